Context: an optimization exercise on an open-source flow, tuned for small area. The choices shown serve that exercise and are no tape-out recipe. Where RTL was checked, it was by simulation tests only, not by an equivalence proof against the original. Runs are listed by start time; runs that overlapped did not see each other's results, and the first one shown may already differ from the original design. Not every run is shown, and edits may drop behaviour that the tests do not exercise. Only the layout flow was run in runs 11, 16, 17 and 21; the RTL was not checked for function there. Power is estimated from default activity; no workload was simulated.

==> flow/config.mk <==
export PLATFORM = sky130hd
export DESIGN_NAME = RandomNumberGenerator
export DESIGN_NICKNAME = RandomNumberGenerator
export VERILOG_FILES = /design/flow/design.v
export SDC_FILE = /design/flow/constraint.sdc
export NUM_CORES = 4
export LEC_CHECK = 0
export CAP_MARGIN = 20
export CORE_MARGIN = 2
export CORE_UTILIZATION = 40
export SLEW_MARGIN = 20
==> flow/constraint.sdc <==
create_clock -name core_clock -period 10.0 [get_ports {clk}]
set_input_delay 2.0000 -clock core_clock [delete_from_list [all_inputs] [get_ports {clk}]]
set_output_delay 2.0000 -clock core_clock [all_outputs]
set_load 0.01 [all_outputs]
==> flow/design.v <==
module RandomNumberGenerator(clk, rst, load, key_x, seed_r, seed_g, seed_b, Rout, Gout, Bout, Key_ready);
    input wire clk;
    input wire rst;
    input wire load;                  
    input wire [15:0] key_x;          
    input wire [15:0] seed_r;         
    input wire [15:0] seed_g;
    input wire [15:0] seed_b;
    output reg [7:0] Rout;
    output reg [7:0] Gout;
    output reg [7:0] Bout;
    output reg Key_ready;
    wire Rout_bit;
    wire Gout_bit;
    wire Bout_bit;
    reg[15:0] Rlfsr;
    reg[15:0] Glfsr;
    reg[15:0] Blfsr;
    reg [2:0] bit_count;
    wire Rfeedback_lfsr;
    wire Gfeedback_lfsr;
    wire Bfeedback_lfsr;
    wire Rout_lfsr;
    wire Gout_lfsr;
    wire Bout_lfsr;
    reg signed [15:0] x; 
    reg signed [31:0] x_square; 
    reg signed [31:0] x_mult;  
    reg signed [15:0] x_next;
    wire out_chaotic;
    assign Rfeedback_lfsr = Rlfsr[15] ^ Rlfsr[13] ^ Rlfsr[12] ^ Rlfsr[10]; 
    assign Gfeedback_lfsr = Glfsr[15] ^ Glfsr[13] ^ Glfsr[12] ^ Glfsr[10]; 
    assign Bfeedback_lfsr = Blfsr[15] ^ Blfsr[13] ^ Blfsr[12] ^ Blfsr[10]; 
    assign Rout_lfsr = Rlfsr[15];
    assign Gout_lfsr = Glfsr[15];
    assign Bout_lfsr = Blfsr[15];
    assign out_chaotic = x_next[15];
    assign Rout_bit = Rout_lfsr ^ out_chaotic;
    assign Gout_bit = Gout_lfsr ^ out_chaotic;
    assign Bout_bit = Bout_lfsr ^ out_chaotic;
    always @(posedge clk or posedge rst) begin
        if (rst) begin
            Rlfsr <= 16'b0000000000000001;
            Glfsr <= 16'b0000000000000010;
            Blfsr <= 16'b0000000000000011;
            x <= 16'sh7EF0;                          
            Rout <= 8'b0;
            Gout <= 8'b0;
            Bout <= 8'b0;
            Key_ready <= 0;
            bit_count <=0;
            x_square <= 0;
            x_next <= 0;
            x_mult <= 0;
        end
        else if (load) begin
            Rlfsr <= seed_r;
            Glfsr <= seed_g;
            Blfsr <= seed_b;
            x <= key_x;
            Rout <= 8'b0;
            Gout <= 8'b0;
            Bout <= 8'b0;
            Key_ready <= 0;
            bit_count <=0;
            x_square <= 0;
            x_next <= 0;
            x_mult <= 0;
        end
        else begin
            Rlfsr <= {Rlfsr[14:0], Rfeedback_lfsr};
            Glfsr <= {Glfsr[14:0], Gfeedback_lfsr};
            Blfsr <= {Blfsr[14:0], Bfeedback_lfsr};
            Rout <= {Rout[6:0], Rout_bit};
            Gout <= {Gout[6:0], Gout_bit};
            Bout <= {Bout[6:0], Bout_bit};
            if (bit_count == 3'd7) begin
                Key_ready <= 1;   
                bit_count <= 0;
            end 
            else begin
                Key_ready <= 0;
                bit_count <= bit_count + 1;
            end
            x_square <= x * x;                        
            x_mult <= x_square <<< 1;                 
            x_next <= 16'sh7FFF - x_mult[30:15];      
            x <= x_next;
        end
    end
endmodule
==> flow/run.sh <==
#!/bin/bash
# synth_recipe.tcl (not shown) runs the flow's synth.tcl, then flattens the netlist and writes it again
# the make line also repeats each setting of config.mk as NAME=value (left out here)
make -C /OpenROAD-flow-scripts/flow DESIGN_CONFIG=/design/flow/config.mk WORK_HOME=/design/flow/orfs CLKGATE_MAP_FILE= SYNTH_SCRIPT=/design/flow/synth_recipe.tcl finish
==> results.txt, run 1 <==
The run finished with no timing, DRC or antenna violations. The net count of the finished layout is 1,667. Global routing used 17.38% of the available tracks.

The via count of the first global-routing pass was 8,893. The count of cells in the finished layout, fillers not included, comes to 1,748. For the DRC violation total after the first TritonRoute iteration, the log shows 480. The tools report the number of search-and-repair iterations in the first detailed-routing pass as 4. The number of sinks handled by clock tree synthesis was 140. The congestion estimate from routability-driven global placement came to 0.8349. Once the clock tree was built, the resizer swapped 0 gates to a different size. Initial antenna violation count: 1. The leading register cell type out of synthesis was sky130_fd_sc_hd__dfrtp_1. 92 I/O pins were placed. The synthesis-to-layout area growth was 14.72%; the average cell area after synthesis was 10.74 µm². The post-route netlist has 9.272% of its cells at a drive strength greater than 1.

The library cell used as clock root buffer was sky130_fd_sc_hd__clkbuf_16. Setup repair after global routing left no endpoint under its margin. The total via count in the routed design was 7,940. Count of mapped cells out of synthesis: 1,217. The run gives 0 as the number of max-slew violations in the final report.

By area the synthesized netlist is led by sky130_fd_sc_hd__fa_1, sky130_fd_sc_hd__dfrtp_1, sky130_fd_sc_hd__inv_1. In this run the number of H-tree levels came out at 4. The tools report the global-route congestion overflow total as 0. For the post-route setup TNS, the log shows 0 ns.

The multi-input combinational cells in the finished layout cover a total of 8237 µm². The relative slew slack came out at 37.25%. After clock tree synthesis, the setup repair step added 0 buffers.

The total CTS buffers is 17. The cell taking the most area after synthesis was sky130_fd_sc_hd__fa_1. Wire length of the first global-routing pass: 45,770 µm.

The horizontal die dimension is 184.8 µm, and the maximum fanout count along the critical path is 16. Number of placed instances, taps included: 1,715. In this run the remaining antenna-violating nets after routing total 0.

STA classifies the critical path startpoint as a register. Path type of the worst min-delay path: register to register. Dividing the detail-routed via count by the number of cells gives 4.542. The portion of synthesized cell area occupied by the leading cell type was 34.14%. The run gives 3521 µm² as the sequential cell area. Of the available clock period, the critical path in the final layout requires 68.08%.

Counting along the longest clock path gives a buffer depth of 2. Entering global routing, the biggest net connects 79 pins. In this run the vertical extent of the chip is 184.8 µm. In this run the cell area of the synthesized design comes to 13,080 µm².

The tools report the area of the die as 34,150 µm². TritonCTS built the clock tree. Endpoint arrival time on the critical path: 7.10 ns. The number of buffers inserted by port buffering was 91; the average wire length per cell after detail routing was 15.36 µm. For this design, the CTS-stage hold fixing added 0 buffers.

The smallest clock period supported by the final layout is computed as 6.808 ns. Clock insertion delay at the later pin of the skew report: 0.42 ns. The count of standard-cell rows came out at 66. Clock-pin slew was measured on the worst setup and hold paths at 0.07 ns. The post-route DRC violation count was 0; the achievable frequency was 146.9 MHz.

The filler cell count in the final layout is 3,057, and the worst-margin pin slew is 0.9413 ns. The synthesized design contains 140 register bits. Counting every net in the synthesized netlist gives 1,592. The number of synthesized flops with an enable pin was 0; the distinct cell type count of the synthesized netlist was 43. The minimum setup slack among reg-to-reg paths came out at 3.19 ns. The final number of hold-violating endpoints came out at 0. The critical path is of the register to register type.

The worst setup path is captured at a register. Summed over all layers, the routed wires come to 26,860 µm. For this configuration, the core starts out at a cell density of 40.39%. The core region is 32,370 µm². The count of maximum capacitance violations is 0. Largest clock skew in the final design: 0.01161 ns.

The total number of yosys warnings came out at 1. Proportion of synthesized chip area in sequential cells: 26.93%. The placed wire-length estimate came out at 21,700 µm. The fraction of synthesis flops using an asynchronous set or reset pin came out at 100.0%. At the worst endpoint, the required time is 10.29 ns.

Setup violations remaining at the end of the flow were counted as 0.
==> metal layers <==
metal / wire, µm / GRT usage, % / up-vias
li1: - / - / 3731
met1: 11870 / 23.35 / 3995
met2: 12930 / 28.19 / 171
met3: 1446 / 3.952 / 43
met4: 613 / 5.238 / 0
met5: 0 / 0 / -
==> flip-flops by register name, indices dropped and copies added (netlist names) <==
signal and count:
x_mult 16, x_next 16, Key_ready 1, Bout 8
bit_count 3, Rout 8, x_square 16, Gout 8
Glfsr 16, x 16, Blfsr 16, Rlfsr 16
==> cell families after synthesis <==
logic type / synth area share [%]
buffers and inverters: 10.08
adder cells (fa/ha/maj): 42.28
AND/OR/NAND/NOR: 9.608
flip-flops: 26.93
multiplexers: 5.598
AO/OA/AOI/OAI: 2.833
XOR/XNOR: 2.679
==> through the flow <==
step	worst slack [ns]	instance area [µm²]	hold WS (ns)	util [%]
floorplan	3.917	13080	0.3730	-
global placement	3.338	14420	0.3736	44.54
detailed placement	3.202	14420	0.3765	44.54
CTS	3.135	15000	0.3844	46.33
global route	2.842	15000	0.3880	46.33
finish	3.192	15000	0.3861	46.34
==> synth_stat cells (14+ instances only) <==
cell	instances
sky130_fd_sc_hd__inv_1	313
sky130_fd_sc_hd__nor2_1	66
sky130_fd_sc_hd__dfstp_2	14
sky130_fd_sc_hd__nand2_1	79
sky130_fd_sc_hd__xnor2_1	34
sky130_fd_sc_hd__and2_1	36
sky130_fd_sc_hd__fa_1	223
sky130_fd_sc_hd__nor2b_1	45
sky130_fd_sc_hd__clkbuf_1	30
sky130_fd_sc_hd__dfrtp_1	126
sky130_fd_sc_hd__a21oi_1	14
sky130_fd_sc_hd__mux2_2	64
sky130_fd_sc_hd__ha_1	85
==> final cells by class <==
| class | instances | share of cell area (%) |
|---|---|---|
| clock buffer | 19 | 2.953 |
| multi-input combinational | 726 | 54.91 |
| sequential | 140 | 23.47 |
| tap | 442 | 3.687 |
| timing repair buffer | 93 | 6.156 |
| clock inverter | 13 | 0.9092 |
| inverter | 314 | 7.891 |
| antenna | 1 | 0.01668 |
==> cells in the final DEF (no fill, tap or decap), drive strengths merged, types with 2 or more instances in the layout <==
cell           count
inv              317
fa               223
dfrtp            126
clkdlybuf4s50     90
ha                85
nand2             79
nor2              66
mux2              65
nor2b             45
and2              36
xnor2             34
clkbuf            19
a21oi             16
dfstp             14
o21ai             12
nor3              12
a21o               7
clkinv             7
nand2b             6
xor2               6
nand4              4
o21a               3
nand3              3
o21bai             3
buf                3
a31o               2
and3               2
o211ai             2
a211o              2
clkinvlp           2
==> worst max-delay path: stages (launching register included) <==
cell	delay, ns
sky130_fd_sc_hd__dfrtp_1	0.57
sky130_fd_sc_hd__inv_1	0.46
sky130_fd_sc_hd__nor2_1	0.12
sky130_fd_sc_hd__fa_1	0.70
sky130_fd_sc_hd__inv_1	0.15
sky130_fd_sc_hd__fa_1	0.76
sky130_fd_sc_hd__inv_1	0.19
sky130_fd_sc_hd__fa_1	0.50
sky130_fd_sc_hd__fa_1	0.60
sky130_fd_sc_hd__fa_1	0.44
sky130_fd_sc_hd__fa_1	0.44
sky130_fd_sc_hd__ha_1	0.36
sky130_fd_sc_hd__and3_1	0.21
sky130_fd_sc_hd__a22o_1	0.21
sky130_fd_sc_hd__a21oi_2	0.25
sky130_fd_sc_hd__a211oi_4	0.13
sky130_fd_sc_hd__o41ai_2	0.23
sky130_fd_sc_hd__mux2_1	0.35
==> final timing paths <==
check                                          start                      to  depth (start not counted)
worst max-delay path                 x[15]$_DFF_PP0_  x_square[28]$_DFF_PP0_                         17
worst min-delay path            x_mult[17]$_DFF_PP0_     x_next[2]$_DFF_PP0_                          1
worst max register to register       x[15]$_DFF_PP0_  x_square[28]$_DFF_PP0_                         17
worst min register to register  x_mult[17]$_DFF_PP0_     x_next[2]$_DFF_PP0_                          1
max in group asynchronous                        rst     Rlfsr[14]$_DFF_PP0_                          3
min in group asynchronous                        rst     Glfsr[10]$_DFF_PP0_                          2
Power of run 1 is left out: the tool's default activity adds up to more than one toggle a clock period on the data nets, which glitch-free logic cannot reach.
==> run 2, diff against run 1 <==
==> flow/design.v (replaced) <==
module RandomNumberGenerator(clk, rst, load, key_x, seed_r, seed_g, seed_b, Rout, Gout, Bout, Key_ready);
    input wire clk;
    input wire rst;
    input wire load;                  
    input wire [15:0] key_x;          
    input wire [15:0] seed_r;         
    input wire [15:0] seed_g;
    input wire [15:0] seed_b;
    output reg [7:0] Rout;
    output reg [7:0] Gout;
    output reg [7:0] Bout;
    output reg Key_ready;
    reg [15:0] Rlfsr;
    reg [15:0] Glfsr;
    reg [15:0] Blfsr;
    reg [2:0] bit_count;
    reg [15:0] x;         
    reg [6:0] zc;         
    wire t0 = x[1] & (x[0] & x[1]);
    wire t1 = (x[0] & x[2]) & t0;
    wire t2 = (x[2] & (x[0] & x[3])) | (x[2] & (x[1] & x[2])) | ((x[0] & x[3]) & (x[1] & x[2]));
    wire t3 = x[2] ^ (x[0] & x[3]) ^ (x[1] & x[2]);
    wire t4 = t1 & t3;
    wire t5 = ((x[0] & x[4]) & (x[1] & x[3])) | ((x[0] & x[4]) & t2) | ((x[1] & x[3]) & t2);
    wire t6 = (x[0] & x[4]) ^ (x[1] & x[3]) ^ t2;
    wire t7 = t4 & t6;
    wire t8 = (x[3] & (x[0] & x[5])) | (x[3] & (x[1] & x[4])) | ((x[0] & x[5]) & (x[1] & x[4]));
    wire t9 = x[3] ^ (x[0] & x[5]) ^ (x[1] & x[4]);
    wire t10 = ((x[2] & x[3]) & t9) | ((x[2] & x[3]) & t5) | (t9 & t5);
    wire t11 = (x[2] & x[3]) ^ t9 ^ t5;
    wire t12 = t7 & t11;
    wire t13 = ((x[0] & x[6]) & (x[1] & x[5])) | ((x[0] & x[6]) & (x[2] & x[4])) | ((x[1] & x[5]) & (x[2] & x[4]));
    wire t14 = (x[0] & x[6]) ^ (x[1] & x[5]) ^ (x[2] & x[4]);
    wire t15 = (t8 & t14) | (t8 & t10) | (t14 & t10);
    wire t16 = t8 ^ t14 ^ t10;
    wire t17 = t12 & t16;
    wire t18 = (x[4] & (x[0] & x[7])) | (x[4] & (x[1] & x[6])) | ((x[0] & x[7]) & (x[1] & x[6]));
    wire t19 = x[4] ^ (x[0] & x[7]) ^ (x[1] & x[6]);
    wire t20 = ((x[2] & x[5]) & (x[3] & x[4])) | ((x[2] & x[5]) & t13) | ((x[3] & x[4]) & t13);
    wire t21 = (x[2] & x[5]) ^ (x[3] & x[4]) ^ t13;
    wire t22 = (t19 & t21) | (t19 & t15) | (t21 & t15);
    wire t23 = t19 ^ t21 ^ t15;
    wire t24 = t17 & t23;
    wire t25 = ((x[0] & x[8]) & (x[1] & x[7])) | ((x[0] & x[8]) & (x[2] & x[6])) | ((x[1] & x[7]) & (x[2] & x[6]));
    wire t26 = (x[0] & x[8]) ^ (x[1] & x[7]) ^ (x[2] & x[6]);
    wire t27 = ((x[3] & x[5]) & t18) | ((x[3] & x[5]) & t26) | (t18 & t26);
    wire t28 = (x[3] & x[5]) ^ t18 ^ t26;
    wire t29 = (t20 & t28) | (t20 & t22) | (t28 & t22);
    wire t30 = t20 ^ t28 ^ t22;
    wire t31 = t24 & t30;
    wire t32 = (x[5] & (x[0] & x[9])) | (x[5] & (x[1] & x[8])) | ((x[0] & x[9]) & (x[1] & x[8]));
    wire t33 = x[5] ^ (x[0] & x[9]) ^ (x[1] & x[8]);
    wire t34 = ((x[2] & x[7]) & (x[3] & x[6])) | ((x[2] & x[7]) & (x[4] & x[5])) | ((x[3] & x[6]) & (x[4] & x[5]));
    wire t35 = (x[2] & x[7]) ^ (x[3] & x[6]) ^ (x[4] & x[5]);
    wire t36 = (t25 & t33) | (t25 & t35) | (t33 & t35);
    wire t37 = t25 ^ t33 ^ t35;
    wire t38 = (t27 & t37) | (t27 & t29) | (t37 & t29);
    wire t39 = t27 ^ t37 ^ t29;
    wire t40 = t31 & t39;
    wire t41 = ((x[0] & x[10]) & (x[1] & x[9])) | ((x[0] & x[10]) & (x[2] & x[8])) | ((x[1] & x[9]) & (x[2] & x[8]));
    wire t42 = (x[0] & x[10]) ^ (x[1] & x[9]) ^ (x[2] & x[8]);
    wire t43 = ((x[3] & x[7]) & (x[4] & x[6])) | ((x[3] & x[7]) & t32) | ((x[4] & x[6]) & t32);
    wire t44 = (x[3] & x[7]) ^ (x[4] & x[6]) ^ t32;
    wire t45 = (t34 & t42) | (t34 & t36) | (t42 & t36);
    wire t46 = t34 ^ t42 ^ t36;
    wire t47 = (t44 & t46) | (t44 & t38) | (t46 & t38);
    wire t48 = t44 ^ t46 ^ t38;
    wire t49 = t40 & t48;
    wire t50 = (x[6] & (x[0] & x[11])) | (x[6] & (x[1] & x[10])) | ((x[0] & x[11]) & (x[1] & x[10]));
    wire t51 = x[6] ^ (x[0] & x[11]) ^ (x[1] & x[10]);
    wire t52 = ((x[2] & x[9]) & (x[3] & x[8])) | ((x[2] & x[9]) & (x[4] & x[7])) | ((x[3] & x[8]) & (x[4] & x[7]));
    wire t53 = (x[2] & x[9]) ^ (x[3] & x[8]) ^ (x[4] & x[7]);
    wire t54 = ((x[5] & x[6]) & t41) | ((x[5] & x[6]) & t51) | (t41 & t51);
    wire t55 = (x[5] & x[6]) ^ t41 ^ t51;
    wire t56 = (t53 & t43) | (t53 & t55) | (t43 & t55);
    wire t57 = t53 ^ t43 ^ t55;
    wire t58 = (t45 & t57) | (t45 & t47) | (t57 & t47);
    wire t59 = t45 ^ t57 ^ t47;
    wire t60 = t49 & t59;
    wire t61 = ((x[0] & x[12]) & (x[1] & x[11])) | ((x[0] & x[12]) & (x[2] & x[10])) | ((x[1] & x[11]) & (x[2] & x[10]));
    wire t62 = (x[0] & x[12]) ^ (x[1] & x[11]) ^ (x[2] & x[10]);
    wire t63 = ((x[3] & x[9]) & (x[4] & x[8])) | ((x[3] & x[9]) & (x[5] & x[7])) | ((x[4] & x[8]) & (x[5] & x[7]));
    wire t64 = (x[3] & x[9]) ^ (x[4] & x[8]) ^ (x[5] & x[7]);
    wire t65 = (t50 & t52) | (t50 & t62) | (t52 & t62);
    wire t66 = t50 ^ t52 ^ t62;
    wire t67 = (t64 & t54) | (t64 & t66) | (t54 & t66);
    wire t68 = t64 ^ t54 ^ t66;
    wire t69 = (t56 & t68) | (t56 & t58) | (t68 & t58);
    wire t70 = t56 ^ t68 ^ t58;
    wire t71 = t60 & t70;
    wire t72 = (x[7] & (x[0] & x[13])) | (x[7] & (x[1] & x[12])) | ((x[0] & x[13]) & (x[1] & x[12]));
    wire t73 = x[7] ^ (x[0] & x[13]) ^ (x[1] & x[12]);
    wire t74 = ((x[2] & x[11]) & (x[3] & x[10])) | ((x[2] & x[11]) & (x[4] & x[9])) | ((x[3] & x[10]) & (x[4] & x[9]));
    wire t75 = (x[2] & x[11]) ^ (x[3] & x[10]) ^ (x[4] & x[9]);
    wire t76 = ((x[5] & x[8]) & (x[6] & x[7])) | ((x[5] & x[8]) & t61) | ((x[6] & x[7]) & t61);
    wire t77 = (x[5] & x[8]) ^ (x[6] & x[7]) ^ t61;
    wire t78 = (t63 & t73) | (t63 & t75) | (t73 & t75);
    wire t79 = t63 ^ t73 ^ t75;
    wire t80 = (t65 & t77) | (t65 & t79) | (t77 & t79);
    wire t81 = t65 ^ t77 ^ t79;
    wire t82 = (t67 & t81) | (t67 & t69) | (t81 & t69);
    wire t83 = t67 ^ t81 ^ t69;
    wire t84 = t71 & t83;
    wire t85 = t71 ^ t83;
    wire t86 = ((x[0] & x[14]) & (x[1] & x[13])) | ((x[0] & x[14]) & (x[2] & x[12])) | ((x[1] & x[13]) & (x[2] & x[12]));
    wire t87 = (x[0] & x[14]) ^ (x[1] & x[13]) ^ (x[2] & x[12]);
    wire t88 = ((x[3] & x[11]) & (x[4] & x[10])) | ((x[3] & x[11]) & (x[5] & x[9])) | ((x[4] & x[10]) & (x[5] & x[9]));
    wire t89 = (x[3] & x[11]) ^ (x[4] & x[10]) ^ (x[5] & x[9]);
    wire t90 = ((x[6] & x[8]) & t72) | ((x[6] & x[8]) & t74) | (t72 & t74);
    wire t91 = (x[6] & x[8]) ^ t72 ^ t74;
    wire t92 = (t87 & t89) | (t87 & t76) | (t89 & t76);
    wire t93 = t87 ^ t89 ^ t76;
    wire t94 = (t78 & t91) | (t78 & t93) | (t91 & t93);
    wire t95 = t78 ^ t91 ^ t93;
    wire t96 = (t80 & t95) | (t80 & t82) | (t95 & t82);
    wire t97 = t80 ^ t95 ^ t82;
    wire t98 = t84 & t97;
    wire t99 = t84 ^ t97;
    wire t100 = (x[8] & (x[1] & x[14])) | (x[8] & (x[2] & x[13])) | ((x[1] & x[14]) & (x[2] & x[13]));
    wire t101 = x[8] ^ (x[1] & x[14]) ^ (x[2] & x[13]);
    wire t102 = ((x[3] & x[12]) & (x[4] & x[11])) | ((x[3] & x[12]) & (x[5] & x[10])) | ((x[4] & x[11]) & (x[5] & x[10]));
    wire t103 = (x[3] & x[12]) ^ (x[4] & x[11]) ^ (x[5] & x[10]);
    wire t104 = ((x[6] & x[9]) & (x[7] & x[8])) | ((x[6] & x[9]) & (x[15] & x[0])) | ((x[7] & x[8]) & (x[15] & x[0]));
    wire t105 = (x[6] & x[9]) ^ (x[7] & x[8]) ^ (x[15] & x[0]);
    wire t106 = (t86 & t88) | (t86 & t101) | (t88 & t101);
    wire t107 = t86 ^ t88 ^ t101;
    wire t108 = (t103 & t105) | (t103 & t90) | (t105 & t90);
    wire t109 = t103 ^ t105 ^ t90;
    wire t110 = (t107 & t92) | (t107 & t109) | (t92 & t109);
    wire t111 = t107 ^ t92 ^ t109;
    wire t112 = (t94 & t111) | (t94 & t96) | (t111 & t96);
    wire t113 = t94 ^ t111 ^ t96;
    wire t114 = t98 & t113;
    wire t115 = t98 ^ t113;
    wire t116 = ((x[2] & x[14]) & (x[3] & x[13])) | ((x[2] & x[14]) & (x[4] & x[12])) | ((x[3] & x[13]) & (x[4] & x[12]));
    wire t117 = (x[2] & x[14]) ^ (x[3] & x[13]) ^ (x[4] & x[12]);
    wire t118 = ((x[5] & x[11]) & (x[6] & x[10])) | ((x[5] & x[11]) & (x[7] & x[9])) | ((x[6] & x[10]) & (x[7] & x[9]));
    wire t119 = (x[5] & x[11]) ^ (x[6] & x[10]) ^ (x[7] & x[9]);
    wire t120 = (~(x[15] & x[0]) & ~(x[15] & x[1])) | (~(x[15] & x[0]) & t100) | (~(x[15] & x[1]) & t100);
    wire t121 = ~(x[15] & x[0]) ^ ~(x[15] & x[1]) ^ t100;
    wire t122 = (t102 & t104) | (t102 & t117) | (t104 & t117);
    wire t123 = t102 ^ t104 ^ t117;
    wire t124 = (t119 & t106) | (t119 & t121) | (t106 & t121);
    wire t125 = t119 ^ t106 ^ t121;
    wire t126 = (t123 & t108) | (t123 & t125) | (t108 & t125);
    wire t127 = t123 ^ t108 ^ t125;
    wire t128 = (t110 & t127) | (t110 & t112) | (t127 & t112);
    wire t129 = t110 ^ t127 ^ t112;
    wire t130 = t114 & t129;
    wire t131 = t114 ^ t129;
    wire t132 = (x[9] & (x[3] & x[14])) | (x[9] & (x[4] & x[13])) | ((x[3] & x[14]) & (x[4] & x[13]));
    wire t133 = x[9] ^ (x[3] & x[14]) ^ (x[4] & x[13]);
    wire t134 = ((x[5] & x[12]) & (x[6] & x[11])) | ((x[5] & x[12]) & (x[7] & x[10])) | ((x[6] & x[11]) & (x[7] & x[10]));
    wire t135 = (x[5] & x[12]) ^ (x[6] & x[11]) ^ (x[7] & x[10]);
    wire t136 = ((x[8] & x[9]) & ~(x[15] & x[2])) | ((x[8] & x[9]) & t116) | (~(x[15] & x[2]) & t116);
    wire t137 = (x[8] & x[9]) ^ ~(x[15] & x[2]) ^ t116;
    wire t138 = (t118 & t133) | (t118 & t135) | (t133 & t135);
    wire t139 = t118 ^ t133 ^ t135;
    wire t140 = (t120 & t122) | (t120 & t137) | (t122 & t137);
    wire t141 = t120 ^ t122 ^ t137;
    wire t142 = (t139 & t124) | (t139 & t141) | (t124 & t141);
    wire t143 = t139 ^ t124 ^ t141;
    wire t144 = (t126 & t143) | (t126 & t128) | (t143 & t128);
    wire t145 = t126 ^ t143 ^ t128;
    wire t146 = t130 & t145;
    wire t147 = t130 ^ t145;
    wire t148 = ((x[4] & x[14]) & (x[5] & x[13])) | ((x[4] & x[14]) & (x[6] & x[12])) | ((x[5] & x[13]) & (x[6] & x[12]));
    wire t149 = (x[4] & x[14]) ^ (x[5] & x[13]) ^ (x[6] & x[12]);
    wire t150 = ((x[7] & x[11]) & (x[8] & x[10])) | ((x[7] & x[11]) & ~(x[15] & x[3])) | ((x[8] & x[10]) & ~(x[15] & x[3]));
    wire t151 = (x[7] & x[11]) ^ (x[8] & x[10]) ^ ~(x[15] & x[3]);
    wire t152 = (t132 & t134) | (t132 & t149) | (t134 & t149);
    wire t153 = t132 ^ t134 ^ t149;
    wire t154 = (t151 & t136) | (t151 & t138) | (t136 & t138);
    wire t155 = t151 ^ t136 ^ t138;
    wire t156 = (t153 & t140) | (t153 & t155) | (t140 & t155);
    wire t157 = t153 ^ t140 ^ t155;
    wire t158 = (t142 & t157) | (t142 & t144) | (t157 & t144);
    wire t159 = t142 ^ t157 ^ t144;
    wire t160 = t146 & t159;
    wire t161 = t146 ^ t159;
    wire t162 = (x[10] & (x[5] & x[14])) | (x[10] & (x[6] & x[13])) | ((x[5] & x[14]) & (x[6] & x[13]));
    wire t163 = x[10] ^ (x[5] & x[14]) ^ (x[6] & x[13]);
    wire t164 = ((x[7] & x[12]) & (x[8] & x[11])) | ((x[7] & x[12]) & (x[9] & x[10])) | ((x[8] & x[11]) & (x[9] & x[10]));
    wire t165 = (x[7] & x[12]) ^ (x[8] & x[11]) ^ (x[9] & x[10]);
    wire t166 = (~(x[15] & x[4]) & t148) | (~(x[15] & x[4]) & t150) | (t148 & t150);
    wire t167 = ~(x[15] & x[4]) ^ t148 ^ t150;
    wire t168 = (t163 & t165) | (t163 & t152) | (t165 & t152);
    wire t169 = t163 ^ t165 ^ t152;
    wire t170 = (t167 & t154) | (t167 & t169) | (t154 & t169);
    wire t171 = t167 ^ t154 ^ t169;
    wire t172 = (t156 & t171) | (t156 & t158) | (t171 & t158);
    wire t173 = t156 ^ t171 ^ t158;
    wire t174 = t160 & t173;
    wire t175 = t160 ^ t173;
    wire t176 = ((x[6] & x[14]) & (x[7] & x[13])) | ((x[6] & x[14]) & (x[8] & x[12])) | ((x[7] & x[13]) & (x[8] & x[12]));
    wire t177 = (x[6] & x[14]) ^ (x[7] & x[13]) ^ (x[8] & x[12]);
    wire t178 = ((x[9] & x[11]) & ~(x[15] & x[5])) | ((x[9] & x[11]) & t162) | (~(x[15] & x[5]) & t162);
    wire t179 = (x[9] & x[11]) ^ ~(x[15] & x[5]) ^ t162;
    wire t180 = (t164 & t177) | (t164 & t166) | (t177 & t166);
    wire t181 = t164 ^ t177 ^ t166;
    wire t182 = (t179 & t168) | (t179 & t181) | (t168 & t181);
    wire t183 = t179 ^ t168 ^ t181;
    wire t184 = (t183 & t170) | (t183 & t172) | (t170 & t172);
    wire t185 = t183 ^ t170 ^ t172;
    wire t186 = t174 & t185;
    wire t187 = t174 ^ t185;
    wire t188 = (x[11] & (x[7] & x[14])) | (x[11] & (x[8] & x[13])) | ((x[7] & x[14]) & (x[8] & x[13]));
    wire t189 = x[11] ^ (x[7] & x[14]) ^ (x[8] & x[13]);
    wire t190 = ((x[9] & x[12]) & (x[10] & x[11])) | ((x[9] & x[12]) & ~(x[15] & x[6])) | ((x[10] & x[11]) & ~(x[15] & x[6]));
    wire t191 = (x[9] & x[12]) ^ (x[10] & x[11]) ^ ~(x[15] & x[6]);
    wire t192 = (t176 & t189) | (t176 & t191) | (t189 & t191);
    wire t193 = t176 ^ t189 ^ t191;
    wire t194 = (t178 & t193) | (t178 & t180) | (t193 & t180);
    wire t195 = t178 ^ t193 ^ t180;
    wire t196 = (t182 & t195) | (t182 & t184) | (t195 & t184);
    wire t197 = t182 ^ t195 ^ t184;
    wire t198 = t186 & t197;
    wire t199 = t186 ^ t197;
    wire t200 = ((x[8] & x[14]) & (x[9] & x[13])) | ((x[8] & x[14]) & (x[10] & x[12])) | ((x[9] & x[13]) & (x[10] & x[12]));
    wire t201 = (x[8] & x[14]) ^ (x[9] & x[13]) ^ (x[10] & x[12]);
    wire t202 = (~(x[15] & x[7]) & t188) | (~(x[15] & x[7]) & t190) | (t188 & t190);
    wire t203 = ~(x[15] & x[7]) ^ t188 ^ t190;
    wire t204 = (t201 & t192) | (t201 & t203) | (t192 & t203);
    wire t205 = t201 ^ t192 ^ t203;
    wire t206 = (t205 & t194) | (t205 & t196) | (t194 & t196);
    wire t207 = t205 ^ t194 ^ t196;
    wire t208 = t198 & t207;
    wire t209 = t198 ^ t207;
    wire t210 = (x[12] & (x[9] & x[14])) | (x[12] & (x[10] & x[13])) | ((x[9] & x[14]) & (x[10] & x[13]));
    wire t211 = x[12] ^ (x[9] & x[14]) ^ (x[10] & x[13]);
    wire t212 = ((x[11] & x[12]) & ~(x[15] & x[8])) | ((x[11] & x[12]) & t200) | (~(x[15] & x[8]) & t200);
    wire t213 = (x[11] & x[12]) ^ ~(x[15] & x[8]) ^ t200;
    wire t214 = (t211 & t202) | (t211 & t213) | (t202 & t213);
    wire t215 = t211 ^ t202 ^ t213;
    wire t216 = (t204 & t215) | (t204 & t206) | (t215 & t206);
    wire t217 = t204 ^ t215 ^ t206;
    wire t218 = t208 & t217;
    wire t219 = t208 ^ t217;
    wire t220 = ((x[10] & x[14]) & (x[11] & x[13])) | ((x[10] & x[14]) & ~(x[15] & x[9])) | ((x[11] & x[13]) & ~(x[15] & x[9]));
    wire t221 = (x[10] & x[14]) ^ (x[11] & x[13]) ^ ~(x[15] & x[9]);
    wire t222 = (t210 & t221) | (t210 & t212) | (t221 & t212);
    wire t223 = t210 ^ t221 ^ t212;
    wire t224 = (t214 & t223) | (t214 & t216) | (t223 & t216);
    wire t225 = t214 ^ t223 ^ t216;
    wire t226 = t218 & t225;
    wire t227 = t218 ^ t225;
    wire t228 = (x[13] & (x[11] & x[14])) | (x[13] & (x[12] & x[13])) | ((x[11] & x[14]) & (x[12] & x[13]));
    wire t229 = x[13] ^ (x[11] & x[14]) ^ (x[12] & x[13]);
    wire t230 = (~(x[15] & x[10]) & t220) | (~(x[15] & x[10]) & t229) | (t220 & t229);
    wire t231 = ~(x[15] & x[10]) ^ t220 ^ t229;
    wire t232 = (t231 & t222) | (t231 & t224) | (t222 & t224);
    wire t233 = t231 ^ t222 ^ t224;
    wire t234 = t226 & t233;
    wire t235 = t226 ^ t233;
    wire t236 = ((x[12] & x[14]) & ~(x[15] & x[11])) | ((x[12] & x[14]) & t228) | (~(x[15] & x[11]) & t228);
    wire t237 = (x[12] & x[14]) ^ ~(x[15] & x[11]) ^ t228;
    wire t238 = (t230 & t237) | (t230 & t232) | (t237 & t232);
    wire t239 = t230 ^ t237 ^ t232;
    wire t240 = t234 & t239;
    wire t241 = t234 ^ t239;
    wire t242 = (x[14] & (x[13] & x[14])) | (x[14] & ~(x[15] & x[12])) | ((x[13] & x[14]) & ~(x[15] & x[12]));
    wire t243 = x[14] ^ (x[13] & x[14]) ^ ~(x[15] & x[12]);
    wire t244 = (t243 & t236) | (t243 & t238) | (t236 & t238);
    wire t245 = t243 ^ t236 ^ t238;
    wire t246 = t240 & t245;
    wire t247 = t240 ^ t245;
    wire t248 = ~(x[15] & x[13]) ^ t242 ^ t244;
    wire t249 = t246 ^ t248;
    wire [29:14] sq;
    assign sq[14] = t85;
    assign sq[15] = t99;
    assign sq[16] = t115;
    assign sq[17] = t131;
    assign sq[18] = t147;
    assign sq[19] = t161;
    assign sq[20] = t175;
    assign sq[21] = t187;
    assign sq[22] = t199;
    assign sq[23] = t209;
    assign sq[24] = t219;
    assign sq[25] = t227;
    assign sq[26] = t235;
    assign sq[27] = t241;
    assign sq[28] = t247;
    assign sq[29] = t249;
    reg zbit;
    always @(*) begin
        case (zc)
            7'd50: zbit = 1'b1;
            7'd51: zbit = 1'b1;
            7'd52: zbit = 1'b1;
            7'd53: zbit = 1'b1;
            7'd54: zbit = 1'b1;
            7'd55: zbit = 1'b1;
            7'd56: zbit = 1'b1;
            7'd59: zbit = 1'b1;
            7'd60: zbit = 1'b1;
            7'd61: zbit = 1'b1;
            7'd66: zbit = 1'b1;
            7'd68: zbit = 1'b1;
            7'd69: zbit = 1'b1;
            7'd71: zbit = 1'b1;
            7'd72: zbit = 1'b1;
            7'd74: zbit = 1'b1;
            7'd79: zbit = 1'b1;
            7'd80: zbit = 1'b1;
            7'd82: zbit = 1'b1;
            7'd87: zbit = 1'b1;
            7'd92: zbit = 1'b1;
            7'd93: zbit = 1'b1;
            7'd94: zbit = 1'b1;
            7'd98: zbit = 1'b1;
            7'd100: zbit = 1'b1;
            7'd102: zbit = 1'b1;
            7'd105: zbit = 1'b1;
            7'd106: zbit = 1'b1;
            7'd107: zbit = 1'b1;
            7'd109: zbit = 1'b1;
            7'd110: zbit = 1'b1;
            7'd111: zbit = 1'b1;
            7'd112: zbit = 1'b1;
            7'd113: zbit = 1'b1;
            7'd115: zbit = 1'b1;
            7'd119: zbit = 1'b1;
            7'd126: zbit = 1'b1;
            7'd127: zbit = 1'b1;
            default: zbit = 1'b0;
        endcase
    end
    wire [15:0] x_new = {sq[29], ~sq[28:14]};
    wire phase3 = (bit_count[1:0] == 2'd3);
    wire c = phase3 ? sq[29] : zbit;
    wire Rfb = Rlfsr[15] ^ Rlfsr[13] ^ Rlfsr[12] ^ Rlfsr[10];
    wire Gfb = Glfsr[15] ^ Glfsr[13] ^ Glfsr[12] ^ Glfsr[10];
    wire Bfb = Blfsr[15] ^ Blfsr[13] ^ Blfsr[12] ^ Blfsr[10];
    always @(posedge clk or posedge rst) begin
        if (rst) begin
            Rlfsr <= 16'h0001;
            Glfsr <= 16'h0002;
            Blfsr <= 16'h0003;
            x <= 16'h7EF0;
            zc <= 7'd48;
            Rout <= 8'b0;
            Gout <= 8'b0;
            Bout <= 8'b0;
            Key_ready <= 1'b0;
            bit_count <= 3'd0;
        end else if (load) begin
            Rlfsr <= seed_r;
            Glfsr <= seed_g;
            Blfsr <= seed_b;
            x <= key_x;
            zc <= 7'd48;
            Rout <= 8'b0;
            Gout <= 8'b0;
            Bout <= 8'b0;
            Key_ready <= 1'b0;
            bit_count <= 3'd0;
        end else begin
            Rlfsr <= {Rlfsr[14:0], Rfb};
            Glfsr <= {Glfsr[14:0], Gfb};
            Blfsr <= {Blfsr[14:0], Bfb};
            Rout <= {Rout[6:0], Rlfsr[15] ^ c};
            Gout <= {Gout[6:0], Glfsr[15] ^ c};
            Bout <= {Bout[6:0], Blfsr[15] ^ c};
            Key_ready <= (bit_count == 3'd7);
            bit_count <= bit_count + 3'd1;
            if (bit_count[1:0] == 2'd0)
                zc <= (zc == 7'd127) ? 7'd49 : zc + 7'd1;
            if (phase3)
                x <= x_new;
        end
    end
endmodule
==> run 2 against run 1 <==
Now fails the layout checks on negative setup slack. Cell count fell by 37%. Cell area fell by 37%. Critical path type unchanged. Worst hold slack improved by 0.084 ns. Critical path depth rose by 19.
==> results.txt, run 2 <==
The critical path is of the register to register type. For this run, the detailed router's first-pass iteration total came to 4. The placed instances occupy a cell area of 9029 µm². The count of maximum capacitance violations is 0, and the end-of-flow core utilization is 50.04%.

The horizontal die dimension was 142.9 µm; the number of buffers inserted by port buffering was 91. Terminus of the critical flop-to-flop path: Bout[0]$_DFF_PP0_. For this run, the top clock speed supported by timing is 95.18 MHz.

The worst setup path is launched from a register. After routing the design area is 9423 µm². The count of inserted antenna diode cells is 0, and the maximum clock path buffer count is 2.

The tools report the number of max-slew violations in the final report as 0. Hold repair after CTS inserted 0 buffers. The minimum setup slack among reg-to-reg paths was -0.51 ns; the via count of the first global-routing pass was 5,830. The total number of yosys warnings was 1; the endpoint arrival time on the critical path was 10.72 ns. Source of the worst register-to-register timing path: x[0]$_DFFE_PP0P_.

The portion of synthesized cell area occupied by the leading cell type was 26.90%; the proportion of synthesized chip area in sequential cells was 32.35%. The post-route netlist has 17.94% of its cells at a drive strength greater than 1. Net count of the finished layout: 1,023. After clock tree synthesis, the clock-pin slew on the worst setup and hold paths is 0.07 ns. The clock period minus final worst setup slack is 10.51 ns. The commonest cells after synthesis are sky130_fd_sc_hd__inv_1, sky130_fd_sc_hd__fa_1, sky130_fd_sc_hd__nand2_1. Summing internal, switching and leakage power gives 2.343 mW. In this run the worst setup path terminates at Bout[0]$_DFF_PP0_. Routability-driven placement finished with a final weighted congestion of 0.8086.

Global routing consumed, over all layers together, 17.17% of the routing resources. The maximum fanout count along the critical path is 4. The largest total area in the synthesized netlist belongs to sky130_fd_sc_hd__dfrtp_1. The cell area that synthesis handed to floorplanning was 7720 µm². The tightest hold path in the finished design has a slack of 0.4703 ns.

The run gives 0 as the final number of hold-violating endpoints. The setup slack of the critical path after layout came out at -0.5062 ns. The maximum number of pins on one net before global-route repair was 79; the filler cell count in the final layout was 1,717. The path type of the worst min-delay path was register to register. The run gives 0 as the initial antenna violation count.

The synthesized netlist net count is 933. The run finished, with violations left. The largest clock skew in the final design was 0.007427 ns. The synthesized netlist contains 42 unique library cells. The die covers 20,430 µm². Dividing the detail-routed via count by the number of cells gives 4.777.

The wire length reported by the detailed router is 16,100 µm, and the wire length of the first global-routing pass is 27,910 µm. Timing analysis after detailed placement gives a worst setup slack of -0.5100 ns. For the met3 routed wirelength, the log shows 712 µm.

For this configuration, the core starts out at a cell density of 41.00%. Among the stages of the critical path, the cell type that occurs most often is sky130_fd_sc_hd__fa_2. The remaining antenna violation count after routing was 0. Power spread over the standard cell area amounts to 248.6 nW/µm². The number of standard cells in the layout, taps in and fillers out was 1,096.

In this run, CTS created clock tree buffers numbering 9. The leading register cell type out of synthesis was sky130_fd_sc_hd__dfrtp_1. The floorplan step set the die height to 142.9 µm. The most frequent cell after synthesis is sky130_fd_sc_hd__inv_1. The most frequent standard cell in the layout excluding fill and tap cells is sky130_fd_sc_hd__inv_1. The worst path uses 105.1% of the clock period. Headroom to the max-slew limit came out at 43.41%. The slowest stage of the critical path is the sky130_fd_sc_hd__fa_1 cell. After detailed routing, no signal wire sits above met4. The standby leakage power is 4.201 nW, and the count of endpoints failing setup in the final report is 4. Leaving out fill and tap cells, the most frequent cells in the layout are sky130_fd_sc_hd__inv_1, sky130_fd_sc_hd__clkdlybuf4s50_1, sky130_fd_sc_hd__nand2_1, sky130_fd_sc_hd__dfrtp_1, sky130_fd_sc_hd__fa_1.

In the detailed route, the total length drawn on met2 is 8165 µm. Kind of end point of the critical path: a register. Worst path required time: 10.21 ns. Library cell used as clock root buffer: sky130_fd_sc_hd__clkbuf_16. Detailed placement ended at an HPWL of 11,880 µm. For this run, asynchronously set or reset flops after synthesis account for 100.0%.

The highest ir drop seen on vdd was 0.1364 mV; the number of top-level design ports was 92. The number of synthesized flops with an enable pin is 0. The clock drives 99 sinks.

In this run the standard cell core region covers 18,830 µm². The total via count in the routed design is 5,236. The synthesis-to-layout area growth is 22.06%. In the post-synthesis netlist, the biggest area contributors are sky130_fd_sc_hd__dfrtp_1, sky130_fd_sc_hd__fa_1, sky130_fd_sc_hd__mux2_2. TritonCTS built the clock tree. At the later pin of the worst-skew pair, clock insertion delay measures 0.34 ns. After detailed routing, the number of remaining DRC violations is 0. Counting cells, the worst reg-to-reg path comes to 36.

After the first detailed-routing iteration, the DRC count stood at 205. Tracing the worst setup path back leads to its startpoint at x[0]$_DFFE_PP0P_. Summed over all failing endpoints, the final setup total negative slack is -1.811 ns. The count of standard-cell rows was 50; the number of H-tree branching levels was 3. The synthesized design contains 99 register bits.

The run gives 1,076 as the number of placed instances, taps included. The total overflow left after global routing is 0. In the synthesized netlist, the number of instances is 741. The average wire length per cell after detail routing is 14.69 µm, and the detailed-routing wirelength on met1 is 7097 µm. The peak per-stage delay on the critical path is 0.50 ns. The checks that failed: negative setup slack. The average cell area after synthesis was 10.42 µm². The worst-margin pin slew works out to 0.8488 ns. Setup repair after global routing could not meet its margin everywhere.
## run 2: layout make-up
| class | instances | area [µm²] | area share, % |
|---|---|---|---|
| multi-input cells | 480 | 4696 | 49.83 |
| flip-flops and latches | 99 | 2497 | 26.50 |
| repair buffers | 122 | 1145 | 12.15 |
| inverters | 119 | 449.2 | 4.767 |
| well taps | 260 | 325.3 | 3.452 |
| clock buffers | 11 | 242.7 | 2.576 |
| clock inverters | 5 | 67.56 | 0.7170 |
## run 2: worst min-delay path by stage
stage          cells after the start                endpoint              startpoint
3_5_place_dp                       1  bit_count[0]$_DFF_PP0_  bit_count[0]$_DFF_PP0_
4_1_cts                            1  bit_count[0]$_DFF_PP0_  bit_count[0]$_DFF_PP0_
6_report                           1  bit_count[0]$_DFF_PP0_  bit_count[0]$_DFF_PP0_
3_3_place_gp                       1  bit_count[0]$_DFF_PP0_  bit_count[0]$_DFF_PP0_
5_1_grt                            1      Rlfsr[7]$_DFF_PP0_      Rlfsr[6]$_DFF_PP0_
2_1_floorplan                      1  bit_count[0]$_DFF_PP0_  bit_count[0]$_DFF_PP0_
## run 2: layer usage
metal,track usage [%],vias up
li1,-,2437
met2,29.89,87
met3,3.991,14
met5,0,-
met4,3.127,0
met1,22.12,2698
## run 2: what timing repair did
action | in CTS | in global routing
pin swaps | 3 | 4
setup endpoints to repair | 4 | 5
hold endpoints to repair | 0 | 0
buffers inserted | 2 | 2
gates resized for setup | 6 | 10
## run 2: cell families after synthesis
group / count (synthesis) / share of synthesized area [%]
xor+xnor: 16 / 1.815
simple gates: 233 / 15.79
compound gates: 56 / 4.571
buf+inv: 162 / 8.250
fa+ha+maj: 125 / 29.98
mux: 50 / 7.245
flops: 99 / 32.35
## run 2: critical path: cells and delay by family (launching register included)
kind            cells  cell delay (ns)
compound gates      4             0.57
xor+xnor            1             0.15
fa+ha+maj          26             8.64
buf+inv             3             0.16
flops               1             0.40
simple gates        2             0.45
## run 2: where the power goes
part	switching (mW)	leakage (nW)	internal [mW]
Clock	0.156	0.153	0.205
Combinational	0.821	2.84	0.678
Sequential	0.0339	1.21	0.449
==> run 3, diff against run 2 <==
==> flow/design.v (replaced) <==
module RandomNumberGenerator(clk, rst, load, key_x, seed_r, seed_g, seed_b, Rout, Gout, Bout, Key_ready);
    input wire clk;
    input wire rst;
    input wire load;                  
    input wire [15:0] key_x;          
    input wire [15:0] seed_r;         
    input wire [15:0] seed_g;
    input wire [15:0] seed_b;
    output reg [7:0] Rout;
    output reg [7:0] Gout;
    output reg [7:0] Bout;
    output reg Key_ready;
    reg [15:0] Rlfsr;
    reg [15:0] Glfsr;
    reg [15:0] Blfsr;
    reg [2:0] bit_count;
    reg [15:0] x;         
    reg [6:0] zc;         
    reg [2:0] csq;        
    wire t0 = ~x[1] | ~(x[0] & x[1]);
    wire t1 = ~(x[0] & x[2]) | t0;
    wire [1:0] t2 = {1'b0, ~x[2]} + {1'b0, ~(x[0] & x[3])} + {1'b0, ~(x[1] & x[2])};
    wire t3 = t1 | t2[0];
    wire [1:0] t4 = {1'b0, ~(x[0] & x[4])} + {1'b0, ~(x[1] & x[3])} + {1'b0, t2[1]};
    wire t5 = t3 | t4[0];
    wire [1:0] t6 = {1'b0, ~x[3]} + {1'b0, ~(x[0] & x[5])} + {1'b0, ~(x[1] & x[4])};
    wire [1:0] t7 = {1'b0, ~(x[2] & x[3])} + {1'b0, t6[0]} + {1'b0, t4[1]};
    wire t8 = t5 | t7[0];
    wire [1:0] t9 = {1'b0, ~(x[0] & x[6])} + {1'b0, ~(x[1] & x[5])} + {1'b0, ~(x[2] & x[4])};
    wire [1:0] t10 = {1'b0, t6[1]} + {1'b0, t9[0]} + {1'b0, t7[1]};
    wire t11 = t8 | t10[0];
    wire [1:0] t12 = {1'b0, ~x[4]} + {1'b0, ~(x[0] & x[7])} + {1'b0, ~(x[1] & x[6])};
    wire [1:0] t13 = {1'b0, ~(x[2] & x[5])} + {1'b0, ~(x[3] & x[4])} + {1'b0, t9[1]};
    wire [1:0] t14 = {1'b0, t12[0]} + {1'b0, t13[0]} + {1'b0, t10[1]};
    wire t15 = t11 | t14[0];
    wire [1:0] t16 = {1'b0, ~(x[0] & x[8])} + {1'b0, ~(x[1] & x[7])} + {1'b0, ~(x[2] & x[6])};
    wire [1:0] t17 = {1'b0, ~(x[3] & x[5])} + {1'b0, t12[1]} + {1'b0, t16[0]};
    wire [1:0] t18 = {1'b0, t13[1]} + {1'b0, t17[0]} + {1'b0, t14[1]};
    wire t19 = t15 | t18[0];
    wire [1:0] t20 = {1'b0, ~x[5]} + {1'b0, ~(x[0] & x[9])} + {1'b0, ~(x[1] & x[8])};
    wire [1:0] t21 = {1'b0, ~(x[2] & x[7])} + {1'b0, ~(x[3] & x[6])} + {1'b0, ~(x[4] & x[5])};
    wire [1:0] t22 = {1'b0, t16[1]} + {1'b0, t20[0]} + {1'b0, t21[0]};
    wire [1:0] t23 = {1'b0, t17[1]} + {1'b0, t22[0]} + {1'b0, t18[1]};
    wire t24 = t19 | t23[0];
    wire [1:0] t25 = {1'b0, ~(x[0] & x[10])} + {1'b0, ~(x[1] & x[9])} + {1'b0, ~(x[2] & x[8])};
    wire [1:0] t26 = {1'b0, ~(x[3] & x[7])} + {1'b0, ~(x[4] & x[6])} + {1'b0, t20[1]};
    wire [1:0] t27 = {1'b0, t21[1]} + {1'b0, t25[0]} + {1'b0, t22[1]};
    wire [1:0] t28 = {1'b0, t26[0]} + {1'b0, t27[0]} + {1'b0, t23[1]};
    wire t29 = t24 | t28[0];
    wire [1:0] t30 = {1'b0, ~x[6]} + {1'b0, ~(x[0] & x[11])} + {1'b0, ~(x[1] & x[10])};
    wire [1:0] t31 = {1'b0, ~(x[2] & x[9])} + {1'b0, ~(x[3] & x[8])} + {1'b0, ~(x[4] & x[7])};
    wire [1:0] t32 = {1'b0, ~(x[5] & x[6])} + {1'b0, t25[1]} + {1'b0, t30[0]};
    wire [1:0] t33 = {1'b0, t31[0]} + {1'b0, t26[1]} + {1'b0, t32[0]};
    wire [1:0] t34 = {1'b0, t27[1]} + {1'b0, t33[0]} + {1'b0, t28[1]};
    wire t35 = t29 | t34[0];
    wire [1:0] t36 = {1'b0, ~(x[0] & x[12])} + {1'b0, ~(x[1] & x[11])} + {1'b0, ~(x[2] & x[10])};
    wire [1:0] t37 = {1'b0, ~(x[3] & x[9])} + {1'b0, ~(x[4] & x[8])} + {1'b0, ~(x[5] & x[7])};
    wire [1:0] t38 = {1'b0, t30[1]} + {1'b0, t31[1]} + {1'b0, t36[0]};
    wire [1:0] t39 = {1'b0, t37[0]} + {1'b0, t32[1]} + {1'b0, t38[0]};
    wire [1:0] t40 = {1'b0, t33[1]} + {1'b0, t39[0]} + {1'b0, t34[1]};
    wire t41 = t35 | t40[0];
    wire [1:0] t42 = {1'b0, t36[1]} + {1'b0, t37[1]} + {1'b0, t38[1]};
    wire [1:0] t43 = {1'b0, t39[1]} + {1'b0, t42[0]} + {1'b0, t40[1]};
    wire t44 = t41 | t43[0];
    wire t45 = ~(t41 ^ t43[0]);
    wire [1:0] t46 = {1'b0, t42[1]} + {1'b0, t43[1]} + {1'b0, t44};
    wire [1:0] t47 = {1'b0, ~x[7]} + {1'b0, csq[0]} + {1'b0, ~(x[0] & x[13])};
    wire [1:0] t48 = {1'b0, ~(x[1] & x[12])} + {1'b0, ~(x[2] & x[11])} + {1'b0, ~(x[3] & x[10])};
    wire [1:0] t49 = {1'b0, ~(x[4] & x[9])} + {1'b0, ~(x[5] & x[8])} + {1'b0, ~(x[6] & x[7])};
    wire [1:0] t50 = {1'b0, t47[0]} + {1'b0, t48[0]} + {1'b0, t49[0]};
    wire [1:0] t51 = {1'b0, csq[1]} + {1'b0, ~(x[0] & x[14])} + {1'b0, ~(x[1] & x[13])};
    wire [1:0] t52 = {1'b0, ~(x[2] & x[12])} + {1'b0, ~(x[3] & x[11])} + {1'b0, ~(x[4] & x[10])};
    wire [1:0] t53 = {1'b0, ~(x[5] & x[9])} + {1'b0, ~(x[6] & x[8])} + {1'b0, t47[1]};
    wire [1:0] t54 = {1'b0, t48[1]} + {1'b0, t49[1]} + {1'b0, t51[0]};
    wire [1:0] t55 = {1'b0, t52[0]} + {1'b0, t50[1]} + {1'b0, t53[0]};
    wire t56 = t54[0] | t55[0];
    wire t57 = ~(t54[0] ^ t55[0]);
    wire [1:0] t58 = {1'b0, ~x[8]} + {1'b0, csq[2]} + {1'b0, ~(x[1] & x[14])};
    wire [1:0] t59 = {1'b0, ~(x[2] & x[13])} + {1'b0, ~(x[3] & x[12])} + {1'b0, ~(x[4] & x[11])};
    wire [1:0] t60 = {1'b0, ~(x[5] & x[10])} + {1'b0, ~(x[6] & x[9])} + {1'b0, ~(x[7] & x[8])};
    wire [1:0] t61 = {1'b0, ~(x[15] & x[0])} + {1'b0, t51[1]} + {1'b0, t52[1]};
    wire [1:0] t62 = {1'b0, t58[0]} + {1'b0, t59[0]} + {1'b0, t60[0]};
    wire [1:0] t63 = {1'b0, t53[1]} + {1'b0, t54[1]} + {1'b0, t61[0]};
    wire [1:0] t64 = {1'b0, t62[0]} + {1'b0, t55[1]} + {1'b0, t63[0]};
    wire t65 = t56 | t64[0];
    wire t66 = ~(t56 ^ t64[0]);
    wire [1:0] t67 = {1'b0, ~(x[2] & x[14])} + {1'b0, ~(x[3] & x[13])} + {1'b0, ~(x[4] & x[12])};
    wire [1:0] t68 = {1'b0, ~(x[5] & x[11])} + {1'b0, ~(x[6] & x[10])} + {1'b0, ~(x[7] & x[9])};
    wire [1:0] t69 = {1'b0, (x[15] & x[0])} + {1'b0, (x[15] & x[1])} + {1'b0, t58[1]};
    wire [1:0] t70 = {1'b0, t59[1]} + {1'b0, t60[1]} + {1'b0, t67[0]};
    wire [1:0] t71 = {1'b0, t68[0]} + {1'b0, t61[1]} + {1'b0, t62[1]};
    wire [1:0] t72 = {1'b0, t69[0]} + {1'b0, t70[0]} + {1'b0, t63[1]};
    wire [1:0] t73 = {1'b0, t71[0]} + {1'b0, t72[0]} + {1'b0, t64[1]};
    wire t74 = t65 | t73[0];
    wire t75 = ~(t65 ^ t73[0]);
    wire [1:0] t76 = {1'b0, ~x[9]} + {1'b0, ~(x[3] & x[14])} + {1'b0, ~(x[4] & x[13])};
    wire [1:0] t77 = {1'b0, ~(x[5] & x[12])} + {1'b0, ~(x[6] & x[11])} + {1'b0, ~(x[7] & x[10])};
    wire [1:0] t78 = {1'b0, ~(x[8] & x[9])} + {1'b0, (x[15] & x[2])} + {1'b0, t67[1]};
    wire [1:0] t79 = {1'b0, t68[1]} + {1'b0, t76[0]} + {1'b0, t77[0]};
    wire [1:0] t80 = {1'b0, t69[1]} + {1'b0, t70[1]} + {1'b0, t78[0]};
    wire [1:0] t81 = {1'b0, t79[0]} + {1'b0, t71[1]} + {1'b0, t80[0]};
    wire [1:0] t82 = {1'b0, t72[1]} + {1'b0, t81[0]} + {1'b0, t73[1]};
    wire t83 = t74 | t82[0];
    wire t84 = ~(t74 ^ t82[0]);
    wire [1:0] t85 = {1'b0, ~(x[4] & x[14])} + {1'b0, ~(x[5] & x[13])} + {1'b0, ~(x[6] & x[12])};
    wire [1:0] t86 = {1'b0, ~(x[7] & x[11])} + {1'b0, ~(x[8] & x[10])} + {1'b0, (x[15] & x[3])};
    wire [1:0] t87 = {1'b0, t76[1]} + {1'b0, t77[1]} + {1'b0, t85[0]};
    wire [1:0] t88 = {1'b0, t86[0]} + {1'b0, t78[1]} + {1'b0, t79[1]};
    wire [1:0] t89 = {1'b0, t87[0]} + {1'b0, t80[1]} + {1'b0, t88[0]};
    wire [1:0] t90 = {1'b0, t81[1]} + {1'b0, t89[0]} + {1'b0, t82[1]};
    wire t91 = t83 | t90[0];
    wire t92 = ~(t83 ^ t90[0]);
    wire [1:0] t93 = {1'b0, ~x[10]} + {1'b0, ~(x[5] & x[14])} + {1'b0, ~(x[6] & x[13])};
    wire [1:0] t94 = {1'b0, ~(x[7] & x[12])} + {1'b0, ~(x[8] & x[11])} + {1'b0, ~(x[9] & x[10])};
    wire [1:0] t95 = {1'b0, (x[15] & x[4])} + {1'b0, t85[1]} + {1'b0, t86[1]};
    wire [1:0] t96 = {1'b0, t93[0]} + {1'b0, t94[0]} + {1'b0, t87[1]};
    wire [1:0] t97 = {1'b0, t95[0]} + {1'b0, t88[1]} + {1'b0, t96[0]};
    wire [1:0] t98 = {1'b0, t89[1]} + {1'b0, t97[0]} + {1'b0, t90[1]};
    wire t99 = t91 | t98[0];
    wire t100 = ~(t91 ^ t98[0]);
    wire [1:0] t101 = {1'b0, ~(x[6] & x[14])} + {1'b0, ~(x[7] & x[13])} + {1'b0, ~(x[8] & x[12])};
    wire [1:0] t102 = {1'b0, ~(x[9] & x[11])} + {1'b0, (x[15] & x[5])} + {1'b0, t93[1]};
    wire [1:0] t103 = {1'b0, t94[1]} + {1'b0, t101[0]} + {1'b0, t95[1]};
    wire [1:0] t104 = {1'b0, t102[0]} + {1'b0, t96[1]} + {1'b0, t103[0]};
    wire [1:0] t105 = {1'b0, t104[0]} + {1'b0, t97[1]} + {1'b0, t98[1]};
    wire t106 = t99 | t105[0];
    wire t107 = ~(t99 ^ t105[0]);
    wire [1:0] t108 = {1'b0, ~x[11]} + {1'b0, ~(x[7] & x[14])} + {1'b0, ~(x[8] & x[13])};
    wire [1:0] t109 = {1'b0, ~(x[9] & x[12])} + {1'b0, ~(x[10] & x[11])} + {1'b0, (x[15] & x[6])};
    wire [1:0] t110 = {1'b0, t101[1]} + {1'b0, t108[0]} + {1'b0, t109[0]};
    wire [1:0] t111 = {1'b0, t102[1]} + {1'b0, t110[0]} + {1'b0, t103[1]};
    wire [1:0] t112 = {1'b0, t104[1]} + {1'b0, t111[0]} + {1'b0, t105[1]};
    wire t113 = t106 | t112[0];
    wire t114 = ~(t106 ^ t112[0]);
    wire [1:0] t115 = {1'b0, ~(x[8] & x[14])} + {1'b0, ~(x[9] & x[13])} + {1'b0, ~(x[10] & x[12])};
    wire [1:0] t116 = {1'b0, (x[15] & x[7])} + {1'b0, t108[1]} + {1'b0, t109[1]};
    wire [1:0] t117 = {1'b0, t115[0]} + {1'b0, t110[1]} + {1'b0, t116[0]};
    wire [1:0] t118 = {1'b0, t117[0]} + {1'b0, t111[1]} + {1'b0, t112[1]};
    wire t119 = t113 | t118[0];
    wire t120 = ~(t113 ^ t118[0]);
    wire [1:0] t121 = {1'b0, ~x[12]} + {1'b0, ~(x[9] & x[14])} + {1'b0, ~(x[10] & x[13])};
    wire [1:0] t122 = {1'b0, ~(x[11] & x[12])} + {1'b0, (x[15] & x[8])} + {1'b0, t115[1]};
    wire [1:0] t123 = {1'b0, t121[0]} + {1'b0, t116[1]} + {1'b0, t122[0]};
    wire [1:0] t124 = {1'b0, t117[1]} + {1'b0, t123[0]} + {1'b0, t118[1]};
    wire t125 = t119 | t124[0];
    wire t126 = ~(t119 ^ t124[0]);
    wire [1:0] t127 = {1'b0, ~(x[10] & x[14])} + {1'b0, ~(x[11] & x[13])} + {1'b0, (x[15] & x[9])};
    wire [1:0] t128 = {1'b0, t121[1]} + {1'b0, t127[0]} + {1'b0, t122[1]};
    wire [1:0] t129 = {1'b0, t123[1]} + {1'b0, t128[0]} + {1'b0, t124[1]};
    wire t130 = t125 | t129[0];
    wire t131 = ~(t125 ^ t129[0]);
    wire [1:0] t132 = {1'b0, ~x[13]} + {1'b0, ~(x[11] & x[14])} + {1'b0, ~(x[12] & x[13])};
    wire [1:0] t133 = {1'b0, (x[15] & x[10])} + {1'b0, t127[1]} + {1'b0, t132[0]};
    wire [1:0] t134 = {1'b0, t133[0]} + {1'b0, t128[1]} + {1'b0, t129[1]};
    wire t135 = t130 | t134[0];
    wire t136 = ~(t130 ^ t134[0]);
    wire [1:0] t137 = {1'b0, ~(x[12] & x[14])} + {1'b0, (x[15] & x[11])} + {1'b0, t132[1]};
    wire [1:0] t138 = {1'b0, t133[1]} + {1'b0, t137[0]} + {1'b0, t134[1]};
    wire t139 = t135 | t138[0];
    wire t140 = ~(t135 ^ t138[0]);
    wire [1:0] t141 = {1'b0, ~x[14]} + {1'b0, ~(x[13] & x[14])} + {1'b0, (x[15] & x[12])};
    wire [1:0] t142 = {1'b0, t141[0]} + {1'b0, t137[1]} + {1'b0, t138[1]};
    wire t143 = t139 | t142[0];
    wire t144 = ~(t139 ^ t142[0]);
    wire t145 = (x[15] & x[13]) ^ t141[1] ^ t142[1];
    wire t146 = ~(t143 ^ t145);
    wire [2:0] csq_new;
    assign csq_new[0] = t45;
    assign csq_new[1] = t46[0];
    assign csq_new[2] = t46[1];
    always @(posedge clk)
        csq <= csq_new;
    wire [29:14] sq;
    assign sq[14] = ~t50[0];
    assign sq[15] = ~t57;
    assign sq[16] = ~t66;
    assign sq[17] = ~t75;
    assign sq[18] = ~t84;
    assign sq[19] = ~t92;
    assign sq[20] = ~t100;
    assign sq[21] = ~t107;
    assign sq[22] = ~t114;
    assign sq[23] = ~t120;
    assign sq[24] = ~t126;
    assign sq[25] = ~t131;
    assign sq[26] = ~t136;
    assign sq[27] = ~t140;
    assign sq[28] = ~t144;
    assign sq[29] = ~t146;
    reg zbit;
    always @(*) begin
        case (zc)
            7'd50: zbit = 1'b1;
            7'd51: zbit = 1'b1;
            7'd52: zbit = 1'b1;
            7'd53: zbit = 1'b1;
            7'd54: zbit = 1'b1;
            7'd55: zbit = 1'b1;
            7'd56: zbit = 1'b1;
            7'd59: zbit = 1'b1;
            7'd60: zbit = 1'b1;
            7'd61: zbit = 1'b1;
            7'd66: zbit = 1'b1;
            7'd68: zbit = 1'b1;
            7'd69: zbit = 1'b1;
            7'd71: zbit = 1'b1;
            7'd72: zbit = 1'b1;
            7'd74: zbit = 1'b1;
            7'd79: zbit = 1'b1;
            7'd80: zbit = 1'b1;
            7'd82: zbit = 1'b1;
            7'd87: zbit = 1'b1;
            7'd92: zbit = 1'b1;
            7'd93: zbit = 1'b1;
            7'd94: zbit = 1'b1;
            7'd98: zbit = 1'b1;
            7'd100: zbit = 1'b1;
            7'd102: zbit = 1'b1;
            7'd105: zbit = 1'b1;
            7'd106: zbit = 1'b1;
            7'd107: zbit = 1'b1;
            7'd109: zbit = 1'b1;
            7'd110: zbit = 1'b1;
            7'd111: zbit = 1'b1;
            7'd112: zbit = 1'b1;
            7'd113: zbit = 1'b1;
            7'd115: zbit = 1'b1;
            7'd119: zbit = 1'b1;
            7'd126: zbit = 1'b1;
            7'd127: zbit = 1'b1;
            default: zbit = 1'b0;
        endcase
    end
    wire [15:0] x_new = {sq[29], ~sq[28:14]};
    wire phase3 = (bit_count[1:0] == 2'd3);
    wire c = phase3 ? sq[29] : zbit;
    wire Rfb = Rlfsr[15] ^ Rlfsr[13] ^ Rlfsr[12] ^ Rlfsr[10];
    wire Gfb = Glfsr[15] ^ Glfsr[13] ^ Glfsr[12] ^ Glfsr[10];
    wire Bfb = Blfsr[15] ^ Blfsr[13] ^ Blfsr[12] ^ Blfsr[10];
    always @(posedge clk or posedge rst) begin
        if (rst) begin
            Rlfsr <= 16'h0001;
            Glfsr <= 16'h0002;
            Blfsr <= 16'h0003;
            x <= 16'h7EF0;
            zc <= 7'd48;
            Rout <= 8'b0;
            Gout <= 8'b0;
            Bout <= 8'b0;
            Key_ready <= 1'b0;
            bit_count <= 3'd0;
        end else if (load) begin
            Rlfsr <= seed_r;
            Glfsr <= seed_g;
            Blfsr <= seed_b;
            x <= key_x;
            zc <= 7'd48;
            Rout <= 8'b0;
            Gout <= 8'b0;
            Bout <= 8'b0;
            Key_ready <= 1'b0;
            bit_count <= 3'd0;
        end else begin
            Rlfsr <= {Rlfsr[14:0], Rfb};
            Glfsr <= {Glfsr[14:0], Gfb};
            Blfsr <= {Blfsr[14:0], Bfb};
            Rout <= {Rout[6:0], Rlfsr[15] ^ c};
            Gout <= {Gout[6:0], Glfsr[15] ^ c};
            Bout <= {Bout[6:0], Blfsr[15] ^ c};
            Key_ready <= (bit_count == 3'd7);
            bit_count <= bit_count + 3'd1;
            if (bit_count[1:0] == 2'd0)
                zc <= (zc == 7'd127) ? 7'd49 : zc + 7'd1;
            if (phase3)
                x <= x_new;
        end
    end
endmodule
==> run 3 against run 2 <==
Now clean on timing, DRC and antenna. Combinational power is 24% lower. Worst hold slack better by 0.0039 ns. Synthesized area down 2.6%. Critical path type unchanged. Synthesized cell count shrank 9.6%. Core utilization fell by 2.1 points. Clock power up 1%.
==> results.txt, run 3 <==
The top cell types in the final layout, fill and taps aside, are sky130_fd_sc_hd__fa_1, sky130_fd_sc_hd__and2_1, sky130_fd_sc_hd__clkdlybuf4s50_1, sky130_fd_sc_hd__dfrtp_1, sky130_fd_sc_hd__nand2_1. The most numerous cell type found on the critical path is sky130_fd_sc_hd__fa_1. The top cell type by area accounts for 27.63% of the synthesized area.

The worst-margin pin slew is 0.7721 ns, and the wire length of the first global-routing pass is 26,900 µm. In this run the most critical hold path is launched from bit_count[0]$_DFF_PP0_. The cell depth of the worst hold path is 1, and the number of resized instances in the post-cts repair step is 0.

Across the VDD grid, the largest voltage drop is 0.1364 mV. The relative slew slack came out at 47.72%. The final number of hold-violating endpoints came out at 0. The synthesized netlist occupies a cell area of 7516 µm². The count of inserted antenna diode cells was 0. The tree is rooted in a sky130_fd_sc_hd__clkbuf_16. Dividing the detail-routed wire length by the instance count gives 16.02 µm. Hold path endpoint: bit_count[0]$_DFF_PP0_.

For the worst path required time, the log shows 10.28 ns. For flop-to-flop paths, the worst setup slack is 0.84 ns. Across the routed clock network, the largest skew measured is 0.007880 ns. The worst path in the final design needs a cycle of 9.161 ns, including I/O delays and setup.

Counting every instance in the synthesized netlist gives 670. Cells with a size suffix above 1 make up 11.42% of the layout. For the number of search-and-repair iterations in the first detailed-routing pass, the log shows 5. In this run the worst path has a maximum fanout of 17. For the final design instance area without fill, the log shows 8910 µm². The run gives 34.03% as the proportion of synthesized chip area in sequential cells.

The logs give 3 for the number of H-tree branching levels and 18,580 µm² for the area inside the core boundary. The largest individual stage delay along the critical path comes from the cell sky130_fd_sc_hd__fa_1. STA classifies the critical path endpoint as a register. The DRC violation total after the first TritonRoute iteration is 236, and the achievable frequency is 109.2 MHz.

The commonest cells after synthesis are sky130_fd_sc_hd__fa_1, sky130_fd_sc_hd__and2_1, sky130_fd_sc_hd__dfrtp_1. Counting every net in the synthesized netlist gives 863. After detailed routing, the number of vias per cell comes to 4.994. On the worst path, the slowest cell contributes a delay of 0.57 ns. Setup violations remaining at the end of the flow were counted as 0. In this design, the largest share of critical-path delay is due to adder cells. The worst setup path category was register to register. For this run the aggregate overflow at the end of global routing stands at 0.

The internal portion of the total power is 1.222 mW. Maximum number of pins on one net before global-route repair: 75. Power spread over the standard cell area amounts to 228.0 nW/µm². By area the synthesized netlist is led by sky130_fd_sc_hd__dfrtp_1, sky130_fd_sc_hd__fa_1, sky130_fd_sc_hd__and2_1.

The most frequent cell after synthesis was sky130_fd_sc_hd__fa_1. Post-detailed-placement cell area: 8606 µm². The number of setup buffers added after CTS is 0. The synthesized design contains 0 enable-type register cells. Most frequent standard cell in the layout excluding fill and tap cells: sky130_fd_sc_hd__fa_1. The biggest area contributor in the post-synthesis netlist is sky130_fd_sc_hd__dfrtp_1. Compared with the post-synthesis result, the final layout area differs by 18.55%. Total power after layout: 2.031 mW. Detailed routing inserted a total of 4,884 vias. In this run the horizontal extent of the chip is 141.1 µm. The maximum clock path buffer count was 2; the clock insertion delay at the later pin of the skew report was 0.35 ns.

Of the total power, the share spent switching nets is 39.83%. The average cell area after synthesis was 11.22 µm². The run finished with no timing, DRC or antenna violations.

Across the whole layout, storage elements account for 2557 µm². The fraction of synthesis flops using an asynchronous set or reset pin was 97.06%. The leading register cell type out of synthesis was sky130_fd_sc_hd__dfrtp_1. The logs give 19,900 µm² for the area of the die and 18.0% for the part of the total power dissipated in the clock network. STA puts the critical path data arrival time at 9.44 ns. The height of the die works out to 141.1 µm.

The count of buffer and inverter cells on the critical path was 2. The share of total power dissipated in combinational logic is 55.9%. For the placed wire-length estimate, the log shows 11,710 µm.

The endpoint identified for the worst register-to-register timing path is Gout[0]$_DFF_PP0_. The cts-stage hold buffer count is 0. The post-route setup TNS was 0 ns. The number of buffers inserted by port buffering was 91.

Global routing consumed, over all layers together, 17.01% of the routing resources. The tightest min-delay check is of the register to register type. For the total number of yosys warnings, the log shows 1. The starting density of the core was 40.45%; the post-route DRC violation count was 0. The initial antenna violation count is 0, and the weighted congestion at the end of routability-driven global placement is 0.8691. The filler cell count in the final layout came out at 1,691. Synthesis instantiated 38 different standard cells from the library. The tools report the count of maximum capacitance violations as 0. The final critical path takes up 91.61% of the cycle. The launching element type of the critical path was a register. The run gives 3.924 nW as the standby leakage power. The tools report the area of the multi-input gates as 4567 µm².

The logs give 0 for the number of max-slew violations in the final report and 15,670 µm for the wire length reported by the detailed router. The cell depth of the worst flop-to-flop path came out at 25. Setup repair after global routing left no endpoint under its margin. The analysis attributes to net switching a power of 809.1 µW. The initialized floorplan defines 50 standard-cell rows.

After the last flow step, the layout net total stands at 933. The synthesis-stage register bit count was 102; the number of sinks handled by clock tree synthesis was 102. Of the total power, registers draw 26.1%. Buffers inserted during clock tree synthesis total 9. After clock tree synthesis, the clock-pin slew on the worst setup and hold paths is 0.07 ns. The tools report the number of top-level design ports as 92. Source of the worst register-to-register timing path: x[2]$_DFFE_PP0P_.

The tools report the via count of the first global-routing pass as 5,496. The count of nets left with antenna violations once routing finished came out at 0. TritonCTS built the clock tree.
run 3: cell count changes in the layout (fill, tap and decap cells not counted), moves of 6 or more:
cell | previous run | this run
sky130_fd_sc_hd__inv_1 | 115 | 59
sky130_fd_sc_hd__fa_1 | 77 | 101
sky130_fd_sc_hd__buf_4 | 31 | 8
sky130_fd_sc_hd__fa_2 | 23 | 0
sky130_fd_sc_hd__nand2_1 | 85 | 63
sky130_fd_sc_hd__and2_1 | 71 | 92
sky130_fd_sc_hd__nand4_1 | 0 | 6
run 3: routing by layer:
metal | routed length, µm | vias up | GRT usage, % | part of all wire, %
met2 | 8036 | 118 | 29.08 | 51
met1 | 6540 | 2502 | 21.80 | 42
met4 | 249 | 0 | 5.105 | 1.6
met3 | 842 | 21 | 3.668 | 5.4
li1 | - | 2243 | - | -
met5 | 0 | - | 0 | 0
run 3: final cells by class:
cell class / instances / area share [%]
Multi-Input combinational cell: 469 / 51.26
Sequential cell: 102 / 28.70
Timing Repair Buffer: 98 / 10.79
Tap cell: 234 / 3.286
Clock buffer: 10 / 2.682
Inverter: 60 / 2.556
Clock inverter: 5 / 0.7302
run 3: how the worst max path moves through the flow:
stage,from,end,cells past startpoint
2_1_floorplan,x[13]$_DFFE_PP1P_,Bout[0]$_DFF_PP0_,28
3_3_place_gp,x[2]$_DFFE_PP0P_,Rout[0]$_DFF_PP0_,25
3_5_place_dp,x[2]$_DFFE_PP0P_,Gout[0]$_DFF_PP0_,25
4_1_cts,x[2]$_DFFE_PP0P_,Gout[0]$_DFF_PP0_,25
5_1_grt,x[2]$_DFFE_PP0P_,Bout[0]$_DFF_PP0_,25
6_report,x[2]$_DFFE_PP0P_,Gout[0]$_DFF_PP0_,25
run 3: logic make-up after synthesis:
family	after synthesis	synth area share, %
adders and majority gates	126	31.06
buffers and inverters	99	5.211
muxes	50	7.408
xor gates and xnor gates	13	1.698
AOI/OAI and AO/OA	50	3.879
and+or+nand+nor	230	16.71
DFF	102	34.03
run 3: power groups by stage:
stage | Combinational [mW] | Sequential, mW | Clock [mW]
2_1_floorplan | 0.869 | 0.499 | 0
3_3_place_gp | 1.13 | 0.535 | 0
3_5_place_dp | 1.16 | 0.537 | 0
4_1_cts | 1.18 | 0.530 | 0.380
5_1_grt | 1.34 | 0.539 | 0.395
6_report | 1.14 | 0.529 | 0.366
run 3: through the flow:
stage | util (%) | std cells | setup slack, ns | hold WS (ns)
6_report | 47.95 | 978 | 0.8389 | 0.4741
5_1_grt | 47.95 | 978 | 0.3843 | 0.4865
4_1_cts | 47.95 | 978 | 0.7590 | 0.4676
3_5_place_dp | 46.32 | 963 | 0.7427 | 0.4567
3_3_place_gp | 46.32 | 963 | 0.9460 | 0.4375
2_1_floorplan | - | 670 | 1.122 | 0.4242
==> run 4, diff against run 3 <==
==> flow/design.v (replaced) <==
module RandomNumberGenerator(clk, rst, load, key_x, seed_r, seed_g, seed_b, Rout, Gout, Bout, Key_ready);
    input wire clk;
    input wire rst;
    input wire load;                  
    input wire [15:0] key_x;          
    input wire [15:0] seed_r;         
    input wire [15:0] seed_g;
    input wire [15:0] seed_b;
    output reg [7:0] Rout;
    output reg [7:0] Gout;
    output reg [7:0] Bout;
    output reg Key_ready;
    reg [15:0] Rlfsr;
    reg [15:0] Glfsr;
    reg [15:0] Blfsr;
    reg [2:0] bit_count;
    reg [15:0] x;         
    reg [6:0] zc;         
    reg [15:0] acc;       
    wire [14:0] w = x[14:0] ^ {15{x[15]}};
    wire [1:0] ph = bit_count[1:0];
    wire [3:0] d = (ph == 2'd0) ? w[3:0] : (ph == 2'd1) ? w[7:4] :
                   (ph == 2'd2) ? w[11:8] : {1'b0, w[14:12]};
    wire [15:0] ain = (ph == 2'd0) ? ({w, 1'b1} & {16{x[15]}}) : acc;
    wire t0 = ~ain[0] | ~(w[0] & d[0]);
    wire [1:0] t1 = {1'b0, ~ain[1]} + {1'b0, ~(w[1] & d[0])} + {1'b0, ~(w[0] & d[1])};
    wire t2 = t0 | t1[0];
    wire [1:0] t3 = {1'b0, ~ain[2]} + {1'b0, ~(w[2] & d[0])} + {1'b0, ~(w[1] & d[1])};
    wire [1:0] t4 = {1'b0, ~(w[0] & d[2])} + {1'b0, t1[1]} + {1'b0, t3[0]};
    wire t5 = t2 | t4[0];
    wire t6 = ~(t2 ^ t4[0]);
    wire [1:0] t7 = {1'b0, ~ain[3]} + {1'b0, ~(w[3] & d[0])} + {1'b0, ~(w[2] & d[1])};
    wire [1:0] t8 = {1'b0, ~(w[1] & d[2])} + {1'b0, ~(w[0] & d[3])} + {1'b0, t3[1]};
    wire [1:0] t9 = {1'b0, t7[0]} + {1'b0, t4[1]} + {1'b0, t8[0]};
    wire t10 = t5 | t9[0];
    wire t11 = ~(t5 ^ t9[0]);
    wire [1:0] t12 = {1'b0, ~ain[4]} + {1'b0, ~(w[4] & d[0])} + {1'b0, ~(w[3] & d[1])};
    wire [1:0] t13 = {1'b0, ~(w[2] & d[2])} + {1'b0, ~(w[1] & d[3])} + {1'b0, t7[1]};
    wire [1:0] t14 = {1'b0, t12[0]} + {1'b0, t8[1]} + {1'b0, t13[0]};
    wire [1:0] t15 = {1'b0, t9[1]} + {1'b0, t14[0]} + {1'b0, t10};
    wire [1:0] t16 = {1'b0, ~ain[5]} + {1'b0, ~(w[5] & d[0])} + {1'b0, ~(w[4] & d[1])};
    wire [1:0] t17 = {1'b0, ~(w[3] & d[2])} + {1'b0, ~(w[2] & d[3])} + {1'b0, t12[1]};
    wire [1:0] t18 = {1'b0, t16[0]} + {1'b0, t13[1]} + {1'b0, t17[0]};
    wire [1:0] t19 = {1'b0, t14[1]} + {1'b0, t18[0]} + {1'b0, t15[1]};
    wire [1:0] t20 = {1'b0, ~ain[6]} + {1'b0, ~(w[6] & d[0])} + {1'b0, ~(w[5] & d[1])};
    wire [1:0] t21 = {1'b0, ~(w[4] & d[2])} + {1'b0, ~(w[3] & d[3])} + {1'b0, t16[1]};
    wire [1:0] t22 = {1'b0, t20[0]} + {1'b0, t17[1]} + {1'b0, t21[0]};
    wire [1:0] t23 = {1'b0, t18[1]} + {1'b0, t22[0]} + {1'b0, t19[1]};
    wire [1:0] t24 = {1'b0, ~ain[7]} + {1'b0, ~(w[7] & d[0])} + {1'b0, ~(w[6] & d[1])};
    wire [1:0] t25 = {1'b0, ~(w[5] & d[2])} + {1'b0, ~(w[4] & d[3])} + {1'b0, t20[1]};
    wire [1:0] t26 = {1'b0, t24[0]} + {1'b0, t21[1]} + {1'b0, t25[0]};
    wire [1:0] t27 = {1'b0, t22[1]} + {1'b0, t26[0]} + {1'b0, t23[1]};
    wire [1:0] t28 = {1'b0, ~ain[8]} + {1'b0, ~(w[8] & d[0])} + {1'b0, ~(w[7] & d[1])};
    wire [1:0] t29 = {1'b0, ~(w[6] & d[2])} + {1'b0, ~(w[5] & d[3])} + {1'b0, t24[1]};
    wire [1:0] t30 = {1'b0, t28[0]} + {1'b0, t25[1]} + {1'b0, t29[0]};
    wire [1:0] t31 = {1'b0, t26[1]} + {1'b0, t30[0]} + {1'b0, t27[1]};
    wire [1:0] t32 = {1'b0, ~ain[9]} + {1'b0, ~(w[9] & d[0])} + {1'b0, ~(w[8] & d[1])};
    wire [1:0] t33 = {1'b0, ~(w[7] & d[2])} + {1'b0, ~(w[6] & d[3])} + {1'b0, t28[1]};
    wire [1:0] t34 = {1'b0, t32[0]} + {1'b0, t29[1]} + {1'b0, t33[0]};
    wire [1:0] t35 = {1'b0, t30[1]} + {1'b0, t34[0]} + {1'b0, t31[1]};
    wire [1:0] t36 = {1'b0, ~ain[10]} + {1'b0, ~(w[10] & d[0])} + {1'b0, ~(w[9] & d[1])};
    wire [1:0] t37 = {1'b0, ~(w[8] & d[2])} + {1'b0, ~(w[7] & d[3])} + {1'b0, t32[1]};
    wire [1:0] t38 = {1'b0, t36[0]} + {1'b0, t33[1]} + {1'b0, t37[0]};
    wire [1:0] t39 = {1'b0, t34[1]} + {1'b0, t38[0]} + {1'b0, t35[1]};
    wire [1:0] t40 = {1'b0, ~ain[11]} + {1'b0, ~(w[11] & d[0])} + {1'b0, ~(w[10] & d[1])};
    wire [1:0] t41 = {1'b0, ~(w[9] & d[2])} + {1'b0, ~(w[8] & d[3])} + {1'b0, t36[1]};
    wire [1:0] t42 = {1'b0, t40[0]} + {1'b0, t37[1]} + {1'b0, t41[0]};
    wire [1:0] t43 = {1'b0, t38[1]} + {1'b0, t42[0]} + {1'b0, t39[1]};
    wire [1:0] t44 = {1'b0, ~ain[12]} + {1'b0, ~(w[12] & d[0])} + {1'b0, ~(w[11] & d[1])};
    wire [1:0] t45 = {1'b0, ~(w[10] & d[2])} + {1'b0, ~(w[9] & d[3])} + {1'b0, t40[1]};
    wire [1:0] t46 = {1'b0, t44[0]} + {1'b0, t41[1]} + {1'b0, t45[0]};
    wire [1:0] t47 = {1'b0, t42[1]} + {1'b0, t46[0]} + {1'b0, t43[1]};
    wire [1:0] t48 = {1'b0, ~ain[13]} + {1'b0, ~(w[13] & d[0])} + {1'b0, ~(w[12] & d[1])};
    wire [1:0] t49 = {1'b0, ~(w[11] & d[2])} + {1'b0, ~(w[10] & d[3])} + {1'b0, t44[1]};
    wire [1:0] t50 = {1'b0, t48[0]} + {1'b0, t45[1]} + {1'b0, t49[0]};
    wire [1:0] t51 = {1'b0, t46[1]} + {1'b0, t50[0]} + {1'b0, t47[1]};
    wire [1:0] t52 = {1'b0, ~ain[14]} + {1'b0, ~(w[14] & d[0])} + {1'b0, ~(w[13] & d[1])};
    wire [1:0] t53 = {1'b0, ~(w[12] & d[2])} + {1'b0, ~(w[11] & d[3])} + {1'b0, t48[1]};
    wire [1:0] t54 = {1'b0, t52[0]} + {1'b0, t49[1]} + {1'b0, t53[0]};
    wire [1:0] t55 = {1'b0, t50[1]} + {1'b0, t54[0]} + {1'b0, t51[1]};
    wire [1:0] t56 = {1'b0, ~ain[15]} + {1'b0, ~(w[14] & d[1])} + {1'b0, ~(w[13] & d[2])};
    wire [1:0] t57 = {1'b0, ~(w[12] & d[3])} + {1'b0, t52[1]} + {1'b0, t56[0]};
    wire [1:0] t58 = {1'b0, t53[1]} + {1'b0, t57[0]} + {1'b0, t54[1]};
    wire t59 = t58[0] | t55[1];
    wire t60 = ~(t58[0] ^ t55[1]);
    wire [1:0] t61 = {1'b0, ~(w[14] & d[2])} + {1'b0, ~(w[13] & d[3])} + {1'b0, t56[1]};
    wire [1:0] t62 = {1'b0, t57[1]} + {1'b0, t61[0]} + {1'b0, t58[1]};
    wire t63 = t62[0] | t59;
    wire t64 = ~(t62[0] ^ t59);
    wire [1:0] t65 = {1'b0, ~(w[14] & d[3])} + {1'b0, t61[1]} + {1'b0, t62[1]};
    wire t66 = t65[0] | t63;
    wire t67 = ~(t65[0] ^ t63);
    wire t68 = t65[1] | t66;
    wire t69 = ~(t65[1] ^ t66);
    wire [19:2] T;
    assign T[2] = ~t6;
    assign T[3] = ~t11;
    assign T[4] = ~t15[0];
    assign T[5] = ~t19[0];
    assign T[6] = ~t23[0];
    assign T[7] = ~t27[0];
    assign T[8] = ~t31[0];
    assign T[9] = ~t35[0];
    assign T[10] = ~t39[0];
    assign T[11] = ~t43[0];
    assign T[12] = ~t47[0];
    assign T[13] = ~t51[0];
    assign T[14] = ~t55[0];
    assign T[15] = ~t60;
    assign T[16] = ~t64;
    assign T[17] = ~t67;
    assign T[18] = ~t69;
    assign T[19] = ~t68;
    reg zbit;
    always @(*) begin
        case (zc)
            7'd50: zbit = 1'b1;
            7'd51: zbit = 1'b1;
            7'd52: zbit = 1'b1;
            7'd53: zbit = 1'b1;
            7'd54: zbit = 1'b1;
            7'd55: zbit = 1'b1;
            7'd56: zbit = 1'b1;
            7'd59: zbit = 1'b1;
            7'd60: zbit = 1'b1;
            7'd61: zbit = 1'b1;
            7'd66: zbit = 1'b1;
            7'd68: zbit = 1'b1;
            7'd69: zbit = 1'b1;
            7'd71: zbit = 1'b1;
            7'd72: zbit = 1'b1;
            7'd74: zbit = 1'b1;
            7'd79: zbit = 1'b1;
            7'd80: zbit = 1'b1;
            7'd82: zbit = 1'b1;
            7'd87: zbit = 1'b1;
            7'd92: zbit = 1'b1;
            7'd93: zbit = 1'b1;
            7'd94: zbit = 1'b1;
            7'd98: zbit = 1'b1;
            7'd100: zbit = 1'b1;
            7'd102: zbit = 1'b1;
            7'd105: zbit = 1'b1;
            7'd106: zbit = 1'b1;
            7'd107: zbit = 1'b1;
            7'd109: zbit = 1'b1;
            7'd110: zbit = 1'b1;
            7'd111: zbit = 1'b1;
            7'd112: zbit = 1'b1;
            7'd113: zbit = 1'b1;
            7'd115: zbit = 1'b1;
            7'd119: zbit = 1'b1;
            7'd126: zbit = 1'b1;
            7'd127: zbit = 1'b1;
            default: zbit = 1'b0;
        endcase
    end
    wire [15:0] x_new = {T[17], ~T[16:2]};
    wire phase3 = (bit_count[1:0] == 2'd3);
    wire c = phase3 ? T[17] : zbit;
    always @(posedge clk)
        acc <= T[19:4];
    wire Rfb = Rlfsr[15] ^ Rlfsr[13] ^ Rlfsr[12] ^ Rlfsr[10];
    wire Gfb = Glfsr[15] ^ Glfsr[13] ^ Glfsr[12] ^ Glfsr[10];
    wire Bfb = Blfsr[15] ^ Blfsr[13] ^ Blfsr[12] ^ Blfsr[10];
    always @(posedge clk or posedge rst) begin
        if (rst) begin
            Rlfsr <= 16'h0001;
            Glfsr <= 16'h0002;
            Blfsr <= 16'h0003;
            x <= 16'h7EF0;
            zc <= 7'd48;
            Rout <= 8'b0;
            Gout <= 8'b0;
            Bout <= 8'b0;
            Key_ready <= 1'b0;
            bit_count <= 3'd0;
        end else if (load) begin
            Rlfsr <= seed_r;
            Glfsr <= seed_g;
            Blfsr <= seed_b;
            x <= key_x;
            zc <= 7'd48;
            Rout <= 8'b0;
            Gout <= 8'b0;
            Bout <= 8'b0;
            Key_ready <= 1'b0;
            bit_count <= 3'd0;
        end else begin
            Rlfsr <= {Rlfsr[14:0], Rfb};
            Glfsr <= {Glfsr[14:0], Gfb};
            Blfsr <= {Blfsr[14:0], Bfb};
            Rout <= {Rout[6:0], Rlfsr[15] ^ c};
            Gout <= {Gout[6:0], Glfsr[15] ^ c};
            Bout <= {Bout[6:0], Blfsr[15] ^ c};
            Key_ready <= (bit_count == 3'd7);
            bit_count <= bit_count + 3'd1;
            if (bit_count[1:0] == 2'd0)
                zc <= (zc == 7'd127) ? 7'd49 : zc + 7'd1;
            if (phase3)
                x <= x_new;
        end
    end
endmodule
==> run 4 against run 3 <==
Still clean on timing, DRC and antenna. Cell area shrank 6.8%. Synthesized area is 13% lower. Fmax fell by 4.0%. Global-route usage decreased by 0.26 points. Core utilization grew 4.1 points. Wire length down 13%.
==> results.txt, run 4 <==
The flow ran to the end and the layout has no timing, DRC or antenna violations. In the post-synthesis netlist, the cell with the most instances is sky130_fd_sc_hd__dfrtp_1. The synthesized design contains 0 enable-type register cells.

The cell taking the most area after synthesis is sky130_fd_sc_hd__dfrtp_1. The tools report the source of the worst register-to-register timing path as x[13]$_DFFE_PP1P_. The total number of yosys warnings is 1. The clock period could shrink to 9.541 ns. The first global-routing pass estimated 22,890 µm of wire. For this run, design rule violations remaining after detail routing come to 0. Of the available clock period, the critical path in the final layout requires 95.41%.

The logs give 4,222 for the total via count in the routed design and 0 for the count of inserted antenna diode cells. The largest clock skew in the final design is 0.008784 ns, and the count of standard-cell rows is 46. Number of search-and-repair iterations in the first detailed-routing pass: 4. Leaving out fill and tap cells, the most frequent cell in the layout is sky130_fd_sc_hd__clkdlybuf4s50_1.

Wires add up to 13,560 µm. Entering global routing, the biggest net connects 69 pins. For the number of max-slew violations in the final report, the log shows 0. The worst register-to-register path ends at Rout[0]$_DFF_PP0_. The horizontal die dimension was 132.0 µm; the clock insertion delay at the later pin of the skew report was 0.42 ns.

The portion of synthesized cell area occupied by the leading cell type was 31.70%. Most frequent cell on the critical path: sky130_fd_sc_hd__fa_1. After synthesis, the cell types taking the most area are sky130_fd_sc_hd__dfrtp_1, sky130_fd_sc_hd__fa_1, sky130_fd_sc_hd__mux2_2. The path class of the tightest hold or removal check is register to register. At the worst endpoint, the required time is 10.26 ns. The logs give 92 for the number of top-level design ports and 41.09% for the starting density of the core.

Dividing the detail-routed via count by the number of cells gives 4.776. The clock edge transition at the registers on the reported setup and hold paths came out at 0.05 ns. The slowest cell on the critical path was sky130_fd_sc_hd__dfstp_2. After synthesis, the mean cell area works out to 11.66 µm².

In this run the clock root is driven by a sky130_fd_sc_hd__clkbuf_16. The net count of the finished layout was 809; the number of sinks handled by clock tree synthesis was 115. The tools report the launch point of the worst hold path as Glfsr[14]$_DFF_PP0_. The logs give 716 for the synthesized netlist net count and 17,420 µm² for the area of the die. In this run the standard cell core region covers 15,940 µm².

At the pin with the least slew margin, the transition time is 0.8840 ns. Routability-driven placement finished with a final weighted congestion of 0.8170. The cell depth of the worst flop-to-flop path works out to 34. The distinct cell type count of the synthesized netlist was 43; the layout cell share with drive strength beyond 1 was 19.16%.

In this design, the stage delay of the slowest critical-path cell is 0.53 ns. Ranked by instance count, the synthesized netlist is headed by sky130_fd_sc_hd__dfrtp_1, sky130_fd_sc_hd__nor2_1, sky130_fd_sc_hd__mux2_2. Across every metal layer, demand over resource in global routing totals 16.75%. Derived from the worst setup path, the maximum achievable clock frequency is 104.8 MHz. The number of buffers inserted by port buffering was 91; the placed wire-length estimate was 9718 µm.

The synthesis-to-layout area growth was 26.74%; the count of maximum capacitance violations was 0. Setup violations remaining at the end of the flow were counted as 0. The fraction of synthesis flops using an asynchronous set or reset pin was 86.09%. The global-route congestion overflow total was 0; the cell depth of the worst hold path was 1. Along the worst path, the maximum fanout reaches 5. Leading register cell type out of synthesis: sky130_fd_sc_hd__dfrtp_1. Synthesis handed over a netlist of 562 instances. Sequential cells were found to cover 43.01% of the synthesized design area. The run gives 4,545 as the via count of the first global-routing pass. TritonCTS built the clock tree. After synthesis the netlist holds a flip-flop and latch count of 115.

The launching element type of the critical path is a register. Leaving out fill and tap cells, the most frequent cells in the layout are sky130_fd_sc_hd__clkdlybuf4s50_1, sky130_fd_sc_hd__dfrtp_1, sky130_fd_sc_hd__nor2_1, sky130_fd_sc_hd__mux2_2, sky130_fd_sc_hd__fa_1. Summing every instance area after synthesis gives 6551 µm².

The total CTS buffers was 17; the height of the die was 132.0 µm. The path with the worst hold slack has its endpoint at Glfsr[15]$_DFF_PP0_. Worst setup path category: register to register. In this run the deepest clock path goes through 2 buffers. STA classifies the critical path endpoint as a register.

After detailed routing, the average wire length per cell comes to 15.34 µm. The endpoint arrival time on the critical path is 9.80 ns, and the initial antenna violation count is 0. The number of H-tree branching levels was 4; the minimum setup slack among reg-to-reg paths was 0.46 ns. The tightest hold path in the finished design has a slack of 0.4708 ns. The remaining antenna violation count after routing came out at 0. Setup repair after global routing left no endpoint under its margin. The run gives 0 as the final number of hold-violating endpoints.

Measured against its own limit, the worst slew margin works out to 41.07%. The post-route setup TNS was 0 ns; the filler cell count in the final layout was 1,403. The detailed router finished its first iteration with 210 violations.
-- run 4: cell count changes after synthesis, sizes merged, moves of 13 or more --
cell / delta
and2: -90
nor2: +59
dfxtp: +13
inv: -26
fa: -45
nand2: -23
mux2: +17
-- run 4: area by class of cell --
type,instances,area (µm²),share of cell area (%)
flip-flops and latches,115,2819,33.95
clock buffers,19,442.9,5.335
inverters,34,130.1,1.567
multi-input cells,385,3497,42.12
well taps,216,270.3,3.255
repair buffers,102,991.0,11.93
clock inverters,13,152.6,1.838
-- run 4: routing by layer --
metal,wire (µm),up-vias,global-route usage (%)
met3,576,17,3.922
met5,0,-,0
met4,198,0,6.582
met1,6271,2083,22.17
met2,6511,80,26.77
li1,-,2042,-
-- run 4: worst max-delay path by stage --
stage,start,endpoint,slack (ns),cells past startpoint
floorplan,x[15]$_DFFE_PP0P_,Bout[0]$_DFF_PP0_,0.45,34
global placement,x[9]$_DFFE_PP1P_,Rout[0]$_DFF_PP0_,0.35,33
detailed placement,x[9]$_DFFE_PP1P_,Gout[0]$_DFF_PP0_,0.18,33
CTS,x[9]$_DFFE_PP1P_,Gout[0]$_DFF_PP0_,0.14,33
global route,x[13]$_DFFE_PP1P_,Rout[0]$_DFF_PP0_,0.01,34
finish,x[13]$_DFFE_PP1P_,Rout[0]$_DFF_PP0_,0.46,34
-- run 4: timing repair --
item,CTS,global route
setup buffers,0,1
endpoints found under the setup margin,0,3
hold buffers,0,0
resized for setup,0,8
-- run 4: critical path, delay by kind of cell (launching register included) --
kind	cells	cell delay [ns]
buffers and inverters	5	0.36
AO/OA/AOI/OAI	4	0.81
AND/OR/NAND/NOR	4	0.49
adder cells (fa/ha/maj)	19	6.73
multiplexers	2	0.45
flip-flops	1	0.53
-- run 4: logic make-up after synthesis --
group                    synth area share (%)
flip-flops                              43.01
buffers and inverters                   4.201
XOR/XNOR                                1.604
multiplexers                            12.34
AO/OA/AOI/OAI                           5.023
adder cells (fa/ha/maj)                 23.03
AND/OR/NAND/NOR                         10.79
-- run 4: per-stage QoR --
| stage | setup slack [ns] | instances | cell area (µm²) | util [%] |
|---|---|---|---|---|
| after CTS | 0.1403 | 883 | 8255 | 51.78 |
| final | 0.4594 | 884 | 8303 | 52.08 |
| after global routing | 0.01432 | 884 | 8303 | 52.08 |
| after floorplan | 0.4539 | 562 | 6551 | - |
| after global placement | 0.3501 | 851 | 7660 | 48.05 |
| after detailed placement | 0.1770 | 851 | 7660 | 48.05 |
Power of run 4 is not shown: the default activity estimate is doubtful for this run.
==> run 5, diff against run 4 <==
==> flow/flow/run.sh (new file) <==
#!/bin/bash
# Standard layout (standard.sh, unchanged synthesis) with two settings changed:
# the port buffers are the smallest buffer, buf_1, instead of
# clkdlybuf4s50_1, and the clock tree uses clkbuf_8 without dummy loads.
set -euo pipefail
export BUFFER_PORTS_ARGS="-buffer_cell sky130_fd_sc_hd__buf_1"
export CTS_ARGS="-sink_clustering_enable -repair_clock_nets -dont_use_dummy_load -buf_list sky130_fd_sc_hd__clkbuf_8 -root_buf sky130_fd_sc_hd__clkbuf_8"
bash standard.sh > standard.log 2>&1
==> flow/standard.sh (new file) <==
#!/bin/bash
# synth_recipe.tcl (not shown) runs the flow's synth.tcl, then flattens the netlist and writes it again
# the make line also repeats each setting of config.mk as NAME=value (left out here)
make -C /OpenROAD-flow-scripts/flow DESIGN_CONFIG=/design/flow/config.mk WORK_HOME=/design/flow/orfs CLKGATE_MAP_FILE= SYNTH_SCRIPT=/design/flow/synth_recipe.tcl "${@:-finish}"
removed: flow/run.sh
==> run 5 against run 4 <==
Via count up 0.17%. Flip-flop and latch count unchanged. Count of clock-buffer cells in the layout decreased by 2. Highest routed layer unchanged. Synthesized cell count did not move. Clock skew increased by 0.0097 ns. Worst hold slack worse by 0.0059 ns. Wire length is 4.6% lower. Sequential share of layout area grew 4.1 points.
==> results.txt, run 5 <==
Number of sinks handled by clock tree synthesis: 115. The count of inserted antenna diode cells is 0. Maximum fanout count along the critical path: 5.

The path type of the worst min-delay path is register to register. Cell taking the most area after synthesis: sky130_fd_sc_hd__dfrtp_1. The library cell used as clock root buffer was sky130_fd_sc_hd__clkbuf_8.

Across the routed clock network, the largest skew measured is 0.01849 ns. The final critical path takes up 94.82% of the cycle. The total number of yosys warnings is 1. The cell depth of the worst hold path was 1.

The critical path contains buffers and inverters numbering 5 combined. For the number of H-tree branching levels, the log shows 4. The tools report the count of standard-cell rows as 46. Global routing finished with a remaining overflow of 0.

The tightest hold path in the finished design has a slack of 0.4649 ns. After synthesis, the most frequently instantiated cells are sky130_fd_sc_hd__dfrtp_1, sky130_fd_sc_hd__nor2_1, sky130_fd_sc_hd__mux2_2. For this design, the slowest cell found on the critical path is sky130_fd_sc_hd__dfstp_2. For the filler cell count in the final layout, the log shows 1,476. After routing, the total negative slack on setup checks comes to 0 ns.

The first TritonRoute pass finished after 4 iterations. In this run, synthesis produced a sequential element count of 115. For this run, the top clock speed supported by timing is 105.5 MHz. For the total CTS buffers, the log shows 17. The congestion estimate from routability-driven global placement came to 0.8541. The post-route netlist has 17.99% of its cells at a drive strength greater than 1. The run gives 16.20% as the global-route usage over all layers. Wires add up to 12,940 µm. Measured against its own limit, the worst slew margin works out to 55.54%. The tool flagged a number of max-cap violations equal to 0. Dividing the detail-routed via count by the number of cells gives 4.850. For the total via count in the routed design, the log shows 4,229.

TritonCTS built the clock tree. Counting I/O delays and the setup requirement, the final critical path takes 9.482 ns. The average wire length per cell after detail routing is 14.84 µm.

Logic depth of the worst path, buffers included: 34. The cell area that synthesis handed to floorplanning was 6551 µm². The clock edge transition at the registers on the reported setup and hold paths works out to 0.07 ns. STA classifies the critical path startpoint as a register.

In this run the mean area of a mapped cell was 11.66 µm². For the number of max-slew violations in the final report, the log shows 0. Of the synthesized area, sequential elements account for 43.01%. Leaving out fill and tap cells, the most frequent cells in the layout are sky130_fd_sc_hd__buf_1, sky130_fd_sc_hd__dfrtp_1, sky130_fd_sc_hd__nor2_1, sky130_fd_sc_hd__mux2_2, sky130_fd_sc_hd__fa_1. The worst setup path is captured at a register. The first global-routing pass estimated 22,400 µm of wire.

In the routed design, unresolved DRC markers number 0. The minimum setup slack among reg-to-reg paths is 0.52 ns. In this run the deepest clock path goes through 2 buffers.

The maximum number of pins on one net before global-route repair came out at 65. Synthesis produced 562 cells. In this run the biggest area consumer among cell types represents 31.70% of the synthesized area.

Synthesis produced a netlist with a net count of 716. The run finished with no timing, DRC or antenna violations. For the pin with the worst max-slew slack, the measured transition is 0.6669 ns. After floorplanning, the core was sized to cover 15,940 µm².

The worst path required time is 10.28 ns. The height of the die is 132.0 µm, and the area of the die is 17,420 µm². The tools report the placed wire-length estimate as 9496 µm.

Buffers inserted to repair hold after CTS numbered 0. The most used flip-flop cell after synthesis is sky130_fd_sc_hd__dfrtp_1. The first routing iteration left 202 violations. Port buffering added 91 buffers. Yosys instantiated no cell more often than sky130_fd_sc_hd__dfrtp_1.

The library cell used most frequently in the layout, excluding fill and tap cells, is sky130_fd_sc_hd__buf_1. The peak per-stage delay on the critical path is 0.53 ns. The tools report the number of top-level design ports as 92.

The tools report the via count of the first global-routing pass as 4,558. Sorting the synthesized cells by area gives the leading types as sky130_fd_sc_hd__dfrtp_1, sky130_fd_sc_hd__fa_1, sky130_fd_sc_hd__mux2_2. Number of synthesized flops with an enable pin: 0. Measured in cells, the most critical reg-to-reg path has a length of 34.

Counting distinct cell types in the post-synthesis netlist gives 43. The tools report the initial antenna violation count as 0. The remaining antenna violation count after routing was 0; the synthesis-to-layout area growth was 13.22%. The tools report the endpoint arrival time on the critical path as 9.76 ns. The horizontal die dimension was 132.0 µm; the count of endpoints failing setup in the final report was 0. The cell family contributing the most delay on the critical path is adder cells.

The critical path in this run is classified as register to register. In this design, the critical path's most frequently occurring cell is sky130_fd_sc_hd__fa_1. After synthesis, the share of flip-flops with an asynchronous set or reset is 86.09%. The final number of hold-violating endpoints was 0; the clock insertion delay at the later pin of the skew report was 0.44 ns. The net count of the finished layout was 812; the starting density of the core was 41.09%.
run 5: cell counts after synthesis:
No cell type changed its count.
run 5: timing repair:
item	in CTS	in global routing
resized for setup	0	10
endpoints found under the setup margin	0	3
endpoints found under the hold margin	0	0
setup buffers	0	4
run 5: routing by layer:
metal	wire length (µm)	track usage (%)	up-vias
li1	-	-	2031
met1	5980	21.21	2108
met2	6235	26.27	76
met3	525	3.883	14
met4	199	5.978	0
met5	0	0	-
run 5: kinds of logic after synthesis:
| logic type | count (synthesis) | synth area share [%] |
|---|---|---|
| fa+ha+maj | 87 | 23.03 |
| simple gates | 158 | 10.79 |
| mux | 73 | 12.34 |
| buf+inv | 62 | 4.201 |
| xor+xnor | 12 | 1.604 |
| compound gates | 55 | 5.023 |
| flops | 115 | 43.01 |
run 5: through the flow:
stage	cell area [µm²]	cells	setup WS [ns]	utilization, %
2_1_floorplan	6551	562	0.4539	-
3_3_place_gp	7097	851	0.3225	44.51
3_5_place_dp	7097	851	0.2032	44.51
4_1_cts	7331	868	0.1783	45.98
5_1_grt	7417	872	-0.01824	46.52
6_report	7417	872	0.5176	46.52
run 5: worst paths after layout:
kind,endpoint,from
worst min-delay path,Blfsr[9]$_DFF_PP0_,Blfsr[8]$_DFF_PP0_
worst max register to register,Gout[0]$_DFF_PP0_,x[9]$_DFFE_PP1P_
worst min register to register,Blfsr[9]$_DFF_PP0_,Blfsr[8]$_DFF_PP0_
min in group asynchronous,Bout[6]$_DFF_PP0_,rst
worst max-delay path,Gout[0]$_DFF_PP0_,x[9]$_DFFE_PP1P_
max in group asynchronous,Glfsr[10]$_DFF_PP0_,rst
run 5: final cells by class:
cell class	count	area, µm²	share of cell area, %
multi-input cells	385	3510	47.32
flip-flops and latches	115	2819	38.01
repair buffers	105	454.2	6.123
well taps	216	270.3	3.644
clock buffers	17	234.0	3.155
inverters	34	130.1	1.754
Power of run 5 is not shown: the default activity estimate is doubtful for this run.
==> run 6, diff against run 5 <==
==> flow/flow/run.sh (replaced) <==
#!/bin/bash
# Standard layout (standard.sh, unchanged synthesis) with two settings changed:
# the port buffers are the smallest buffer, buf_1, instead of
# clkdlybuf4s50_1, and the clock tree uses clkbuf_4 without dummy loads.
set -euo pipefail
export BUFFER_PORTS_ARGS="-buffer_cell sky130_fd_sc_hd__buf_1"
export CTS_ARGS="-sink_clustering_enable -repair_clock_nets -dont_use_dummy_load -buf_list sky130_fd_sc_hd__clkbuf_4 -root_buf sky130_fd_sc_hd__clkbuf_4"
bash standard.sh > standard.log 2>&1
==> run 6 against run 5 <==
Die area unchanged. Fmax up 0.24%. Critical endpoint unchanged. Critical path type unchanged. Largest cell class unchanged. Flip-flop and latch count unchanged. First-iteration DRC count up 5.0%. Highest routed layer unchanged.
==> results.txt, run 6 <==
The flow ran to the end and the layout has no timing, DRC or antenna violations. The first detailed-routing pass took 4 iterations. The die is 132.0 µm tall. Summing the sequential cell areas from Yosys gives 43.01% of the chip area. Max-cap violations in this run came to 0.

For the setup slack of the critical path after layout, the log shows 0.5407 ns. The worst register-to-register path begins at x[15]$_DFFE_PP0P_. The tools report the total via count in the routed design as 4,255.

Of all flip-flops after synthesis, the portion carrying an async set or reset was 86.09%. The path type of the worst min-delay path is register to register. The floorplan step defined a die boundary enclosing 17,420 µm². For hold timing, the worst endpoint is Blfsr[9]$_DFF_PP0_. The global-route usage over all layers was 16.18%; the worst path required time was 10.37 ns.

The relative slew slack was 55.61%; the clock insertion delay at the later pin of the skew report was 0.51 ns. The synthesis-to-layout area growth is 11.42%, and the wire length of the first global-routing pass is 22,380 µm. The mapped netlist covers 6551 µm².

Entering global routing, the biggest net connects 65 pins. In this run the standard cell core region covers 15,940 µm². Yosys mapped a number of flops with a built-in enable equal to 0.

The clock passes through at most 2 buffers. The worst hold-check slack is 0.4598 ns. The most frequent cell on the critical path was sky130_fd_sc_hd__fa_1. The portion of synthesized cell area occupied by the leading cell type is 31.70%, and the average cell area after synthesis is 11.66 µm². Sequential cell area: 2819 µm². The weighted congestion at the end of routability-driven global placement came out at 0.8541. The horizontal die dimension is 132.0 µm, and the cts-stage hold buffer count is 0.

The launching element type of the critical path was a register. Synthesis handed over a netlist of 562 instances. The post-route netlist has 18.02% of its cells at a drive strength greater than 1.

The run gives 12,960 µm as the wire length reported by the detailed router. Counting flops and latches in the post-synthesis netlist gives 115. The commonest cells after synthesis are sky130_fd_sc_hd__dfrtp_1, sky130_fd_sc_hd__nor2_1, sky130_fd_sc_hd__mux2_2. Static timing analysis puts the maximum clock frequency at 105.7 MHz. Summing all multi-input logic gate instances after layout gives 3503 µm². The clock period minus final worst setup slack came out at 9.459 ns. The cell depth of the worst hold path was 1. The share of the clock period used by the worst path after layout was 94.59%. The total number of yosys warnings came out at 1.

The startpoint identified for the worst hold timing path is Blfsr[8]$_DFF_PP0_. During I/O placement, the number of pins put on the boundary was 92. The final number of hold-violating endpoints is 0, and the DRC violation total after the first TritonRoute iteration is 212.

The via count of the first global-routing pass came out at 4,536. After detailed routing, the number of remaining DRC violations is 0. The number of max-slew violations in the final report is 0. When the netlist entered floorplanning its net count stood at 716. STA classifies the critical path endpoint as a register. Worst setup slack before clock tree synthesis: 0.2032 ns. In this run, placement finished with an instance count of 851. For the distinct cell type count of the synthesized netlist, the log shows 43. The tools report the initial antenna violation count as 1.

The slowest stage of the critical path belongs to the cell sky130_fd_sc_hd__fa_1. The peak per-stage delay on the critical path came out at 0.55 ns. Once detailed placement completed, the half-perimeter wirelength came to 9496 µm. Once detail routing completed, the nets flagged for antenna violations numbered 0. Leaving out fill and tap cells, the most frequent cell in the layout is sky130_fd_sc_hd__buf_1. Dividing the detail-routed wire length by the instance count gives 14.87 µm.

After detailed routing, the number of vias per cell comes to 4.880. Leading register cell type out of synthesis: sky130_fd_sc_hd__dfrtp_1. By instance count, the leading cell after synthesis is sky130_fd_sc_hd__dfrtp_1. The H-tree was split into 4 levels. Clock-pin slew was measured on the worst setup and hold paths at 0.11 ns. In the layout the commonest cells are sky130_fd_sc_hd__buf_1, sky130_fd_sc_hd__dfrtp_1, sky130_fd_sc_hd__nor2_1, sky130_fd_sc_hd__mux2_2, sky130_fd_sc_hd__fa_1.

The filler cell count in the final layout is 1,482, and the total CTS buffers is 17. At the end of the flow, the number of nets in the layout was 811. The maximum fanout count along the critical path was 13; the largest clock skew in the final design was 0.02882 ns. In this run the critical register-to-register path is captured at Gout[0]$_DFF_PP0_. After floorplanning, the core was divided into 46 placement rows. In the post-synthesis netlist, the biggest area contributors are sky130_fd_sc_hd__dfrtp_1, sky130_fd_sc_hd__fa_1, sky130_fd_sc_hd__mux2_2. The finished layout holds 872 standard cells, fillers aside. The count of endpoints failing setup in the final report was 0; the number of buffers inserted by port buffering was 91.

TritonCTS built the clock tree. The tools report the global-route congestion overflow total as 0. Cell taking the most area after synthesis: sky130_fd_sc_hd__dfrtp_1. The end-of-flow core utilization was 45.79%. The library cell used as clock root buffer was sky130_fd_sc_hd__clkbuf_4. At the pin with the least slew margin, the transition time is 0.6659 ns.

The starting density of the core was 41.09%; the minimum setup slack among reg-to-reg paths was 0.54 ns. The cell depth of the worst flop-to-flop path is 35. The setup path with the least slack is of type register to register. The tree built by TritonCTS fans out to 115 sinks. STA puts the critical path data arrival time at 9.83 ns.
-- run 6: cell families after synthesis --
kind of cell | Yosys count | synth area share, %
adder cells (fa/ha/maj) | 87 | 23.03
AO/OA/AOI/OAI | 55 | 5.023
multiplexers | 73 | 12.34
buffers and inverters | 62 | 4.201
flip-flops | 115 | 43.01
AND/OR/NAND/NOR | 158 | 10.79
XOR/XNOR | 12 | 1.604
-- run 6: per-stage QoR --
step                cell area, µm²      TNS, ns
floorplan                     6551            0
global placement              7097            0
detailed placement            7097            0
CTS                           7224            0
global route                  7300  -0.00009770
finish                        7300            0
-- run 6: layout make-up --
type	count	area share [%]
diodes	1	0.03428
multi-input cells	385	47.99
inverters	34	1.783
repair buffers	104	6.119
clock buffers	17	1.748
flip-flops and latches	115	38.62
well taps	216	3.702
-- run 6: repair_timing --
| item | CTS | global route |
|---|---|---|
| gates resized for setup | 0 | 11 |
| endpoints found under the setup margin | 0 | 3 |
| buffers inserted | 0 | 3 |
-- run 6: critical path, delay by kind of cell (launching register included) --
kind	cells	cell delay, ns
adder cells (fa/ha/maj)	19	6.93
buffers and inverters	6	0.56
multiplexers	1	0.09
AND/OR/NAND/NOR	4	0.39
AO/OA/AOI/OAI	5	0.88
flip-flops	1	0.45
-- run 6: layer usage --
| metal | global-route usage, % | part of all wire, % | up-vias | wire (µm) |
|---|---|---|---|---|
| met5 | 0 | 0 | - | 0 |
| met1 | 21.33 | 47 | 2122 | 6085 |
| met4 | 5.797 | 1.3 | 0 | 172 |
| li1 | - | - | 2035 | - |
| met3 | 3.883 | 4.1 | 12 | 526 |
| met2 | 26.16 | 48 | 86 | 6179 |
-- run 6: worst max-delay path by stage --
stage / endpoint / depth (start not counted) / startpoint / slack [ns]
6_report: Gout[0]$_DFF_PP0_ / 35 / x[15]$_DFFE_PP0P_ / 0.54
5_1_grt: Rout[0]$_DFF_PP0_ / 34 / x[15]$_DFFE_PP0P_ / -0.0001
4_1_cts: Rout[0]$_DFF_PP0_ / 34 / x[15]$_DFFE_PP0P_ / 0.17
3_5_place_dp: Bout[0]$_DFF_PP0_ / 33 / x[13]$_DFFE_PP1P_ / 0.20
3_3_place_gp: Rout[0]$_DFF_PP0_ / 33 / x[9]$_DFFE_PP1P_ / 0.32
2_1_floorplan: Bout[0]$_DFF_PP0_ / 34 / x[15]$_DFFE_PP0P_ / 0.45
Power of run 6 is not shown: the default activity estimate is doubtful for this run.
==> run 7, diff against run 6 <==
--- a/flow/design.v
+++ b/flow/design.v
@@ -13,15 +13,19 @@
     reg [15:0] Rlfsr;
     reg [15:0] Glfsr;
     reg [15:0] Blfsr;
-    reg [2:0] bit_count;
+    reg [1:0] g;
+    reg h;
     reg [15:0] x;         
     reg [6:0] zc;         
+    wire ph0 = ~g[1] & ~g[0];
+    wire ph1 = ~g[1] &  g[0];
+    wire ph2 =  g[1] &  g[0];
+    wire ph3 =  g[1] & ~g[0];
     reg [15:0] acc;       
     wire [14:0] w = x[14:0] ^ {15{x[15]}};
-    wire [1:0] ph = bit_count[1:0];
-    wire [3:0] d = (ph == 2'd0) ? w[3:0] : (ph == 2'd1) ? w[7:4] :
-                   (ph == 2'd2) ? w[11:8] : {1'b0, w[14:12]};
-    wire [15:0] ain = (ph == 2'd0) ? ({w, 1'b1} & {16{x[15]}}) : acc;
+    wire [3:0] d = ({4{ph0}} & w[3:0]) | ({4{ph1}} & w[7:4]) |
+                   ({4{ph2}} & w[11:8]) | ({4{ph3}} & {1'b0, w[14:12]});
+    wire [15:0] ain = ph0 ? ({w, 1'b1} & {16{x[15]}}) : acc;
     wire t0 = ~ain[0] | ~(w[0] & d[0]);
     wire [1:0] t1 = {1'b0, ~ain[1]} + {1'b0, ~(w[1] & d[0])} + {1'b0, ~(w[0] & d[1])};
     wire t2 = t0 | t1[0];
@@ -156,8 +160,7 @@
         endcase
     end
     wire [15:0] x_new = {T[17], ~T[16:2]};
-    wire phase3 = (bit_count[1:0] == 2'd3);
-    wire c = phase3 ? T[17] : zbit;
+    wire c = ph3 ? T[17] : zbit;
     always @(posedge clk)
         acc <= T[19:4];
     wire Rfb = Rlfsr[15] ^ Rlfsr[13] ^ Rlfsr[12] ^ Rlfsr[10];
@@ -174,7 +177,8 @@
             Gout <= 8'b0;
             Bout <= 8'b0;
             Key_ready <= 1'b0;
-            bit_count <= 3'd0;
+            g <= 2'b00;
+            h <= 1'b0;
         end else if (load) begin
             Rlfsr <= seed_r;
             Glfsr <= seed_g;
@@ -185,7 +189,8 @@
             Gout <= 8'b0;
             Bout <= 8'b0;
             Key_ready <= 1'b0;
-            bit_count <= 3'd0;
+            g <= 2'b00;
+            h <= 1'b0;
         end else begin
             Rlfsr <= {Rlfsr[14:0], Rfb};
             Glfsr <= {Glfsr[14:0], Gfb};
@@ -193,11 +198,13 @@
             Rout <= {Rout[6:0], Rlfsr[15] ^ c};
             Gout <= {Gout[6:0], Glfsr[15] ^ c};
             Bout <= {Bout[6:0], Blfsr[15] ^ c};
-            Key_ready <= (bit_count == 3'd7);
-            bit_count <= bit_count + 3'd1;
-            if (bit_count[1:0] == 2'd0)
+            Key_ready <= h & ph3;
+            g <= {g[0], ~g[1]};
+            if (ph3)
+                h <= ~h;
+            if (ph0)
                 zc <= (zc == 7'd127) ? 7'd49 : zc + 7'd1;
-            if (phase3)
+            if (ph3)
                 x <= x_new;
         end
     end
==> run 7 against run 6 <==
Critical endpoint is now Bout[0]$_DFF_PP0_. Worst hold slack better by 0.0097 ns. First-iteration DRC count up 3.8%. Die area down 0.27%. Global-route usage up 0.61 points. Flip-flop and latch count unchanged. Highest routed layer unchanged. Via count up 3.8%. Sequential share of layout area up 0.39 points. Still clean on timing, DRC and antenna.
==> results.txt, run 7 <==
The run finished with no timing, DRC or antenna violations. The final number of hold-violating endpoints came out at 0. The count of endpoints failing setup in the final report is 0, and the post-route setup TNS is 0 ns. STA puts the critical path data arrival time at 9.85 ns. The tools report the hold path endpoint as Blfsr[4]$_DFF_PP0_. From bottom edge to top edge, the die measures 131.8 µm. Summed over all layers, the routed wires come to 13,360 µm. The number of standard cells in the layout, taps in and fillers out is 900.

Horizontal die dimension: 131.8 µm. The library cell used as clock root buffer was sky130_fd_sc_hd__clkbuf_4. Counting every net in the synthesized netlist gives 744.

92 I/O pins were placed. In the final design database the tool counted 834 nets. The source of the worst register-to-register timing path was x[15]$_DFFE_PP0P_. After detailed routing, the number of remaining DRC violations is 0. The summed instance area of the synthesized netlist was 6533 µm²; the distinct cell type count of the synthesized netlist was 45. The number of search-and-repair iterations in the first detailed-routing pass was 5.

Clock-pin slew was measured on the worst setup and hold paths at 0.12 ns. In this run the remaining antenna-violating nets after routing total 0. At the placement stage, the worst setup path has a slack of 0.4511 ns. Sorting the synthesized cells by area gives the leading types as sky130_fd_sc_hd__dfrtp_1, sky130_fd_sc_hd__fa_1, sky130_fd_sc_hd__mux2_2. Across the routed clock network, the largest skew measured is 0.03415 ns.

The global-route usage over all layers came out at 16.80%. The worst setup path is launched from a register. Data on the critical path is required at its endpoint by 10.38 ns.

At the end of routability-driven placement, the weighted congestion stood at 0.8865. Together, buffers and inverters on the worst path number 6. Average cell area after synthesis: 10.98 µm². Synthesis inferred 115 register bits.

The run gives 0.52 ns as the clock insertion delay at the later pin of the skew report. The H-tree was split into 4 levels. The worst path uses 94.67% of the clock period. The average wire length per cell after detail routing is 14.85 µm. The cts-stage hold buffer count came out at 0.

The worst setup path is captured at a register. The cell depth of the worst flop-to-flop path was 31. The synthesis-to-layout area growth came out at 10.57%. Sequential cells were found to cover 43.13% of the synthesized design area. The maximum clock path buffer count was 2; the clock period minus final worst setup slack was 9.467 ns. Once routing completed, OpenROAD measured the worst setup slack at 0.5330 ns. The maximum number of pins on one net before global-route repair was 73. Of the cells placed in the final design, the portion with a size suffix greater than 1 is 14.49%. The run gives 1 as the initial antenna violation count. In this run the critical register-to-register path is captured at Bout[0]$_DFF_PP0_. In this run, the number of DRC markers left after iteration 0 of detailed routing was 220. The initial utilization of the core area, before any placement, comes to 40.97%. After clock tree synthesis, the repair step resized 0 gates.

The library cells used most frequently in the layout, excluding fill and tap cells, are sky130_fd_sc_hd__buf_1, sky130_fd_sc_hd__nor2_1, sky130_fd_sc_hd__dfrtp_1, sky130_fd_sc_hd__nand2_1, sky130_fd_sc_hd__fa_1. For the pin with the worst max-slew slack, the measured transition is 0.7604 ns. In this run the worst setup path begins at x[15]$_DFFE_PP0P_. The worst hold path begins at Blfsr[3]$_DFF_PP0_. The total via count in the routed design was 4,418. For the number of placed instances, taps included, the log shows 882.

Most frequent standard cell in the layout excluding fill and tap cells: sky130_fd_sc_hd__buf_1. Input and output buffers added on the ports amount to 91. The number of sinks handled by clock tree synthesis is 115, and the number of synthesized flops with an enable pin is 0. The largest single stage delay on the critical path is 0.56 ns. The number of max-slew violations in the final report is 0. The first global-routing pass estimated 23,400 µm of wire.

TritonCTS built the clock tree. The placed wire-length estimate was 9982 µm. After synthesis, the share of flip-flops with an asynchronous set or reset is 86.09%. Leading register cell type out of synthesis: sky130_fd_sc_hd__dfrtp_1.

In this run the post-CTS setup repair buffer count came out at 0. Dominant delay contributor by cell family on the critical path: adder cells. The relative slew slack came out at 49.30%. Path type of the worst min-delay path: register to register. In this design, the critical path's most frequently occurring cell is sky130_fd_sc_hd__fa_1. The count of maximum capacitance violations was 0; the count of mapped cells out of synthesis was 595. For the global-route congestion overflow total, the log shows 0.

The slowest cell on the critical path was sky130_fd_sc_hd__fa_1. By count the netlist is led by sky130_fd_sc_hd__nor2_1, sky130_fd_sc_hd__dfrtp_1, sky130_fd_sc_hd__nand2_1. The synthesized design devotes to its leading area cell type 31.79% of total area. For the area of the die, the log shows 17,370 µm². For the count of standard-cell rows, the log shows 46. The most frequent cell after synthesis is sky130_fd_sc_hd__nor2_1.

In this run the register-to-register setup slack is 0.53 ns. The total area inside the core boundary comes to 15,940 µm². After detailed routing, the number of vias per cell comes to 4.909.

The cell depth of the worst hold path was 1; the total number of yosys warnings was 1. Derived from the worst setup path, the maximum achievable clock frequency is 105.6 MHz. Total CTS buffers: 17. The cell taking the most area after synthesis was sky130_fd_sc_hd__dfrtp_1. The worst setup path category is register to register. The maximum fanout count along the critical path came out at 14. The run gives 4,819 as the via count of the first global-routing pass.

Setup repair after global routing left no endpoint under its margin.
-- run 7: per-layer routing --
layer	up-vias	track usage, %	wire (µm)
li1	2104	-	-
met1	2195	22.00	6062
met2	105	27.81	6605
met3	14	3.652	525
met4	0	5.797	167
met5	-	0	0
-- run 7: per-stage QoR --
stage | utilization [%] | cell area [µm²] | hold slack (ns)
2_1_floorplan | - | 6533 | 0.4556
3_3_place_gp | 44.49 | 7093 | 0.4573
3_5_place_dp | 44.49 | 7093 | 0.4678
4_1_cts | 45.29 | 7221 | 0.4741
5_1_grt | 45.31 | 7223 | 0.4920
6_report | 45.31 | 7223 | 0.4695
-- run 7: cells by family after synthesis --
family                     count (synthesis)  share of synthesized area (%)
buffers and inverters                     64                          4.022
muxes                                     50                          9.117
adders and majority gates                 82                          22.14
and+or+nand+nor                          206                          13.79
AOI/OAI and AO/OA                         67                          6.321
xor gates and xnor gates                  11                          1.475
DFF                                      115                          43.13
-- run 7: worst max-delay path by stage --
stage	end	slack, ns	depth (start not counted)
after floorplan	Rout[0]$_DFF_PP0_	0.82	30
after global placement	Gout[0]$_DFF_PP0_	0.67	31
after detailed placement	Bout[0]$_DFF_PP0_	0.45	31
after CTS	Bout[0]$_DFF_PP0_	0.45	31
after global routing	Gout[0]$_DFF_PP0_	0.03	31
final	Bout[0]$_DFF_PP0_	0.53	31
-- run 7: final cells by class --
type	count	area, µm²
fillers	1513	8720
multi-input cells	416	3455
flip-flops and latches	115	2818
repair buffers	101	420.4
well taps	216	270.3
inverters	34	130.1
clock buffers	17	127.6
diodes	1	2.502
-- run 7: worst register-to-register path: cells and delay by family (launching register included) --
kind / cells / cell delay (ns)
adders and majority gates: 19 / 7.18
AOI/OAI and AO/OA: 3 / 0.65
buffers and inverters: 6 / 0.62
and+or+nand+nor: 2 / 0.26
DFF: 1 / 0.38
muxes: 1 / 0.27
Power of run 7 is not shown: the default activity estimate is doubtful for this run.
==> run 8, diff against run 7 <==
==> flow/flow/run.sh (replaced) <==
#!/bin/bash
set -euo pipefail
here=$(pwd)
rm -rf "$here/scripts_mod"
cp -r "$FLOW_HOME/scripts" "$here/scripts_mod"
printf '%s\n' '&get -n' '&st' '&dch' '&nf -a' '&put' > "$here/scripts_mod/abc_speed.script"
export SCRIPTS_DIR="$here/scripts_mod"
export BUFFER_PORTS_ARGS="-buffer_cell sky130_fd_sc_hd__buf_1"
export CTS_ARGS="-sink_clustering_enable -repair_clock_nets -dont_use_dummy_load -buf_list sky130_fd_sc_hd__clkbuf_4 -root_buf sky130_fd_sc_hd__clkbuf_4"
bash standard.sh > standard.log 2>&1
==> run 8 against run 7 <==
Sequential share of layout area up 1.1 points. Clock skew is 0.0051 ns lower. First-iteration DRC count increased by 15%. Largest cell class unchanged. Cell area decreased by 2.8%. Global-route usage increased by 0.52 points.
==> results.txt, run 8 <==
The flow ran to the end and the layout has no timing, DRC or antenna violations. On the critical path the largest part of the delay comes from adder cells. After the last flow step, the layout net total stands at 793.

Summed over all layers, the routed wires come to 12,990 µm. The H-tree was split into 4 levels. The layout cell share with drive strength beyond 1 was 6.854%.

The peak per-stage delay on the critical path was 0.80 ns. Summing the sequential cell areas from Yosys gives 45.13% of the chip area. The distinct cell type count of the synthesized netlist came out at 30.

STA classifies the critical path startpoint as a register. The run gives 2 as the maximum clock path buffer count. The run gives 0.51 ns as the clock insertion delay at the later pin of the skew report. Worst setup path category: register to register.

The hold path endpoint is Blfsr[4]$_DFF_PP0_. The initial antenna violation count came out at 1. The run gives 254 as the DRC violation total after the first TritonRoute iteration.

The die covers 16,620 µm². When the netlist entered floorplanning its net count stood at 675. Clock-pin slew was measured on the worst setup and hold paths at 0.11 ns. The post-route DRC violation count was 0. The cell depth of the worst flop-to-flop path works out to 30. Averaged over all synthesized cells, the footprint is 11.87 µm². Buffers added to address setup during post-CTS repair amount to 0.

The run gives 17.32% as the global-route usage over all layers. The endpoint arrival time on the critical path is 9.88 ns, and the via count of the first global-routing pass is 4,498. The tools report the total number of yosys warnings as 1. STA classifies the critical path endpoint as a register. The cts-stage hold buffer count was 0.

The relative slew slack was 42.61%. The cell sitting at the root of the clock tree is a sky130_fd_sc_hd__clkbuf_4. The worst register-to-register path has a setup slack of 0.48 ns. The placed wire-length estimate was 9565 µm.

The slowest cell on the critical path was sky130_fd_sc_hd__dfrtp_1. The logs give 6243 µm² for the summed instance area of the synthesized netlist and 0.9011 for the weighted congestion at the end of routability-driven global placement. Sorting the synthesized cells by how often they occur yields sky130_fd_sc_hd__dfrtp_1, sky130_fd_sc_hd__nor2_1, sky130_fd_sc_hd__mux2_1. The path type of the worst min-delay path was register to register. Across the run, the number of max-cap violations was 0. In this run the worst path has a maximum fanout of 17.

The logs give 0 for the final number of hold-violating endpoints and 45 for the count of standard-cell rows. The endpoint identified for the worst register-to-register timing path is Bout[0]$_DFF_PP0_. Synthesis inferred 115 register bits. The number of top-level design ports came out at 92. The height of the die is 128.9 µm.

After clock tree synthesis, the repair step resized 0 gates. The number of buffers inserted by port buffering came out at 91. The most frequent standard cell in the layout excluding fill and tap cells is sky130_fd_sc_hd__buf_1.

Compared with the post-synthesis result, the final layout area differs by 12.42%. The initial utilization of the core area, before any placement, comes to 41.07%. Total CTS buffers: 17. After layout, the worst path uses 95.18% of the clock period.

The cell that appears most often on the critical path is sky130_fd_sc_hd__fa_1. The run gives 0 as the remaining antenna violation count after routing. The via-per-instance ratio came out at 5.008. The worst-margin pin slew was 0.8609 ns. After detailed routing, the average wire length per cell comes to 15.63 µm.

After synthesis, the largest area contributor takes up 33.27% of total cell area. The count of buffer and inverter cells on the critical path is 4. The first global-routing pass estimated 22,160 µm of wire. For this run, asynchronously set or reset flops after synthesis account for 86.09%.

The first detailed-routing pass took 5 iterations. After synthesis, the cell types taking the most area are sky130_fd_sc_hd__dfrtp_1, sky130_fd_sc_hd__fa_1, sky130_fd_sc_hd__mux2_1. The number of synthesized flops with an enable pin works out to 0. Based on the critical path, the design can be clocked at up to 105.1 MHz.

Synthesis produced a netlist whose cell count is 526. Setup repair after global routing left no endpoint under its margin. The cell taking the most area after synthesis is sky130_fd_sc_hd__dfrtp_1. The tools report the post-route setup TNS as 0 ns.

Setup violations remaining at the end of the flow were counted as 0. TritonCTS built the clock tree. The cell depth of the worst hold path was 1. The source of the worst register-to-register timing path was x[15]$_DFFE_PP0P_. The most common cell in the synthesized netlist is sky130_fd_sc_hd__dfrtp_1.

The run gives 10.36 ns as the worst path required time. The global-route congestion overflow total is 0. For this run, the leading register cell type out of synthesis is sky130_fd_sc_hd__dfrtp_1.

For the largest clock skew in the final design, the log shows 0.02907 ns. Detailed routing inserted a total of 4,162 vias. The launch point of the worst hold path is Blfsr[3]$_DFF_PP0_. The top cell types in the final layout, fill and taps aside, are sky130_fd_sc_hd__buf_1, sky130_fd_sc_hd__dfrtp_1, sky130_fd_sc_hd__nor2_1, sky130_fd_sc_hd__mux2_1, sky130_fd_sc_hd__fa_1.

The clock period minus final worst setup slack is 9.518 ns. The horizontal die dimension is 128.9 µm. The number of sinks handled by clock tree synthesis is 115, and the maximum number of pins on one net before global-route repair is 68. The area inside the core boundary is 15,200 µm², and the number of max-slew violations in the final report is 0.
[run 8: changes by cell type after synthesis, moves of 6 or more]
cell,before,now
sky130_fd_sc_hd__a21oi_1,22,7
sky130_fd_sc_hd__buf_2,9,0
sky130_fd_sc_hd__clkbuf_1,16,0
sky130_fd_sc_hd__clkinv_1,0,33
sky130_fd_sc_hd__inv_1,34,0
sky130_fd_sc_hd__mux2_1,1,60
sky130_fd_sc_hd__mux2_2,45,0
sky130_fd_sc_hd__nand2_1,72,43
sky130_fd_sc_hd__nor2_1,86,79
sky130_fd_sc_hd__o21ai_0,10,37
sky130_fd_sc_hd__o21ai_1,14,0
sky130_fd_sc_hd__o22ai_1,0,9
sky130_fd_sc_hd__xor2_1,0,6
[run 8: worst max path at each step]
stage	start	to	depth (start not counted)	slack, ns
after floorplan	g[1]$_DFF_PP0_	Bout[0]$_DFF_PP0_	30	0.44
after global placement	x[15]$_DFFE_PP0P_	Gout[0]$_DFF_PP0_	30	0.59
after detailed placement	x[15]$_DFFE_PP0P_	Gout[0]$_DFF_PP0_	30	0.41
after CTS	x[15]$_DFFE_PP0P_	Bout[0]$_DFF_PP0_	30	0.40
after global routing	x[15]$_DFFE_PP0P_	Bout[0]$_DFF_PP0_	30	0.06
final	x[15]$_DFFE_PP0P_	Bout[0]$_DFF_PP0_	30	0.48
[run 8: metal layers]
layer	GRT usage, %	up-vias	routed length (µm)
met5	0	-	0
met3	3.742	19	500
met4	7.033	0	276
li1	-	1969	-
met2	28.35	100	6310
met1	22.50	2074	5898
[run 8: metrics by stage]
step           cell area (µm²)  setup WS, ns  utilization (%)  hold slack (ns)  instances
2_1_floorplan             6243        0.4379                -           0.4325        526
3_3_place_gp              6887        0.5891            45.30           0.4387        813
3_5_place_dp              6887        0.4129            45.30           0.4418        813
4_1_cts                   7014        0.4002            46.14           0.4558        830
5_1_grt                   7019       0.06250            46.17           0.4781        831
6_report                  7019        0.4822            46.17           0.4509        831
[run 8: cell type report]
type                    count  area, µm²
flip-flops and latches    115       2818
repair buffers             99      405.4
diodes                      1      2.502
multi-input cells         378       3304
inverters                  33      126.4
well taps                 188      235.2
clock buffers              17      127.6
fillers                  1460       8183
[run 8: kinds of logic after synthesis]
family	after synthesis	share of synthesized area, %
xor+xnor	14	1.964
compound gates	62	5.611
fa+ha+maj	82	23.17
simple gates	157	10.84
flops	115	45.13
mux	63	11.30
buf+inv	33	1.984
[run 8: worst reg2reg max path: cells and delay by family, from the launching register on]
family	cells	cell delay, ns
buf+inv	4	0.39
compound gates	2	0.59
xor+xnor	1	0.17
flops	1	0.80
simple gates	4	0.45
fa+ha+maj	19	7.00
Power of run 8 is left out: the tool's default activity adds up to more than one toggle a clock period on the data nets, which glitch-free logic cannot reach.
==> run 9, diff against run 8 <==
==> flow/flow/run.sh (replaced) <==
#!/bin/bash
set -euo pipefail
here=$(pwd)
rm -rf "$here/scripts_mod"
cp -r "$FLOW_HOME/scripts" "$here/scripts_mod"
printf '%s\n' '&get -n' '&st' '&dch' '&nf -a' '&put' > "$here/scripts_mod/abc_speed.script"
export SCRIPTS_DIR="$here/scripts_mod"
export BUFFER_PORTS_ARGS="-buffer_cell sky130_fd_sc_hd__buf_1"
export CTS_ARGS="-sink_clustering_enable -repair_clock_nets -dont_use_dummy_load -sink_clustering_size 40 -sink_clustering_max_diameter 200 -buf_list sky130_fd_sc_hd__clkbuf_8 -root_buf sky130_fd_sc_hd__clkbuf_8"
bash standard.sh > standard.log 2>&1
==> run 9 against run 8 <==
Global-route usage is essentially flat. Cell area is 1.5% higher. Fmax is 0.39% lower. Setup slack got worse by 0.037 ns. Die area did not move. Worst hold slack better by 0.0037 ns. Still clean on timing, DRC and antenna. Synthesized cell count unchanged. Cell count down 0.12%. First-iteration DRC count decreased by 9.4%.
==> results.txt, run 9 <==
The clock net in this run drives a total of 115 sinks. The most used flip-flop cell after synthesis is sky130_fd_sc_hd__dfrtp_1. Worst path required time: 10.28 ns.

The starting density of the core is 41.07%. The fraction of synthesis flops using an asynchronous set or reset pin came out at 86.09%. Setup repair after global routing left no endpoint under its margin.

After detailed routing, the met3 layer carries 518 µm of wire. The slowest cell on the critical path is sky130_fd_sc_hd__dfrtp_1. In this run the cell area of the synthesized design comes to 6243 µm². For this run, design rule violations remaining after detail routing come to 0.

For the maximum clock path buffer count, the log shows 2. The peak per-stage delay on the critical path is 0.82 ns, and the synthesized netlist net count is 675. Minimum setup slack among reg-to-reg paths: 0.45 ns. The clock insertion delay at the later pin of the skew report is 0.42 ns. The capture point of the critical path was Bout[0]$_DFF_PP0_. The tools report the distinct cell type count of the synthesized netlist as 30.

Setup violations remaining at the end of the flow were counted as 0. The remaining antenna violation count after routing came out at 0. Summed over all layers, the global routing overflow is 0. Hold is met by 0.4546 ns. The run gives 4 as the number of search-and-repair iterations in the first detailed-routing pass. By count the netlist is led by sky130_fd_sc_hd__dfrtp_1, sky130_fd_sc_hd__nor2_1, sky130_fd_sc_hd__mux2_1. The most frequent cell on the critical path is sky130_fd_sc_hd__fa_1. The synthesized design contains 115 register bits. At the pin with the least slew margin, the transition time is 0.8589 ns. TritonCTS built the clock tree. Synthesis handed over a netlist of 526 instances. The net count of the finished layout was 793; the cell depth of the worst flop-to-flop path was 30.

Yosys mapped a number of flops with a built-in enable equal to 0. For the post-route setup TNS, the log shows 0 ns. In this run the core area contains 45 standard-cell rows.

The most frequent cell after synthesis was sky130_fd_sc_hd__dfrtp_1. Setup slack closes at 0.4451 ns. Dividing the final minimum period by the clock period gives 95.55%. The first global-routing pass estimated 22,200 µm of wire.

The clock period minus final worst setup slack is 9.555 ns. The clock edge transition at the registers on the reported setup and hold paths is 0.07 ns, and the achievable frequency is 104.7 MHz. The tools report the filler cell count in the final layout as 1,443. Summed over its instances, the top area cell type makes up 33.27% of the synthesized netlist area. For this design the top-level I/O count stands at 92. The worst pin sits at a relative slew slack of 42.74%. The tools report the start point of the critical path as x[15]$_DFFE_PP0P_. Entering global routing, the biggest net connects 68 pins.

In the layout the commonest cells are sky130_fd_sc_hd__buf_1, sky130_fd_sc_hd__dfrtp_1, sky130_fd_sc_hd__nor2_1, sky130_fd_sc_hd__mux2_1, sky130_fd_sc_hd__fa_1. Number of max-slew violations in the final report: 0. The highest metal layer carrying signal wires in the routed design is met4. The repair_antennas step left the layout with diodes totalling 0. Worst setup path category: register to register. Across the run, the number of max-cap violations was 0.

The die covers 16,620 µm². The die is 128.9 µm tall. Maximum fanout count along the critical path: 17. The placed wire-length estimate is 9565 µm. The detailed-routing wirelength on met1 is 5956 µm, and the post-CTS setup repair buffer count is 0. Wire segments on met2 add up to 6272 µm in the final route.

The endpoint identified for the worst register-to-register timing path is Bout[0]$_DFF_PP0_. The tools report the endpoint arrival time on the critical path as 9.84 ns. Leaving out fill and tap cells, the most frequent cell in the layout is sky130_fd_sc_hd__buf_1. The end-of-flow core utilization was 46.86%.

The tools report the final number of hold-violating endpoints as 0. Via count of the first global-routing pass: 4,498. By area the synthesized netlist is led by sky130_fd_sc_hd__dfrtp_1, sky130_fd_sc_hd__fa_1, sky130_fd_sc_hd__mux2_1.

The worst setup path is launched from a register. For the global-route usage over all layers, the log shows 17.35%. The cell taking the most area after synthesis is sky130_fd_sc_hd__dfrtp_1.

Sequential elements use 45.13% of the synthesized area. The average wire length per cell after detail routing was 15.63 µm. In this run the tool buffered the top-level ports with 91 buffer cells.

The synthesis-to-layout area growth came out at 14.09%. The worst setup slack before clock tree synthesis is 0.4129 ns. The total number of yosys warnings was 1. For the cts-stage hold buffer count, the log shows 0.

After floorplanning, the core was sized to cover 15,200 µm². Clock tree synthesis inserted a total of 17 buffers. The number of resized instances in the post-cts repair step came out at 0. The worst setup path is captured at a register. The worst hold path belongs to the class register to register.

The flow ran to the end and the layout has no timing, DRC or antenna violations. In this run the critical register-to-register path is launched from x[15]$_DFFE_PP0P_. The tree is rooted in a sky130_fd_sc_hd__clkbuf_8. Detailed routing inserted a total of 4,103 vias. In the final layout, the share of cells above drive strength 1 is 6.854%. The via-per-instance ratio works out to 4.943. At the end of routability-driven placement, the weighted congestion stood at 0.9011. The horizontal die dimension is 128.9 µm, and the largest clock skew in the final design is 0.01880 ns. The DRC violation total after the first TritonRoute iteration was 230. After synthesis, the mean cell area works out to 11.87 µm². Summed over all layers, the routed wires come to 12,980 µm.

The number of H-tree branching levels is 4, and the initial antenna violation count is 0.
-- run 9: how the worst min path moves through the flow --
stage	startpoint	end	slack, ns	cells past startpoint
after floorplan	Blfsr[9]$_DFF_PP0_	Blfsr[10]$_DFF_PP0_	0.43	1
after global placement	Glfsr[2]$_DFF_PP0_	Glfsr[3]$_DFF_PP0_	0.44	1
after detailed placement	Blfsr[9]$_DFF_PP0_	Blfsr[10]$_DFF_PP0_	0.44	1
after CTS	Blfsr[3]$_DFF_PP0_	Blfsr[4]$_DFF_PP0_	0.46	1
after global routing	Glfsr[3]$_DFF_PP0_	Glfsr[4]$_DFF_PP0_	0.48	1
final	Blfsr[3]$_DFF_PP0_	Blfsr[4]$_DFF_PP0_	0.45	1
-- run 9: per-layer routing --
layer,global-route usage [%],vias up
li1,-,1962
met1,22.53,2042
met2,28.45,81
met3,3.992,18
met4,6.650,0
met5,0,-
-- run 9: cell families (layout without fill, tap and decap cells) --
group / count (synthesis) / after routing / share of synthesized area [%]
flops: 115 / 115 / 45.13
buf+inv: 33 / 149 / 1.984
xor+xnor: 14 / 14 / 1.964
mux: 63 / 63 / 11.30
compound gates: 62 / 62 / 5.611
simple gates: 157 / 157 / 10.84
fa+ha+maj: 82 / 82 / 23.17
-- run 9: per-stage QoR --
step / cells / instance area, µm²
4_1_cts: 830 / 7121
3_3_place_gp: 813 / 6887
5_1_grt: 830 / 7123
6_report: 830 / 7123
2_1_floorplan: 526 / 6243
3_5_place_dp: 813 / 6887
-- run 9: critical path: cells and delay by family (launching register included) --
kind | cells | cell delay (ns)
adders and majority gates | 19 | 6.99
DFF | 1 | 0.82
AOI/OAI and AO/OA | 2 | 0.60
and+or+nand+nor | 4 | 0.44
buffers and inverters | 4 | 0.39
xor gates and xnor gates | 1 | 0.17
-- run 9: layout make-up --
class | instances | area (µm²) | share of cell area [%]
multi-input cells | 378 | 3304 | 46.39
flip-flops and latches | 115 | 2818 | 39.56
repair buffers | 99 | 405.4 | 5.691
well taps | 188 | 235.2 | 3.302
clock buffers | 17 | 234.0 | 3.285
inverters | 33 | 126.4 | 1.774
Power of run 9 is left out for the same reason.
==> run 10, diff against run 9 <==
==> flow/flow/run.sh (replaced) <==
#!/bin/bash
set -euo pipefail
here=$(pwd)
rm -rf "$here/scripts_mod"
cp -r "$FLOW_HOME/scripts" "$here/scripts_mod"
printf '%s\n' '&get -n' '&st' '&dch' '&nf -a' '&put' > "$here/scripts_mod/abc_speed.script"
export SCRIPTS_DIR="$here/scripts_mod"
export BUFFER_PORTS_ARGS="-buffer_cell sky130_fd_sc_hd__buf_1"
export CTS_ARGS="-sink_clustering_enable -repair_clock_nets -dont_use_dummy_load -sink_clustering_size 30 -sink_clustering_max_diameter 150 -buf_list sky130_fd_sc_hd__clkbuf_4 -root_buf sky130_fd_sc_hd__clkbuf_4"
bash standard.sh > standard.log 2>&1
==> run 10 against run 9 <==
Still clean on timing, DRC and antenna. Cell count up 0.12%. Core utilization down 0.68 points. Flip-flop and latch count unchanged. Critical path depth unchanged. Cell area down 1.5%. Count of clock-buffer cells in the layout unchanged. Largest cell class unchanged.
==> results.txt, run 10 <==
End-of-flow core utilization: 46.17%. The wire length reported by the detailed router was 12,990 µm; the fraction of synthesis flops using an asynchronous set or reset pin was 86.09%. The maximum number of pins on one net before global-route repair came out at 68.

Of the total synthesized cell area, the portion taken by AND, OR, NAND and NOR gates is 10.84%. In the final layout, the share of cells above drive strength 1 is 6.854%. The number of buffers inserted by port buffering came out at 91.

Final hold analysis gives a worst-case slack of 0.4509 ns. The number of resized instances in the post-cts repair step came out at 0. The min-delay analysis places its worst path in the category register to register. For this run, the slowest stage of the critical path takes 0.80 ns. The slowest cell on the critical path is sky130_fd_sc_hd__dfrtp_1. The average instance in the mapped netlist occupies 11.87 µm². For this run, design rule violations remaining after detail routing come to 0. Multiplexer cells account for 11.30% of the synthesized area. The tools report the remaining antenna violation count after routing as 0.

Yosys attributes the largest share of cell area to sky130_fd_sc_hd__dfrtp_1, sky130_fd_sc_hd__fa_1, sky130_fd_sc_hd__mux2_1. Proportion of synthesized chip area in sequential cells: 45.13%. The tools report the initial antenna violation count as 1.

Count of maximum capacitance violations: 0. The worst setup path is of the register to register kind. Fill cells in the final layout number 1,460.

The horizontal die dimension was 128.9 µm; the area of the die was 16,620 µm². The final number of hold-violating endpoints came out at 0. Endpoint arrival time on the critical path: 9.88 ns. The flow ran to the end and the layout has no timing, DRC or antenna violations.

The height of the die is 128.9 µm. sky130_fd_sc_hd__dfrtp_1 takes more of the synthesized area than any other cell. Wire length of the first global-routing pass: 22,160 µm. Counting both buffers and inverters, the worst setup path holds a total of 4. At the later pin of the worst-skew pair, clock insertion delay measures 0.51 ns. The maximum fanout count along the critical path was 17. After synthesis, the largest family of logic cells by area is adder cells. Derived from the worst setup path, the maximum achievable clock frequency is 105.1 MHz. Routability-driven placement finished with a final weighted congestion of 0.9011.

After clock tree synthesis, the clock-pin slew on the worst setup and hold paths is 0.11 ns. The relative slew slack was 42.61%; the area of the multi-input gates was 3304 µm². The most numerous cell type found on the critical path is sky130_fd_sc_hd__fa_1.

Post-route setup TNS: 0 ns. The clock period minus final worst setup slack works out to 9.518 ns. The synthesized design contains 115 register bits. The global-route congestion overflow total is 0.

Largest clock skew in the final design: 0.02907 ns. The global-route usage over all layers is 17.32%. For the maximum clock path buffer count, the log shows 2.

For the number of top-level design ports, the log shows 92. Synthesis produced a netlist with a net count of 675. The share of the clock period used by the worst path after layout was 95.18%.

In the synthesized netlist, the number of instances is 526. The detailed router placed 4,162 vias in this run. The number of clock buffers added by TritonCTS is 17.

The most common cell in the synthesized netlist is sky130_fd_sc_hd__dfrtp_1. The post-CTS setup repair buffer count came out at 0. STA classifies the critical path endpoint as a register. Number of synthesized flops with an enable pin: 0.

The average wire length per cell after detail routing works out to 15.63 µm. The share of the synthesized netlist area taken by xor and xnor gates works out to 1.964%. The tools report the number of sinks handled by clock tree synthesis as 115.

At the pin with the least slew margin, the transition time is 0.8609 ns. After legalization and detailed placement, the total HPWL measured 9565 µm. The via count of the first global-routing pass was 4,498. TritonCTS built the clock tree. The post-synthesis compound-gate area fraction was 5.611%. The worst setup path is launched from a register. The count of endpoints failing setup in the final report was 0; the summed instance area of the synthesized netlist was 6243 µm². The first routing iteration left 254 violations. The root buffer cell chosen for the clock tree is sky130_fd_sc_hd__clkbuf_4.

The commonest cells after synthesis are sky130_fd_sc_hd__dfrtp_1, sky130_fd_sc_hd__nor2_1, sky130_fd_sc_hd__mux2_1. For the area inside the core boundary, the log shows 15,200 µm². The number of max-slew violations in the final report is 0, and the worst path required time is 10.36 ns. The first detailed-routing pass took 5 iterations. Setup repair after global routing left no endpoint under its margin. The sequential cells in the finished layout cover a total of 2818 µm². The logs give 45 for the count of standard-cell rows and 6887 µm² for the post-detailed-placement cell area.

CTS built an H-tree with a depth of 4. The run gives 7019 µm² as the final design instance area without fill. The synthesis-to-layout area growth came out at 12.42%. The total number of yosys warnings was 1.

In the synthesized netlist the dominant register cell turns out to be sky130_fd_sc_hd__dfrtp_1. The starting density of the core came out at 41.07%. The library cells used most frequently in the layout, excluding fill and tap cells, are sky130_fd_sc_hd__buf_1, sky130_fd_sc_hd__dfrtp_1, sky130_fd_sc_hd__nor2_1, sky130_fd_sc_hd__mux2_1, sky130_fd_sc_hd__fa_1. The portion of synthesized cell area occupied by the leading cell type was 33.27%. In this run, post-CTS hold repair placed 0 buffers. Dominant delay contributor by cell family on the critical path: adder cells.

The arithmetic-cell share of the synthesized area counting full adders, half adders and majority gates was 23.17%; the net count of the finished layout was 793. Leaving out fill and tap cells, the most frequent cell in the layout is sky130_fd_sc_hd__buf_1. After detailed routing, the number of vias per cell comes to 5.008. The tools report the distinct cell type count of the synthesized netlist as 30.
==> run 10: cell counts after synthesis <==
Identical to the previous run, type by type.
==> run 10: path summary, 6_finish.rpt <==
path,cells past startpoint,end,start,slack (ns)
max in group asynchronous,3,x[3]$_DFFE_PP0P_,rst,7.29
min in group asynchronous,2,Gout[7]$_DFF_PP0_,rst,1.46
worst max-delay path,30,Bout[0]$_DFF_PP0_,x[15]$_DFFE_PP0P_,0.48
worst min register to register,1,Blfsr[4]$_DFF_PP0_,Blfsr[3]$_DFF_PP0_,0.45
worst min-delay path,1,Blfsr[4]$_DFF_PP0_,Blfsr[3]$_DFF_PP0_,0.45
worst max register to register,30,Bout[0]$_DFF_PP0_,x[15]$_DFFE_PP0P_,0.48
==> run 10: kinds of logic (layout without fill, tap and decap cells) <==
family                     Yosys count  in the layout
buffers and inverters               33            149
and+or+nand+nor                    157            157
muxes                               63             63
xor gates and xnor gates            14             14
other                                0              1
adders and majority gates           82             82
AOI/OAI and AO/OA                   62             62
DFF                                115            115
==> run 10: per-layer routing <==
metal,up-vias,global-route usage [%],part of all wire [%]
li1,1969,-,-
met1,2074,22.50,45
met2,100,28.35,49
met3,19,3.742,3.9
met4,0,7.033,2.1
met5,-,0,0
==> run 10: worst register-to-register path: cells and delay by family, from the launching register on <==
kind	cells	cell delay [ns]
fa+ha+maj	19	7.00
simple gates	4	0.45
buf+inv	4	0.39
flops	1	0.80
compound gates	2	0.59
xor+xnor	1	0.17
==> run 10: area by class of cell <==
| class | count | area share [%] |
|---|---|---|
| antenna | 1 | 0.03565 |
| clock buffer | 17 | 1.818 |
| inverter | 33 | 1.800 |
| multi-input combinational | 378 | 47.08 |
| sequential | 115 | 40.14 |
| tap | 188 | 3.351 |
| timing repair buffer | 99 | 5.775 |
==> run 10: per-stage QoR <==
stage,setup slack [ns],instances
2_1_floorplan,0.4379,526
3_3_place_gp,0.5891,813
3_5_place_dp,0.4129,813
4_1_cts,0.4002,830
5_1_grt,0.06250,831
6_report,0.4822,831
Power of run 10 is left out for the same reason.
==> run 11, diff against run 10 <==
--- a/flow/design.v
+++ b/flow/design.v
@@ -115,50 +115,22 @@
     assign T[17] = ~t67;
     assign T[18] = ~t69;
     assign T[19] = ~t68;
-    reg zbit;
-    always @(*) begin
-        case (zc)
-            7'd50: zbit = 1'b1;
-            7'd51: zbit = 1'b1;
-            7'd52: zbit = 1'b1;
-            7'd53: zbit = 1'b1;
-            7'd54: zbit = 1'b1;
-            7'd55: zbit = 1'b1;
-            7'd56: zbit = 1'b1;
-            7'd59: zbit = 1'b1;
-            7'd60: zbit = 1'b1;
-            7'd61: zbit = 1'b1;
-            7'd66: zbit = 1'b1;
-            7'd68: zbit = 1'b1;
-            7'd69: zbit = 1'b1;
-            7'd71: zbit = 1'b1;
-            7'd72: zbit = 1'b1;
-            7'd74: zbit = 1'b1;
-            7'd79: zbit = 1'b1;
-            7'd80: zbit = 1'b1;
-            7'd82: zbit = 1'b1;
-            7'd87: zbit = 1'b1;
-            7'd92: zbit = 1'b1;
-            7'd93: zbit = 1'b1;
-            7'd94: zbit = 1'b1;
-            7'd98: zbit = 1'b1;
-            7'd100: zbit = 1'b1;
-            7'd102: zbit = 1'b1;
-            7'd105: zbit = 1'b1;
-            7'd106: zbit = 1'b1;
-            7'd107: zbit = 1'b1;
-            7'd109: zbit = 1'b1;
-            7'd110: zbit = 1'b1;
-            7'd111: zbit = 1'b1;
-            7'd112: zbit = 1'b1;
-            7'd113: zbit = 1'b1;
-            7'd115: zbit = 1'b1;
-            7'd119: zbit = 1'b1;
-            7'd126: zbit = 1'b1;
-            7'd127: zbit = 1'b1;
-            default: zbit = 1'b0;
-        endcase
-    end
+    wire zbit =
+        (~zc[6] & zc[2] & ~zc[1]) |
+        (zc[5] & ~zc[4] & zc[1] & zc[0]) |
+        (~zc[5] & ~zc[4] & ~zc[2] & ~zc[0]) |
+        (~zc[5] & zc[4] & zc[2] & ~zc[0]) |
+        (zc[6] & zc[5] & ~zc[3] & zc[2] & zc[1]) |
+        (~zc[6] & ~zc[4] & zc[1]) |
+        (~zc[4] & zc[2] & zc[1] & zc[0]) |
+        (zc[5] & ~zc[4] & ~zc[3] & zc[0]) |
+        (zc[4] & zc[3] & ~zc[2] & zc[1] & ~zc[0]) |
+        (zc[6] & zc[5] & zc[3] & ~zc[2] & ~zc[1]) |
+        (~zc[6] & ~zc[3] & ~zc[1] & ~zc[0]) |
+        (~zc[6] & zc[3] & zc[2] & zc[0]) |
+        (zc[5] & ~zc[4] & ~zc[3] & zc[1]) |
+        (~zc[6] & ~zc[3] & ~zc[2] & zc[1] & zc[0]) |
+        (~zc[5] & zc[4] & ~zc[3] & zc[2] & ~zc[1]);
     wire [15:0] x_new = {T[17], ~T[16:2]};
     wire c = ph3 ? T[17] : zbit;
     always @(posedge clk)
@@ -172,7 +144,7 @@
             Glfsr <= 16'h0002;
             Blfsr <= 16'h0003;
             x <= 16'h7EF0;
-            zc <= 7'd48;
+            zc <= 7'd40;
             Rout <= 8'b0;
             Gout <= 8'b0;
             Bout <= 8'b0;
@@ -184,7 +156,7 @@
             Glfsr <= seed_g;
             Blfsr <= seed_b;
             x <= key_x;
-            zc <= 7'd48;
+            zc <= 7'd40;
             Rout <= 8'b0;
             Gout <= 8'b0;
             Bout <= 8'b0;
@@ -203,7 +175,7 @@
             if (ph3)
                 h <= ~h;
             if (ph0)
-                zc <= (zc == 7'd127) ? 7'd49 : zc + 7'd1;
+                zc <= (zc == 7'd119) ? 7'd41 : zc + 7'd1;
             if (ph3)
                 x <= x_new;
         end
==> flow/flow/run.sh (replaced) <==
#!/bin/bash
set -euo pipefail
here=$(pwd)
rm -rf "$here/scripts_mod"
cp -r "$FLOW_HOME/scripts" "$here/scripts_mod"
printf '%s\n' '&get -n' '&st' '&dch' '&nf -a' '&put' > "$here/scripts_mod/abc_speed.script"
export SCRIPTS_DIR="$here/scripts_mod"
export BUFFER_PORTS_ARGS="-buffer_cell sky130_fd_sc_hd__buf_1"
export CTS_ARGS="-sink_clustering_enable -repair_clock_nets -dont_use_dummy_load -buf_list sky130_fd_sc_hd__clkbuf_4 -root_buf sky130_fd_sc_hd__clkbuf_4"
res="$here/orfs/results/$FLOW_PLATFORM/RandomNumberGenerator/base"
bash standard.sh synth > standard_synth.log 2>&1
python3 "$here/flow/netopt.py" "$res/1_2_yosys.v" > netopt.log 2>&1
rm -f "$res/1_synth.odb" "$res/1_synth.sdc"
bash standard.sh > standard.log 2>&1
==> flow/flow/netopt.py (new file) <==
#!/usr/bin/env python3
"""Area clean-up of the Yosys netlist (in place), keeping every register and
the function: each rewrite replaces cells by cells of the same function.

  * ha_1 whose SUM is unused -> and2_1; whose COUT is unused -> xor2_1;
  * mux2_N / mux2i_N -> a22o_1 / a22oi_1 fed by the select and its
    complement (an existing inverter's input when the select is an inverter's
    output, otherwise one shared inv_1 per select net).

usage: netopt.py netlist.v
"""
import re, sys, collections

path = sys.argv[1]
text = open(path).read()
P = "sky130_fd_sc_hd__"
OUTPINS = {"X", "Y", "Q", "Q_N", "SUM", "COUT"}

m = re.search(r"\bmodule\s+(\w+)\s*\((.*?)\);", text, re.S)
body_start = m.end()
end = text.rindex("endmodule")
body = text[body_start:end]

inst_re = re.compile(r"(\s*)(" + P + r"\w+)\s+(\S+)\s*\((.*?)\);", re.S)
pin_re = re.compile(r"\.(\w+)\(\s*(.*?)\s*\)\s*(?:,|$)", re.S)

items = []          # list of [kind, payload]; kind 'text' or 'inst'
pos = 0
for im in inst_re.finditer(body):
    items.append(["text", body[pos:im.start()]])
    pins = collections.OrderedDict((p, n.strip()) for p, n in pin_re.findall(im.group(4)))
    items.append(["inst", {"type": im.group(2), "name": im.group(3), "pins": pins}])
    pos = im.end()
items.append(["text", body[pos:]])
insts = [it[1] for it in items if it[0] == "inst"]

# uses of each net: instance inputs, plus output ports and assigns
uses = collections.Counter()
drv = {}
for c in insts:
    for p, n in c["pins"].items():
        if p in OUTPINS:
            drv[n] = c
        else:
            uses[n] += 1
ports_out = set()
for om in re.finditer(r"^\s*output\s+(\[[^\]]*\]\s*)?(\w+)\s*;", text, re.M):
    ports_out.add(om.group(2))
def used(n):
    if n == "":
        return False
    base = re.sub(r"\s*\[.*$", "", n).lstrip("\\").strip()
    return uses[n] > 0 or base in ports_out or re.search(r"\bassign\b[^;]*" + re.escape(n), text) is not None

stats = collections.Counter()
new_wires = []
inv_of = {}          # select net -> its complement net

def comp(net):
    """a net carrying ~net: an inverter's input if net is an inverter's
    output, else a new shared inverter."""
    if net in inv_of:
        return inv_of[net]
    d = drv.get(net)
    if d is not None and re.match(P + r"(clk)?inv_\d+$", d["type"]):
        inv_of[net] = d["pins"]["A"]
        return inv_of[net]
    w = "_netopt_n%d_" % len(new_wires)
    new_wires.append(w)
    insts_new.append({"type": P + "inv_1", "name": "_netopt_i%d_" % len(new_wires),
                      "pins": collections.OrderedDict([("A", net), ("Y", w)])})
    inv_of[net] = w
    stats["inv_added"] += 1
    return w

selcount = collections.Counter(c["pins"]["S"] for c in insts
                               if re.match(P + r"mux2i?_\d+$", c["type"]))
insts_new = []
for c in insts:
    t = c["type"]; pn = c["pins"]
    if t == P + "ha_1":
        su, co = used(pn["SUM"]), used(pn["COUT"])
        if not su and co:
            c["type"] = P + "and2_1"
            c["pins"] = collections.OrderedDict([("A", pn["A"]), ("B", pn["B"]), ("X", pn["COUT"])])
            stats["ha->and2"] += 1
        elif su and not co:
            c["type"] = P + "xor2_1"
            c["pins"] = collections.OrderedDict([("A", pn["A"]), ("B", pn["B"]), ("X", pn["SUM"])])
            stats["ha->xor2"] += 1
    elif re.match(P + r"mux2i?_\d+$", t):
        s = pn["S"]
        d = drv.get(s)
        has_inv = d is not None and re.match(P + r"(clk)?inv_\d+$", d["type"])
        if selcount[s] < 2 and not has_inv and s not in inv_of:
            continue
        sb = comp(s)
        inverting = "mux2i" in t
        out = pn["Y"] if inverting else pn["X"]
        c["type"] = P + ("a22oi_1" if inverting else "a22o_1")
        c["pins"] = collections.OrderedDict([("A1", s), ("A2", pn["A1"]), ("B1", sb),
                                             ("B2", pn["A0"]), ("Y" if inverting else "X", out)])
        stats["mux2i->a22oi" if inverting else "mux2->a22o"] += 1

def fmt(c):
    pins = ",\n".join("    .%s(%s%s)" % (p, n, " " if n.startswith("\\") else "")
                      for p, n in c["pins"].items())
    return "  %s %s (\n%s\n  );" % (c["type"], c["name"], pins)

out = [text[:body_start]]
out.append("\n" + "".join("  wire %s;\n" % w for w in new_wires))
for kind, x in items:
    if kind == "text":
        out.append(x)
    else:
        out.append("\n" + fmt(x))
for c in insts_new:
    out.append("\n" + fmt(c) + "\n")
out.append(text[end:])
open(path, "w").write("".join(out))
sys.stderr.write("netopt: %s\n" % dict(stats))
==> run 11 against run 10 <==
Still clean on timing, DRC and antenna. Die area shrank 2.6%. Via count grew 4.0%. Critical path depth grew 1. Register-to-register slack gained 0.21 ns. Critical path type unchanged.
==> results.txt, run 11 <==
The flow ran to the end and the layout has no timing, DRC or antenna violations. Entering global routing, the biggest net connects 83 pins. The logs give 9.70 ns for the endpoint arrival time on the critical path and 523 for the count of mapped cells out of synthesis.

For the pin with the worst max-slew slack, the measured transition is 0.9943 ns. The run gives 2 as the maximum clock path buffer count. In this run the post-CTS setup repair buffer count came out at 0. The launching element type of the critical path was a register. The tools report the relative slew slack as 33.55%.

The final number of hold-violating endpoints was 0; the synthesis-to-layout area growth was 13.51%. TritonCTS built the clock tree. For the worst-skew pair, the clock arrives at the later sink with an insertion delay of 0.52 ns. The number of buffers inserted by port buffering was 91. The largest clock skew in the final design is 0.03339 ns.

The tree is rooted in a sky130_fd_sc_hd__clkbuf_4. The tools report the wire length reported by the detailed router as 13,100 µm. The run gives 4 as the number of H-tree branching levels. 0 antenna diodes ended up in the layout.

The total number of yosys warnings is 1. Global routing finished with a remaining overflow of 0. The cts-stage hold buffer count is 0.

After routing the design area is 6897 µm². The tools report the number of max-slew violations in the final report as 0. The count of standard-cell rows came out at 45. For the placed wire-length estimate, the log shows 9449 µm.

The starting density of the core is 40.42%, and the cell depth of the worst flop-to-flop path is 31. The average cell area after synthesis works out to 11.62 µm². The total via count in the routed design is 4,327. The number of nets handed over by synthesis was 668.

The wire length of the first global-routing pass was 22,180 µm; the number of resized instances in the post-cts repair step was 0. The maximum fanout count along the critical path is 14. The cell depth of the worst hold path was 1; the height of the die was 127.2 µm. Leaving out fill and tap cells, the most frequent cells in the layout are sky130_fd_sc_hd__buf_1, sky130_fd_sc_hd__dfrtp_1, sky130_fd_sc_hd__nor2_1, sky130_fd_sc_hd__a22o_1, sky130_fd_sc_hd__fa_1.

The end-of-flow core utilization came out at 45.88%. Setup violations remaining at the end of the flow were counted as 0. The source of the worst register-to-register timing path was x[15]$_DFFE_PP0P_. The post-route DRC violation count was 0. The run gives 92 as the number of top-level design ports. The worst setup path is captured at a register. At the end of routability-driven placement, the weighted congestion stood at 0.9131. The terminus of the critical flop-to-flop path is Bout[0]$_DFF_PP0_. The worst hold path begins at Glfsr[2]$_DFF_PP0_. In the final design database the tool counted 790 nets. Dividing the detail-routed via count by the number of cells gives 5.207. The most frequent standard cell in the layout excluding fill and tap cells was sky130_fd_sc_hd__buf_1. Of the available clock period, the critical path in the final layout requires 93.12%.

After detailed placement, the total cell area comes to 6741 µm². Across the run, the number of max-cap violations was 0. The first detailed-routing pass ran for 4 iterations. Of the cells placed in the final design, the portion with a size suffix greater than 1 is 7.309%.

The total area inside the core boundary comes to 15,030 µm². Hold path endpoint: Glfsr[3]$_DFF_PP0_. The tools report the remaining antenna violation count after routing as 0. The peak per-stage delay on the critical path is 0.60 ns. Across every metal layer, demand over resource in global routing totals 17.60%. The tools report the achievable frequency as 107.4 MHz. The area of the die was 16,190 µm².

Via count of the first global-routing pass: 4,599. Setup repair after global routing left no endpoint under its margin. In this run, the number of DRC markers left after iteration 0 of detailed routing was 221.

The cell area that synthesis handed to floorplanning was 6076 µm². The path type of the worst min-delay path is register to register. The clock edge transition at the registers on the reported setup and hold paths came out at 0.12 ns.

The initial antenna violation count came out at 0. The worst setup path is of the register to register kind. The slowest stage of the critical path belongs to the cell sky130_fd_sc_hd__dfrtp_1. In this run, CTS created clock tree buffers numbering 17. Most frequent cell on the critical path: sky130_fd_sc_hd__fa_1.

The run gives 0 ns as the post-route setup TNS. The horizontal die dimension works out to 127.2 µm. The logs give 10.39 ns for the worst path required time and 115 for the number of sinks handled by clock tree synthesis. The minimum setup slack among reg-to-reg paths was 0.69 ns; the clock period minus final worst setup slack was 9.312 ns. Dividing the detail-routed wire length by the instance count gives 15.76 µm.
[run 11: changes by cell type in the layout (fill, tap and decap cells not counted), moves of 3 or more]
cell                       delta
sky130_fd_sc_hd__a22o_1      +59
sky130_fd_sc_hd__mux2_1      -59
sky130_fd_sc_hd__ha_1         -4
sky130_fd_sc_hd__nor2_1       -4
sky130_fd_sc_hd__a21oi_1      -3
sky130_fd_sc_hd__and3_1       +3
sky130_fd_sc_hd__buf_4        +3
sky130_fd_sc_hd__clkinv_1     -3
sky130_fd_sc_hd__mux2i_1      -3
sky130_fd_sc_hd__nor3_1       +3
sky130_fd_sc_hd__xnor2_1      +3
[run 11: cell type report]
class	instances	area [µm²]
Clock buffer	17	127.6
Fill cell	1433	8137
Inverter	32	122.6
Multi-Input combinational cell	376	3138
Sequential cell	115	2818
Tap cell	188	235.2
Timing Repair Buffer	103	455.4
[run 11: worst max path at each step]
stage | slack (ns) | cells past startpoint | endpoint | startpoint
floorplan | 0.65 | 30 | Bout[0]$_DFF_PP0_ | g[1]$_DFF_PP0_
global placement | 0.75 | 31 | Gout[0]$_DFF_PP0_ | x[15]$_DFFE_PP0P_
detailed placement | 0.59 | 31 | Bout[0]$_DFF_PP0_ | x[15]$_DFFE_PP0P_
CTS | 0.63 | 31 | Bout[0]$_DFF_PP0_ | x[15]$_DFFE_PP0P_
global route | 0.20 | 30 | Rout[0]$_DFF_PP0_ | x[15]$_DFFE_PP0P_
finish | 0.69 | 31 | Bout[0]$_DFF_PP0_ | x[15]$_DFFE_PP0P_
[run 11: worst max-delay path, delay by kind of cell, from the launching register on]
kind                     cells  cell delay [ns]
adder cells (fa/ha/maj)     19             7.10
AND/OR/NAND/NOR              4             0.38
buffers and inverters        5             0.55
flip-flops                   1             0.60
XOR/XNOR                     1             0.17
AO/OA/AOI/OAI                2             0.43
[run 11: through the flow]
stage	instances	hold WS, ns	setup slack (ns)
finish	831	0.4476	0.6881
global route	831	0.4731	0.1953
detailed placement	813	0.4496	0.5895
CTS	830	0.4576	0.6256
global placement	813	0.4479	0.7476
floorplan	523	0.4424	0.6537
[run 11: metal layers]
metal  share of wire (%)  GRT usage (%)  wire (µm)  vias to the layer above
met1                  44          22.79       5754                     2149
li1                    -              -          -                     2035
met3                 5.0          4.858        658                       22
met5                   0              0          0                        -
met2                  49          28.40       6425                      121
met4                 2.0          6.723        261                        0
Power of run 11 is left out for the same reason.
==> run 12, diff against run 11 <==
==> flow/design.v: back to that of run 7 <==
--- a/flow/config.mk
+++ b/flow/config.mk
@@ -5,7 +5,7 @@
 export SDC_FILE = /design/flow/constraint.sdc
 export NUM_CORES = 4
 export LEC_CHECK = 0
-export CAP_MARGIN = 20
+export CAP_MARGIN = 0
 export CORE_MARGIN = 2
-export CORE_UTILIZATION = 40
-export SLEW_MARGIN = 20
+export CORE_UTILIZATION = 60
+export SLEW_MARGIN = 0
==> run 12 against run 11 <==
Flip-flop and latch count unchanged. Count of clock-buffer cells in the layout unchanged. Synthesized area is essentially flat. Wire length decreased by 7.9%. Critical path depth fell by 1. Cell count shrank 6.4%. Via count down 2.8%. Die area fell by 32%. Fmax is 1.9% lower. Global-route usage up 7.1 points. Critical endpoint is now Rout[0]$_DFF_PP0_. Largest cell class unchanged. Highest routed layer unchanged.
==> results.txt, run 12 <==
The run finished with no timing, DRC or antenna violations. The net count of the finished layout was 793; the count of endpoints failing setup in the final report was 0. For the worst-skew pair, the clock arrives at the later sink with an insertion delay of 0.52 ns.

Setup slack on the worst reg-to-reg path comes out at 0.51 ns. For the pin with the worst max-slew slack, the measured transition is 1.022 ns. In this run the tightest slew margin relative to its limit is 31.67%. The run gives 0 as the initial antenna violation count. The path class of the tightest hold or removal check is register to register. The global-route usage over all layers came out at 24.69%. The wire length reported by the detailed router came out at 12,070 µm.

The tools report the launching element type of the critical path as a register. The run gives 0 as the final number of hold-violating endpoints. Counting I/O delays and the setup requirement, the final critical path takes 9.495 ns. Detailed placement ended at an HPWL of 8730 µm. Summed over all failing endpoints, the final setup total negative slack is 0 ns.

The number of hold buffers added after CTS was 0. When the netlist entered floorplanning its net count stood at 674. The library cells used most frequently in the layout, excluding fill and tap cells, are sky130_fd_sc_hd__buf_1, sky130_fd_sc_hd__dfrtp_1, sky130_fd_sc_hd__nor2_1, sky130_fd_sc_hd__a22o_1, sky130_fd_sc_hd__fa_1.

After synthesis, the mean cell area works out to 11.51 µm². TritonCTS built the clock tree. The repair_antennas step left the layout with diodes totalling 0. Setup repair after global routing left no endpoint under its margin. The horizontal die dimension was 104.6 µm. The number of setup buffers added after CTS is 0. The worst register-to-register path ends at Rout[0]$_DFF_PP0_. met2 is the most crowded layer. The run gives 0 as the post-route DRC violation count. The logs give 85 for the maximum number of pins on one net before global-route repair and 0.8788 for the weighted congestion at the end of routability-driven global placement.

The worst setup path category was register to register. Global routing consumed, on the met2 layer, 37.96% of the routing resources. Static timing analysis puts the maximum clock frequency at 105.3 MHz. Number of sinks handled by clock tree synthesis: 115.

In the routed layout, each cell is associated on average with a via count of 5.404. Of all nets on the critical path, the largest fanout is 17. In this run, CTS created clock tree buffers numbering 17. Across the run, the number of max-cap violations was 0. The post-route netlist has 6.822% of its cells at a drive strength greater than 1. The launch point of the worst hold path was Glfsr[4]$_DFF_PP0_. The average wire length per cell after detail routing is 15.51 µm, and the area of the die is 10,950 µm².

Between clock sinks in the finished design, the worst skew comes to 0.04155 ns. The first global-routing pass estimated 21,010 µm of wire. The floorplan has 36 rows.

The die is 104.6 µm tall. The kind of end point of the critical path is a register. The worst register-to-register path has a depth of 30. Met1 layer usage reported by global route: 34.13%.

The worst register-to-register path begins at x[15]$_DFFE_PP0P_. The worst hold path terminates at Glfsr[5]$_DFF_PP0_. Once the floorplan was initialized, standard cells occupied 61.89% of the core. For the number of max-slew violations in the final report, the log shows 0. In this run the remaining antenna-violating nets after routing total 0. The peak per-stage delay on the critical path is 0.77 ns, and the total number of yosys warnings is 1. Before antenna repair, the detailed router went through 5 iterations. After the first detailed-routing iteration, the DRC count stood at 284. The total via count in the routed design is 4,204, and the number of H-tree branching levels is 4.

The count of mapped cells out of synthesis was 528; the cell depth of the worst hold path was 1. The slowest cell on the critical path was sky130_fd_sc_hd__dfrtp_1. For met3 alone, demand over resource in global routing was 6.114%. The run gives 92 as the number of top-level design ports. Endpoint arrival time on the critical path: 9.84 ns. The global-route congestion overflow total was 0; the summed instance area of the synthesized netlist was 6077 µm². The clock passes through at most 2 buffers. The via count of the first global-routing pass is 4,410. Data on the critical path is required at its endpoint by 10.35 ns.

Clock-pin slew was measured on the worst setup and hold paths at 0.11 ns. The cell sitting at the root of the clock tree is a sky130_fd_sc_hd__clkbuf_4. Counting stages on the worst path, the most repeated cell is sky130_fd_sc_hd__fa_1. The area growth from synthesis to layout is 11.67%. Input and output buffers added on the ports amount to 91.

Leaving out fill and tap cells, the most frequent cell in the layout is sky130_fd_sc_hd__buf_1. The area inside the core boundary is 9819 µm², and the number of resized instances in the post-cts repair step is 0. Share of the clock period used by the worst path after layout: 94.95%.
-- run 12: layout make-up --
cell class	count	area [µm²]
well taps	133	166.4
inverters	35	133.9
flip-flops and latches	115	2818
fillers	828	3033
clock buffers	17	127.6
multi-input cells	378	3128
repair buffers	100	412.9
-- run 12: worst max-delay path, delay by kind of cell, from the launching register on --
kind                     cells  cell delay [ns]
AND/OR/NAND/NOR              4             0.44
buffers and inverters        4             0.38
XOR/XNOR                     1             0.19
adder cells (fa/ha/maj)     19             7.04
AO/OA/AOI/OAI                2             0.55
flip-flops                   1             0.77
-- run 12: worst max path at each step --
stage | startpoint | to | slack [ns] | cells past startpoint
after floorplan | g[1]$_DFF_PP0_ | Bout[0]$_DFF_PP0_ | 0.63 | 30
after global placement | x[15]$_DFFE_PP0P_ | Bout[0]$_DFF_PP0_ | 0.67 | 30
after detailed placement | x[15]$_DFFE_PP0P_ | Rout[0]$_DFF_PP0_ | 0.55 | 30
after CTS | x[15]$_DFFE_PP0P_ | Rout[0]$_DFF_PP0_ | 0.53 | 30
after global routing | x[15]$_DFFE_PP0P_ | Rout[0]$_DFF_PP0_ | 0.10 | 30
final | x[15]$_DFFE_PP0P_ | Rout[0]$_DFF_PP0_ | 0.51 | 30
-- run 12: routing by layer --
layer  routed length (µm)  vias to the layer above
met5                    0                        -
met4                  234                        0
met3                  615                       18
met2                 5738                      126
met1                 5482                     2025
li1                     -                     2035
-- run 12: per-stage QoR --
| stage | cells | cell area [µm²] | setup slack (ns) | util (%) | hold WS [ns] |
|---|---|---|---|---|---|
| 2_1_floorplan | 528 | 6077 | 0.6283 | - | 0.4424 |
| 3_3_place_gp | 761 | 6659 | 0.6739 | 67.81 | 0.4493 |
| 3_5_place_dp | 761 | 6659 | 0.5471 | 67.81 | 0.4480 |
| 4_1_cts | 778 | 6787 | 0.5292 | 69.11 | 0.4540 |
| 5_1_grt | 778 | 6787 | 0.1017 | 69.11 | 0.4511 |
| 6_report | 778 | 6787 | 0.5050 | 69.11 | 0.4467 |
Power of run 12 is left out for the same reason.
==> run 13, diff against run 12 <==
==> flow/flow/run.sh (replaced) <==
#!/bin/bash
set -euo pipefail
here=$(pwd)
rm -rf "$here/scripts_mod"
cp -r "$FLOW_HOME/scripts" "$here/scripts_mod"
printf '%s\n' '&get -n' '&st' '&dch' '&nf -a' '&put' > "$here/scripts_mod/abc_speed.script"
export SCRIPTS_DIR="$here/scripts_mod"
export BUFFER_PORTS_ARGS="-buffer_cell sky130_fd_sc_hd__buf_1"
export CTS_ARGS="-sink_clustering_enable -repair_clock_nets -dont_use_dummy_load -sink_buffer_max_cap_derate 1.0 -sink_clustering_size 30 -sink_clustering_max_diameter 300 -buf_list sky130_fd_sc_hd__clkbuf_4 -root_buf sky130_fd_sc_hd__clkbuf_4"
res="$here/orfs/results/$FLOW_PLATFORM/RandomNumberGenerator/base"
bash standard.sh synth > standard_synth.log 2>&1
python3 "$here/flow/netopt.py" "$res/1_2_yosys.v" > netopt.log 2>&1
rm -f "$res/1_synth.odb" "$res/1_synth.sdc"
bash standard.sh > standard.log 2>&1
--- a/flow/config.mk
+++ b/flow/config.mk
@@ -5,7 +5,7 @@
 export SDC_FILE = /design/flow/constraint.sdc
 export NUM_CORES = 4
 export LEC_CHECK = 0
-export CAP_MARGIN = 0
+export CAP_MARGIN = 20
 export CORE_MARGIN = 2
-export CORE_UTILIZATION = 60
-export SLEW_MARGIN = 0
+export CORE_UTILIZATION = 40
+export SLEW_MARGIN = 20
==> run 13 against run 12 <==
Die area increased by 48%. Core utilization shrank 23 points. Flip-flop and latch count is the same. Register-to-register slack about the same. Fmax hardly changed. Cell area increased by 1.2%. Count of clock-buffer cells in the layout is the same. Non-clock buffer count is 1 higher.
==> results.txt, run 13 <==
The flow ran to the end and the layout has no timing, DRC or antenna violations. The number of max-slew violations in the final report came out at 0. The count of maximum capacitance violations came out at 0.

No sink is reached through more buffers than the 2 on the longest clock path. The logs give 0 for the initial antenna violation count and 5 for the number of search-and-repair iterations in the first detailed-routing pass. For the total CTS buffers, the log shows 17. The count of endpoints failing setup in the final report came out at 0. The most frequent standard cell in the layout excluding fill and tap cells is sky130_fd_sc_hd__buf_1. After synthesis the cells add up to 6077 µm². The run gives 1 as the total number of yosys warnings. The cts-stage hold buffer count was 0.

The height of the die came out at 127.3 µm. The layout cell share with drive strength beyond 1 was 7.121%; the maximum fanout count along the critical path was 17. The peak per-stage delay on the critical path came out at 0.79 ns. The average wire length per cell after detail routing is 15.94 µm, and the share of the clock period used by the worst path after layout is 94.92%. For this run, the share of the core covered by cells in the final layout is 45.67%. The worst setup path is captured at a register. TritonCTS built the clock tree.

The library cells used most frequently in the layout, excluding fill and tap cells, are sky130_fd_sc_hd__buf_1, sky130_fd_sc_hd__dfrtp_1, sky130_fd_sc_hd__nor2_1, sky130_fd_sc_hd__a22o_1, sky130_fd_sc_hd__fa_1. After clock tree synthesis, the clock-pin slew on the worst setup and hold paths is 0.11 ns. The average instance in the mapped netlist occupies 11.51 µm². Entering global routing, the biggest net connects 70 pins.

The detailed-routing wirelength on met1 was 5668 µm. CTS built an H-tree with a depth of 4. The horizontal die dimension is 127.3 µm. The cell that appears most often on the critical path is sky130_fd_sc_hd__fa_1. Summing all multi-input logic gate instances after layout gives 3131 µm². For the total via count in the routed design, the log shows 4,349. At the later pin of the worst-skew pair, clock insertion delay measures 0.53 ns.

In this run the tool buffered the top-level ports with 91 buffer cells. The post-detailed-placement cell area was 6735 µm²; the area of the die was 16,200 µm². The via count of the first global-routing pass came out at 4,569. The setup path with the least slack is of type register to register. Measured against its own limit, the worst slew margin works out to 41.51%. The routed design has 13,290 µm of wire.

Once the floorplan was initialized, standard cells occupied 40.42% of the core. The number of buffers and inverters on the critical path is 4. Number of sinks handled by clock tree synthesis: 115. Path type of the worst min-delay path: register to register. In this run the top signal layer used is met4.

The number of top-level design ports was 92; the endpoint arrival time on the critical path was 9.86 ns. The logs give 0 for the post-CTS setup repair buffer count and 0.04948 ns for the largest clock skew in the final design. For the count of mapped cells out of synthesis, the log shows 528. The largest individual stage delay along the critical path comes from the cell sky130_fd_sc_hd__dfrtp_1. The count of standard-cell rows was 45.

The worst hold path begins at Glfsr[9]$_DFF_PP0_. The logs give 0 for the final number of hold-violating endpoints and 794 for the net count of the finished layout. The clock period minus final worst setup slack was 9.492 ns. When the netlist entered floorplanning its net count stood at 674.

Relative to the synthesized area, the layout overhead comes to 12.97%. The critical path starts at x[15]$_DFFE_PP0P_. Detailed routing placed a total of 975 µm of wire on met3. The congestion estimate from routability-driven global placement came to 0.8845. The worst register-to-register path begins at x[15]$_DFFE_PP0P_. Fill cells in the final layout number 1,434. Detailed placement finished with a half-perimeter wire length of 9534 µm.

Timing would allow up to 105.3 MHz. The first global-routing pass estimated 22,620 µm of wire. The via-per-instance ratio works out to 5.215. Remaining antenna violation count after routing: 0. Summed over all failing endpoints, the final setup total negative slack is 0 ns. For the sum of met2 wire segment lengths after detailed routing, the log shows 6293 µm. The cell sitting at the root of the clock tree is a sky130_fd_sc_hd__clkbuf_4. In the final layout, flip-flops and latches occupy 2818 µm². The post-route DRC violation count is 0.

Grouping stages by cell kind, the critical path spends the most delay in adder cells. The number of resized instances in the post-cts repair step is 0, and the worst path required time is 10.37 ns. The final design instance area without fill is 6865 µm², and the DRC violation total after the first TritonRoute iteration is 293. The worst setup path is launched from a register.

Setup repair after global routing left no endpoint under its margin. Global routing used 18.03% of the available tracks across all layers. Global routing finished with a remaining overflow of 0.

The repair_antennas step left the layout with diodes totalling 0. At the pin with the least slew margin, the transition time is 0.8773 ns. In this run the standard cell core region covers 15,030 µm².
run 13: worst reg2reg max path, delay by kind of cell, from the launching register on:
family / cells / cell delay, ns
fa+ha+maj: 19 / 7.02
flops: 1 / 0.79
compound gates: 2 / 0.57
simple gates: 4 / 0.42
buf+inv: 4 / 0.38
xor+xnor: 1 / 0.17
run 13: layout make-up:
type,instances,share of cell area (%)
Multi-Input combinational cell,378,45.60
Sequential cell,115,41.04
Timing Repair Buffer,101,6.124
Tap cell,188,3.426
Inverter,35,1.950
Clock buffer,17,1.859
run 13: stage by stage:
stage	worst slack, ns	hold slack, ns	cells
2_1_floorplan	0.6283	0.4424	528
3_3_place_gp	0.6315	0.4488	817
3_5_place_dp	0.4667	0.4544	817
4_1_cts	0.4652	0.4633	834
5_1_grt	0.02923	0.4969	834
6_report	0.5077	0.4575	834
run 13: routing by layer:
layer | global-route usage, % | up-vias
met5 | 0 | -
met2 | 27.78 | 148
li1 | - | 2039
met4 | 7.692 | 0
met1 | 23.56 | 2139
met3 | 5.821 | 23
run 13: path summary, 6_finish.rpt:
kind | cells past startpoint | end | slack, ns
worst min register to register | 1 | Glfsr[10]$_DFF_PP0_ | 0.46
min in group asynchronous | 2 | Glfsr[14]$_DFF_PP0_ | 1.45
worst min-delay path | 1 | Glfsr[10]$_DFF_PP0_ | 0.46
worst max register to register | 30 | Gout[0]$_DFF_PP0_ | 0.51
max in group asynchronous | 3 | zc[6]$_DFFE_PP0P_ | 7.31
worst max-delay path | 30 | Gout[0]$_DFF_PP0_ | 0.51
Power of run 13 is left out for the same reason.
==> run 14, diff against run 13 <==
==> flow/flow/run.sh (replaced) <==
#!/bin/bash
set -euo pipefail
here=$(pwd)
rm -rf "$here/scripts_mod"
cp -r "$FLOW_HOME/scripts" "$here/scripts_mod"
printf '%s\n' '&get -n' '&st' '&dch' '&nf -a' '&put' > "$here/scripts_mod/abc_speed.script"
export SCRIPTS_DIR="$here/scripts_mod"
export BUFFER_PORTS_ARGS="-buffer_cell sky130_fd_sc_hd__buf_1"
export CTS_ARGS="-sink_clustering_enable -repair_clock_nets -dont_use_dummy_load -buf_list sky130_fd_sc_hd__clkbuf_4 -root_buf sky130_fd_sc_hd__clkbuf_4"
res="$here/orfs/results/$FLOW_PLATFORM/RandomNumberGenerator/base"
bash standard.sh synth > standard_synth.log 2>&1
python3 "$here/flow/netopt.py" "$res/1_2_yosys.v" > netopt.log 2>&1
rm -f "$res/1_synth.odb" "$res/1_synth.sdc"
bash standard.sh > standard.log 2>&1
==> run 14 against run 13 <==
Clock skew is the same. Non-clock buffer count is the same. Synthesized cell count is the same. Via count is the same. Die area is the same. Setup slack is the same. Core utilization is the same. Wire length is the same. Global-route usage is the same. First-iteration DRC count is the same. Synthesized area is the same. Largest cell class unchanged.
==> results.txt, run 14 <==
Relative to the synthesized area, the layout overhead comes to 12.97%. Routability-driven placement finished with a final weighted congestion of 0.8845. The clock passes through at most 2 buffers.

The critical path ends at Gout[0]$_DFF_PP0_. The average wire length per cell after detail routing works out to 15.94 µm. The logs give 0.04948 ns for the largest clock skew in the final design and 9534 µm for the placed wire-length estimate. Terminus of the critical flop-to-flop path: Gout[0]$_DFF_PP0_. The cell depth of the worst flop-to-flop path is 30.

The area inside the core boundary came out at 15,030 µm². The worst path required time was 10.37 ns; the clock edge transition at the registers on the reported setup and hold paths was 0.11 ns. In the routed layout, each cell is associated on average with a via count of 5.215.

Clock tree synthesis found a total of 115 sinks. Setup repair after global routing left no endpoint under its margin. The synthesized netlist net count is 674, and the area of the die is 16,200 µm². The worst register-to-register path has a setup slack of 0.51 ns. The global-route congestion overflow total was 0; the cts-stage hold buffer count was 0.

At the end of the flow the core is filled with cells to 45.67%. The worst-margin pin slew came out at 0.8773 ns. The worst setup path is launched from a register. Of the available clock period, the critical path in the final layout requires 94.92%. The maximum number of pins on one net before global-route repair came out at 70. Max-cap violations in this run came to 0.

After floorplanning, the core was divided into 45 placement rows. The run gives 41.51% as the relative slew slack. The average cell area after synthesis was 11.51 µm². The cell family contributing the most delay on the critical path is adder cells. The number of top-level design ports came out at 92. In the final timing run, aggregate negative setup slack is 0 ns. Clock period minus final worst setup slack: 9.492 ns.

The post-route DRC violation count came out at 0. The library cell used as clock root buffer was sky130_fd_sc_hd__clkbuf_4. TritonCTS created 17 clock buffers. The flow ran to the end and the layout has no timing, DRC or antenna violations.

Most frequent standard cell in the layout excluding fill and tap cells: sky130_fd_sc_hd__buf_1. The run gives 0 as the number of max-slew violations in the final report. The worst register-to-register path begins at x[15]$_DFFE_PP0P_. The remaining antenna violation count after routing is 0.

The number of placed instances, taps included was 817; the count of endpoints failing setup in the final report was 0. CTS built an H-tree with a depth of 4. In the layout the commonest cells are sky130_fd_sc_hd__buf_1, sky130_fd_sc_hd__dfrtp_1, sky130_fd_sc_hd__nor2_1, sky130_fd_sc_hd__a22o_1, sky130_fd_sc_hd__fa_1.

The initial antenna violation count is 0. The number of setup buffers added after CTS is 0. For the summed instance area of the synthesized netlist, the log shows 6077 µm². TritonCTS built the clock tree.

The count of buffer and inverter cells on the critical path was 4. The critical path runs through a total of 30 cells. The tools report the start point of the critical path as x[15]$_DFFE_PP0P_. The via count of the first global-routing pass is 4,569.

The first global-routing pass estimated 22,620 µm of wire. The worst setup path category was register to register. The initial utilization of the core area, before any placement, comes to 40.42%. For the achievable frequency, the log shows 105.3 MHz.

At the end of the flow, the number of nets in the layout was 794. The detailed router placed 4,349 vias in this run. The tools report the count of mapped cells out of synthesis as 528. Before antenna repair, the detailed router went through 5 iterations. Among all stages on the critical path, the largest delay is contributed by sky130_fd_sc_hd__dfrtp_1. The peak per-stage delay on the critical path is 0.79 ns. After clock tree synthesis, the repair step resized 0 gates.

Data on the critical path arrives at its endpoint at 9.86 ns. In this run the tool buffered the top-level ports with 91 buffer cells. The worst setup path is captured at a register. The wire length reported by the detailed router is 13,290 µm, and the final number of hold-violating endpoints is 0.

Across every metal layer, demand over resource in global routing totals 18.03%. From left edge to right edge, the die measures 127.3 µm. The cell that appears most often on the critical path is sky130_fd_sc_hd__fa_1. The height of the die is 127.3 µm, and the total number of yosys warnings is 1.

Of all nets on the critical path, the largest fanout is 17. For the worst-skew pair, the clock arrives at the later sink with an insertion delay of 0.53 ns. Hold timing on the final database bottoms out at a slack of 0.4575 ns. The layout cell share with drive strength beyond 1 is 7.121%. Leaving out filler cells and counting taps, the final layout contains 834. The path type of the worst min-delay path is register to register. The count of inserted antenna diode cells came out at 0. In this run, the number of DRC markers left after iteration 0 of detailed routing was 293.
-- run 14: cell counts in the layout (fill, tap and decap cells not counted) --
Identical to the previous run, type by type.
-- run 14: worst register-to-register path: cells and delay by family, from the launching register on --
family                     cells  cell delay, ns
AOI/OAI and AO/OA              2            0.57
xor gates and xnor gates       1            0.17
adders and majority gates     19            7.02
buffers and inverters          4            0.38
DFF                            1            0.79
and+or+nand+nor                4            0.42
-- run 14: layout make-up --
| type | instances | area, µm² |
|---|---|---|
| sequential | 115 | 2818 |
| multi-input combinational | 378 | 3131 |
| inverter | 35 | 133.9 |
| timing repair buffer | 101 | 420.4 |
| clock buffer | 17 | 127.6 |
| tap | 188 | 235.2 |
| fill | 1434 | 8168 |
-- run 14: worst min-delay path by stage --
| stage | startpoint | end | cells past startpoint | slack (ns) |
|---|---|---|---|---|
| finish | Glfsr[9]$_DFF_PP0_ | Glfsr[10]$_DFF_PP0_ | 1 | 0.46 |
| global placement | Glfsr[9]$_DFF_PP0_ | Glfsr[10]$_DFF_PP0_ | 1 | 0.45 |
| global route | Glfsr[9]$_DFF_PP0_ | Glfsr[10]$_DFF_PP0_ | 1 | 0.50 |
| detailed placement | Blfsr[14]$_DFF_PP0_ | Blfsr[15]$_DFF_PP0_ | 1 | 0.45 |
| floorplan | Blfsr[9]$_DFF_PP0_ | Blfsr[10]$_DFF_PP0_ | 1 | 0.44 |
| CTS | Glfsr[9]$_DFF_PP0_ | Glfsr[10]$_DFF_PP0_ | 1 | 0.46 |
-- run 14: metal layers --
metal  up-vias  GRT usage [%]  wire (µm)
met2       148          27.78       6293
met4         0          7.692        355
met1      2139          23.56       5668
li1       2039              -          -
met5         -              0          0
met3        23          5.821        975
-- run 14: metrics by stage --
| step | setup slack (ns) | instance area [µm²] |
|---|---|---|
| 2_1_floorplan | 0.6283 | 6077 |
| 6_report | 0.5077 | 6865 |
| 3_5_place_dp | 0.4667 | 6735 |
| 3_3_place_gp | 0.6315 | 6735 |
| 5_1_grt | 0.02923 | 6865 |
| 4_1_cts | 0.4652 | 6863 |
Power of run 14 is left out for the same reason.
==> run 15, diff against run 14 <==
==> flow/flow/run.sh (replaced) <==
#!/bin/bash
set -euo pipefail
here=$(pwd)
rm -rf "$here/scripts_mod"
cp -r "$FLOW_HOME/scripts" "$here/scripts_mod"
printf '%s\n' '&get -n' '&st' '&dch' '&nf -a' '&put' > "$here/scripts_mod/abc_speed.script"
export SCRIPTS_DIR="$here/scripts_mod"
export BUFFER_PORTS_ARGS="-buffer_cell sky130_fd_sc_hd__buf_1"
export CTS_ARGS="-repair_clock_nets -dont_use_dummy_load -buf_list sky130_fd_sc_hd__clkbuf_4 -root_buf sky130_fd_sc_hd__clkbuf_4"
res="$here/orfs/results/$FLOW_PLATFORM/RandomNumberGenerator/base"
bash standard.sh synth > standard_synth.log 2>&1
python3 "$here/flow/netopt.py" "$res/1_2_yosys.v" > netopt.log 2>&1
rm -f "$res/1_synth.odb" "$res/1_synth.sdc"
bash standard.sh > standard.log 2>&1
==> run 15 against run 14 <==
Via count is the same. Fmax stayed put. Non-clock buffer count stayed put. Synthesized cell count stayed put. Sequential share of layout area is the same. Wire length stayed put. Register-to-register slack is essentially flat. Critical path type unchanged. Critical endpoint unchanged. Highest routed layer unchanged.
==> results.txt, run 15 <==
The achievable frequency is 105.3 MHz, and the count of endpoints failing setup in the final report is 0. The layer flagged by global routing as most heavily used is met2. The remaining antenna violation count after routing was 0. The run finished with no timing, DRC or antenna violations. The mapped netlist covers 6077 µm².

The run gives 9.86 ns as the endpoint arrival time on the critical path. Setup repair after global routing left no endpoint under its margin. The congestion estimate from routability-driven global placement came to 0.8845. Dividing the detail-routed wire length by the instance count gives 15.94 µm.

The H-tree was split into 4 levels. For this run, the post-layout net count is 794. The height of the die works out to 127.3 µm.

The logs give 0 for the post-route DRC violation count and 4,569 for the via count of the first global-routing pass. The tools report the post-route setup TNS as 0 ns. TritonCTS built the clock tree.

The tools report the met2 routing resource usage after global routing as 27.78%. The peak per-stage delay on the critical path was 0.79 ns. The launching element type of the critical path was a register.

Summed over all layers, the global routing overflow is 0. The relative slew slack was 41.51%; the number of search-and-repair iterations in the first detailed-routing pass was 5. The minimum setup slack among reg-to-reg paths was 0.51 ns.

Entering global routing, the biggest net connects 70 pins. At the pin with the least slew margin, the transition time is 0.8773 ns. After clock tree synthesis, the setup repair step added 0 buffers. The placed wire-length estimate is 9534 µm, and the count of standard-cell rows is 45. The logs give 0 for the cts-stage hold buffer count and 0.4667 ns for the worst setup slack before clock tree synthesis.

The library cell used as clock root buffer is sky130_fd_sc_hd__clkbuf_4. Worst path required time: 10.37 ns. The final number of hold-violating endpoints came out at 0. Global routing consumed, on the met1 layer, 23.56% of the routing resources. The path type of the worst min-delay path is register to register. Initial antenna violation count: 0. In this run the standard cell core region covers 15,030 µm². The worst path needs 9.492 ns of the cycle, external delays included.

The largest clock skew in the final design was 0.04948 ns. The logs give 92 for the number of top-level design ports and 1,434 for the filler cell count in the final layout. Summed over all layers, the routed wires come to 13,290 µm. The most frequent cell on the critical path was sky130_fd_sc_hd__fa_1.

The most frequent standard cell in the layout excluding fill and tap cells is sky130_fd_sc_hd__buf_1. The logs give 1 for the total number of yosys warnings and 40.42% for the starting density of the core. The tools report the global-route track usage on met3 as 5.821%. The clock passes through at most 2 buffers. Counting every instance in the synthesized netlist gives 528. The top cell types in the final layout, fill and taps aside, are sky130_fd_sc_hd__buf_1, sky130_fd_sc_hd__dfrtp_1, sky130_fd_sc_hd__nor2_1, sky130_fd_sc_hd__a22o_1, sky130_fd_sc_hd__fa_1. Total CTS buffers: 17.

A synthesized cell averages 11.51 µm². Across the run, the number of max-cap violations was 0. Number of max-slew violations in the final report: 0. Compared with the post-synthesis result, the final layout area differs by 12.97%. The share of the clock period used by the worst path after layout was 94.92%. Global-route usage over all layers: 18.03%. Measured along the x axis, the die boundary spans 127.3 µm. Synthesized netlist net count: 674.

The clock edge transition at the registers on the reported setup and hold paths was 0.11 ns; the layout cell share with drive strength beyond 1 was 7.121%. For this block, the via count after detailed routing is 4,349. The critical path in this run is classified as register to register. The number of buffers inserted by port buffering came out at 91.

The maximum fanout count along the critical path was 17. Dividing the detail-routed via count by the number of cells gives 5.215. The slowest cell on the critical path is sky130_fd_sc_hd__dfrtp_1. The run gives 0 as the number of resized instances in the post-cts repair step. The number of antenna diodes in the final layout is 0. The tree built by TritonCTS fans out to 115 sinks. Once routing completed, OpenROAD measured the worst setup slack at 0.5077 ns. STA classifies the critical path endpoint as a register. The first global-routing pass estimated 22,620 µm of wire. The area of the die was 16,200 µm².

In this run, the number of DRC markers left after iteration 0 of detailed routing was 293. The clock reaches the later pin of the worst-skew pair after 0.53 ns.
[run 15: path summary, 6_finish.rpt]
| kind | depth (start not counted) | from | end |
|---|---|---|---|
| worst max-delay path | 30 | x[15]$_DFFE_PP0P_ | Gout[0]$_DFF_PP0_ |
| min in group asynchronous | 2 | rst | Glfsr[14]$_DFF_PP0_ |
| worst min register to register | 1 | Glfsr[9]$_DFF_PP0_ | Glfsr[10]$_DFF_PP0_ |
| worst min-delay path | 1 | Glfsr[9]$_DFF_PP0_ | Glfsr[10]$_DFF_PP0_ |
| worst max register to register | 30 | x[15]$_DFFE_PP0P_ | Gout[0]$_DFF_PP0_ |
| max in group asynchronous | 3 | rst | zc[6]$_DFFE_PP0P_ |
[run 15: metal layers]
layer	vias up	part of all wire [%]
li1	2039	-
met1	2139	43
met2	148	47
met3	23	7.3
met4	0	2.7
met5	-	0
[run 15: worst max-delay path, delay by kind of cell (launching register included)]
kind	cells	cell delay, ns
buffers and inverters	4	0.38
xor gates and xnor gates	1	0.17
AOI/OAI and AO/OA	2	0.57
DFF	1	0.79
adders and majority gates	19	7.00
and+or+nand+nor	4	0.42
[run 15: cell type report]
| type | count | area [µm²] | share of cell area [%] |
|---|---|---|---|
| well taps | 188 | 235.2 | 3.426 |
| flip-flops and latches | 115 | 2818 | 41.04 |
| inverters | 35 | 133.9 | 1.950 |
| multi-input cells | 378 | 3131 | 45.60 |
| clock buffers | 17 | 127.6 | 1.859 |
| repair buffers | 101 | 420.4 | 6.124 |
[run 15: stage by stage]
step | cell area [µm²] | hold slack [ns] | utilization, % | std cells
after global placement | 6735 | 0.4488 | 44.80 | 817
final | 6865 | 0.4575 | 45.67 | 834
after global routing | 6865 | 0.4969 | 45.67 | 834
after CTS | 6863 | 0.4633 | 45.65 | 834
after floorplan | 6077 | 0.4424 | - | 528
after detailed placement | 6735 | 0.4544 | 44.80 | 817
Power of run 15 is left out for the same reason.
==> run 16, diff against run 15 <==
--- a/flow/design.v
+++ b/flow/design.v
@@ -25,7 +25,7 @@
     wire [14:0] w = x[14:0] ^ {15{x[15]}};
     wire [3:0] d = ({4{ph0}} & w[3:0]) | ({4{ph1}} & w[7:4]) |
                    ({4{ph2}} & w[11:8]) | ({4{ph3}} & {1'b0, w[14:12]});
-    wire [15:0] ain = ph0 ? ({w, 1'b1} & {16{x[15]}}) : acc;
+    wire [15:0] ain = ({16{ph0 & x[15]}} & {w, 1'b1}) | ({16{~ph0}} & acc);
     wire t0 = ~ain[0] | ~(w[0] & d[0]);
     wire [1:0] t1 = {1'b0, ~ain[1]} + {1'b0, ~(w[1] & d[0])} + {1'b0, ~(w[0] & d[1])};
     wire t2 = t0 | t1[0];
@@ -160,12 +160,27 @@
         endcase
     end
     wire [15:0] x_new = {T[17], ~T[16:2]};
-    wire c = ph3 ? T[17] : zbit;
+    wire c = (ph3 & T[17]) | (~ph3 & zbit);
     always @(posedge clk)
         acc <= T[19:4];
-    wire Rfb = Rlfsr[15] ^ Rlfsr[13] ^ Rlfsr[12] ^ Rlfsr[10];
-    wire Gfb = Glfsr[15] ^ Glfsr[13] ^ Glfsr[12] ^ Glfsr[10];
-    wire Bfb = Blfsr[15] ^ Blfsr[13] ^ Blfsr[12] ^ Blfsr[10];
+    wire nl = ~load;
+    wire [15:0] Rl_d = ({16{load}} & seed_r) |
+        ({16{nl}} & {Rlfsr[14:0], Rlfsr[15] ^ Rlfsr[13] ^ Rlfsr[12] ^ Rlfsr[10]});
+    wire [15:0] Gl_d = ({16{load}} & seed_g) |
+        ({16{nl}} & {Glfsr[14:0], Glfsr[15] ^ Glfsr[13] ^ Glfsr[12] ^ Glfsr[10]});
+    wire [15:0] Bl_d = ({16{load}} & seed_b) |
+        ({16{nl}} & {Blfsr[14:0], Blfsr[15] ^ Blfsr[13] ^ Blfsr[12] ^ Blfsr[10]});
+    wire [7:0] Ro_d = {8{nl}} & {Rout[6:0], Rlfsr[15] ^ c};
+    wire [7:0] Go_d = {8{nl}} & {Gout[6:0], Glfsr[15] ^ c};
+    wire [7:0] Bo_d = {8{nl}} & {Bout[6:0], Blfsr[15] ^ c};
+    wire sel_n = nl & ph3;
+    wire sel_h = nl & ~ph3;
+    wire [15:0] x_d = ({16{load}} & key_x) | ({16{sel_n}} & x_new) | ({16{sel_h}} & x);
+    wire [6:0] zc_inc = (zc == 7'd127) ? 7'd49 : zc + 7'd1;
+    wire [6:0] zc_d = ({7{load}} & 7'd48) | ({7{nl & ph0}} & zc_inc) | ({7{nl & ~ph0}} & zc);
+    wire [1:0] g_d = {2{nl}} & {g[0], ~g[1]};
+    wire h_d = nl & (h ^ ph3);
+    wire kr_d = nl & h & ph3;
     always @(posedge clk or posedge rst) begin
         if (rst) begin
             Rlfsr <= 16'h0001;
@@ -179,33 +194,18 @@
             Key_ready <= 1'b0;
             g <= 2'b00;
             h <= 1'b0;
-        end else if (load) begin
-            Rlfsr <= seed_r;
-            Glfsr <= seed_g;
-            Blfsr <= seed_b;
-            x <= key_x;
-            zc <= 7'd48;
-            Rout <= 8'b0;
-            Gout <= 8'b0;
-            Bout <= 8'b0;
-            Key_ready <= 1'b0;
-            g <= 2'b00;
-            h <= 1'b0;
         end else begin
-            Rlfsr <= {Rlfsr[14:0], Rfb};
-            Glfsr <= {Glfsr[14:0], Gfb};
-            Blfsr <= {Blfsr[14:0], Bfb};
-            Rout <= {Rout[6:0], Rlfsr[15] ^ c};
-            Gout <= {Gout[6:0], Glfsr[15] ^ c};
-            Bout <= {Bout[6:0], Blfsr[15] ^ c};
-            Key_ready <= h & ph3;
-            g <= {g[0], ~g[1]};
-            if (ph3)
-                h <= ~h;
-            if (ph0)
-                zc <= (zc == 7'd127) ? 7'd49 : zc + 7'd1;
-            if (ph3)
-                x <= x_new;
+            Rlfsr <= Rl_d;
+            Glfsr <= Gl_d;
+            Blfsr <= Bl_d;
+            x <= x_d;
+            zc <= zc_d;
+            Rout <= Ro_d;
+            Gout <= Go_d;
+            Bout <= Bo_d;
+            Key_ready <= kr_d;
+            g <= g_d;
+            h <= h_d;
         end
     end
 endmodule
==> flow/flow/run.sh (replaced) <==
#!/bin/bash
set -euo pipefail
here=$(pwd)
rm -rf "$here/scripts_mod"
cp -r "$FLOW_HOME/scripts" "$here/scripts_mod"
printf '%s\n' '&get -n' '&st' '&dch' '&nf -a' '&put' > "$here/scripts_mod/abc_speed.script"
export SCRIPTS_DIR="$here/scripts_mod"
export BUFFER_PORTS_ARGS="-buffer_cell sky130_fd_sc_hd__buf_1"
export CTS_ARGS="-sink_clustering_enable -repair_clock_nets -dont_use_dummy_load -buf_list sky130_fd_sc_hd__clkbuf_4 -root_buf sky130_fd_sc_hd__clkbuf_4"
res="$here/orfs/results/$FLOW_PLATFORM/RandomNumberGenerator/base"
bash standard.sh synth > standard_synth.log 2>&1
python3 "$here/flow/netopt.py" "$res/1_2_yosys.v" > netopt.log 2>&1
rm -f "$res/1_synth.odb" "$res/1_synth.sdc"
bash standard.sh > standard.log 2>&1
==> run 16 against run 15 <==
Register-to-register slack better by 0.11 ns. Cell count is 4.1% lower. Die area is 2.7% lower. Critical path depth is 2 lower. Synthesized area is 2.8% lower. Cell area is 1.5% lower. Via count is 4.1% lower. Wire length is 4.5% lower. Synthesized cell count is 6.1% lower. Core utilization is 1.0 points higher. Global-route usage is 0.53 points lower. Critical path type unchanged. Critical endpoint is now Rout[0]$_DFF_PP0_.
==> results.txt, run 16 <==
Adding up every negative setup slack in the final design gives 0 ns. Most frequent cell on the critical path: sky130_fd_sc_hd__fa_1. The worst setup path category was register to register.

The DRC violation total after the first TritonRoute iteration came out at 229. The count of endpoints failing setup in the final report came out at 0. Along the worst path, the maximum fanout reaches 17. Across the whole layout, storage elements account for 2819 µm².

TritonCTS built the clock tree. The largest clock skew in the final design is 0.03748 ns. The run finished with no timing, DRC or antenna violations.

The worst register-to-register path has a setup slack of 0.62 ns. Relative to the synthesized area, the layout overhead comes to 14.46%. The final critical path takes up 93.78% of the cycle.

The number of placed instances, taps included is 782, and the area of the die is 15,760 µm². The average cell area after synthesis was 11.91 µm²; the achievable frequency was 106.6 MHz. For this configuration, the core starts out at a cell density of 40.81%.

In the final routed layout, each cell accounts on average for 15.87 µm. Data arrives at the worst endpoint at 9.76 ns. At the pin with the least slew margin, the transition time is 0.8837 ns. For this design, the sink count on the clock tree is 115. The die is 125.5 µm tall. Cells with a size suffix above 1 make up 9.106% of the layout. At the later pin of the worst-skew pair, clock insertion delay measures 0.52 ns. Synthesis produced a netlist whose cell count is 496. The worst setup path is captured at a register.

Path type of the worst min-delay path: register to register. After floorplanning, the core was sized to cover 14,480 µm². Number of top-level design ports: 92. For this block, the via count after detailed routing is 4,171.

At the worst endpoint, the required time is 10.39 ns. The synthesized netlist net count was 627; the global-route congestion overflow total was 0. For the post-CTS setup repair buffer count, the log shows 0. The library cell used most frequently in the layout, excluding fill and tap cells, is sky130_fd_sc_hd__buf_1. Using the TritonRoute via totals, the vias-per-cell ratio works out to 5.214. Placed wire-length estimate: 8932 µm. The total number of yosys warnings was 1; the worst setup slack before clock tree synthesis was 0.2477 ns. The net count of the finished layout came out at 748. The run gives 0 as the count of maximum capacitance violations. Setup repair after global routing left no endpoint under its margin. The remaining antenna violation count after routing is 0, and the horizontal die dimension is 125.5 µm. For the number of search-and-repair iterations in the first detailed-routing pass, the log shows 6.

The number of max-slew violations in the final report is 0, and the relative slew slack is 40.82%. The number of standard cells in the layout, taps in and fillers out is 800, and the peak per-stage delay on the critical path is 0.78 ns. The summed instance area of the synthesized netlist is 5908 µm², and the initial antenna violation count is 1. The longest clock path from root to sink contains 2 buffers. The filler cell count in the final layout is 1,370, and the weighted congestion at the end of routability-driven global placement is 0.8615.

The tools report the via count of the first global-routing pass as 4,425. The first global-routing pass estimated 21,860 µm of wire. Across all setup checks in the final design, the least slack found is 0.6223 ns. The library cells used most frequently in the layout, excluding fill and tap cells, are sky130_fd_sc_hd__buf_1, sky130_fd_sc_hd__dfrtp_1, sky130_fd_sc_hd__nor2_1, sky130_fd_sc_hd__fa_1, sky130_fd_sc_hd__a22o_1.

During placement, the flow inserted port buffers numbering 91. Row generation in the floorplan step produced 44 rows. The area of the multi-input gates is 3082 µm², and the wire length reported by the detailed router is 12,700 µm. The worst path needs 9.378 ns of the cycle, external delays included. In this run, post-CTS repair resized a total of 0 instances. The launching element type of the critical path is a register. For this design, the CTS-stage hold fixing added 0 buffers. The global-route usage over all layers came out at 17.50%. The largest individual stage delay along the critical path comes from the cell sky130_fd_sc_hd__dfrtp_2.

The tree is rooted in a sky130_fd_sc_hd__clkbuf_4. After clock tree synthesis, the clock-pin slew on the worst setup and hold paths is 0.10 ns. Entering global routing, the biggest net connects 80 pins.

The H-tree was split into 4 levels. Buffers inserted during clock tree synthesis total 17. The final number of hold-violating endpoints was 0; the post-route DRC violation count was 0.
-- run 16: cell type report --
type | instances | share of cell area [%]
diodes | 1 | 0.03700
inverters | 19 | 1.092
flip-flops and latches | 115 | 41.68
repair buffers | 102 | 6.327
multi-input cells | 362 | 45.57
clock buffers | 17 | 1.887
well taps | 184 | 3.404
-- run 16: per-stage QoR --
step | instance area [µm²] | hold slack (ns) | utilization (%)
2_1_floorplan | 5908 | 0.4424 | -
3_3_place_gp | 6571 | 0.4500 | 45.39
3_5_place_dp | 6571 | 0.4473 | 45.39
4_1_cts | 6699 | 0.4447 | 46.27
5_1_grt | 6763 | 0.4528 | 46.71
6_report | 6763 | 0.4397 | 46.71
-- run 16: worst max-delay path, delay by kind of cell (launching register included) --
kind	cells	cell delay, ns
AND/OR/NAND/NOR	4	0.42
adder cells (fa/ha/maj)	18	7.04
buffers and inverters	2	0.15
AO/OA/AOI/OAI	2	0.47
XOR/XNOR	2	0.39
flip-flops	1	0.78
-- run 16: final timing paths --
path	startpoint	end	cells after the start
max	x[15]$_DFF_PP0_	Rout[0]$_DFF_PP0_	28
min	Blfsr[5]$_DFF_PP0_	Blfsr[6]$_DFF_PP0_	1
max reg2reg	x[15]$_DFF_PP0_	Rout[0]$_DFF_PP0_	28
min reg2reg	Blfsr[5]$_DFF_PP0_	Blfsr[6]$_DFF_PP0_	1
max in group asynchronous	rst	x[15]$_DFF_PP0_	3
min in group asynchronous	rst	Gout[3]$_DFF_PP0_	2
-- run 16: metal layers --
metal | GRT usage (%) | share of wire (%) | vias up
met4 | 6.667 | 1.7 | 0
met5 | 0 | 0 | -
met3 | 5.349 | 6.5 | 17
met1 | 23.82 | 46 | 2079
li1 | - | - | 1949
met2 | 26.49 | 46 | 126
Power of run 16 is not shown: the default activity estimate is doubtful for this run.
==> run 17, diff against run 16 <==
--- a/flow/flow/run.sh
+++ b/flow/flow/run.sh
@@ -5,6 +5,7 @@
 cp -r "$FLOW_HOME/scripts" "$here/scripts_mod"
 printf '%s\n' '&get -n' '&st' '&dch' '&nf -a' '&put' > "$here/scripts_mod/abc_speed.script"
 export SCRIPTS_DIR="$here/scripts_mod"
+export DONT_USE_CELLS="sky130_fd_sc_hd__buf_4 sky130_fd_sc_hd__buf_6 sky130_fd_sc_hd__buf_8 sky130_fd_sc_hd__buf_12 sky130_fd_sc_hd__buf_16 sky130_fd_sc_hd__bufbuf_8 sky130_fd_sc_hd__bufbuf_16 sky130_fd_sc_hd__clkbuf_8 sky130_fd_sc_hd__clkbuf_16"
 export BUFFER_PORTS_ARGS="-buffer_cell sky130_fd_sc_hd__buf_1"
 export CTS_ARGS="-sink_clustering_enable -repair_clock_nets -dont_use_dummy_load -buf_list sky130_fd_sc_hd__clkbuf_4 -root_buf sky130_fd_sc_hd__clkbuf_4"
 res="$here/orfs/results/$FLOW_PLATFORM/RandomNumberGenerator/base"
==> run 17 against run 16 <==
Still clean. Via count stayed put. Sequential share of layout area stayed put. Register-to-register slack hardly changed. Setup slack stayed put. Clock skew stayed put. Critical path depth stayed put. Flip-flop and latch count stayed put. Die area stayed put. Synthesized area stayed put. Count of clock-buffer cells in the layout stayed put. Non-clock buffer count stayed put. Critical path type unchanged. Largest cell class unchanged. Highest routed layer unchanged.
==> results.txt, run 17 <==
The run gives 12,700 µm as the wire length reported by the detailed router. In this run, post-CTS repair resized a total of 0 instances. The slowest cell on the critical path is sky130_fd_sc_hd__dfrtp_2. The wire length of the first global-routing pass was 21,860 µm. From left edge to right edge, the die measures 125.5 µm. The logic depth of the worst path, buffers included is 28, and the synthesized netlist net count is 627. Cells with a size suffix above 1 make up 9.106% of the layout.

Along the worst path, the maximum fanout reaches 17. In the final timing run, aggregate negative setup slack is 0 ns. Clock-pin slew was measured on the worst setup and hold paths at 0.10 ns. The detail route stage leaves a number of antenna-violating nets equal to 0.

Worst hold-check slack: 0.4397 ns. The net count of the finished layout came out at 748. Counting every sink on the clock net gives 115. Final number of hold-violating endpoints: 0.

The run finished with no timing, DRC or antenna violations. Setup violations remaining at the end of the flow were counted as 0. The detailed router placed 4,171 vias in this run. The most frequent cell on the critical path was sky130_fd_sc_hd__fa_1.

The average cell area after synthesis is 11.91 µm². The congestion estimate from routability-driven global placement came to 0.8615. The number of hold buffers added after CTS was 0. The post-route DRC violation count came out at 0. Initial antenna violation count: 1. For the worst setup path, the data arrival time is 9.76 ns.

Via count of the first global-routing pass: 4,425. The peak per-stage delay on the critical path came out at 0.78 ns. In this run the cell area of the synthesized design comes to 5908 µm².

In this run the worst setup path begins at x[15]$_DFF_PP0_. At the pin with the least slew margin, the transition time is 0.8837 ns. In this design, the largest share of critical-path delay is due to adder cells. Entering global routing, the biggest net connects 80 pins. The number of max-slew violations in the final report is 0, and the count of standard-cell rows is 44.

The library cell used as clock root buffer is sky130_fd_sc_hd__clkbuf_4. The tools report the launching element type of the critical path as a register. The logs give 6 for the number of search-and-repair iterations in the first detailed-routing pass and 800 for the number of standard cells in the layout, taps in and fillers out. The average wire length per cell after detail routing came out at 15.87 µm. The floorplan step defined a die boundary enclosing 15,760 µm². The placed wire-length estimate came out at 8932 µm. The clock period minus final worst setup slack came out at 9.378 ns.

The tool flagged a number of max-cap violations equal to 0. Using the TritonRoute via totals, the vias-per-cell ratio works out to 5.214. Global routing used 17.50% of the available tracks. The worst setup path is captured at a register. TritonCTS built the clock tree.

The clock tree synthesis step divided the H-tree into 4 levels. Count of mapped cells out of synthesis: 496. The run gives 2 as the maximum clock path buffer count.

The setup path with the least slack is of type register to register. The cell depth of the worst flop-to-flop path works out to 28. Measured along the y axis, the die boundary spans 125.5 µm. The library cell used most frequently in the layout, excluding fill and tap cells, is sky130_fd_sc_hd__buf_1. The achievable frequency is 106.6 MHz. The top cell types in the final layout, fill and taps aside, are sky130_fd_sc_hd__buf_1, sky130_fd_sc_hd__dfrtp_1, sky130_fd_sc_hd__nor2_1, sky130_fd_sc_hd__fa_1, sky130_fd_sc_hd__a22o_1. The run gives 17 as the total CTS buffers. The total number of yosys warnings came out at 1.

Setup repair after global routing left no endpoint under its margin. The DRC violation total after the first TritonRoute iteration came out at 229. The number of buffers and inverters on the critical path is 2. The global-route congestion overflow total was 0; the share of the clock period used by the worst path after layout was 93.78%.

The endpoint identified for the worst register-to-register timing path is Rout[0]$_DFF_PP0_. The tools report the capture point of the critical path as Rout[0]$_DFF_PP0_. In this run the post-CTS setup repair buffer count came out at 0.

The path type of the worst min-delay path is register to register. The clock insertion delay at the later pin of the skew report was 0.52 ns; the starting density of the core was 40.81%. The source of the worst register-to-register timing path was x[15]$_DFF_PP0_.

The core region is 14,480 µm². Between clock sinks in the finished design, the worst skew comes to 0.03748 ns. The number of placed instances, taps included is 782, and the worst path required time is 10.39 ns. In this run the register-to-register setup slack is 0.62 ns.

The worst pin sits at a relative slew slack of 40.82%. The number of top-level design ports came out at 92. The count of buffers added on input and output ports is 91. From synthesis to final layout, the design area changed by 14.46%.
## run 17: per-layer routing
metal / share of wire, % / routed length [µm] / track usage (%)
met5: 0 / 0 / 0
met4: 1.7 / 217 / 6.667
met3: 6.5 / 829 / 5.349
met2: 46 / 5869 / 26.49
met1: 46 / 5778 / 23.82
## run 17: how the worst min path moves through the flow
stage               slack (ns)                 from             endpoint  cells after the start
global placement          0.45  Blfsr[11]$_DFF_PP0_  Blfsr[12]$_DFF_PP0_                      1
floorplan                 0.44   Blfsr[9]$_DFF_PP0_  Blfsr[10]$_DFF_PP0_                      1
global route              0.45   Blfsr[5]$_DFF_PP0_   Blfsr[6]$_DFF_PP0_                      1
detailed placement        0.45   Rlfsr[8]$_DFF_PP0_   Rlfsr[9]$_DFF_PP0_                      1
finish                    0.44   Blfsr[5]$_DFF_PP0_   Blfsr[6]$_DFF_PP0_                      1
CTS                       0.44   Blfsr[5]$_DFF_PP0_   Blfsr[6]$_DFF_PP0_                      1
## run 17: final cells by class
cell class                 instances  area, µm²
tap                              184      230.2
multi-input combinational        362       3082
timing repair buffer             102      427.9
sequential                       115       2819
fill                            1370       7716
clock buffer                      17      127.6
antenna                            1      2.502
inverter                          19      73.82
## run 17: per-stage QoR
stage / area [µm²] / util, % / worst slack (ns)
detailed placement: 6571 / 45.39 / 0.2477
global placement: 6571 / 45.39 / 0.4981
finish: 6763 / 46.71 / 0.6223
global route: 6763 / 46.71 / 0.04073
floorplan: 5908 / - / 0.5479
CTS: 6699 / 46.27 / 0.2801
Power of run 17 is not shown: the default activity estimate is doubtful for this run.
==> run 18, diff against run 17 <==
--- a/flow/design.v
+++ b/flow/design.v
@@ -115,50 +115,22 @@
     assign T[17] = ~t67;
     assign T[18] = ~t69;
     assign T[19] = ~t68;
-    reg zbit;
-    always @(*) begin
-        case (zc)
-            7'd50: zbit = 1'b1;
-            7'd51: zbit = 1'b1;
-            7'd52: zbit = 1'b1;
-            7'd53: zbit = 1'b1;
-            7'd54: zbit = 1'b1;
-            7'd55: zbit = 1'b1;
-            7'd56: zbit = 1'b1;
-            7'd59: zbit = 1'b1;
-            7'd60: zbit = 1'b1;
-            7'd61: zbit = 1'b1;
-            7'd66: zbit = 1'b1;
-            7'd68: zbit = 1'b1;
-            7'd69: zbit = 1'b1;
-            7'd71: zbit = 1'b1;
-            7'd72: zbit = 1'b1;
-            7'd74: zbit = 1'b1;
-            7'd79: zbit = 1'b1;
-            7'd80: zbit = 1'b1;
-            7'd82: zbit = 1'b1;
-            7'd87: zbit = 1'b1;
-            7'd92: zbit = 1'b1;
-            7'd93: zbit = 1'b1;
-            7'd94: zbit = 1'b1;
-            7'd98: zbit = 1'b1;
-            7'd100: zbit = 1'b1;
-            7'd102: zbit = 1'b1;
-            7'd105: zbit = 1'b1;
-            7'd106: zbit = 1'b1;
-            7'd107: zbit = 1'b1;
-            7'd109: zbit = 1'b1;
-            7'd110: zbit = 1'b1;
-            7'd111: zbit = 1'b1;
-            7'd112: zbit = 1'b1;
-            7'd113: zbit = 1'b1;
-            7'd115: zbit = 1'b1;
-            7'd119: zbit = 1'b1;
-            7'd126: zbit = 1'b1;
-            7'd127: zbit = 1'b1;
-            default: zbit = 1'b0;
-        endcase
-    end
+    wire zbit =
+        (~zc[6] & zc[2] & ~zc[1]) |
+        (zc[5] & ~zc[4] & zc[1] & zc[0]) |
+        (~zc[5] & ~zc[4] & ~zc[2] & ~zc[0]) |
+        (~zc[5] & zc[4] & zc[2] & ~zc[0]) |
+        (zc[6] & zc[5] & ~zc[3] & zc[2] & zc[1]) |
+        (~zc[6] & ~zc[4] & zc[1]) |
+        (~zc[4] & zc[2] & zc[1] & zc[0]) |
+        (zc[5] & ~zc[4] & ~zc[3] & zc[0]) |
+        (zc[4] & zc[3] & ~zc[2] & zc[1] & ~zc[0]) |
+        (zc[6] & zc[5] & zc[3] & ~zc[2] & ~zc[1]) |
+        (~zc[6] & ~zc[3] & ~zc[1] & ~zc[0]) |
+        (~zc[6] & zc[3] & zc[2] & zc[0]) |
+        (zc[5] & ~zc[4] & ~zc[3] & zc[1]) |
+        (~zc[6] & ~zc[3] & ~zc[2] & zc[1] & zc[0]) |
+        (~zc[5] & zc[4] & ~zc[3] & zc[2] & ~zc[1]);
     wire [15:0] x_new = {T[17], ~T[16:2]};
     wire c = (ph3 & T[17]) | (~ph3 & zbit);
     always @(posedge clk)
@@ -176,8 +148,8 @@
     wire sel_n = nl & ph3;
     wire sel_h = nl & ~ph3;
     wire [15:0] x_d = ({16{load}} & key_x) | ({16{sel_n}} & x_new) | ({16{sel_h}} & x);
-    wire [6:0] zc_inc = (zc == 7'd127) ? 7'd49 : zc + 7'd1;
-    wire [6:0] zc_d = ({7{load}} & 7'd48) | ({7{nl & ph0}} & zc_inc) | ({7{nl & ~ph0}} & zc);
+    wire [6:0] zc_inc = (zc == 7'd119) ? 7'd41 : zc + 7'd1;
+    wire [6:0] zc_d = ({7{load}} & 7'd40) | ({7{nl & ph0}} & zc_inc) | ({7{nl & ~ph0}} & zc);
     wire [1:0] g_d = {2{nl}} & {g[0], ~g[1]};
     wire h_d = nl & (h ^ ph3);
     wire kr_d = nl & h & ph3;
@@ -187,7 +159,7 @@
             Glfsr <= 16'h0002;
             Blfsr <= 16'h0003;
             x <= 16'h7EF0;
-            zc <= 7'd48;
+            zc <= 7'd40;
             Rout <= 8'b0;
             Gout <= 8'b0;
             Bout <= 8'b0;
==> flow/flow/run.sh (replaced) <==
#!/bin/bash
set -euo pipefail
here=$(pwd)
rm -rf "$here/scripts_mod"
cp -r "$FLOW_HOME/scripts" "$here/scripts_mod"
printf '%s\n' '&get -n' '&st' '&dch' '&nf -a' '&put' > "$here/scripts_mod/abc_speed.script"
export SCRIPTS_DIR="$here/scripts_mod"
export BUFFER_PORTS_ARGS="-buffer_cell sky130_fd_sc_hd__buf_1"
export CTS_ARGS="-sink_clustering_enable -repair_clock_nets -dont_use_dummy_load -buf_list sky130_fd_sc_hd__clkbuf_4 -root_buf sky130_fd_sc_hd__clkbuf_4"
res="$here/orfs/results/$FLOW_PLATFORM/RandomNumberGenerator/base"
bash standard.sh synth > standard_synth.log 2>&1
python3 "$here/flow/netopt.py" "$res/1_2_yosys.v" > netopt.log 2>&1
rm -f "$res/1_synth.odb" "$res/1_synth.sdc"
bash standard.sh > standard.log 2>&1
==> run 18 against run 17 <==
Critical path type unchanged. Cell area fell by 1.3%. Cell count fell by 0.88%. Worst hold slack improved by 0.016 ns. Synthesized area fell by 0.59%. Via count barely moved.
==> results.txt, run 18 <==
In the post-route analysis, the smallest setup slack over all paths is 0.5275 ns. The number of standard cells in the layout, taps in and fillers out is 793, and the layout cell share with drive strength beyond 1 is 8.046%. The maximum number of pins on one net before global-route repair is 63, and the synthesis-to-layout area growth is 13.70%.

The congestion estimate from routability-driven global placement came to 0.8479. The via count of the first global-routing pass was 4,445. Measured along the x axis, the die boundary spans 125.2 µm. TritonCTS built the clock tree.

The number of max-slew violations in the final report was 0. After detailed routing, the number of vias per cell comes to 5.259. After detailed placement, the total cell area comes to 6526 µm².

CTS placed an instance of sky130_fd_sc_hd__clkbuf_4 at the clock tree root. The die covers 15,670 µm². In the global route stage, overall resource usage came out at 17.99%.

STA classifies the critical path endpoint as a register. The number of placed instances, taps included is 776. The total CTS buffers is 17, and the count of standard-cell rows is 44.

Along the worst path, the maximum fanout reaches 17. A synthesized cell averages 11.96 µm². The worst-margin pin slew works out to 0.8012 ns.

Setup repair after global routing left no endpoint under its margin. In this run the number of H-tree levels came out at 4. The total area inside the core boundary comes to 14,420 µm². The library cell used most frequently in the layout, excluding fill and tap cells, is sky130_fd_sc_hd__buf_1.

Clock period minus final worst setup slack: 9.472 ns. The worst setup path is launched from a register. The wire length of the first global-routing pass is 22,180 µm, and the largest clock skew in the final design is 0.04605 ns. At the worst endpoint, the required time is 10.38 ns. The number of nets in the synthesized netlist is 621. OpenSTA, run right after detailed placement, puts the worst setup slack at 0.2944 ns. The finished cells cover 6678 µm². For this run, design rule violations remaining after detail routing come to 0. The run finished with no timing, DRC or antenna violations. The tools report the DRC violation total after the first TritonRoute iteration as 265. Synthesis handed over a netlist of 491 instances. The average wire length per cell after detail routing works out to 16.53 µm. The count of maximum capacitance violations came out at 0.

The library cells used most frequently in the layout, excluding fill and tap cells, are sky130_fd_sc_hd__buf_1, sky130_fd_sc_hd__dfrtp_1, sky130_fd_sc_hd__nor2_1, sky130_fd_sc_hd__fa_1, sky130_fd_sc_hd__a22o_1. The final number of hold-violating endpoints was 0; the initial antenna violation count was 0. The count of endpoints failing setup in the final report was 0; the height of the die was 125.2 µm. The number of search-and-repair iterations in the first detailed-routing pass was 4; the clock edge transition at the registers on the reported setup and hold paths was 0.12 ns.

Endpoint arrival time on the critical path: 9.85 ns. Worst setup path category: register to register. For the remaining antenna violation count after routing, the log shows 0. The total number of yosys warnings came out at 1. The maximum clock path buffer count was 2. For this run, the top clock speed supported by timing is 105.6 MHz. Path type of the worst min-delay path: register to register. The clock insertion delay at the later pin of the skew report came out at 0.53 ns. Detailed routing inserted a total of 4,170 vias. The tools report the wire length reported by the detailed router as 13,110 µm. Filler cell count in the final layout: 1,351. The repair_antennas step left the layout with diodes totalling 0. Port buffering added 91 buffers. The run gives 0 as the global-route congestion overflow total. In this run, post-CTS hold repair placed 0 buffers. CTS saw 115 sinks. The summed instance area of the synthesized netlist came out at 5873 µm². The HPWL after detailed placement is 9247 µm.

Pin placement for this block handled 92 I/O pins. Dividing the final minimum period by the clock period gives 94.72%. The worst pin sits at a relative slew slack of 46.59%. The post-route setup TNS was 0 ns. The initial utilization of the core area, before any placement, comes to 40.72%. The net count of the finished layout came out at 741.
==> run 18: repair_timing <==
action | in CTS | in global routing
setup endpoints to repair | 0 | 3
setup buffers | 0 | 0
gates resized for setup | 0 | 4
==> run 18: cell type report <==
| class | count | area, µm² | area share, % |
|---|---|---|---|
| inverters | 12 | 47.55 | 0.7120 |
| flip-flops and latches | 115 | 2819 | 42.21 |
| clock buffers | 17 | 127.6 | 1.911 |
| well taps | 184 | 230.2 | 3.448 |
| multi-input cells | 364 | 3033 | 45.42 |
| repair buffers | 101 | 420.4 | 6.296 |
==> run 18: path summary, 6_finish.rpt <==
path,start,to,cells after the start,slack [ns]
worst max-delay path,x[15]$_DFF_PP0_,Rout[0]$_DFF_PP0_,27,0.53
worst min-delay path,Blfsr[8]$_DFF_PP0_,Blfsr[9]$_DFF_PP0_,1,0.46
worst max register to register,x[15]$_DFF_PP0_,Rout[0]$_DFF_PP0_,27,0.53
worst min register to register,Blfsr[8]$_DFF_PP0_,Blfsr[9]$_DFF_PP0_,1,0.46
max in group asynchronous,rst,x[15]$_DFF_PP0_,3,7.33
min in group asynchronous,rst,Gout[1]$_DFF_PP0_,2,1.47
==> run 18: critical path: stages (launching register included) <==
cell and delay, ns:
sky130_fd_sc_hd__dfrtp_2 0.62, sky130_fd_sc_hd__xnor2_1 0.45, sky130_fd_sc_hd__o22ai_1 0.14, sky130_fd_sc_hd__nor2_1 0.24, sky130_fd_sc_hd__nor2_1 0.10, sky130_fd_sc_hd__fa_1 0.43, sky130_fd_sc_hd__fa_1 0.55, sky130_fd_sc_hd__clkinv_1 0.08
sky130_fd_sc_hd__fa_1 0.51, sky130_fd_sc_hd__clkinv_1 0.06, sky130_fd_sc_hd__ha_1 0.19, sky130_fd_sc_hd__fa_1 0.42, sky130_fd_sc_hd__fa_1 0.43, sky130_fd_sc_hd__fa_1 0.44, sky130_fd_sc_hd__fa_1 0.43, sky130_fd_sc_hd__fa_1 0.44
sky130_fd_sc_hd__fa_1 0.43, sky130_fd_sc_hd__fa_1 0.43, sky130_fd_sc_hd__fa_1 0.42, sky130_fd_sc_hd__fa_1 0.42, sky130_fd_sc_hd__fa_1 0.42, sky130_fd_sc_hd__fa_1 0.41, sky130_fd_sc_hd__ha_1 0.19, sky130_fd_sc_hd__ha_1 0.19
sky130_fd_sc_hd__ha_1 0.32, sky130_fd_sc_hd__o32ai_1 0.33, sky130_fd_sc_hd__xor2_1 0.21, sky130_fd_sc_hd__nor2_1 0.05
==> run 18: metal layers <==
layer,global-route usage [%],wire (µm),vias to the layer above
met3,6.376,811,22
met4,5.033,233,0
met1,23.69,5824,2096
met5,0,0,-
met2,28.45,6240,116
li1,-,-,1936
==> run 18: metrics by stage <==
step	hold WS [ns]	util [%]
2_1_floorplan	0.4424	-
3_3_place_gp	0.4478	45.25
3_5_place_dp	0.4496	45.25
4_1_cts	0.4673	46.13
5_1_grt	0.4833	46.30
6_report	0.4558	46.30
Power of run 18 is not shown: the default activity estimate is doubtful for this run.
==> run 19, diff against run 18 <==
--- a/flow/design.v
+++ b/flow/design.v
@@ -116,21 +116,19 @@
     assign T[18] = ~t69;
     assign T[19] = ~t68;
     wire zbit =
-        (~zc[6] & zc[2] & ~zc[1]) |
-        (zc[5] & ~zc[4] & zc[1] & zc[0]) |
-        (~zc[5] & ~zc[4] & ~zc[2] & ~zc[0]) |
-        (~zc[5] & zc[4] & zc[2] & ~zc[0]) |
-        (zc[6] & zc[5] & ~zc[3] & zc[2] & zc[1]) |
-        (~zc[6] & ~zc[4] & zc[1]) |
-        (~zc[4] & zc[2] & zc[1] & zc[0]) |
-        (zc[5] & ~zc[4] & ~zc[3] & zc[0]) |
-        (zc[4] & zc[3] & ~zc[2] & zc[1] & ~zc[0]) |
-        (zc[6] & zc[5] & zc[3] & ~zc[2] & ~zc[1]) |
-        (~zc[6] & ~zc[3] & ~zc[1] & ~zc[0]) |
-        (~zc[6] & zc[3] & zc[2] & zc[0]) |
-        (zc[5] & ~zc[4] & ~zc[3] & zc[1]) |
-        (~zc[6] & ~zc[3] & ~zc[2] & zc[1] & zc[0]) |
-        (~zc[5] & zc[4] & ~zc[3] & zc[2] & ~zc[1]);
+        (zc[6] & ~zc[4] & zc[3] & ~zc[1]) |
+        (~zc[6] & zc[5] & ~zc[4] & ~zc[3]) |
+        (zc[5] & zc[4] & zc[2] & ~zc[1]) |
+        (zc[6] & zc[5] & ~zc[2] & ~zc[1]) |
+        (zc[4] & ~zc[3] & ~zc[2] & zc[0]) |
+        (~zc[5] & ~zc[4] & ~zc[3] & ~zc[2] & ~zc[0]) |
+        (zc[4] & zc[3] & zc[2] & zc[1] & zc[0]) |
+        (~zc[6] & zc[5] & zc[3] & ~zc[2] & zc[1]) |
+        (zc[6] & ~zc[5] & zc[3] & zc[1] & ~zc[0]) |
+        (zc[6] & zc[5] & ~zc[3] & zc[2] & ~zc[0]) |
+        (~zc[6] & zc[5] & ~zc[3] & zc[0]) |
+        (~zc[6] & ~zc[4] & zc[3] & ~zc[2] & zc[0]) |
+        (~zc[6] & ~zc[5] & ~zc[3] & ~zc[2] & zc[1] & ~zc[0]);
     wire [15:0] x_new = {T[17], ~T[16:2]};
     wire c = (ph3 & T[17]) | (~ph3 & zbit);
     always @(posedge clk)
@@ -148,8 +146,8 @@
     wire sel_n = nl & ph3;
     wire sel_h = nl & ~ph3;
     wire [15:0] x_d = ({16{load}} & key_x) | ({16{sel_n}} & x_new) | ({16{sel_h}} & x);
-    wire [6:0] zc_inc = (zc == 7'd119) ? 7'd41 : zc + 7'd1;
-    wire [6:0] zc_d = ({7{load}} & 7'd40) | ({7{nl & ph0}} & zc_inc) | ({7{nl & ~ph0}} & zc);
+    wire [6:0] zc_step = {zc[5:0], zc[6] ^ zc[5]} ^ ({7{zc == 7'd66}} & 7'd65);
+    wire [6:0] zc_d = ({7{load}} & 7'd98) | ({7{nl & ph0}} & zc_step) | ({7{nl & ~ph0}} & zc);
     wire [1:0] g_d = {2{nl}} & {g[0], ~g[1]};
     wire h_d = nl & (h ^ ph3);
     wire kr_d = nl & h & ph3;
@@ -159,7 +157,7 @@
             Glfsr <= 16'h0002;
             Blfsr <= 16'h0003;
             x <= 16'h7EF0;
-            zc <= 7'd40;
+            zc <= 7'd98;
             Rout <= 8'b0;
             Gout <= 8'b0;
             Bout <= 8'b0;
==> flow/flow/run.sh (replaced) <==
#!/bin/bash
set -euo pipefail
here=$(pwd)
rm -rf "$here/scripts_mod"
cp -r "$FLOW_HOME/scripts" "$here/scripts_mod"
printf '%s\n' '&get -n' '&st' '&dch' '&nf -a' '&put' > "$here/scripts_mod/abc_speed.script"
export SCRIPTS_DIR="$here/scripts_mod"
export BUFFER_PORTS_ARGS="-buffer_cell sky130_fd_sc_hd__buf_1"
export CTS_ARGS="-sink_clustering_enable -repair_clock_nets -dont_use_dummy_load -sink_clustering_size 50 -sink_clustering_max_diameter 500 -sink_clustering_levels 1 -buf_list sky130_fd_sc_hd__clkbuf_4 -root_buf sky130_fd_sc_hd__clkbuf_8 -distance_between_buffers 500"
res="$here/orfs/results/$FLOW_PLATFORM/RandomNumberGenerator/base"
bash standard.sh synth > standard_synth.log 2>&1
python3 "$here/flow/netopt.py" "$res/1_2_yosys.v" > netopt.log 2>&1
rm -f "$res/1_synth.odb" "$res/1_synth.sdc"
bash standard.sh > standard.log 2>&1
==> run 19 against run 18 <==
Still clean on timing, DRC and antenna. Setup slack got worse by 0.0051 ns. Count of clock-buffer cells in the layout unchanged. Die area decreased by 0.43%. Wire length decreased by 0.28%. Global-route usage increased by 0.17 points. Non-clock buffer count increased by 1. Synthesized area decreased by 0.45%. Clock skew decreased by 0.026 ns. Sequential share of layout area decreased by 0.59 points. Critical path type unchanged. Critical endpoint is now Gout[0]$_DFF_PP0_.
==> results.txt, run 19 <==
The flow ran to the end and the layout has no timing, DRC or antenna violations. For the number of max-slew violations in the final report, the log shows 0. After detailed routing, the total wire length is 13,070 µm.

The run gives 5847 µm² as the summed instance area of the synthesized netlist. The tools report the achievable frequency as 105.5 MHz. The maximum number of pins on one net before global-route repair was 100; the count of endpoints failing setup in the final report was 0. The total CTS buffers is 17. The cell depth of the worst hold path is 1, and the worst-margin pin slew is 1.028 ns. The run gives 5779 µm as the detailed-routing wirelength on met1. Clock period minus final worst setup slack: 9.478 ns. Largest clock skew in the final design: 0.01970 ns. Using the TritonRoute via totals, the vias-per-cell ratio works out to 5.251. For this run, the total global-route usage over all layers was measured as 18.17%. The source of the worst register-to-register timing path was x[15]$_DFF_PP0_.

In the routed design, unresolved DRC markers number 0. In this run the standard cell core region covers 14,420 µm². The total number of yosys warnings was 1; the clock insertion delay at the later pin of the skew report was 0.44 ns.

Setup repair after global routing left no endpoint under its margin. Count of mapped cells out of synthesis: 486. Data arrives at the worst endpoint at 9.76 ns. Dividing the detail-routed wire length by the instance count gives 16.55 µm. Detailed routing placed a total of 738 µm of wire on met3.

The first routing iteration left 276 violations. In this run the critical register-to-register path is captured at Gout[0]$_DFF_PP0_. TritonCTS built the clock tree. Cells with a size suffix above 1 make up 8.595% of the layout.

The run gives 737 as the net count of the finished layout. After global routing the overflow that remains totals 0. The library cell used as clock root buffer is sky130_fd_sc_hd__clkbuf_8. Path type of the worst min-delay path: register to register.

Buffers added to address setup during post-CTS repair amount to 0. The tools report the kind of end point of the critical path as a register. The synthesis-to-layout area growth works out to 15.88%. 92 I/O pins were placed. The logs give 4,469 for the via count of the first global-routing pass and 31.44% for the relative slew slack. The number of buffers inserted by port buffering was 91. Across the whole layout, storage elements account for 2820 µm².

The initial antenna violation count is 1, and the horizontal die dimension is 124.9 µm. The cts-stage hold buffer count came out at 0. The wire length of the first global-routing pass is 22,200 µm, and the share of the clock period used by the worst path after layout is 94.78%.

For the worst setup path, the data required time is 10.29 ns. The worst setup path category is register to register. The logs give 1,351 for the filler cell count in the final layout and 0 for the remaining antenna violation count after routing. The clock edge transition at the registers on the reported setup and hold paths works out to 0.08 ns. The die is 124.9 µm tall.

The tools report the area of the die as 15,600 µm². The synthesized netlist net count came out at 616. Leaving out fill and tap cells, the most frequent cells in the layout are sky130_fd_sc_hd__buf_1, sky130_fd_sc_hd__dfrtp_1, sky130_fd_sc_hd__nor2_1, sky130_fd_sc_hd__fa_1, sky130_fd_sc_hd__a22o_1.

Once detailed placement completed, the half-perimeter wirelength came to 9221 µm. The routed design uses 6274 µm of met2 wire. After detailed routing, no signal wire sits above met4. The initial utilization of the core area, before any placement, comes to 40.54%. Counting every sink on the clock net gives 115. The launching element type of the critical path is a register.

The congestion estimate from routability-driven global placement came to 0.8720. The tools report the post-route setup TNS as 0 ns. The startpoint identified for the worst hold timing path is Blfsr[7]$_DFF_PP0_. The hold path endpoint is Blfsr[8]$_DFF_PP0_. The run gives 0 as the final number of hold-violating endpoints. The tools report the maximum clock path buffer count as 2.

Max-cap violations in this run came to 0. The detailed router placed 4,148 vias in this run. The number of resized instances in the post-cts repair step came out at 0. Summing all multi-input logic gate instances after layout gives 2994 µm². A synthesized cell averages 12.03 µm². The number of search-and-repair iterations in the first detailed-routing pass came out at 4.

The floorplan has 44 rows. Leaving out fill and tap cells, the most frequent cell in the layout is sky130_fd_sc_hd__buf_1. The H-tree was split into 4 levels. Counting cells, the worst reg-to-reg path comes to 27.

The maximum fanout count along the critical path was 17. In this run the register-to-register setup slack is 0.52 ns.
[run 19: metrics by stage]
stage | setup WS, ns | area [µm²] | cells | hold WS, ns | utilization (%)
2_1_floorplan | 0.5998 | 5847 | 486 | 0.4424 | -
3_5_place_dp | 0.2383 | 6507 | 772 | 0.4534 | 45.12
3_3_place_gp | 0.4697 | 6507 | 772 | 0.4488 | 45.12
6_report | 0.5225 | 6775 | 790 | 0.4694 | 46.97
4_1_cts | 0.2051 | 6741 | 789 | 0.4736 | 46.74
5_1_grt | 0.06823 | 6773 | 789 | 0.4910 | 46.96
[run 19: cell type report]
class	count	area share, %
Antenna cell	1	0.03693
Clock buffer	17	3.453
Inverter	17	0.9788
Multi-Input combinational cell	354	44.19
Sequential cell	115	41.63
Tap cell	184	3.398
Timing Repair Buffer	102	6.316
[run 19: critical path, cell delays in order, from the launching register on]
cell and delay (ns):
sky130_fd_sc_hd__dfrtp_2 0.73, sky130_fd_sc_hd__xnor2_1 0.26, sky130_fd_sc_hd__o22ai_1 0.25, sky130_fd_sc_hd__nor2_1 0.09
sky130_fd_sc_hd__buf_4 0.19, sky130_fd_sc_hd__or2_0 0.26, sky130_fd_sc_hd__fa_1 0.44, sky130_fd_sc_hd__fa_1 0.40
sky130_fd_sc_hd__fa_1 0.49, sky130_fd_sc_hd__clkinv_1 0.06, sky130_fd_sc_hd__ha_1 0.19, sky130_fd_sc_hd__fa_1 0.42
sky130_fd_sc_hd__fa_1 0.43, sky130_fd_sc_hd__fa_1 0.44, sky130_fd_sc_hd__fa_1 0.43, sky130_fd_sc_hd__fa_1 0.43
sky130_fd_sc_hd__fa_1 0.43, sky130_fd_sc_hd__fa_1 0.42, sky130_fd_sc_hd__fa_1 0.43, sky130_fd_sc_hd__fa_1 0.44
sky130_fd_sc_hd__fa_1 0.43, sky130_fd_sc_hd__fa_1 0.40, sky130_fd_sc_hd__ha_1 0.19, sky130_fd_sc_hd__ha_1 0.19
sky130_fd_sc_hd__ha_1 0.31, sky130_fd_sc_hd__o32ai_1 0.32, sky130_fd_sc_hd__xor2_1 0.20, sky130_fd_sc_hd__nor2_1 0.05
[run 19: worst max-delay path by stage]
stage | startpoint | end | slack, ns
floorplan | g[1]$_DFF_PP0_ | Bout[0]$_DFF_PP0_ | 0.60
global placement | x[15]$_DFF_PP0_ | Rout[0]$_DFF_PP0_ | 0.47
detailed placement | x[15]$_DFF_PP0_ | Gout[0]$_DFF_PP0_ | 0.24
CTS | x[15]$_DFF_PP0_ | Gout[0]$_DFF_PP0_ | 0.21
global route | x[15]$_DFF_PP0_ | Rout[0]$_DFF_PP0_ | 0.07
finish | x[15]$_DFF_PP0_ | Gout[0]$_DFF_PP0_ | 0.52
[run 19: per-layer routing]
| metal | GRT usage, % | vias to the layer above |
|---|---|---|
| li1 | - | 1917 |
| met1 | 22.98 | 2102 |
| met2 | 28.93 | 104 |
| met3 | 5.369 | 25 |
| met4 | 8.497 | 0 |
| met5 | 0 | - |
Power of run 19 is not shown: the default activity estimate is doubtful for this run.
==> run 20, diff against run 19 <==
==> flow/flow/run.sh (replaced) <==
#!/bin/bash
set -euo pipefail
here=$(pwd)
rm -rf "$here/scripts_mod"
cp -r "$FLOW_HOME/scripts" "$here/scripts_mod"
printf '%s\n' '&get -n' '&st' '&dch' '&nf -a' '&put' > "$here/scripts_mod/abc_speed.script"
export SCRIPTS_DIR="$here/scripts_mod"
export BUFFER_PORTS_ARGS="-buffer_cell sky130_fd_sc_hd__buf_1"
export CTS_ARGS="-sink_clustering_enable -repair_clock_nets -dont_use_dummy_load -buf_list sky130_fd_sc_hd__clkbuf_4 -root_buf sky130_fd_sc_hd__clkbuf_4"
res="$here/orfs/results/$FLOW_PLATFORM/RandomNumberGenerator/base"
bash standard.sh synth > standard_synth.log 2>&1
python3 "$here/flow/netopt.py" "$res/1_2_yosys.v" > netopt.log 2>&1
rm -f "$res/1_synth.odb" "$res/1_synth.sdc"
bash standard.sh > standard.log 2>&1
==> run 20 against run 19 <==
Clock skew grew 0.012 ns. Count of clock-buffer cells in the layout is the same. Synthesized area is the same. Critical path depth is the same.
==> results.txt, run 20 <==
The flow ran to the end and the layout has no timing, DRC or antenna violations. In the final timing run, aggregate negative setup slack is 0 ns. For the number of search-and-repair iterations in the first detailed-routing pass, the log shows 6. The global-route usage over all layers is 18.02%.

The library cell used most frequently in the layout, excluding fill and tap cells, is sky130_fd_sc_hd__buf_1. Once the floorplan was initialized, standard cells occupied 40.54% of the core. Synthesis produced a netlist whose cell count is 486. The count of endpoints failing setup in the final report is 0. Setup repair after global routing left no endpoint under its margin. The clock drives 115 sinks. The count of maximum capacitance violations is 0. After clock tree synthesis, the clock-pin slew on the worst setup and hold paths is 0.09 ns. The total via count in the routed design is 4,108. The worst setup path is captured at a register. From synthesis to final layout, the design area changed by 14.06%. After detailed placement, the design holds a cell count of 772. The initial antenna violation count came out at 1. The path type of the worst min-delay path was register to register.

The via count of the first global-routing pass is 4,435. The run gives 0.49 ns as the clock insertion delay at the later pin of the skew report. In the layout the commonest cells are sky130_fd_sc_hd__buf_1, sky130_fd_sc_hd__dfrtp_1, sky130_fd_sc_hd__nor2_1, sky130_fd_sc_hd__fa_1, sky130_fd_sc_hd__a22o_1. The most frequent cell on the critical path is sky130_fd_sc_hd__fa_1. The count of standard-cell rows was 44. The run gives 9221 µm as the placed wire-length estimate. The slowest cell on the critical path is sky130_fd_sc_hd__dfrtp_2. Once the clock tree was built, the setup fixing pass inserted 0 buffers. Once layout is complete, the utilization of the core stands at 46.24%. The clock passes through at most 2 buffers. Hold repair after CTS inserted 0 buffers. The total area inside the core boundary comes to 14,420 µm². Number of max-slew violations in the final report: 0. Dividing the final minimum period by the clock period gives 94.79%.

Average cell area after synthesis: 12.03 µm². The detail route stage leaves a number of antenna-violating nets equal to 0. Input and output buffers added on the ports amount to 91.

The logs give 92 for the number of top-level design ports and 0 for the final number of hold-violating endpoints. TritonCTS built the clock tree. The library cell used as clock root buffer was sky130_fd_sc_hd__clkbuf_4.

In the final routed layout, each cell accounts on average for 16.46 µm. The run gives 0.5211 ns as the setup slack of the critical path after layout. After detailed routing, the number of remaining DRC violations is 0. The summed instance area of the synthesized netlist is 5847 µm², and the worst path required time is 10.35 ns.

The run gives 0.03133 ns as the largest clock skew in the final design. The worst setup path is of the register to register kind. The floorplan step set the die width to 124.9 µm. After the last flow step, the layout net total stands at 737.

The first global-routing pass estimated 22,200 µm of wire. From bottom edge to top edge, the die measures 124.9 µm. Dividing the detail-routed via count by the number of cells gives 5.200.

For the pin with the worst max-slew slack, the measured transition is 1.017 ns. The worst pin sits at a relative slew slack of 32.18%. The logs give 9.83 ns for the endpoint arrival time on the critical path and 790 for the number of standard cells in the layout, taps in and fillers out. STA classifies the critical path startpoint as a register.

Entering global routing, the biggest net connects 100 pins. The die covers 15,600 µm². The clock period minus final worst setup slack was 9.479 ns; the weighted congestion at the end of routability-driven global placement was 0.8720. Along the worst path, the maximum fanout reaches 17.

Timing would allow up to 105.5 MHz. The total number of yosys warnings is 1, and the peak per-stage delay on the critical path is 0.74 ns. The H-tree was split into 4 levels. OpenSTA, run right after detailed placement, puts the worst setup slack at 0.2383 ns. Summed over all layers, the routed wires come to 13,000 µm. After global routing the overflow that remains totals 0.

The number of nets handed over by synthesis was 616. The layout cell share with drive strength beyond 1 came out at 8.595%. TritonCTS created 17 clock buffers. The first routing iteration left 256 violations.
run 20: final cells by class:
cell class	instances	area [µm²]
fillers	1372	7755
well taps	184	230.2
repair buffers	102	427.9
multi-input cells	354	2994
flip-flops and latches	115	2820
inverters	17	66.31
clock buffers	17	127.6
diodes	1	2.502
run 20: path summary, 6_finish.rpt:
path                                     from  slack [ns]             endpoint  cells past startpoint
setup / recovery              x[15]$_DFF_PP0_        0.52    Gout[0]$_DFF_PP0_                     27
hold / removal             Glfsr[9]$_DFF_PP0_        0.48  Glfsr[10]$_DFF_PP0_                      1
setup reg to reg              x[15]$_DFF_PP0_        0.52    Gout[0]$_DFF_PP0_                     27
hold reg to reg            Glfsr[9]$_DFF_PP0_        0.48  Glfsr[10]$_DFF_PP0_                      1
max in group asynchronous                 rst        7.30      x[15]$_DFF_PP0_                      3
min in group asynchronous                 rst        1.54   Blfsr[9]$_DFF_PP0_                      2
run 20: through the flow:
| stage | hold WS, ns | area (µm²) |
|---|---|---|
| 2_1_floorplan | 0.4424 | 5847 |
| 3_3_place_gp | 0.4488 | 6507 |
| 3_5_place_dp | 0.4534 | 6507 |
| 4_1_cts | 0.4830 | 6635 |
| 5_1_grt | 0.5007 | 6666 |
| 6_report | 0.4780 | 6669 |
run 20: critical path, delay by kind of cell (launching register included):
kind	cells	cell delay (ns)
XOR/XNOR	2	0.46
flip-flops	1	0.74
buffers and inverters	2	0.25
AO/OA/AOI/OAI	2	0.57
adder cells (fa/ha/maj)	18	6.91
AND/OR/NAND/NOR	3	0.40
run 20: layer usage:
layer  part of all wire, %  up-vias  GRT usage [%]
li1                      -     1921              -
met1                    44     2072          23.06
met2                    49      103          28.99
met3                   5.8       12          5.498
met4                   1.1        0          6.928
met5                     0        -              0
run 20: timing repair:
item	4_1_cts	5_1_grt
endpoints found under the setup margin	0	3
hold endpoints to repair	0	0
gates resized for setup	0	5
Power of run 20 is not shown: the default activity estimate is doubtful for this run.
==> run 21, diff against run 20 <==
--- a/flow/design.v
+++ b/flow/design.v
@@ -9,7 +9,7 @@
     output reg [7:0] Rout;
     output reg [7:0] Gout;
     output reg [7:0] Bout;
-    output reg Key_ready;
+    output wire Key_ready;
     reg [15:0] Rlfsr;
     reg [15:0] Glfsr;
     reg [15:0] Blfsr;
@@ -150,7 +150,7 @@
     wire [6:0] zc_d = ({7{load}} & 7'd98) | ({7{nl & ph0}} & zc_step) | ({7{nl & ~ph0}} & zc);
     wire [1:0] g_d = {2{nl}} & {g[0], ~g[1]};
     wire h_d = nl & (h ^ ph3);
-    wire kr_d = nl & h & ph3;
+    assign Key_ready = ph0 & ~h & (zc != 7'd98);
     always @(posedge clk or posedge rst) begin
         if (rst) begin
             Rlfsr <= 16'h0001;
@@ -161,7 +161,6 @@
             Rout <= 8'b0;
             Gout <= 8'b0;
             Bout <= 8'b0;
-            Key_ready <= 1'b0;
             g <= 2'b00;
             h <= 1'b0;
         end else begin
@@ -173,7 +172,6 @@
             Rout <= Ro_d;
             Gout <= Go_d;
             Bout <= Bo_d;
-            Key_ready <= kr_d;
             g <= g_d;
             h <= h_d;
         end
==> run 21 against run 20 <==
Still clean. Wire length fell by 0.98%. Worst hold slack got worse by 0.021 ns. Cell count fell by 0.89%. Via count rose by 0.12%. Clock skew fell by 0.0011 ns. Flip-flop and latch count fell by 1. Synthesized area fell by 0.26%. Sequential share of layout area fell by 0.44 points. First-iteration DRC count fell by 16%. Cell area rose by 0.15%. Fmax rose by 0.53%. Synthesized cell count fell by 1.2%. Critical path type unchanged. Highest routed layer unchanged.
==> results.txt, run 21 <==
The logs give 10.37 ns for the worst path required time and 14,370 µm² for the area inside the core boundary. Including well taps, the total number of placed cells is 765. The launch point of the worst hold path was Blfsr[7]$_DFF_PP0_.

The die is 124.7 µm tall. In this run the remaining antenna-violating nets after routing total 0. The endpoint identified for the worst register-to-register timing path is Rout[0]$_DFF_PP0_. Final number of hold-violating endpoints: 0. The first global-routing pass estimated 21,850 µm of wire. Counting along the longest clock path gives a buffer depth of 2.

For the number of sinks handled by clock tree synthesis, the log shows 114. The finished cells cover 6679 µm². On the final layout, the worst clock skew is 0.03018 ns. In this run the worst hold path is classified as register to register. At the end of the flow, the number of nets in the layout was 730. For the worst flop-to-flop path, the logic depth is 27. The DRC violation total after the first TritonRoute iteration came out at 216.

For hold timing, the worst endpoint is Blfsr[8]$_DFF_PP0_. The source of the worst register-to-register timing path is x[15]$_DFF_PP0_. Together, buffers and inverters on the worst path number 2. The global-route usage over all layers came out at 17.67%. The most frequent cell on the critical path was sky130_fd_sc_hd__fa_1. Dividing the detail-routed via count by the number of cells gives 5.253. The library cell used as clock root buffer is sky130_fd_sc_hd__clkbuf_4.

The clock period minus final worst setup slack was 9.429 ns; the initial antenna violation count was 1. On the critical path the largest part of the delay comes from adder cells. The average cell area after synthesis is 12.15 µm². By startpoint and endpoint, the worst setup path is classified as register to register.

In this run, post-CTS hold repair placed 0 buffers. The tools report the endpoint arrival time on the critical path as 9.79 ns. The wire-length estimate of the detail-placed layout is 9073 µm. The number of standard cells in the layout, taps in and fillers out came out at 783. Port buffering added 91 buffers. The number of nets in the synthesized netlist is 610. The mapped netlist covers 5832 µm². Dividing the final minimum period by the clock period gives 94.29%. The most frequent standard cell in the layout excluding fill and tap cells is sky130_fd_sc_hd__buf_1. The tools report the count of standard-cell rows as 44.

The run gives 5 as the number of search-and-repair iterations in the first detailed-routing pass. Timing would allow up to 106.1 MHz. TritonCTS created 17 clock buffers. TritonCTS built the clock tree.

The total number of yosys warnings is 1. For the post-route DRC violation count, the log shows 0. For the maximum number of pins on one net before global-route repair, the log shows 87. For the pin with the worst max-slew slack, the measured transition is 0.8249 ns. The clock edge transition at the registers on the reported setup and hold paths was 0.10 ns; the horizontal die dimension was 124.7 µm. In the layout the commonest cells are sky130_fd_sc_hd__buf_1, sky130_fd_sc_hd__dfrtp_1, sky130_fd_sc_hd__nor2_1, sky130_fd_sc_hd__fa_1, sky130_fd_sc_hd__a22o_1. For this configuration, the core starts out at a cell density of 40.59%. STA classifies the critical path startpoint as a register.

Across the run, the number of max-cap violations was 0. STA classifies the critical path endpoint as a register. The number of max-slew violations in the final report is 0, and the via count of the first global-routing pass is 4,376.

Counting every instance in the synthesized netlist gives 480. After global routing the overflow that remains totals 0. In this run the worst path has a maximum fanout of 17.

The slowest cell on the critical path was sky130_fd_sc_hd__dfrtp_2. The routed design has 12,880 µm of wire. The number of top-level design ports is 92, and the cell depth of the worst hold path is 1. The flow ran to the end and the layout has no timing, DRC or antenna violations.

The largest single stage delay on the critical path is 0.76 ns. The logs give 4,113 for the total via count in the routed design and 0.8652 for the weighted congestion at the end of routability-driven global placement. Setup repair after global routing left no endpoint under its margin.

Relative to the synthesized area, the layout overhead comes to 14.52%. After routing, the total negative slack on setup checks comes to 0 ns. The run gives 0.57 ns as the minimum setup slack among reg-to-reg paths. The layout cell share with drive strength beyond 1 was 9.197%. The number of H-tree branching levels is 4, and the count of endpoints failing setup in the final report is 0. At the later pin of the worst-skew pair, clock insertion delay measures 0.52 ns. The run gives 45.01% as the relative slew slack. In this run the cell area measured after placement is 6485 µm². The area of the die is 15,560 µm², and the average wire length per cell after detail routing is 16.45 µm.
## run 21: timing repair
item	4_1_cts	5_1_grt
resized for setup	0	9
buffers inserted	0	0
setup endpoints to repair	0	3
## run 21: worst max path at each step
stage,slack (ns),depth (start not counted),startpoint,to
after floorplan,0.50,27,g[1]$_DFF_PP0_,Bout[0]$_DFF_PP0_
after global routing,0.01,27,x[15]$_DFF_PP0_,Rout[0]$_DFF_PP0_
after detailed placement,0.19,27,x[15]$_DFF_PP0_,Rout[0]$_DFF_PP0_
after global placement,0.48,27,x[15]$_DFF_PP0_,Bout[0]$_DFF_PP0_
final,0.57,27,x[15]$_DFF_PP0_,Rout[0]$_DFF_PP0_
after CTS,0.16,27,x[15]$_DFF_PP0_,Rout[0]$_DFF_PP0_
## run 21: routing by layer
| layer | routed length, µm | global-route usage (%) | vias to the layer above |
|---|---|---|---|
| li1 | - | - | 1911 |
| met1 | 5774 | 23.74 | 2057 |
| met2 | 6168 | 27.13 | 124 |
| met3 | 720 | 4.897 | 21 |
| met4 | 213 | 7.336 | 0 |
| met5 | 0 | 0 | - |
## run 21: through the flow
step	hold WS, ns	utilization (%)	setup WS [ns]
6_report	0.4568	46.48	0.5707
5_1_grt	0.4790	46.48	0.01137
4_1_cts	0.4565	46.02	0.1614
3_5_place_dp	0.4529	45.13	0.1899
3_3_place_gp	0.4484	45.13	0.4753
2_1_floorplan	0.4424	-	0.5046
## run 21: cell type report
class,instances,area [µm²]
repair buffers,101,424.2
diodes,1,2.502
flip-flops and latches,114,2795
multi-input cells,352,3044
inverters,14,55.05
fillers,1349,7690
clock buffers,17,127.6
well taps,184,230.2
Power of run 21 is not shown: the default activity estimate is doubtful for this run.

[separate check: timing with driven ports]
How much do the figures lean on ideal ports? The routed layouts below were timed once more, with nothing changed but the port constraints. Step 1: set_driving_cell puts a clkbuf_16 on clk and a buf_2 on each other input, an assumption about the parent block. Step 2 adds t to the input delays and takes it off the output delays; t is the mean of the earliest and latest rising clock arrival at the registers after step 1. Input paths then give back, and output paths get back, about the clock's delay inside the block. Three values: ideal, step 1, step 2; two values: the first two.
run	t (ns)	setup slack, ns	worst setup path at the end	cell pins on the clock port's net
run 1	0.455	3.192 / 3.192 / 3.192	register to register	1
run 2	0.381	-0.506 / -0.506 / -0.506	register to register	1
run 3	0.379	0.839 / 0.839 / 0.839	register to register	1
run 4	0.456	0.459 / 0.459 / 0.459	register to register	1
run 5	0.462	0.518 / 0.518 / 0.518	register to register	1
run 6	0.536	0.541 / 0.541 / 0.541	register to register	1
run 7	0.535	0.533 / 0.533 / 0.533	register to register	1
run 8	0.534	0.482 / 0.482 / 0.482	register to register	1
run 9	0.456	0.445 / 0.445 / 0.445	register to register	1
run 10	0.534	0.482 / 0.482 / 0.482	register to register	1
run 11	0.549	0.688 / 0.688 / 0.688	register to register	1
run 12	0.530	0.505 / 0.505 / 0.505	register to register	1
run 13	0.538	0.508 / 0.508 / 0.508	register to register	1
run 14	0.538	0.508 / 0.508 / 0.508	register to register	1
run 15	0.538	0.508 / 0.508 / 0.508	register to register	1
run 16	0.545	0.622 / 0.622 / 0.622	register to register	1
run 17	0.545	0.622 / 0.622 / 0.622	register to register	1
run 18	0.542	0.528 / 0.528 / 0.528	register to register	1
run 19	0.474	0.522 / 0.522 / 0.522	register to register	1
run 20	0.526	0.521 / 0.521 / 0.521	register to register	1
run 21	0.552	0.571 / 0.571 / 0.571	register to register	1
